This design comes from an exercise in tuning for small area and a short achievable clock period on the open sky130 flow, not from production work.
At most, simulation tests tie the RTL to the original design; equivalence was not proved.
Order is by start time. A run may have started before the one above it ended, and the first run may already hold edits.
Not every run is shown, and edits may drop behaviour that the tests do not exercise.
Function not checked in runs 3 to 7 and 9: the RTL went through the layout flow alone.
Power is estimated from default activity; no workload was simulated.

==> flow/design.v <==
module Sign_Extenter_6bit(out_16, in_6);
output [15:0] out_16;
input [5:0] in_6;
assign out_16 = {{10{in_6[5]}},in_6[5:0]};
endmodule
module Sign_Extenter_9bit(out_16, in_9);
output [15:0] out_16;
input [8:0] in_9;
assign out_16 = {{7{in_9[8]}},in_9[8:0]};
endmodule
module Zero_Padder_9bit(out_16, in_9);
output [15:0] out_16;
input [8:0] in_9;
assign out_16 = {in_9[8:0], {7{1'b0}}};
endmodule
module PC_Plus_Immediate(PC_out, PC_in, Imm_in);
output [15:0] PC_out;
input [15:0] PC_in, Imm_in;
assign PC_out = PC_in + Imm_in;
endmodule
module mux2to1_16bit
(out_data,in_data0,in_data1,select);
input [15:0] in_data0,in_data1;
input select;
output reg [15:0] out_data;
always @(*)
  begin
    case (select)
      1'b0: out_data = in_data0;
      1'b1: out_data = in_data1;
	endcase
  end
endmodule 
module mux4to1_16bit
(out_data,in_data0,in_data1,in_data2,in_data3,select,reset);
input [15:0] in_data0,in_data1,in_data2,in_data3;
input [1:0] select;
input reset;
output reg [15:0] out_data;
always @(*)
  begin
    case (select)
      2'b00: 
		begin
			if(reset)
				out_data <= 16'b0;
			else
				out_data <= in_data0;
		end
      2'b01: 
		begin
			if(reset)
				out_data <= 16'b0;
			else
				out_data <= in_data1;
		end
      2'b10:
		begin
			if(reset)
				out_data <= 16'b0;
			else
				out_data <= in_data2;
		end
      2'b11:
		begin
			if(reset)
				out_data <= 16'b0;
			else
				out_data <= in_data3;
		end
    endcase
  end
endmodule 
module mux8to1_16bit(out_data,in_data0,in_data1,in_data2,in_data3,in_data4,in_data5,in_data6,in_data7,select);
input [15:0] in_data0,in_data1,in_data2,in_data3,in_data4,in_data5,in_data6,in_data7;
input [2:0] select;
output reg [15:0] out_data;
always @(*)
  begin
    case (select)
      3'b000: out_data = in_data0;
      3'b001: out_data = in_data1;
      3'b010: out_data = in_data2;
      3'b011: out_data = in_data3;
		3'b100: out_data = in_data4;
		3'b101: out_data = in_data5;
		3'b110: out_data = in_data6;
		3'b111: out_data = in_data7;
    endcase
  end
endmodule 
module decoder3to8(outp,inp,enable);
input [2:0]inp;
input enable;
output reg [7:0]outp;
always @(*)  
	begin  
		if(enable == 1'b1)
		begin
			case (inp)  
				3'b000 : outp <= 8'b00000001;  
				3'b001 : outp <= 8'b00000010;  
				3'b010 : outp <= 8'b00000100;   
				3'b011 : outp <= 8'b00001000;    
				3'b100 : outp <= 8'b00010000;    
				3'b101 : outp <= 8'b00100000;    
				3'b110 : outp <= 8'b01000000;   
				3'b111 : outp <= 8'b10000000;    
		 endcase  
		end
		else
			outp <= 8'b0;
  end  
endmodule
module register_16bit(data_out,data_in,clock,reset,enable);
input [15:0] data_in;
input clock,reset,enable;
output reg [15:0] data_out;
always @(posedge clock)
begin
	if(! reset)
	begin
		if(enable)
			data_out <= data_in;
	end
	else
		data_out <= 16'b0;
end
endmodule
module RegisterFile
(data_read0, 
data_read1, 
data_write, 
data_read0_address, 
data_read1_address, 
data_write_address, 
clock, 
reset, 
reg_write_enable);
input [15:0] data_write;
input [2:0] data_read0_address, data_read1_address, data_write_address;
input clock, reset, reg_write_enable;
output [15:0] data_read0, data_read1;
wire [15:0] reg_output [7:0];
wire [7:0] reg_enable ;
decoder3to8 decoder_regFile (reg_enable,data_write_address,reg_write_enable);
assign reg_output[0] = 16'b0;
genvar i;
generate
	for(i=1 ; i<8 ;i=i+1) begin : gen_reg
		register_16bit reg_i (reg_output[i],data_write,clock,reset,reg_enable[i]);
	end
endgenerate
mux8to1_16bit mux_0(data_read0,reg_output[0],reg_output[1],reg_output[2],reg_output[3],reg_output[4],reg_output[5],reg_output[6],reg_output[7],data_read0_address);
mux8to1_16bit mux_1(data_read1,reg_output[0],reg_output[1],reg_output[2],reg_output[3],reg_output[4],reg_output[5],reg_output[6],reg_output[7],data_read1_address);
endmodule
module PC(PC_out, PC_in, clock, reset);
output reg [15:0] PC_out;
input [15:0] PC_in;
input clock, reset;
always @(posedge clock)
begin
	if(! reset)
		PC_out <= PC_in;
	else
		PC_out <= 16'b0;
end
endmodule
module PC_Incrementer(PC_out, PC_in, reset, clock);
output reg [15:0] PC_out;
input [15:0] PC_in;
input reset, clock;
always @(*)
begin
	if(reset)
		PC_out <= 16'b0;
	else
		PC_out <= PC_in + 1'b1;
end
endmodule
module BP_Controller(PC_mux_sel_line, BTA_in, H_BP_out, clock, reset);
output reg PC_mux_sel_line;
input [15:0] BTA_in;
input clock, reset, H_BP_out;
always @(posedge clock)
begin
	if(reset)
		PC_mux_sel_line <= 1'b0;
	else if(BTA_in == 16'b0 && !reset)
		PC_mux_sel_line <= 1'b0;
	else if(BTA_in != 16'b0 && !reset && H_BP_out)
		PC_mux_sel_line <= 1'b1;
	else
		PC_mux_sel_line <= 1'b0;
end
endmodule
module BranchPredictor(add_BP_out, BTA_BP_out, BTA_BP_out_delayed, H_BP_out, add_BP_in, PC_BP_in, BTA_BP_in, H_BP_in, PC_in, clock, reset, BP_write_enable);
output reg [15:0] BTA_BP_out, BTA_BP_out_delayed;
output reg H_BP_out;
output reg [3:0] add_BP_out;
input [15:0] PC_BP_in, BTA_BP_in, PC_in;  
input H_BP_in, clock, reset, BP_write_enable;
input [2:0] add_BP_in;
reg [15:0] PC_BP[7:0];
reg [15:0] BTA_BP[7:0];
reg [2:0] add_BP[7:0];
reg H_BP[7:0];	 
integer k;
always @(posedge clock)
begin
	if(reset)
	begin
		for(k=0; k< 8; k=k+1)
		begin
			PC_BP[k] <= 16'b0;
			BTA_BP[k] <= 16'b0;
			add_BP[k] <= 3'b0;
			H_BP[k] <= 1'b0;
		end
	end
	else if(BP_write_enable)
	begin
		PC_BP[add_BP_in] <= PC_BP_in;
		BTA_BP[add_BP_in] <= BTA_BP_in;
		add_BP[add_BP_in] <= add_BP_in;
		H_BP[add_BP_in] <= H_BP_in;
	end
end
always @(*)  
begin
	if(PC_BP_in == PC_BP[0])
	begin
		add_BP_out <= {1'b1, add_BP[0]};
	end
	else if(PC_BP_in == PC_BP[1])
	begin
		add_BP_out <= {1'b1, add_BP[1]};
	end
	else if(PC_BP_in == PC_BP[2])
	begin
		add_BP_out <= {1'b1, add_BP[2]};
	end
	else if(PC_BP_in == PC_BP[3])
	begin
		add_BP_out <= {1'b1, add_BP[3]};
	end
	else if(PC_BP_in == PC_BP[4])
	begin
		add_BP_out <= {1'b1, add_BP[4]};
	end
	else if(PC_BP_in == PC_BP[5])
	begin
		add_BP_out <= {1'b1, add_BP[5]};
	end
	else if(PC_BP_in == PC_BP[6])
	begin
		add_BP_out <= {1'b1, add_BP[6]};
	end
	else if(PC_BP_in == PC_BP[7])
	begin
		add_BP_out <= {1'b1, add_BP[7]};
	end
	else 
	begin
		add_BP_out <= 4'b0000;
	end
end
always @(*)    
begin
	if(PC_in == PC_BP[0])
	begin
		BTA_BP_out <= BTA_BP[0];
		H_BP_out <= H_BP[0];
	end
	else if(PC_in == PC_BP[1])
		begin
		BTA_BP_out <= BTA_BP[1];
		H_BP_out <= H_BP[1];
	end
	else if(PC_in == PC_BP[2])
		begin
		BTA_BP_out <= BTA_BP[2];
		H_BP_out <= H_BP[2];
	end
	else if(PC_in == PC_BP[3])
		begin
		BTA_BP_out <= BTA_BP[3];
		H_BP_out <= H_BP[3];
	end
	else if(PC_in == PC_BP[4])
		begin
		BTA_BP_out <= BTA_BP[4];
		H_BP_out <= H_BP[4];
	end
	else if(PC_in == PC_BP[5])
		begin
		BTA_BP_out <= BTA_BP[5];
		H_BP_out <= H_BP[5];
	end
	else if(PC_in == PC_BP[6])
		begin
		BTA_BP_out <= BTA_BP[6];
		H_BP_out <= H_BP[6];
	end
	else if(PC_in == PC_BP[7])
		begin
		BTA_BP_out <= BTA_BP[7];
		H_BP_out <= H_BP[7];
	end
	else
		begin
		BTA_BP_out <= 16'b0;
		H_BP_out <= 1'b0;
	end
end
always @(posedge clock)    
begin
	if(PC_in == PC_BP[0])
	begin
		BTA_BP_out_delayed <= BTA_BP[0];
	end
	else if(PC_in == PC_BP[1])
		begin
		BTA_BP_out_delayed <= BTA_BP[1];
	end
	else if(PC_in == PC_BP[2])
		begin
		BTA_BP_out_delayed <= BTA_BP[2];
	end
	else if(PC_in == PC_BP[3])
		begin
		BTA_BP_out_delayed <= BTA_BP[3];
	end
	else if(PC_in == PC_BP[4])
		begin
		BTA_BP_out_delayed <= BTA_BP[4];
	end
	else if(PC_in == PC_BP[5])
		begin
		BTA_BP_out_delayed <= BTA_BP[5];
	end
	else if(PC_in == PC_BP[6])
		begin
		BTA_BP_out_delayed <= BTA_BP[6];
	end
	else if(PC_in == PC_BP[7])
		begin
		BTA_BP_out_delayed <= BTA_BP[7];
	end
	else
		begin
		BTA_BP_out_delayed <= 16'b0;
	end
end
endmodule
module Branch_Predictor_address_counter(count, clock, reset, enable);
output reg [1:0] count;
input clock,reset, enable;
always @(posedge clock)
begin
	if(reset)
		count <= 2'b0;
	else if(!reset && enable)
		count <= count + 1;
end
endmodule
module IF_ID_reg
(
PC_plus1_out_IF_ID,
PC_out_IF_ID,
Instruction_out_IF_ID,
Valid_out_IF_ID,
PC_plus1_in_IF_ID,
PC_in_IF_ID,
Instruction_in_IF_ID,
Valid_in_IF_ID,
clock,
flush
);
output reg [15:0] PC_plus1_out_IF_ID,PC_out_IF_ID, Instruction_out_IF_ID;
output reg Valid_out_IF_ID;
input [15:0] Instruction_in_IF_ID, PC_plus1_in_IF_ID, PC_in_IF_ID;
input Valid_in_IF_ID, clock, flush;
always @(posedge clock)
begin
	if(flush)  
	begin
		PC_plus1_out_IF_ID <= 16'b0;
		Instruction_out_IF_ID <= 16'b1111111111111111;
		PC_out_IF_ID <= 16'b0;
		Valid_out_IF_ID <= 1'b0;
	end
	else 
	begin
		PC_plus1_out_IF_ID <= PC_plus1_in_IF_ID;
		PC_out_IF_ID <= PC_in_IF_ID;
		Instruction_out_IF_ID <= Instruction_in_IF_ID;
		Valid_out_IF_ID <= Valid_in_IF_ID;
	end
end
endmodule
module Instruction_decoder(
WB,
Memory,
EX,
src1,
src2,
dest,
imm9,
imm6,
imm_controller,
Instruction
);
output reg [2:0] WB;
output reg [1:0] Memory;
output reg [3:0] EX;
output reg [3:0] src1, src2;
output reg [2:0] dest;
output reg [8:0] imm9;
output reg [5:0] imm6;
output reg imm_controller;
input [15:0] Instruction;
wire [1:0] condition;
assign condition = Instruction[1:0];
wire [3:0] opcode;
assign opcode = Instruction[15:12];
always @(*)
begin
	case(opcode)
		4'b0000:                              
		begin
			WB <= 3'b110;
			Memory <= 2'b00;
			EX[3] <= 1'b0;
			src1 <= {1'b1, Instruction[11:9]};
			src2 <= {1'b1, Instruction[8:6]};
			dest <= Instruction[5:3];
			imm6 <= Instruction[5:0];
			imm9 <= Instruction[8:0];
			imm_controller <= 1'b0;
				if(condition == 2'b00)          
					EX[2:0] <= 3'b000;	
				else if (condition == 2'b10)    
					EX[2:0] <= 3'b001;
				else if (condition == 2'b01)    
					EX[2:0] <= 3'b010;
				else
					EX[2:0] <= 3'b111;
		end
		4'b0001:  
		begin
			WB <= 3'b110;
			Memory <= 2'b00;
			EX <= 4'b1011;
			src1 <= {1'b1, Instruction[11:9]};
			src2 <= {1'b0, Instruction[8:6]};   
			dest <= Instruction[8:6];   
			imm6 <= Instruction[5:0];
			imm9 <= Instruction[8:0];
			imm_controller <= 1'b1;
		end
		4'b0010:  
		begin
			WB <= 3'b110;
			Memory <= 2'b00;
			EX[3] <= 1'b0;
			src1 <= {1'b1, Instruction[11:9]};
			src2 <= {1'b1, Instruction[8:6]};
			dest <= Instruction[5:3];
			imm6 <= Instruction[5:0];
			imm9 <= Instruction[8:0];
			imm_controller <= 1'b0;
				if(condition == 2'b00) 
					EX[2:0] <= 3'b100;	
				else if (condition == 2'b10) 
					EX[2:0] <= 3'b101;
				else if (condition == 2'b01) 
					EX[2:0] <= 3'b110;
				else
					EX[2:0] <= 3'b111;
		end
		4'b0011:  
		begin
			WB <= 3'b111;
			Memory <= 2'b00;
			EX <= 4'b1111;
			src1 <= {1'b0, Instruction[11:9]};  
			src2 <= {1'b0, Instruction[8:6]};   
			dest <= Instruction[11:9];  
			imm6 <= Instruction[5:0];
			imm9 <= Instruction[8:0];
			imm_controller <= 1'b0;
		end
		4'b0100:  
		begin
			WB <= 3'b100;
			Memory <= 2'b10;
			EX <= 4'b1011;
			src1 <= {1'b1, Instruction[11:9]};		 
			src2 <= {1'b0, Instruction[11:9]};  	 
			dest <= Instruction[8:6]; 		 
			imm6 <= Instruction[5:0];
			imm9 <= Instruction[8:0];
			imm_controller <= 1'b0;
		end
		4'b0101:  
		begin
			WB <= 3'b000;
			Memory <= 2'b01;
			EX <= 4'b1011;
			src1 <= {1'b1, Instruction[11:9]};		 
			src2 <= {1'b1, Instruction[8:6]};	  	 
			dest <= Instruction[8:6]; 				 
			imm6 <= Instruction[5:0];
			imm9 <= Instruction[8:0];
			imm_controller <= 1'b0;
		end
		4'b1100:  
		begin
			WB <= 3'b000;
			Memory <= 2'b00;
			EX <= 4'b0000;
			src1 <= {1'b1, Instruction[11:9]};  
			src2 <= {1'b1, Instruction[8:6]};   
			dest <= Instruction[11:9];  
			imm6 <= Instruction[5:0];
			imm9 <= Instruction[8:0];
			imm_controller <= 1'b0;
		end
		4'b1000:  
		begin
			WB <= 3'b101;
			Memory <= 2'b00;
			EX <= 4'b0000;
			src1 <= {1'b0, Instruction[11:9]};  
			src2 <= {1'b0, Instruction[8:6]};   
			dest <= Instruction[11:9];  
			imm6 <= Instruction[5:0];
			imm9 <= Instruction[8:0];
			imm_controller <= 1'b1;
		end
		4'b1001:  
		begin
			WB <= 3'b101;
			Memory <= 2'b00;
			EX <= 4'b0000;
			src1 <= {1'b0, Instruction[11:9]};  
			src2 <= {1'b1, Instruction[8:6]};   
			dest <= Instruction[11:9];  
			imm6 <= Instruction[5:0];
			imm9 <= Instruction[8:0];
			imm_controller <= 1'b0;
		end
		default :
			begin
			WB <= 3'b000;
			Memory <= 2'b00;
			EX <= 4'b1111;
			src1 <= {1'b0, Instruction[11:9]};  
			src2 <= {1'b1, Instruction[8:6]};  
			dest <= Instruction[11:9];  
			imm6 <= Instruction[5:0];
			imm9 <= Instruction[8:0];
			imm_controller <= 1'b0;
		end
	endcase
end
endmodule
module ID_RF_reg(
PC_out_ID_RF,
PC_plus1_out_ID_RF,
WB_out_ID_RF,
Memory_out_ID_RF,
Ex_out_ID_RF,
opcode_out,
src1_out_ID_RF,
src2_out_ID_RF,
dest_out_ID_RF,
imm9_out,
imm6_out,
Valid_out_ID_RF,
imm_controller_out,
PC_in_ID_RF,
PC_plus1_in_ID_RF,
WB_in_ID_RF,
Memory_in_ID_RF,
Ex_in_ID_RF,
opcode_in,
src1_in_ID_RF,
src2_in_ID_RF,
dest_in_ID_RF,
imm9_in,
imm6_in,
Valid_in_ID_RF,
imm_controller_in,
clock,
reset
);
output reg [15:0] PC_out_ID_RF;
output reg [15:0] PC_plus1_out_ID_RF;
output reg [2:0] WB_out_ID_RF;
output reg [1:0] Memory_out_ID_RF;
output reg [3:0] Ex_out_ID_RF;
output reg [3:0] src1_out_ID_RF, src2_out_ID_RF;
output reg [2:0] dest_out_ID_RF;
output reg [3:0] opcode_out;
output reg [5:0] imm6_out;
output reg [8:0] imm9_out;
output reg Valid_out_ID_RF, imm_controller_out;
input [15:0] PC_in_ID_RF;
input [15:0] PC_plus1_in_ID_RF;
input [2:0] WB_in_ID_RF;
input [1:0] Memory_in_ID_RF;
input [3:0] Ex_in_ID_RF;
input [3:0] src1_in_ID_RF, src2_in_ID_RF;
input [2:0] dest_in_ID_RF;
input [3:0] opcode_in;
input [8:0] imm9_in;
input [5:0] imm6_in;
input Valid_in_ID_RF, imm_controller_in;
input clock;
input reset;
always @(posedge clock)
begin
	if(! reset)
		begin
			PC_out_ID_RF <= PC_in_ID_RF;
			PC_plus1_out_ID_RF <= PC_plus1_in_ID_RF;
			WB_out_ID_RF <= WB_in_ID_RF;
			Memory_out_ID_RF <= Memory_in_ID_RF;
			Ex_out_ID_RF <= Ex_in_ID_RF;
			src1_out_ID_RF <= src1_in_ID_RF;
			src2_out_ID_RF <= src2_in_ID_RF;
			dest_out_ID_RF <= dest_in_ID_RF;
			imm9_out <= imm9_in;
			imm6_out <= imm6_in;
			opcode_out <= opcode_in;
			Valid_out_ID_RF <= Valid_in_ID_RF;
			imm_controller_out <= imm_controller_in;
		end
	else
		begin
			PC_out_ID_RF <= 16'b0;
			PC_plus1_out_ID_RF <= 16'b0;
			WB_out_ID_RF <= 3'b0;
			Memory_out_ID_RF <= 2'b0;
			Ex_out_ID_RF <= 4'b0;
			src1_out_ID_RF <= 4'b0;
			src2_out_ID_RF <= 4'b0;
			dest_out_ID_RF <= 3'b0;
			imm9_out <= 9'b0;
			imm6_out <= 6'b0;
			opcode_out <= 4'b1111;
			Valid_out_ID_RF <= 1'b0;
			imm_controller_out <= 1'b0;
		end
end
endmodule
module Branch_Load_controller
(
mux_controller,
valid,
BP_write_enable,
PC_BP_in,
BTA_BP_in,
H_BP_in,
add_BP_in,
enable1, 
enable2,
IF_ID_src1,
IF_ID_src2,
ID_RF_opcode,
IF_ID_opcode,
ID_RF_dest,
RA_read,
RB_read,
Valid_out_ID_RF,
add_BP_out,
BTA_in_pc_plus_imm,
PC_out_IF_ID,					 
PC_out_ID_RF,
count1,
count2,
clock,
reset
);
output reg [1:0] mux_controller;
output reg valid, BP_write_enable, H_BP_in, enable1, enable2;
output reg [15:0] PC_BP_in, BTA_BP_in;
output reg [2:0] add_BP_in;
input [3:0] IF_ID_src1, IF_ID_src2;
input [2:0] ID_RF_dest;
input [3:0] ID_RF_opcode, IF_ID_opcode, add_BP_out;
input [15:0] RA_read, RB_read, BTA_in_pc_plus_imm, PC_out_IF_ID, PC_out_ID_RF;
input Valid_out_ID_RF, clock, reset;
input [1:0] count1;
input [1:0] count2;
always @(*)
begin
	case(ID_RF_opcode)
		4'b1100:  
		begin
			if((RA_read == RB_read) && Valid_out_ID_RF && (PC_out_IF_ID == BTA_in_pc_plus_imm))
			begin
				mux_controller <= 2'b11;
				valid <=1'b1;                
				BP_write_enable <= 1'b0;
				PC_BP_in <= 16'b0;
				BTA_BP_in <= 16'b0;
				H_BP_in <= 1'b0;
				add_BP_in <= 3'b0;
				enable1 <= 1'b0;
				enable2 <= 1'b0;
			end
			else if((RA_read == RB_read) && Valid_out_ID_RF && (PC_out_IF_ID != BTA_in_pc_plus_imm))
			begin
				mux_controller <= 2'b01;
				valid <=1'b0;                
				BP_write_enable <= 1'b1;
				PC_BP_in <= PC_out_ID_RF;
				BTA_BP_in <= BTA_in_pc_plus_imm;
				H_BP_in <= 1'b1;
				if (add_BP_out[3] == 1'b0)
				begin
					add_BP_in <= {1'b0, count1};
				end
				else
				begin
					add_BP_in <= add_BP_out[2:0];
				end
				enable1 <= 1'b1;
				enable2 <= 1'b0;
			end
			else if((RA_read != RB_read) && Valid_out_ID_RF && (PC_out_IF_ID == BTA_in_pc_plus_imm))	 
			begin
				mux_controller <= 2'b10;
				valid <=1'b0;                
				BP_write_enable <= 1'b1;
				PC_BP_in <= PC_out_ID_RF;
				BTA_BP_in <= BTA_in_pc_plus_imm;
				H_BP_in <= 1'b0;
				add_BP_in <= add_BP_out[2:0];
				enable1 <= 1'b0;
				enable2 <= 1'b0;
			end
			else if((RA_read != RB_read) && Valid_out_ID_RF && (PC_out_IF_ID != BTA_in_pc_plus_imm)) 
			begin
				mux_controller <= 2'b11;
				valid <=1'b1;                
				BP_write_enable <= 1'b1;
				PC_BP_in <= PC_out_ID_RF;
				BTA_BP_in <= BTA_in_pc_plus_imm;
				H_BP_in <= 1'b0;
				if (add_BP_out[3] == 1'b0)
				begin
					add_BP_in <= {1'b0, count1};
				end
				else
				begin
					add_BP_in <= add_BP_out[2:0];
				end
				enable1 <= 1'b0;
				enable2 <= 1'b0;
			end
			else
			begin
				mux_controller <= 2'b11;
				valid <=1'b1;
				BP_write_enable <= 1'b0;
				PC_BP_in <= 16'b0;
				BTA_BP_in <= 16'b0;
				H_BP_in <= 1'b1;
				add_BP_in <= 3'b0;
				enable1 <= 1'b0;
				enable2 <= 1'b0;
			end	
		end
		4'b1000:  
		begin
			if(Valid_out_ID_RF && (PC_out_IF_ID == BTA_in_pc_plus_imm))
			begin
				mux_controller <= 2'b11;
				valid <=1'b1;                
				BP_write_enable <= 1'b0;
				PC_BP_in <= 16'b0;
				BTA_BP_in <= 16'b0;
				H_BP_in <= 1'b1;
				add_BP_in <= 3'b0;
				enable1 <= 1'b0;
				enable2 <= 1'b0;
			end
			else if(Valid_out_ID_RF && (PC_out_IF_ID != BTA_in_pc_plus_imm))
			begin
				mux_controller <= 2'b01;
				valid <=1'b0;                
				BP_write_enable <= 1'b1;
				PC_BP_in <= PC_out_ID_RF;
				BTA_BP_in <= BTA_in_pc_plus_imm;
				H_BP_in <= 1'b1;
				if (add_BP_out[3] == 1'b0)
				begin
					add_BP_in <= {1'b1, count2};
				end
				else
				begin
					add_BP_in <= add_BP_out[2:0];
				end
				enable1 <= 1'b0;
				enable2 <= 1'b1;
			end
			else
			begin
				mux_controller <= 2'b11;
				valid <=1'b1;
				BP_write_enable <= 1'b0;
				PC_BP_in <= 16'b0;
				BTA_BP_in <= 16'b0;
				H_BP_in <= 1'b0;
				add_BP_in <= 3'b0;
				enable1 <= 1'b0;
				enable2 <= 1'b0;
			end	
		end
		4'b1001:  
		begin
			if(Valid_out_ID_RF)
			begin
				mux_controller <= 2'b00;          
				valid <=1'b0;
				BP_write_enable <= 1'b0;
				PC_BP_in <= 16'b0;
				BTA_BP_in <= 16'b0;
				H_BP_in <= 1'b0;
				add_BP_in <= 3'b0;
				enable1 <= 1'b0;
				enable2 <= 1'b0;
			end
			else
			begin
				mux_controller <= 2'b11;
				valid <=1'b1;
				BP_write_enable <= 1'b0;
				PC_BP_in <= 16'b0;
				BTA_BP_in <= 16'b0;
				H_BP_in <= 1'b0;
				add_BP_in <= 3'b0;
				enable1 <= 1'b0;
				enable2 <= 1'b0;
			end
		end
		4'b0011:  
		begin
				mux_controller <= 2'b11;
				valid <=1'b1;
				BP_write_enable <= 1'b0;
				PC_BP_in <= 16'b0;
				BTA_BP_in <= 16'b0;
				H_BP_in <= 1'b0;
				add_BP_in <= 3'b0;
				enable1 <= 1'b0;
				enable2 <= 1'b0;
		end
		4'b0100:  
		begin
			if((((IF_ID_src1[2:0] == ID_RF_dest) && (IF_ID_src1[3] == 1'b1)) || ((IF_ID_src2[2:0] == ID_RF_dest) && (IF_ID_src2[3] == 1'b1))) && (IF_ID_opcode == 4'b0000 || IF_ID_opcode == 4'b0001 || IF_ID_opcode == 4'b0010 
			|| IF_ID_opcode == 4'b0101 || IF_ID_opcode == 4'b1100 || IF_ID_opcode == 4'b1001) && Valid_out_ID_RF)  
			begin
				mux_controller <= 2'b10;
				valid <=1'b0;
				BP_write_enable <= 1'b0;
				PC_BP_in <= 16'b0;
				BTA_BP_in <= 16'b0;
				H_BP_in <= 1'b0;
				add_BP_in <= 3'b0;
				enable1 <= 1'b0;
				enable2 <= 1'b0;
			end
			else
			begin
				mux_controller <= 2'b11;
				valid <=1'b1;
				BP_write_enable <= 1'b0;
				PC_BP_in <= 16'b0;
				BTA_BP_in <= 16'b0;
				H_BP_in <= 1'b0;
				add_BP_in <= 3'b0;
				enable1 <= 1'b0;
				enable2 <= 1'b0;
			end
		end
		default:
		begin
			mux_controller <= 2'b11;
			valid <=1'b1;
			BP_write_enable <= 1'b0;
			PC_BP_in <= 16'b0;
			BTA_BP_in <= 16'b0;
			H_BP_in <= 1'b0;
			add_BP_in <= 3'b0;
			enable1 <= 1'b0;
			enable2 <= 1'b0;
		end
	endcase
end
endmodule
module Forward_Controller
(
mux_controller_A,
mux_controller_B,
src1_ID_RF,
src2_ID_RF,
dest_RF_EX,
dest_EX_M,
dest_M_WB,
wb_RF_EX,
wb_EX_M,
wb_M_WB
);
output reg [1:0] mux_controller_A, mux_controller_B;
input [2:0] src1_ID_RF, src2_ID_RF, dest_RF_EX, dest_EX_M, dest_M_WB;
input wb_RF_EX, wb_EX_M, wb_M_WB;
always @(*)
begin
	if(src1_ID_RF == dest_RF_EX && wb_RF_EX)
		mux_controller_A <= 2'b01;
	else if(src1_ID_RF == dest_EX_M && wb_EX_M)
		mux_controller_A <= 2'b10;
	else if(src1_ID_RF == dest_M_WB && wb_M_WB)
		mux_controller_A <= 2'b11;
	else
		mux_controller_A <= 2'b00;
end
always @(*)
begin
	if(src2_ID_RF == dest_RF_EX && wb_RF_EX)
		mux_controller_B <= 2'b01;
	else if(src2_ID_RF == dest_EX_M && wb_EX_M)
		mux_controller_B <= 2'b10;
	else if(src2_ID_RF == dest_M_WB && wb_M_WB)
		mux_controller_B <= 2'b11;
	else
		mux_controller_B <= 2'b00;
end
endmodule
module RF_EX_reg
(
PC_plus1_out_RF_EX,
WB_out_RF_EX,
Memory_out_RF_EX,
Ex_out_RF_EX,
src1_out_RF_EX,
src2_out_RF_EX,
RA_data_out,
RB_data_out,
RB_direct_data_out,
SE16_out_RF_EX,
Zero_pad_out_RF_EX,
Dest_out_RF_EX,
Valid_out_RF_EX,
PC_plus1_in_RF_EX,
WB_in_RF_EX,
Memory_in_RF_EX,
Ex_in_RF_EX,
src1_in_RF_EX,
src2_in_RF_EX,
RA_data_in,
RB_data_in,
RB_direct_data_in,
SE16_in_RF_EX,
Zero_pad_in_RF_EX,
Dest_in_RF_EX,
Valid_in_RF_EX,
clock,
reset
);
output reg [15:0] PC_plus1_out_RF_EX;
output reg [2:0] WB_out_RF_EX;
output reg [1:0] Memory_out_RF_EX;
output reg [3:0] Ex_out_RF_EX;
output reg [3:0] src1_out_RF_EX, src2_out_RF_EX;
output reg [15:0] RA_data_out, RB_data_out, RB_direct_data_out, SE16_out_RF_EX, Zero_pad_out_RF_EX;
output reg [2:0] Dest_out_RF_EX;
output reg Valid_out_RF_EX;
input [15:0] PC_plus1_in_RF_EX;
input [2:0] WB_in_RF_EX;
input [1:0] Memory_in_RF_EX;
input [3:0] Ex_in_RF_EX;
input [3:0] src1_in_RF_EX, src2_in_RF_EX;
input [15:0] RA_data_in, RB_data_in, RB_direct_data_in, SE16_in_RF_EX, Zero_pad_in_RF_EX;
input [2:0] Dest_in_RF_EX;
input Valid_in_RF_EX;
input clock;
input reset;
always @(posedge clock)
begin
	if(! reset)
		begin
			PC_plus1_out_RF_EX <= PC_plus1_in_RF_EX;
			WB_out_RF_EX <= WB_in_RF_EX;
			Memory_out_RF_EX <= Memory_in_RF_EX;
			Ex_out_RF_EX <= Ex_in_RF_EX;
			src1_out_RF_EX <= src1_in_RF_EX;
			src2_out_RF_EX <= src2_in_RF_EX;
			RA_data_out <= RA_data_in;
			RB_data_out <= RB_data_in;
			RB_direct_data_out <= RB_direct_data_in;
			SE16_out_RF_EX <= SE16_in_RF_EX;
			Zero_pad_out_RF_EX <= Zero_pad_in_RF_EX;
			Dest_out_RF_EX <= Dest_in_RF_EX;
			Valid_out_RF_EX <= Valid_in_RF_EX;
		end
	else
		begin
			PC_plus1_out_RF_EX <= 16'b0;
			WB_out_RF_EX <= 3'b0;
			Memory_out_RF_EX <= 2'b0;
			Ex_out_RF_EX <= 4'b0;
			src1_out_RF_EX <= 4'b0;
			src2_out_RF_EX <= 4'b0;
			RA_data_out <= 16'b0;
			RB_data_out <= 16'b0;
			RB_direct_data_out <= 16'b0;
			SE16_out_RF_EX <= 16'b0;
			Zero_pad_out_RF_EX <= 16'b0;
			Dest_out_RF_EX <= 3'b0;
			Valid_out_RF_EX <= 1'b0;
		end
end
endmodule
module ALU(out_alu, carry_out, zero_out, ccr_enable, bus_a, bus_b, carry_in, zero_in, alu_control);
output reg [15:0] out_alu;
output reg carry_out, zero_out, ccr_enable;
input [15:0] bus_a, bus_b;
input [2:0] alu_control;
input carry_in, zero_in;
wire [16:0] temp_result;
assign temp_result = bus_a + bus_b;
always @(*)
begin
	out_alu <= 16'b0;
	carry_out <= carry_in;
	zero_out <= zero_in;
	ccr_enable <= 1'b0;
	case(alu_control)
		3'b000 :  
		begin
			out_alu <= temp_result[15:0];
			carry_out <= temp_result[16];
			if(temp_result[15:0] == 16'b0)
			begin
				zero_out <= 1'b1;
				ccr_enable <= 1'b1;
			end
			else
			begin
				zero_out <= 1'b0;
				ccr_enable <= 1'b1;
			end
		end
		3'b001 :  
		begin
			if(carry_in == 1'b1)
			begin
				out_alu <= temp_result[15:0];
				carry_out <= temp_result[16];
				if(temp_result[15:0] == 16'b0)
				begin
					zero_out <= 1'b1;
					ccr_enable <= 1'b1;
				end
				else
				begin
					zero_out <= 1'b0;
					ccr_enable <= 1'b1;
				end
			end
			else
			begin
				out_alu <= 16'b0;
				ccr_enable <= 1'b0;
			end
		end
		3'b010 :  
		begin
			if(zero_in == 1'b1)
			begin
				out_alu <= temp_result[15:0];
				carry_out <= temp_result[16];
				if(temp_result[15:0] == 16'b0) 
				begin
					zero_out <= 1'b1;
					ccr_enable <= 1'b1;
				end
				else
				begin
					zero_out <= 1'b0;
					ccr_enable <= 1'b1;
				end
			end
			else
			begin
				out_alu <= 16'b0;
				ccr_enable <= 1'b0;
			end
		end
		3'b011 :  
			begin
				out_alu <= temp_result[15:0];
				if(temp_result[15:0] == 16'b0)
				begin
					zero_out <= 1'b1;
					ccr_enable <= 1'b1;
				end
				else
				begin
					zero_out <= 1'b0;
					ccr_enable <= 1'b1;
				end
			end
		3'b100 :  
			begin
				out_alu <= ~(bus_a & bus_b);
				if(temp_result[15:0] == 16'b0)
				begin
					zero_out <= 1'b1;
					ccr_enable <= 1'b1;
				end
				else
				begin
					zero_out <= 1'b0;
					ccr_enable <= 1'b1;
				end
			end
		3'b101 :  
			begin
				out_alu <= ~(bus_a & bus_b);
				if(temp_result[15:0] == 16'b0)
				begin
					zero_out <= 1'b1;
					ccr_enable <= 1'b1;
				end
				else
				begin
					zero_out <= 1'b0;
					ccr_enable <= 1'b1;
				end
			end
		3'b110 :  
			begin
				out_alu <= ~(bus_a & bus_b);
				if(temp_result[15:0] == 16'b0)
				begin
					zero_out <= 1'b1;
					ccr_enable <= 1'b1;
				end
				else
				begin
					zero_out <= 1'b0;
					ccr_enable <= 1'b1;
				end
			end
		3'b111 :  
			out_alu <= 16'b0;
		default : 
			out_alu <= 16'b0;
	endcase
end
endmodule
module CCR(carry_out, zero_out, carry_in, zero_in, enable, clock, reset);
output reg carry_out, zero_out;
input carry_in, zero_in, enable, clock, reset;
always @(posedge clock)
begin
if(! reset)
	begin
		if(enable)
		begin
			carry_out <= carry_in;
			zero_out <= zero_in;
		end
	end
else
	begin
		carry_out <= 1'b0;
		zero_out <= 1'b0;
	end
end
endmodule
module ALU_with_CCR(
out_alu, bus_a, bus_b, alu_control, clock, reset
);
output [15:0] out_alu;
input [15:0] bus_a, bus_b;
input [2:0] alu_control;
input clock, reset;
wire carry_temp, zero_temp,zero_out, carry_in, carry_out, ccr_enable_temp;
ALU alu_instance(out_alu, carry_temp, zero_temp, ccr_enable_temp, bus_a, bus_b, carry_out, zero_out, alu_control);
CCR ccr_instance(carry_out, zero_out, carry_temp, zero_temp, ccr_enable_temp, clock, reset);
endmodule
module EX_M_reg
(
PC_plus1_out_EX_M,
WB_out_EX_M,
Memory_out_EX_M,
Memory_data_write_out_EX_M,
ALU_out,
Zero_pad_out_EX_M,
Dest_out_EX_M,
Valid_out_EX_M,
PC_plus1_in_EX_M,
WB_in_EX_M,
Memory_in_EX_M,
Memory_data_write_in_EX_M,
ALU_in,
Zero_pad_in_EX_M,
Dest_in_EX_M,
Valid_in_EX_M,
clock,
reset
);
output reg [15:0] PC_plus1_out_EX_M;
output reg [2:0] WB_out_EX_M;
output reg [1:0] Memory_out_EX_M;
output reg [15:0] ALU_out, Memory_data_write_out_EX_M, Zero_pad_out_EX_M;
output reg [2:0] Dest_out_EX_M;
output reg Valid_out_EX_M;
input [15:0] PC_plus1_in_EX_M;
input [2:0] WB_in_EX_M;
input [1:0] Memory_in_EX_M;
input [15:0] ALU_in, Memory_data_write_in_EX_M, Zero_pad_in_EX_M;
input [2:0] Dest_in_EX_M;
input Valid_in_EX_M;
input clock;
input reset;
always @(posedge clock)
begin
	if(! reset)
		begin
			PC_plus1_out_EX_M <= PC_plus1_in_EX_M;
			WB_out_EX_M <= WB_in_EX_M;
			Memory_out_EX_M <= Memory_in_EX_M;
			ALU_out <= ALU_in;
			Memory_data_write_out_EX_M <= Memory_data_write_in_EX_M;
			Zero_pad_out_EX_M <= Zero_pad_in_EX_M;
			Dest_out_EX_M <= Dest_in_EX_M;
			Valid_out_EX_M <= Valid_in_EX_M;
		end
	else
		begin
			PC_plus1_out_EX_M <= 16'b0;
			WB_out_EX_M <= 3'b0;
			Memory_out_EX_M <= 2'b0;
			ALU_out <= 16'b0;
			Memory_data_write_out_EX_M <=16'b0;
			Zero_pad_out_EX_M <= 16'b0;
			Dest_out_EX_M <= 3'b0;
			Valid_out_EX_M <= 1'b0;
		end
end
endmodule
module M_WB_reg
(
PC_plus1_out_M_WB,
WB_out_M_WB,
Memory_data_read_out_M_WB,
ALU_out,
Zero_pad_out_M_WB,
Dest_out_M_WB,
Valid_out_M_WB,
PC_plus1_in_M_WB,
WB_in_M_WB,
Memory_data_read_in_M_WB,
ALU_in,
Zero_pad_in_M_WB,
Dest_in_M_WB,
Valid_in_M_WB,
clock,
reset
);
output reg [15:0] PC_plus1_out_M_WB;
output reg [2:0] WB_out_M_WB;
output reg [15:0] ALU_out, Memory_data_read_out_M_WB, Zero_pad_out_M_WB;
output reg [2:0] Dest_out_M_WB;
output reg Valid_out_M_WB;
input [15:0] PC_plus1_in_M_WB;
input [2:0] WB_in_M_WB;
input [15:0] ALU_in, Memory_data_read_in_M_WB, Zero_pad_in_M_WB;
input [2:0] Dest_in_M_WB;
input Valid_in_M_WB;
input clock;
input reset;
always @(posedge clock)
begin
	if(! reset)
	begin
		PC_plus1_out_M_WB <= PC_plus1_in_M_WB;
		WB_out_M_WB <= WB_in_M_WB;
		ALU_out <= ALU_in;
		Memory_data_read_out_M_WB <= Memory_data_read_in_M_WB;
		Zero_pad_out_M_WB <= Zero_pad_in_M_WB;
		Dest_out_M_WB <= Dest_in_M_WB;
		Valid_out_M_WB <= Valid_in_M_WB;
	end
	else
	begin
		PC_plus1_out_M_WB <= 16'b0;
		WB_out_M_WB <= 3'b0;
		ALU_out <= 16'b0;
		Memory_data_read_out_M_WB <=16'b0;
		Zero_pad_out_M_WB <= 16'b0;
		Dest_out_M_WB <= 3'b0;
		Valid_out_M_WB <= 1'b0;
	end
end
endmodule
module CPU(clock, reset,
imem_addr, imem_data,
dmem_addr, dmem_wdata, dmem_we, dmem_re, dmem_rdata,
rf_we, rf_waddr, rf_wdata);
input clock, reset;
output [15:0] imem_addr;
input [15:0] imem_data;
output [15:0] dmem_addr, dmem_wdata;
output dmem_we, dmem_re;
input [15:0] dmem_rdata;
output rf_we;
output [2:0] rf_waddr;
output [15:0] rf_wdata;
wire [15:0] mux_out, pc_out, inst_bus, pc_plus_one, BTA_out, out_pc, PC_BP_in, BTA_BP_in, BTA_BP_out_delayed;
wire [2:0] WB, add_BP_in;
wire [1:0] Memory, count1, count2;
wire [3:0] EX;
wire [3:0] src1, src2, add_BP_out;
wire [2:0] dest;
wire [8:0] imm9;
wire [5:0] imm6;
wire [15:0] PC_plus1_out_IF_ID, PC_out_IF_ID, Instruction_out_IF_ID;
wire Valid_in, Valid_out_IF_ID, H_BP_in, enable1, enable2, PC_mux_sel, BP_write_enable, H_BP_out; 
wire imm_controller;
wire [15:0] PC_out_ID_RF;
wire [15:0] PC_plus1_out_ID_RF;
wire [2:0] WB_out_ID_RF;
wire [1:0] Memory_out_ID_RF;
wire [3:0] Ex_out_ID_RF;
wire [3:0] src1_out_ID_RF, src2_out_ID_RF;
wire [2:0] dest_out_ID_RF;
wire [3:0] opcode_out;
wire [5:0] imm6_out;
wire [8:0] imm9_out;
wire Valid_out_ID_RF, imm_controller_out;
wire Valid_in_and_gate;
wire [15:0] data_read0, data_read1, data_write;
wire [15:0] out_16_9bit, out_16_6bit, out_16_zero_padder;
wire [15:0] out_data;
wire [15:0] PC_out_mux_in;
wire [1:0] select_from_BL_controller;
wire [15:0] PC_plus1_out_RF_EX;
wire [2:0] WB_out_RF_EX;
wire [1:0] Memory_out_RF_EX;
wire [3:0] Ex_out_RF_EX;
wire [3:0] src1_out_RF_EX, src2_out_RF_EX;
wire [15:0] RA_data_out, RB_data_out, RB_direct_data_out, SE16_out_RF_EX, Zero_pad_out_RF_EX;
wire [2:0] Dest_out_RF_EX;
wire Valid_out_RF_EX;
wire [15:0] mux_instance2_4to1_out, mux_instance3_4to1_out, mux_instance2_2to1_out;
wire [15:0] alu_out_EX, alu_zero_pad_out_mux;
wire [1:0] mux_controller_A, mux_controller_B;
wire [15:0] PC_plus1_out_EX_M;
wire [2:0] WB_out_EX_M;
wire [1:0] Memory_out_EX_M;
wire [15:0] ALU_out_EX_M, Memory_data_write_out_EX_M, Zero_pad_out_EX_M, alu_mem_data_read_out_mux;
wire [2:0] Dest_out_EX_M;
wire Valid_out_EX_M;
wire [15:0] data_bus_read;
wire and1_output;
wire [15:0] PC_plus1_out_M_WB;
wire [2:0] WB_out_M_WB;
wire [15:0] ALU_out_M_WB, Memory_data_read_out_M_WB, Zero_pad_out_M_WB;
wire [2:0] Dest_out_M_WB;
wire Valid_out_M_WB;
wire reg_write_enable;
mux2to1_16bit mux2to1_16bit_instance5(out_pc, mux_out, BTA_BP_out_delayed, PC_mux_sel);
BP_Controller BP_Controller_instance(PC_mux_sel, BTA_out, H_BP_out, clock, reset);
PC pc_instance(pc_out, out_pc, clock, reset);
assign imem_addr = pc_out;
assign inst_bus = imem_data;
PC_Incrementer pc_incrementer_instance(pc_plus_one, pc_out, reset, clock);
BranchPredictor BranchPredictor_instance(add_BP_out, BTA_out, BTA_BP_out_delayed, H_BP_out, 
add_BP_in, PC_BP_in, BTA_BP_in, H_BP_in, mux_out, clock, reset, BP_write_enable);
Branch_Predictor_address_counter counter1(count1, clock, reset, enable1);
Branch_Predictor_address_counter counter2(count2, clock, reset, enable2);
IF_ID_reg if_id_reg_instance(PC_plus1_out_IF_ID, PC_out_IF_ID, Instruction_out_IF_ID, Valid_out_IF_ID,
 pc_plus_one, pc_out, inst_bus, Valid_in, clock, reset );
Instruction_decoder instruction_decoder_instance(WB, Memory, EX, src1, src2, dest, imm9, imm6, imm_controller, Instruction_out_IF_ID);
and and_instance3(Valid_in_and_gate, Valid_in, Valid_out_IF_ID);
ID_RF_reg id_RF_reg_instance(PC_out_ID_RF, PC_plus1_out_ID_RF, WB_out_ID_RF, Memory_out_ID_RF, Ex_out_ID_RF, opcode_out, src1_out_ID_RF,
src2_out_ID_RF, dest_out_ID_RF, imm9_out, imm6_out, Valid_out_ID_RF,imm_controller_out,
PC_out_IF_ID, PC_plus1_out_IF_ID, WB, Memory, EX,
Instruction_out_IF_ID[15:12], src1, src2, dest, imm9, imm6,
Valid_in_and_gate, imm_controller, clock,reset);
RegisterFile registerFile_instance(data_read0, data_read1, 
data_write, src1_out_ID_RF[2:0], src2_out_ID_RF[2:0], Dest_out_M_WB, clock, reset, reg_write_enable);
Sign_Extenter_9bit sign_Extenter_9bit_instance (out_16_9bit, imm9_out);
Sign_Extenter_6bit sign_Extenter_6bit_instance (out_16_6bit, imm6_out);
Zero_Padder_9bit zero_Padder_9bit_instance(out_16_zero_padder, imm9_out);
mux2to1_16bit mux2to1_16bit_instance1(out_data,out_16_6bit,out_16_9bit,imm_controller_out);
PC_Plus_Immediate pc_Plus_Immediate_instance (PC_out_mux_in, PC_out_ID_RF, out_data);
mux4to1_16bit mux4to1_16bit_instance1(mux_out,mux_instance2_2to1_out,PC_out_mux_in,PC_plus1_out_ID_RF,pc_plus_one,select_from_BL_controller, reset);
Branch_Load_controller branch_Load_controller_instance(select_from_BL_controller, 
Valid_in, BP_write_enable, PC_BP_in, BTA_BP_in, H_BP_in, add_BP_in,
enable1, enable2, src1, src2, opcode_out, Instruction_out_IF_ID[15:12], 
dest_out_ID_RF, mux_instance2_4to1_out, mux_instance2_2to1_out, Valid_out_ID_RF,
add_BP_out, PC_out_mux_in, PC_out_IF_ID, PC_out_ID_RF, count1, count2, clock, reset);
Forward_Controller forward_Controller_instance
(
mux_controller_A,
mux_controller_B,
src1_out_ID_RF[2:0], src2_out_ID_RF[2:0], Dest_out_RF_EX, Dest_out_EX_M, Dest_out_M_WB, WB_out_RF_EX[2], WB_out_EX_M[2], WB_out_M_WB[2]);
mux4to1_16bit mux4to1_16bit_instance2(mux_instance2_4to1_out, data_read0, alu_zero_pad_out_mux, alu_mem_data_read_out_mux, data_write, mux_controller_A, reset);
mux4to1_16bit mux4to1_16bit_instance3(mux_instance3_4to1_out, data_read1, alu_zero_pad_out_mux, alu_mem_data_read_out_mux, data_write, mux_controller_B, reset);
mux2to1_16bit mux2to1_16bit_instance2(mux_instance2_2to1_out, mux_instance3_4to1_out, out_16_6bit, Ex_out_ID_RF[3]);
RF_EX_reg rf_ex_reg_instance
(
PC_plus1_out_RF_EX, WB_out_RF_EX, Memory_out_RF_EX, Ex_out_RF_EX, src1_out_RF_EX, src2_out_RF_EX, RA_data_out,
RB_data_out, RB_direct_data_out, SE16_out_RF_EX, Zero_pad_out_RF_EX, Dest_out_RF_EX, Valid_out_RF_EX,
PC_plus1_out_ID_RF, WB_out_ID_RF, Memory_out_ID_RF, Ex_out_ID_RF, src1_out_ID_RF, src2_out_ID_RF,
mux_instance2_4to1_out, mux_instance2_2to1_out, mux_instance3_4to1_out, out_16_6bit, out_16_zero_padder, dest_out_ID_RF, Valid_out_ID_RF, clock, reset);
ALU_with_CCR alu_instance(alu_out_EX, RA_data_out, RB_data_out, Ex_out_RF_EX[2:0], clock, reset);
mux2to1_16bit mux2to1_16bit_instance3(alu_zero_pad_out_mux, alu_out_EX, Zero_pad_out_RF_EX, (WB_out_RF_EX[2] & WB_out_RF_EX[1] & WB_out_RF_EX[0]));
EX_M_reg EX_M_reg_instance
(
PC_plus1_out_EX_M, WB_out_EX_M, Memory_out_EX_M, Memory_data_write_out_EX_M, ALU_out_EX_M,
Zero_pad_out_EX_M, Dest_out_EX_M, Valid_out_EX_M,
PC_plus1_out_RF_EX, WB_out_RF_EX, Memory_out_RF_EX, RB_direct_data_out, alu_out_EX, Zero_pad_out_RF_EX,
Dest_out_RF_EX,Valid_out_RF_EX,clock,reset);
and and_instance1(and1_output, Memory_out_EX_M[1], Valid_out_EX_M);
assign dmem_addr = ALU_out_EX_M;
assign dmem_wdata = Memory_data_write_out_EX_M;
assign dmem_we = Memory_out_EX_M[0] & ~and1_output;
assign dmem_re = and1_output & ~Memory_out_EX_M[0];
assign data_bus_read = dmem_rdata;
mux4to1_16bit mux4to1_16bit_instance5(alu_mem_data_read_out_mux, data_bus_read, 16'b0, ALU_out_EX_M, Zero_pad_out_EX_M, WB_out_EX_M[1:0], reset);
M_WB_reg M_WB_reg_instance
(
PC_plus1_out_M_WB, WB_out_M_WB, Memory_data_read_out_M_WB, ALU_out_M_WB, Zero_pad_out_M_WB, Dest_out_M_WB, Valid_out_M_WB,
PC_plus1_out_EX_M, WB_out_EX_M, data_bus_read, ALU_out_EX_M, Zero_pad_out_EX_M, Dest_out_EX_M, Valid_out_EX_M, clock, reset);
mux4to1_16bit mux4to1_16bit_instance4(data_write, Memory_data_read_out_M_WB, 
PC_plus1_out_M_WB, ALU_out_M_WB, Zero_pad_out_M_WB, WB_out_M_WB[1:0], reset);
and and_instance2(reg_write_enable, WB_out_M_WB[2], Valid_out_M_WB);
assign rf_we = reg_write_enable;
assign rf_waddr = Dest_out_M_WB;
assign rf_wdata = data_write;
endmodule
==> flow/run.sh <==
#!/bin/bash
# synth_recipe.tcl (not shown) runs the flow's synth.tcl, then flattens the netlist and writes it again
# the make line also repeats each setting of config.mk as NAME=value (left out here)
make -C /OpenROAD-flow-scripts/flow DESIGN_CONFIG=/design/flow/config.mk WORK_HOME=/design/flow/orfs CLKGATE_MAP_FILE= SYNTH_SCRIPT=/design/flow/synth_recipe.tcl finish
==> flow/config.mk <==
export PLATFORM = sky130hd
export DESIGN_NAME = CPU
export DESIGN_NICKNAME = CPU
export VERILOG_FILES = /design/flow/design.v
export SDC_FILE = /design/flow/constraint.sdc
export NUM_CORES = 4
export LEC_CHECK = 0
export CAP_MARGIN = 20
export CORE_MARGIN = 2
export CORE_UTILIZATION = 40
export PLACE_DENSITY = 0.6
export SLEW_MARGIN = 20
==> flow/constraint.sdc <==
create_clock -name core_clock -period 12.0 [get_ports {clock}]
set_input_delay 2.4000 -clock core_clock [delete_from_list [all_inputs] [get_ports {clock}]]
set_output_delay 2.4000 -clock core_clock [all_outputs]
set_load 0.01 [all_outputs]
==> results of run 1 <==
[stage by stage]
stage	cell area [sq um]	power [mW]	instances	hold WS [ns]	util
2_1_floorplan	40900	3.19	4505	0.414	-
3_3_place_gp	43500	3.44	5788	0.415	0.428
4_1_cts	46300	6.08	5936	0.430	0.455
5_1_grt	46300	6.22	5936	0.442	0.455
6_report	46300	6.06	5938	0.433	0.456
3_5_place_dp	43500	3.44	5788	0.420	0.428
[worst max-delay path: stages]
cell	delay, ns
buf_8	0.20
or2_2	0.39
nor4_2	0.86
a22oi_1	0.26
a31oi_1	0.50
xor2_1	0.13
a211o_1	0.36
nor4_2	0.64
nand2_1	0.31
o21ai_2	0.93
buf_4	0.36
a31oi_1	0.14
a21oi_1	0.77
xnor2_1	0.20
nand4_1	0.51
nor4_4	0.62
nor2b_1	0.16
a221o_1	0.32
a222oi_1	0.38
or4b_1	0.50
nor4_1	0.25
a41oi_1	0.14
[cell type report]
class | count | share of cell area
Clock buffer | 110 | 0.0506
Clock inverter | 38 | 0.0102
Sequential cell | 775 | 0.398
Timing Repair Buffer | 228 | 0.0446
Multi-Input combinational cell | 3325 | 0.452
Inverter | 92 | 0.00746
Tap cell | 1368 | 0.0370
Antenna cell | 2 | 0.000108
[power groups by stage]
stage	combinational (mW)	sequential, mW	clock [mW]
floorplan	0.301	2.89	0
global placement	0.488	2.95	0
detailed placement	0.488	2.95	0
CTS	0.490	2.89	2.69
global route	0.525	2.90	2.79
finish	0.503	2.90	2.66
[flip-flops by register name (all words and copies together), names as in the netlist, 24 cells and up, named ones only]
name and flops:
BranchPredictor_instance.BTA_BP 128, BranchPredictor_instance.PC_BP 128, BranchPredictor_instance.add_BP 24, registerFile_instance.gen.reg_i.data_out 112
[cells by family (layout without fill, tap and decap cells)]
kind of cell	Yosys count	after routing
buf+inv	405	468
fa+ha+maj	34	34
flops	775	775
mux	120	120
xor+xnor	199	199
compound gates	1060	1060
other cells	1	14
simple gates	1900	1900
[placed cells by master, fill, tap and decap left out, drive strengths merged, types with 33 or more instances in the layout]
master / netlist / routed
o32ai: 43 / 43
nor4: 57 / 57
nor3: 116 / 116
a22oi: 52 / 52
clkdlybuf4s50: 0 / 102
mux2i: 47 / 47
a211oi: 100 / 100
or3: 33 / 33
o211ai: 41 / 41
inv: 91 / 94
edfxtp: 288 / 288
nand2b: 42 / 42
and3: 42 / 42
xor2: 64 / 64
nand3: 105 / 105
or2: 50 / 50
and2: 37 / 37
a21oi: 264 / 264
nor4bb: 38 / 38
a31oi: 79 / 79
clkbuf: 188 / 110
nor2b: 228 / 228
mux2: 44 / 44
nor2: 619 / 619
o21ai: 126 / 126
nand2: 411 / 411
buf: 125 / 126
dfxtp: 487 / 487
nand4: 38 / 38
xnor2: 132 / 132
[routing by layer]
layer  GRT usage  part of all wire
met2       0.534              0.44
met1       0.443              0.40
met5           0           0.00012
met3      0.0589             0.085
met4       0.212             0.073
[how the worst min path moves through the flow]
stage                                                             start                                                          to  slack, ns  cells after the start
global placement       if_id_reg_instance.PC_plus1_out_IF_ID[2]$_DFF_P_         id_RF_reg_instance.PC_plus1_out_ID_RF[2]$_SDFF_PP0_       0.42                      1
detailed placement  rf_ex_reg_instance.RB_direct_data_out[0]$_SDFF_PP0_  EX_M_reg_instance.Memory_data_write_out_EX_M[0]$_SDFF_PP0_       0.42                      1
CTS                    if_id_reg_instance.PC_plus1_out_IF_ID[5]$_DFF_P_         id_RF_reg_instance.PC_plus1_out_ID_RF[5]$_SDFF_PP0_       0.43                      1
finish                 if_id_reg_instance.PC_plus1_out_IF_ID[9]$_DFF_P_         id_RF_reg_instance.PC_plus1_out_ID_RF[9]$_SDFF_PP0_       0.43                      1
global route          EX_M_reg_instance.PC_plus1_out_EX_M[4]$_SDFF_PP0_           M_WB_reg_instance.PC_plus1_out_M_WB[4]$_SDFF_PP0_       0.44                      1
floorplan           rf_ex_reg_instance.RB_direct_data_out[0]$_SDFF_PP0_  EX_M_reg_instance.Memory_data_write_out_EX_M[0]$_SDFF_PP0_       0.41                      1
==> insert_results.sql, run 1 <==
INSERT INTO impl_metrics (metric_group, metric, value, unit) VALUES
('pwr', 'ir_drop', '0.124', 'mV'),
('logic_synthesis', 'synth_compound_gate_area_share', '0.182', ''),
('route', 'wl_per_cell', '30.8', 'microns'),
('cells_and_area', 'fillerInstances', '9827', ''),
('grt', 'grt_antenna_before_repair', '7', ''),
('timing', 'report.final.slew_viol_count', '0', ''),
('status', 'outcome', 'timing/DRC/antenna clean', ''),
('clocking', 'clkTransAtPathRegs', '0.06', 'ns'),
('timing', 'postLayoutSetupSlackWorst', '1.16', 'ns'),
('hold_path', 'worst_hold_path_type', 'register to register', ''),
('critical_path', 'r2r_slack', '1.89', 'ns'),
('grt', 'grt_first_pass_wirelength', '257', 'mm'),
('pwr', 'p_int', '4.50', 'mW'),
('clocking', 'tritoncts', 'built', ''),
('timing', 'max_freq', '92.3', 'MHz'),
('critical_path', 'worst_setup_path_endpoint', 'BP_Controller_instance.PC_mux_sel_line$_SDFF_PP0_', ''),
('timing', 'timing.final.crit_period', '10.84', 'ns'),
('timing', 'totalNegativeSetupSlack', '0', 'ns'),
('placed_design', 'dpl_hpwl', '138', 'mm'),
('route', 'routed_wirelength', '183', 'mm'),
('route', 'drt_first_pass_iters', '7', ''),
('cells_and_area', 'num-nets-final', '4575', ''),
('critical_path', 'worst-r2r-cell-count', '23', ''),
('route', 'average_via_count_per_standard_cell', '6.28', ''),
('floorplanning', 'rows', '117', ''),
('timing', 'final_hold_viol_count', '0', ''),
('route', 'detailroute.via_count', '37273', ''),
('clocking', 'cts_setup_buffers', '0', ''),
('logic_synthesis', 'netlist.top_cell.by_area', 'dfxtp_1', ''),
('logic_synthesis', 'synth_simple_gate_area_share', '0.232', ''),
('logic_synthesis', 'synthesis.area', '40900', 'sq um'),
('critical_path', 'start_kind', 'input pin', ''),
('clocking', 'max-clock-path-buffers', '3', ''),
('logic_synthesis', 'post_synth_num_cell_types', '114', ''),
('clocking', 'cts_made_buffers', '85', ''),
('cells_and_area', 'final-seq-area', '18400', 'sq um'),
('clocking', 'clock_tree.root_cell', 'clkbuf_16', ''),
('placed_design', 'pre_cts_slack', '0.743', 'ns'),
('logic_synthesis', 'fraction_of_synthesis_flops_using_an_asynchronous_set_or_reset_pin', '0', ''),
('logic_synthesis', 'synth_mux_area_frac', '0.0397', ''),
('pwr', 'power_density', '131', 'nW/um^2'),
('timing', 'fin_crit_sh', '0.903', ''),
('critical_path', 'startpoint', 'reset', ''),
('critical_path', 'critical_path_data_arrival_time', '11.38', 'ns'),
('pwr', 'power_switching_share', '0.257', ''),
('logic_synthesis', 'post_synth_most_frequent_cells', '618 x nor2_1, 487 x dfxtp_1, 410 x nand2_1, 288 x edfxtp_1, 258 x a21oi_1', ''),
('clocking', 'cts_hold_buffers', '0', ''),
('logic_synthesis', 'syn_area_per_cell', '9.09', 'sq um'),
('clocking', 'cts.repair.resized', '0', ''),
('critical_path', 'reg2reg_end', 'BP_Controller_instance.PC_mux_sel_line$_SDFF_PP0_', ''),
('logic_synthesis', 'synth-edff-count', '288', ''),
('critical_path', 'end_kind', 'register', ''),
('floorplanning', 'io-pin-count', '104', ''),
('logic_synthesis', 'synth-seq-cells', '775', ''),
('pwr', 'share_clk_of_total_power', '0.439', ''),
('flow_run', 'drv_cap', '0', ''),
('timing', 'setup_viol', '0', ''),
('logic_synthesis', 'synthFlopType', 'dfxtp_1', ''),
('logic_synthesis', 'synth_top_cell_area_share', '0.239', ''),
('pwr', 'pwr-share-comb', '0.083', ''),
('critical_path', 'critical_path.max_fanout', '83', ''),
('logic_synthesis', 'count_leader_synth', 'nor2_1', ''),
('route', 'final_ant_viol_nets', '0', ''),
('clocking', 'insertion_delay', '0.69', 'ns'),
('logic_synthesis', 'synthAdderAreaFrac', '0.0108', ''),
('pwr', 'seqPwrFrac', '0.478', ''),
('logic_synthesis', 'post_synth_inst_count', '4494', ''),
('critical_path', 'worstSetupPathType', 'input pin to register', ''),
('timing', 'timing_worst_slew_pin_value', '1.24', 'ns'),
('floorplanning', 'fp.dieArea', '105000', 'sq um'),
('pwr', 'switching_power', '1.56', 'mW');
==> run 2, diff against run 1 <==
==> flow/design.v (replaced) <==
module CPU(clock, reset,
imem_addr, imem_data,
dmem_addr, dmem_wdata, dmem_we, dmem_re, dmem_rdata,
rf_we, rf_waddr, rf_wdata);
input clock, reset;
output [15:0] imem_addr;
input  [15:0] imem_data;
output [15:0] dmem_addr, dmem_wdata;
output dmem_we, dmem_re;
input  [15:0] dmem_rdata;
output rf_we;
output [2:0] rf_waddr;
output [15:0] rf_wdata;
reg [15:0] pc;
reg [15:0] btb_pc  [0:7];
reg [8:0]  btb_off [0:7];
reg [7:0]  btb_pred;           
reg [7:1]  btb_wr;             
reg [1:0]  cnt1, cnt2;
reg [15:0] bp_key;             
reg [15:0] pc1, ir1;
reg        v1;
reg [15:0] pc2, ir2;
reg        v2;
reg [15:0] a3, b3, d3;         
reg [2:0]  op3, dst3;
reg        fw3, lhi3, lnk3, ld3, sw3, v3;
reg        bw_we, bw_nt, bw_jal, bw_pred, bw_en1, bw_en2;
reg [8:0]  bw_off;
reg [15:0] res4, wd4;
reg [2:0]  dst4;
reg        fw4, ld4, lnk4, sw4, re4, rw4;
reg [15:0] res5;
reg [2:0]  dst5;
reg        fw5, we5;
reg        cf, zf;
reg [15:0] rf [1:7];
assign imem_addr = pc;
wire [15:0] pc_inc = pc + 16'd1;
wire [3:0] op2 = ir2[15:12];
wire [2:0] ra2 = ir2[11:9];
wire [2:0] rb2 = ir2[8:6];
wire [2:0] rc2 = ir2[5:3];
wire is_alu2 = (op2 == 4'b0000) | (op2 == 4'b0010);
wire is_adi2 = (op2 == 4'b0001);
wire is_lhi2 = (op2 == 4'b0011);
wire is_lw2  = (op2 == 4'b0100);
wire is_sw2  = (op2 == 4'b0101);
wire is_beq2 = (op2 == 4'b1100);
wire is_jal2 = (op2 == 4'b1000);
wire is_jlr2 = (op2 == 4'b1001);
wire lnk2    = is_jal2 | is_jlr2;
wire fw2     = is_alu2 | is_adi2 | is_lhi2 | is_lw2 | lnk2;
wire [2:0] dst2 = is_alu2 ? rc2 : (is_adi2 | is_lw2 | is_sw2) ? rb2 : ra2;
wire immb2   = is_adi2 | is_lhi2 | is_lw2 | is_sw2 | ~(is_alu2 | is_beq2 | lnk2);
reg  [2:0] aop2;
always @(*) begin
  if (op2 == 4'b0000)
    case (ir2[1:0]) 2'b00: aop2 = 3'b000; 2'b10: aop2 = 3'b001; 2'b01: aop2 = 3'b010; default: aop2 = 3'b111; endcase
  else if (op2 == 4'b0010)
    case (ir2[1:0]) 2'b00: aop2 = 3'b100; 2'b10: aop2 = 3'b101; 2'b01: aop2 = 3'b110; default: aop2 = 3'b111; endcase
  else if (is_adi2 | is_lw2 | is_sw2)
    aop2 = 3'b011;
  else if (is_beq2 | lnk2)
    aop2 = 3'b000;
  else
    aop2 = 3'b111;
end
wire [15:0] se6 = {{10{ir2[5]}}, ir2[5:0]};
wire [8:0]  off2 = is_jal2 ? ir2[8:0] : {{3{ir2[5]}}, ir2[5:0]};
wire [15:0] bta = pc2 + {{7{off2[8]}}, off2};
wire [15:0] pc2_inc = pc2 + 16'd1;
wire [15:0] rda = (ra2 == 3'd0) ? 16'd0 : rf[ra2];
wire [15:0] rdb = (rb2 == 3'd0) ? 16'd0 : rf[rb2];
wire [16:0] sum3 = {1'b0, a3} + {1'b0, b3};
wire [15:0] nand3 = ~(a3 & b3);
reg  [15:0] alu3;
reg         cf_n, zf_n;
always @(*) begin
  alu3 = 16'd0;
  cf_n = cf;
  zf_n = zf;
  case (op3)
    3'b000: begin alu3 = sum3[15:0]; cf_n = sum3[16]; zf_n = (sum3[15:0] == 16'd0); end
    3'b001: if (cf) begin alu3 = sum3[15:0]; cf_n = sum3[16]; zf_n = (sum3[15:0] == 16'd0); end
    3'b010: if (zf) begin alu3 = sum3[15:0]; cf_n = sum3[16]; zf_n = (sum3[15:0] == 16'd0); end
    3'b011: begin alu3 = sum3[15:0]; zf_n = (sum3[15:0] == 16'd0); end
    3'b100, 3'b101, 3'b110: begin alu3 = nand3; zf_n = (sum3[15:0] == 16'd0); end
    default: ;
  endcase
end
wire [15:0] exfwd = lhi3 ? d3 : alu3;
wire [15:0] d3_inc = d3 + 16'd1;
wire [15:0] mfwd = ld4 ? dmem_rdata : (lnk4 ? 16'd0 : res4);
wire [15:0] fa = (fw3 & (ra2 == dst3)) ? exfwd :
                 (fw4 & (ra2 == dst4)) ? mfwd  :
                 (fw5 & (ra2 == dst5)) ? res5  : rda;
wire [15:0] fb = (fw3 & (rb2 == dst3)) ? exfwd :
                 (fw4 & (rb2 == dst4)) ? mfwd  :
                 (fw5 & (rb2 == dst5)) ? res5  : rdb;
wire [15:0] bm = immb2 ? se6 : fb;
wire eq = (fa == fb);
wire pm = (pc1 == bta);
wire [3:0] op1 = ir1[15:12];
wire s1v = (op1 == 4'b0000) | (op1 == 4'b0001) | (op1 == 4'b0010) | (op1 == 4'b0101) | (op1 == 4'b1100);
wire s2v = (op1 == 4'b0000) | (op1 == 4'b0010) | (op1 == 4'b0101) | (op1 == 4'b1100) | (op1 == 4'b1001);
wire dep = (s1v & (ir1[11:9] == rb2)) | (s2v & (ir1[8:6] == rb2));
wire vbeq    = v2 & is_beq2;
wire beq_tk  = vbeq & eq & ~pm;              
wire beq_nt  = vbeq & ~eq & pm;              
wire beq_upd = vbeq & ~eq & ~pm;             
wire jal_tk  = v2 & is_jal2 & ~pm;
wire jlr_tk  = v2 & is_jlr2;
wire lw_il   = v2 & is_lw2 & dep;
wire sq_eq1 = (vbeq & ~pm) | jal_tk | jlr_tk | lw_il;
wire sq_eq0 = (vbeq & pm) | jal_tk | jlr_tk | lw_il;
wire squash = eq ? sq_eq1 : sq_eq0;
wire [15:0] npc_eq1 = ((vbeq & ~pm) | jal_tk) ? bta : lw_il ? pc2_inc : pc_inc;
wire [15:0] npc_eq0 = jal_tk ? bta : ((vbeq & pm) | lw_il) ? pc2_inc : pc_inc;
wire [15:0] npc = jlr_tk ? bm : (eq ? npc_eq1 : npc_eq0);
wire [7:0] wrv = {btb_wr, 1'b0};
reg        hit2;
reg  [2:0] add2;
integer k;
always @(*) begin
  hit2 = 1'b0;
  add2 = 3'd0;
  for (k = 7; k >= 0; k = k - 1)
    if (btb_pc[k] == d3) begin
      hit2 = 1'b1;
      add2 = wrv[k] ? k : 3'd0;
    end
end
wire [2:0] bp_addr = (hit2 | bw_nt) ? add2 : (bw_jal ? {1'b1, cnt2} : {1'b0, cnt1});
reg        bp_sel;
reg  [8:0] bp_off;
always @(*) begin
  bp_sel = 1'b0;
  bp_off = btb_off[7];
  for (k = 7; k >= 0; k = k - 1)
    if (btb_pc[k] == bp_key) begin
      bp_sel = btb_pred[k];
      bp_off = btb_off[k];
    end
end
wire [15:0] bp_tgt = bp_key + {{7{bp_off[8]}}, bp_off};
always @(posedge clock) begin
  pc     <= reset ? 16'd0 : (bp_sel ? bp_tgt : npc);
  bp_key <= npc;
  pc1 <= pc;
  ir1 <= {imem_data[15:12] | {4{reset}}, imem_data[11:0]};
  v1  <= ~reset & ~squash;
  pc2 <= pc1;
  ir2 <= {ir1[15:12] | {4{reset}}, ir1[11:0]};
  v2  <= ~reset & ~squash & v1;
  a3   <= fa;
  b3   <= bm;
  d3   <= is_lhi2 ? {ir2[8:0], 7'd0} : ((lnk2 | is_beq2) ? pc2 : fb);
  op3  <= aop2;
  dst3 <= dst2;
  fw3  <= fw2;
  lhi3 <= is_lhi2;
  lnk3 <= lnk2;
  ld3  <= is_lw2;
  sw3  <= is_sw2;
  v3   <= v2;
  bw_we   <= beq_tk | beq_nt | beq_upd | jal_tk;
  bw_nt   <= beq_nt;
  bw_jal  <= is_jal2;
  bw_pred <= (beq_tk | jal_tk) & (bta != 16'd0);
  bw_en1  <= beq_tk;
  bw_en2  <= jal_tk;
  bw_off  <= off2;
  res4 <= lhi3 ? d3 : (lnk3 ? d3_inc : alu3);
  wd4  <= d3;
  dst4 <= dst3;
  fw4  <= ~reset & fw3;
  ld4  <= ld3;
  lnk4 <= lnk3;
  sw4  <= ~reset & sw3;
  re4  <= ~reset & ld3 & v3;
  rw4  <= ~reset & fw3 & v3;
  res5 <= ld4 ? dmem_rdata : res4;
  dst5 <= dst4;
  fw5  <= fw4;
  we5  <= ~reset & rw4;
  if (reset) begin
    cf <= 1'b0;
    zf <= 1'b1;
  end else begin
    cf <= cf_n;
    zf <= zf_n;
  end
  if (reset) begin
    cnt1 <= 2'd0;
    cnt2 <= 2'd0;
  end else begin
    if (bw_en1) cnt1 <= cnt1 + 2'd1;
    if (bw_en2) cnt2 <= cnt2 + 2'd1;
  end
end
wire [15:0] wdat = reset ? 16'd0 : res5;
genvar g;
generate
  for (g = 1; g < 8; g = g + 1) begin : gen_rf
    always @(posedge clock)
      if (reset | (we5 & (dst5 == g)))
        rf[g] <= wdat;
  end
endgenerate
generate
  for (g = 0; g < 8; g = g + 1) begin : gen_btb
    always @(posedge clock) begin
      if (reset | (bw_we & (bp_addr == g))) begin
        btb_pc[g]   <= reset ? 16'd0 : d3;
        btb_pred[g] <= ~reset & bw_pred;
      end
      if (~reset & bw_we & (bp_addr == g))
        btb_off[g] <= bw_off;
    end
    if (g != 0) begin : gen_wr
      always @(posedge clock)
        if (reset | (bw_we & (bp_addr == g)))
          btb_wr[g] <= ~reset;
    end
  end
endgenerate
assign dmem_addr  = res4;
assign dmem_wdata = wd4;
assign dmem_we    = sw4;
assign dmem_re    = re4;
assign rf_we      = we5;
assign rf_waddr   = dst5;
assign rf_wdata   = wdat;
endmodule
==> run 2 against run 1 <==
Against the previous run:
- still clean
- synthesized cell count fell by 38%
- global-route usage fell by 8.7 points
- via count fell by 39%
- critical path type is now input pin to output pin
- highest routed layer is now met4
==> insert_results.sql, run 2 <==
INSERT INTO impl_metrics (metric_group, metric, value, unit) VALUES
('logic_synthesis', 'yosys-top-cells-area', 'edfxtp_1 33%, dfxtp_1 16%, xor2_1 7.2%, xnor2_1 3.9%, mux2i_1 3.2%', ''),
('placed_design', 'dpl_hpwl', '70.7', 'mm'),
('timing', 'hold_slack', '0.325', 'ns'),
('cells_and_area', 'reg.largest.list', 'btb_pc (128), rf (112), btb_off (72)', ''),
('placed_design', 'pre_cts_slack', '5.50', 'ns'),
('timing', 'skew', '0.0175', 'ns'),
('pwr', 'post-layout-total-power', '4.84', 'mW'),
('critical_path', 'r2r_slack', '5.74', 'ns'),
('floorplanning', 'io-pin-count', '104', ''),
('cells_and_area', 'largest_register_ffs', '128', ''),
('cells_and_area', 'final_core_util', '0.459', ''),
('hold_path', 'timing.hold.worst_path_depth', '0', ''),
('critical_path', 'reg2reg_end', 'pc[14]$_SDFF_PP0_', ''),
('floorplanning', 'die-width', '276', 'microns'),
('timing', 'fin_crit_sh', '0.532', ''),
('logic_synthesis', 'synth-edff-count', '327', ''),
('clocking', 'max-clock-path-buffers', '3', ''),
('route', 'routed_wirelength', '101', 'mm'),
('timing', 'slew-limit-headroom', '0.216', ''),
('timing', 'timing_worst_slew_pin_value', '1.17', 'ns'),
('hold_path', 'holdCritStartpoint', 'ir1[2]$_DFF_P_', ''),
('clocking', 'cts_hold_buffers', '0', ''),
('route', 'detailroute.via_count', '22916', ''),
('critical_path', 'critical_path_data_arrival_time', '3.99', 'ns'),
('critical_path', 'start_kind', 'input pin', ''),
('timing', 'totalNegativeSetupSlack', '0', 'ns'),
('timing', 'grt_setup_unrepaired', 'false', ''),
('cells_and_area', 'most-common-layout-cells', '327 x edfxtp_1, 243 x xor2_1, 236 x dfxtp_1', ''),
('route', 'wl_per_cell', '26.1', 'microns'),
('logic_synthesis', 'synth-seq-cells', '568', ''),
('logic_synthesis', 'synth_sequential_area_ratio', '0.494', ''),
('logic_synthesis', 'synthesis.area', '29600', 'sq um'),
('placed_design', 'dpl_cell_area', '31500', 'sq um'),
('route', 'average_via_count_per_standard_cell', '5.95', ''),
('timing', 'max_freq', '157', 'MHz'),
('clocking', 'cts_made_buffers', '60', ''),
('critical_path', 'critical_path.max_fanout', '34', ''),
('clocking', 'clock_tree.root_cell', 'clkbuf_16', ''),
('timing', 'final_hold_viol_count', '0', ''),
('clocking', 'insertion_delay', '0.66', 'ns'),
('logic_synthesis', 'post_synth_most_frequent_cells', '327 x edfxtp_1, 243 x xor2_1, 241 x dfxtp_1, 193 x nor2_1, 182 x nand2_1', ''),
('clocking', 'tritoncts', 'built', ''),
('logic_synthesis', 'netlist.top_cell.by_area', 'edfxtp_1', ''),
('logic_synthesis', 'count_leader_synth', 'edfxtp_1', ''),
('hold_path', 'worst_hold_path_type', 'register to register', ''),
('route', 'final_ant_viol_nets', '0', ''),
('grt', 'grt_start_max_net_pins', '65', ''),
('clocking', 'clkTransAtPathRegs', '0.06', 'ns'),
('logic_synthesis', 'syn_area_per_cell', '10.6', 'sq um'),
('timing', 'postLayoutSetupSlackWorst', '5.61', 'ns'),
('logic_synthesis', 'fraction_of_synthesis_flops_using_an_asynchronous_set_or_reset_pin', '0', ''),
('critical_path', 'rr_startpoint', 'bp_key[14]$_DFF_P_', ''),
('floorplanning', 'start_util', '0.405', ''),
('clocking', 'number_of_h_tree_levels', '2', ''),
('grt', 'gr-usage-all-layers', '0.255', ''),
('cells_and_area', 'layout-drive-gt1-share', '0.104', ''),
('timing', 'report.final.slew_viol_count', '0', ''),
('logic_synthesis', 'synthFlopType', 'edfxtp_1', ''),
('clocking', 'cts_num_sinks', '568', ''),
('clocking', 'cts.repair.resized', '0', ''),
('timing', 'setup_viol', '0', ''),
('critical_path', 'worst-r2r-cell-count', '26', ''),
('logic_synthesis', 'synth_top_cell_area_share', '0.332', ''),
('critical_path', 'worstSetupPathType', 'input pin to output pin', ''),
('cells_and_area', 'flow.area_growth_from_synthesis', '13.1', '%'),
('critical_path', 'required', '9.60', 'ns'),
('route', 'drt_first_pass_iters', '17', ''),
('placed_design', 'dpl.cell_count', '3739', ''),
('cells_and_area', 'number_of_standard_cells_in_the_final_layout_excluding_fillers', '3854', ''),
('cells_and_area', 'finish.instance_area', '33500', 'sq um'),
('critical_path', 'end_kind', 'output pin', ''),
('floorplanning', 'fp.dieArea', '76200', 'sq um'),
('logic_synthesis', 'synthesis_warning_total', '20', ''),
('cells_and_area', 'num-nets-final', '2928', ''),
('grt', 'grt_first_pass_wirelength', '147', 'mm'),
('grt', 'grt-ovfl-total', '0', ''),
('pwr', 'power_density', '144', 'nW/um^2'),
('route', 'drc', '0', ''),
('grt', 'grt_antenna_before_repair', '2', ''),
('cells_and_area', 'registers.top_by_ff_count', 'btb_pc', ''),
('pwr', 'ir_drop', '0.124', 'mV'),
('placed_design', 'place_congestion', '0.979', ''),
('clocking', 'cts_setup_buffers', '0', ''),
('placed_design', 'portBuffers', '103', ''),
('hold_path', 'hold_end', 'ir2[2]$_DFF_P_', ''),
('cells_and_area', 'mostFrequentLayoutCell', 'edfxtp_1', ''),
('flow_run', 'drv_cap', '0', ''),
('floorplanning', 'die_height', '276', 'microns'),
('timing', 'timing.final.crit_period', '6.39', 'ns'),
('floorplanning', 'fp.coreArea', '73100', 'sq um'),
('floorplanning', 'rows', '99', ''),
('logic_synthesis', 'post_synth_num_cell_types', '105', ''),
('grt', 'via_count_of_the_first_global_routing_pass', '22336', ''),
('status', 'outcome', 'timing/DRC/antenna clean', ''),
('route', 'detailedRoute.firstIterationViolations', '2540', ''),
('pwr', 'static-leakage-power', '12.7', 'nW'),
('logic_synthesis', 'post_synth_inst_count', '2791', '');
[run 2: changes by cell type in the layout (fill, tap and decap cells not counted), moves of 50 or more]
cell / delta
xor2_1: +181
nor3_1: -78
nand2_1: -220
mux2i_1: +50
a31oi_1: -50
nor2b_1: -178
buf_4: -52
nor2_1: -424
a21oi_1: -99
dfxtp_1: -243
[run 2: final cells by class]
class	count	area, sq um
fill	6719	39600
sequential	568	14700
multi-input combinational	1997	14000
clock buffer	85	1730
timing repair buffer	170	1530
tap	959	1200
clock inverter	28	226
inverter	45	169
antenna	2	5.00
[run 2: report_power, final]
part	switching [mW]	total, mW	internal [mW]
sequential	0.0989	2.28	2.18
clock	0.829	1.86	1.03
combinational	0.433	0.699	0.266
[run 2: worst max path at each step]
stage                                  start           endpoint  depth (start not counted)
after floorplan                        reset       rf_wdata[12]                          3
after global placement         dmem_rdata[2]   pc[3]$_SDFF_PP0_                         12
after detailed placement       dmem_rdata[2]   pc[3]$_SDFF_PP0_                         12
after CTS                              reset        rf_wdata[7]                          3
after global routing      bp_key[14]$_DFF_P_  pc[14]$_SDFF_PP0_                         26
final                                  reset        rf_wdata[3]                          3
[run 2: worst max-delay path: stages]
cell	delay (ns)
buf_2	0.34
nor2b_1	0.57
clkdlybuf4s50_1	0.66
[run 2: logic make-up after synthesis]
logic type                 count (synthesis)  share of synthesized area
and+or+nand+nor                          768                      0.130
xor gates and xnor gates                 377                      0.113
muxes                                    162                     0.0607
AOI/OAI and AO/OA                        638                      0.145
adders and majority gates                 52                     0.0227
DFF                                      568                      0.494
buffers and inverters                    226                     0.0343
[run 2: metal layers]
layer	global-route usage	vias to the layer above	part of all wire
met4	0.127	0	0.055
li1	-	10361	-
met3	0.0332	258	0.071
met1	0.336	11260	0.42
met2	0.414	1037	0.46
met5	0	-	0
==> run 3, diff against run 2 <==
--- a/flow/design.v
+++ b/flow/design.v
@@ -13,7 +13,7 @@
 output [15:0] rf_wdata;
 reg [15:0] pc;
 reg [15:0] btb_pc  [0:7];
-reg [8:0]  btb_off [0:7];
+reg [10:0] btb_tgt [0:7];      
 reg [7:0]  btb_pred;           
 reg [7:1]  btb_wr;             
 reg [1:0]  cnt1, cnt2;
@@ -22,11 +22,14 @@
 reg        v1;
 reg [15:0] pc2, ir2;
 reg        v2;
+reg [15:0] bta;                
+reg        pm, c9;             
+reg        rst_q;              
 reg [15:0] a3, b3, d3;         
 reg [2:0]  op3, dst3;
 reg        fw3, lhi3, lnk3, ld3, sw3, v3;
 reg        bw_we, bw_nt, bw_jal, bw_pred, bw_en1, bw_en2;
-reg [8:0]  bw_off;
+reg [10:0] bw_tgt;
 reg [15:0] res4, wd4;
 reg [2:0]  dst4;
 reg        fw4, ld4, lnk4, sw4, re4, rw4;
@@ -68,7 +71,6 @@
 end
 wire [15:0] se6 = {{10{ir2[5]}}, ir2[5:0]};
 wire [8:0]  off2 = is_jal2 ? ir2[8:0] : {{3{ir2[5]}}, ir2[5:0]};
-wire [15:0] bta = pc2 + {{7{off2[8]}}, off2};
 wire [15:0] pc2_inc = pc2 + 16'd1;
 wire [15:0] rda = (ra2 == 3'd0) ? 16'd0 : rf[ra2];
 wire [15:0] rdb = (rb2 == 3'd0) ? 16'd0 : rf[rb2];
@@ -100,7 +102,8 @@
                  (fw5 & (rb2 == dst5)) ? res5  : rdb;
 wire [15:0] bm = immb2 ? se6 : fb;
 wire eq = (fa == fb);
-wire pm = (pc1 == bta);
+wire [8:0]  off1 = (ir1[15:12] == 4'b1000) ? ir1[8:0] : {{3{ir1[5]}}, ir1[5:0]};
+wire [15:0] bta1 = pc1 + {{7{off1[8]}}, off1};
 wire [3:0] op1 = ir1[15:12];
 wire s1v = (op1 == 4'b0000) | (op1 == 4'b0001) | (op1 == 4'b0010) | (op1 == 4'b0101) | (op1 == 4'b1100);
 wire s2v = (op1 == 4'b0000) | (op1 == 4'b0010) | (op1 == 4'b0101) | (op1 == 4'b1100) | (op1 == 4'b1001);
@@ -133,17 +136,19 @@
 end
 wire [2:0] bp_addr = (hit2 | bw_nt) ? add2 : (bw_jal ? {1'b1, cnt2} : {1'b0, cnt1});
 reg        bp_sel;
-reg  [8:0] bp_off;
+reg [10:0] bp_t;
 always @(*) begin
   bp_sel = 1'b0;
-  bp_off = btb_off[7];
+  bp_t   = btb_tgt[7];
   for (k = 7; k >= 0; k = k - 1)
     if (btb_pc[k] == bp_key) begin
       bp_sel = btb_pred[k];
-      bp_off = btb_off[k];
-    end
-end
-wire [15:0] bp_tgt = bp_key + {{7{bp_off[8]}}, bp_off};
+      bp_t   = btb_tgt[k];
+    end
+end
+wire [6:0]  key_hi_inc = bp_key[15:9] + 7'd1;
+wire [6:0]  key_hi_dec = bp_key[15:9] - 7'd1;
+wire [15:0] bp_tgt = {bp_t[10] ? key_hi_inc : (bp_t[9] ? key_hi_dec : bp_key[15:9]), bp_t[8:0]};
 always @(posedge clock) begin
   pc     <= reset ? 16'd0 : (bp_sel ? bp_tgt : npc);
   bp_key <= npc;
@@ -153,6 +158,10 @@
   pc2 <= pc1;
   ir2 <= {ir1[15:12] | {4{reset}}, ir1[11:0]};
   v2  <= ~reset & ~squash & v1;
+  bta <= bta1;
+  pm  <= (pc == bta1);
+  c9  <= bta1[9] ^ pc1[9] ^ off1[8];
+  rst_q <= reset;
   a3   <= fa;
   b3   <= bm;
   d3   <= is_lhi2 ? {ir2[8:0], 7'd0} : ((lnk2 | is_beq2) ? pc2 : fb);
@@ -170,7 +179,7 @@
   bw_pred <= (beq_tk | jal_tk) & (bta != 16'd0);
   bw_en1  <= beq_tk;
   bw_en2  <= jal_tk;
-  bw_off  <= off2;
+  bw_tgt  <= {c9 & ~off2[8], off2[8] & ~c9, bta[8:0]};
   res4 <= lhi3 ? d3 : (lnk3 ? d3_inc : alu3);
   wd4  <= d3;
   dst4 <= dst3;
@@ -184,14 +193,14 @@
   dst5 <= dst4;
   fw5  <= fw4;
   we5  <= ~reset & rw4;
-  if (reset) begin
+  if (rst_q) begin
     cf <= 1'b0;
     zf <= 1'b1;
   end else begin
     cf <= cf_n;
     zf <= zf_n;
   end
-  if (reset) begin
+  if (rst_q) begin
     cnt1 <= 2'd0;
     cnt2 <= 2'd0;
   end else begin
@@ -199,29 +208,29 @@
     if (bw_en2) cnt2 <= cnt2 + 2'd1;
   end
 end
-wire [15:0] wdat = reset ? 16'd0 : res5;
+wire [15:0] wdat = rst_q ? 16'd0 : res5;
 genvar g;
 generate
   for (g = 1; g < 8; g = g + 1) begin : gen_rf
     always @(posedge clock)
-      if (reset | (we5 & (dst5 == g)))
+      if (rst_q | (we5 & (dst5 == g)))
         rf[g] <= wdat;
   end
 endgenerate
 generate
   for (g = 0; g < 8; g = g + 1) begin : gen_btb
     always @(posedge clock) begin
-      if (reset | (bw_we & (bp_addr == g))) begin
-        btb_pc[g]   <= reset ? 16'd0 : d3;
-        btb_pred[g] <= ~reset & bw_pred;
+      if (rst_q | (bw_we & (bp_addr == g))) begin
+        btb_pc[g]   <= rst_q ? 16'd0 : d3;
+        btb_pred[g] <= ~rst_q & bw_pred;
       end
-      if (~reset & bw_we & (bp_addr == g))
-        btb_off[g] <= bw_off;
+      if (~rst_q & bw_we & (bp_addr == g))
+        btb_tgt[g] <= bw_tgt;
     end
     if (g != 0) begin : gen_wr
       always @(posedge clock)
-        if (reset | (bw_we & (bp_addr == g)))
-          btb_wr[g] <= ~reset;
+        if (rst_q | (bw_we & (bp_addr == g)))
+          btb_wr[g] <= ~rst_q;
     end
   end
 endgenerate
@@ -231,5 +240,5 @@
 assign dmem_re    = re4;
 assign rf_we      = we5;
 assign rf_waddr   = dst5;
-assign rf_wdata   = wdat;
+assign rf_wdata   = reset ? 16'd0 : res5;    
 endmodule
==> flow/flow/run.sh (new file) <==
#!/bin/bash
# Standard ORFS layout, with faster port buffers and a timing-repair target
# tighter than the clock period (the SDC and clock period are unchanged).
set -euo pipefail
bash standard.sh \
  "BUFFER_PORTS_ARGS=-buffer_cell sky130_fd_sc_hd__buf_4" \
  "SETUP_SLACK_MARGIN=7" \
  finish > flow.log 2>&1
==> flow/standard.sh (new file) <==
#!/bin/bash
# synth_recipe.tcl (not shown) runs the flow's synth.tcl, then flattens the netlist and writes it again
# the make line also repeats each setting of config.mk as NAME=value (left out here)
make -C /OpenROAD-flow-scripts/flow DESIGN_CONFIG=/design/flow/config.mk WORK_HOME=/design/flow/orfs CLKGATE_MAP_FILE= SYNTH_SCRIPT=/design/flow/synth_recipe.tcl "${@:-finish}"
removed: flow/run.sh
==> run 3 against run 2 <==
Against the previous run:
- synthesized cell count is 0.32% higher
- clock power is 19% higher
- die area increased by 1.7%
- sequential power rose by 8%
- largest cell class unchanged
- routed wire length increased by 0.99%
==> insert_results.sql, run 3 <==
INSERT INTO impl_metrics (metric_group, metric, value, unit) VALUES
('cells_and_area', 'mostFrequentLayoutCell', 'edfxtp_1', ''),
('pwr', 'ir_drop', '0.121', 'mV'),
('floorplanning', 'fp.coreArea', '74400', 'sq um'),
('timing', 'fin_crit_sh', '0.431', ''),
('pwr', 'share_clk_of_total_power', '0.412', ''),
('grt', 'grt_start_max_net_pins', '57', ''),
('timing', 'postLayoutSetupSlackWorst', '6.83', 'ns'),
('route', 'drc', '0', ''),
('logic_synthesis', 'fraction_of_synthesis_flops_using_an_asynchronous_set_or_reset_pin', '0', ''),
('flow_run', 'drv_cap', '0', ''),
('route', 'drt_first_pass_iters', '8', ''),
('pwr', 'p_int', '3.89', 'mW'),
('placed_design', 'place_congestion', '0.936', ''),
('pwr', 'switching_power', '1.46', 'mW'),
('placed_design', 'dpl_hpwl', '68.9', 'mm'),
('critical_path', 'required', '9.60', 'ns'),
('pwr', 'seqPwrFrac', '0.460', ''),
('critical_path', 'end_kind', 'output pin', ''),
('grt', 'gr-usage-all-layers', '0.258', ''),
('logic_synthesis', 'synth_sequential_area_ratio', '0.516', ''),
('hold_path', 'worst_hold_path_type', 'register to register', ''),
('timing', 'totalNegativeSetupSlack', '0', 'ns'),
('cells_and_area', 'final-seq-area', '15600', 'sq um'),
('floorplanning', 'start_util', '0.405', ''),
('floorplanning', 'die-width', '278', 'microns'),
('clocking', 'cts_hold_buffers', '0', ''),
('clocking', 'max-clock-path-buffers', '3', ''),
('cells_and_area', 'registers.top_by_ff_count', 'btb_pc', ''),
('logic_synthesis', 'syn_area_per_cell', '10.8', 'sq um'),
('clocking', 'clock_tree.root_cell', 'clkbuf_16', ''),
('grt', 'grt_first_pass_wirelength', '149', 'mm'),
('logic_synthesis', 'post_synth_most_frequent_cells', '343 x edfxtp_1, 262 x dfxtp_1, 216 x xor2_1, 191 x nor2_1, 185 x nand2_1', ''),
('timing', 'slew-limit-headroom', '0.185', ''),
('logic_synthesis', 'post_synth_num_cell_types', '93', ''),
('timing', 'report.final.slew_viol_count', '0', ''),
('pwr', 'power_density', '154', 'nW/um^2'),
('timing', 'timing_worst_slew_pin_value', '1.22', 'ns'),
('logic_synthesis', 'synth_top_cell_area_share', '0.342', ''),
('cells_and_area', 'final_core_util', '0.466', ''),
('critical_path', 'critical_path_data_arrival_time', '2.77', 'ns'),
('timing', 'setup_viol', '0', ''),
('clocking', 'clkTransAtPathRegs', '0.06', 'ns'),
('critical_path', 'worstSetupPathType', 'input pin to output pin', ''),
('placed_design', 'pre_cts_slack', '5.61', 'ns'),
('floorplanning', 'fp.dieArea', '77500', 'sq um'),
('logic_synthesis', 'yosys-top-cells-area', 'edfxtp_1 34%, dfxtp_1 17%, xor2_1 6.3%, xnor2_1 4.7%, mux2i_1 3.6%', ''),
('route', 'average_via_count_per_standard_cell', '5.99', ''),
('logic_synthesis', 'synth-seq-cells', '605', ''),
('placed_design', 'dpl.cell_count', '3752', ''),
('cells_and_area', 'layout-drive-gt1-share', '0.145', ''),
('grt', 'globalRoute.busiestLayer', 'met2', ''),
('critical_path', 'critical_path.max_fanout', '5', ''),
('logic_synthesis', 'synthesis.area', '30100', 'sq um'),
('cells_and_area', 'most-common-layout-cells', '343 x edfxtp_1, 255 x dfxtp_1, 216 x xor2_1', ''),
('pwr', 'pwr-share-comb', '0.128', ''),
('logic_synthesis', 'post_synth_inst_count', '2800', ''),
('grt', 'grt_antenna_before_repair', '3', ''),
('route', 'final_ant_viol_nets', '0', ''),
('floorplanning', 'die_height', '278', 'microns'),
('timing', 'skew', '0.0401', 'ns'),
('floorplanning', 'rows', '100', ''),
('cells_and_area', 'number_of_standard_cells_in_the_final_layout_excluding_fillers', '3896', ''),
('logic_synthesis', 'synth-edff-count', '343', ''),
('grt', 'grt-ovfl-total', '0', ''),
('cells_and_area', 'reg.largest.list', 'btb_pc (128), rf (112), btb_tgt (88)', ''),
('route', 'detailroute.via_count', '23329', ''),
('grt', 'via_count_of_the_first_global_routing_pass', '22738', ''),
('grt', 'met3_use_gr', '0.0499', ''),
('logic_synthesis', 'synthesis_warning_total', '20', ''),
('logic_synthesis', 'netlist.top_cell.by_area', 'edfxtp_1', ''),
('cells_and_area', 'largest_register_ffs', '128', ''),
('status', 'outcome', 'timing/DRC/antenna clean', ''),
('route', 'routed_wirelength', '102', 'mm'),
('critical_path', 'start_kind', 'input pin', ''),
('clocking', 'cts_num_sinks', '605', ''),
('cells_and_area', 'multi_input_area', '13800', 'sq um'),
('cells_and_area', 'diodes', '0', ''),
('clocking', 'cts_made_buffers', '70', ''),
('timing', 'timing.final.crit_period', '5.17', 'ns'),
('pwr', 'power_switching_share', '0.273', ''),
('logic_synthesis', 'count_leader_synth', 'edfxtp_1', ''),
('clocking', 'number_of_h_tree_levels', '3', ''),
('cells_and_area', 'flow.area_growth_from_synthesis', '15.2', '%'),
('timing', 'grt_setup_unrepaired', 'true', ''),
('cells_and_area', 'fillerInstances', '6693', ''),
('grt', 'grt_use_met1', '0.355', ''),
('timing', 'final_hold_viol_count', '0', ''),
('floorplanning', 'io-pin-count', '104', ''),
('cells_and_area', 'num-nets-final', '2941', ''),
('clocking', 'insertion_delay', '0.64', 'ns'),
('logic_synthesis', 'synthFlopType', 'edfxtp_1', ''),
('grt', 'gr-usage-met2', '0.407', ''),
('timing', 'max_freq', '193', 'MHz'),
('placed_design', 'portBuffers', '103', ''),
('pwr', 'static-leakage-power', '13.3', 'nW'),
('clocking', 'tritoncts', 'built', ''),
('route', 'wl_per_cell', '26.1', 'microns'),
('route', 'detailedRoute.firstIterationViolations', '2389', '');
==> run 3: cells by family (layout without fill, tap and decap cells) <==
group                      Yosys count  in the layout  synth area share
muxes                              167            167            0.0609
adders and majority gates           38             38            0.0163
AOI/OAI and AO/OA                  581            581             0.129
and+or+nand+nor                    797            798             0.136
DFF                                605            605             0.516
buffers and inverters              234            360            0.0322
xor gates and xnor gates           378            378             0.110
==> run 3: worst paths after layout <==
path                  start                to  slack [ns]  cells past startpoint
min          pc1[4]$_DFF_P_    pc2[4]$_DFF_P_        0.36                      0
max                   reset      rf_wdata[15]        6.83                      3
max reg2reg   a3[1]$_DFF_P_  pc[2]$_SDFF_PP0_        7.15                     15
min reg2reg  pc1[4]$_DFF_P_    pc2[4]$_DFF_P_        0.36                      0
==> run 3: repair_timing <==
item / 4_1_cts / 5_1_grt
endpoints found under the setup margin: 54 / 50
cloned: 4 / 0
pin swaps: 2 / 2
setup buffers: 4 / 4
gates resized for setup: 25 / 13
==> run 3: power by group through the flow <==
stage	Combinational, mW	Sequential [mW]	Clock, mW
floorplan	0.441	2.44	0
global placement	0.649	2.50	0
detailed placement	0.655	2.50	0
CTS	0.668	2.46	2.23
global route	0.729	2.47	2.31
finish	0.686	2.46	2.21
==> run 3: final cells by class <==
cell class,instances,area share
clock buffer,97,0.0579
clock inverter,33,0.0111
inverter,59,0.00638
multi-input combinational,1962,0.399
sequential,605,0.448
tap,969,0.0350
timing repair buffer,171,0.0420
==> run 3: worst max-delay path, stage by stage <==
cell     delay [ns]
buf_16         0.13
nor2b_4        0.12
buf_6          0.11
==> run 3: routing by layer <==
| metal | share of wire | wire, microns |
|---|---|---|
| met1 | 0.43 | 43600 |
| met2 | 0.45 | 46200 |
| met3 | 0.084 | 8590 |
| met4 | 0.032 | 3240 |
| met5 | 0 | 0 |
==> run 3: per-stage QoR <==
stage / hold slack (ns) / total power, mW / area (sq um)
6_report: 0.355 / 5.35 / 34700
5_1_grt: 0.360 / 5.51 / 34700
3_5_place_dp: 0.346 / 3.16 / 31900
2_1_floorplan: 0.324 / 2.88 / 30300
4_1_cts: 0.358 / 5.35 / 34600
3_3_place_gp: 0.327 / 3.15 / 31900
==> run 4, diff against run 3 <==
--- a/flow/design.v
+++ b/flow/design.v
@@ -236,7 +236,7 @@
 endgenerate
 assign dmem_addr  = res4;
 assign dmem_wdata = wd4;
-assign dmem_we    = sw4;
+assign dmem_we    = sw4 & ~re4 & ~fw4 & ~ld4;
 assign dmem_re    = re4;
 assign rf_we      = we5;
 assign rf_waddr   = dst5;
==> flow/flow/run.sh (replaced) <==
#!/bin/bash
# Standard ORFS layout, with faster port buffers and a timing-repair target
# tighter than the clock period (the SDC and clock period are unchanged).
set -euo pipefail
bash standard.sh \
  "BUFFER_PORTS_ARGS=-buffer_cell sky130_fd_sc_hd__buf_2" \
  "SETUP_SLACK_MARGIN=7" \
  finish > flow.log 2>&1
--- a/flow/config.mk
+++ b/flow/config.mk
@@ -8,5 +8,8 @@
 export CAP_MARGIN = 20
 export CORE_MARGIN = 2
 export CORE_UTILIZATION = 40
+export CTS_BUF_LIST = sky130_fd_sc_hd__clkbuf_8
+export CTS_CLUSTER_DIAMETER = 60
+export CTS_CLUSTER_SIZE = 20
 export PLACE_DENSITY = 0.6
 export SLEW_MARGIN = 20
==> run 4 against run 3 <==
Against the previous run:
- sequential share of layout area rose by 1.7 points
- global-route usage rose by 0.40 points
- highest routed layer unchanged
- routed wire length rose by 2.9%
- largest cell class unchanged
- largest power group unchanged
==> insert_results.sql, run 4 <==
INSERT INTO impl_metrics (metric_group, metric, value, unit) VALUES
('grt', 'gr-usage-all-layers', '0.262', ''),
('timing', 'grt_setup_unrepaired', 'true', ''),
('clocking', 'cts_hold_buffers', '0', ''),
('critical_path', 'critical_path_data_arrival_time', '3.08', 'ns'),
('route', 'final_ant_viol_nets', '0', ''),
('grt', 'grt_first_pass_wirelength', '149', 'mm'),
('timing', 'setup_viol', '0', ''),
('critical_path', 'worstSetupPathType', 'input pin to output pin', ''),
('clocking', 'cts_num_sinks', '605', ''),
('timing', 'timing.final.crit_period', '5.48', 'ns'),
('pwr', 'static-leakage-power', '12.6', 'nW'),
('timing', 'hold_slack', '0.360', 'ns'),
('timing', 'report.final.slew_viol_count', '0', ''),
('logic_synthesis', 'post_synth_num_cell_types', '93', ''),
('route', 'dr_wl_met3', '10.3', 'mm'),
('route', 'wl_met1', '44.5', 'mm'),
('pwr', 'share_clk_of_total_power', '0.308', ''),
('logic_synthesis', 'synth_sequential_area_ratio', '0.517', ''),
('route', 'wl_per_cell', '27.3', 'microns'),
('status', 'outcome', 'timing/DRC/antenna clean', ''),
('cells_and_area', 'flow.area_growth_from_synthesis', '11.1', '%'),
('grt', 'grt_antenna_before_repair', '5', ''),
('timing', 'timing_worst_slew_pin_value', '1.31', 'ns'),
('floorplanning', 'rows', '100', ''),
('floorplanning', 'die-width', '278', 'microns'),
('cells_and_area', 'layout-drive-gt1-share', '0.160', ''),
('cells_and_area', 'most-common-layout-cells', '343 x edfxtp_1, 256 x dfxtp_1, 231 x xor2_1', ''),
('route', 'length_of_routed_met2_wiring', '46.1', 'mm'),
('clocking', 'insertion_delay', '0.71', 'ns'),
('logic_synthesis', 'fraction_of_synthesis_flops_using_an_asynchronous_set_or_reset_pin', '0', ''),
('clocking', 'clock_tree.root_cell', 'clkbuf_8', ''),
('cells_and_area', 'fillerInstances', '6879', ''),
('cells_and_area', 'num-nets-final', '2888', ''),
('route', 'detailroute.via_count', '23144', ''),
('timing', 'skew', '0.0514', 'ns'),
('logic_synthesis', 'netlist.top_cell.by_area', 'edfxtp_1', ''),
('placed_design', 'dpl_cell_area', '31700', 'sq um'),
('route', 'topRoutingLayerUsed', 'met4', ''),
('route', 'drc', '0', ''),
('floorplanning', 'io-pin-count', '104', ''),
('pwr', 'pwr-share-comb', '0.154', ''),
('timing', 'max_freq', '183', 'MHz'),
('route', 'routed_wirelength', '105', 'mm'),
('hold_path', 'worst_hold_path_type', 'register to register', ''),
('timing', 'slew-limit-headroom', '0.128', ''),
('logic_synthesis', 'synthFlopType', 'edfxtp_1', ''),
('timing', 'fin_crit_sh', '0.456', ''),
('pwr', 'p_int', '3.16', 'mW'),
('grt', 'via_count_of_the_first_global_routing_pass', '22186', ''),
('logic_synthesis', 'yosys-top-cells-area', 'edfxtp_1 34%, dfxtp_1 17%, xor2_1 6.7%, xnor2_1 4.4%, a21oi_1 2.7%', ''),
('logic_synthesis', 'count_leader_synth', 'edfxtp_1', ''),
('pwr', 'switching_power', '1.38', 'mW'),
('placed_design', 'portBuffers', '103', ''),
('placed_design', 'dpl_hpwl', '72.4', 'mm'),
('route', 'detailedRoute.firstIterationViolations', '2661', ''),
('pwr', 'ir_drop', '0.119', 'mV'),
('cells_and_area', 'reg.largest.list', 'btb_pc (128), rf (112), btb_tgt (88)', ''),
('grt', 'grt-ovfl-total', '0', ''),
('pwr', 'power_switching_share', '0.303', ''),
('critical_path', 'required', '9.60', 'ns'),
('clocking', 'tritoncts', 'built', ''),
('logic_synthesis', 'post_synth_inst_count', '2748', ''),
('clocking', 'clkTransAtPathRegs', '0.11', 'ns'),
('route', 'drt_first_pass_iters', '6', ''),
('logic_synthesis', 'synth_top_cell_area_share', '0.342', ''),
('pwr', 'seqPwrFrac', '0.538', ''),
('critical_path', 'critical_path.max_fanout', '6', ''),
('placed_design', 'place_congestion', '0.965', ''),
('critical_path', 'end_kind', 'output pin', ''),
('pwr', 'power_density', '136', 'nW/um^2'),
('floorplanning', 'fp.coreArea', '74400', 'sq um'),
('logic_synthesis', 'synthesis.area', '30100', 'sq um'),
('cells_and_area', 'finish.instance_area', '33400', 'sq um'),
('cells_and_area', 'largest_register_ffs', '128', ''),
('critical_path', 'start_kind', 'input pin', ''),
('logic_synthesis', 'synth-seq-cells', '605', ''),
('clocking', 'max-clock-path-buffers', '3', ''),
('cells_and_area', 'registers.top_by_ff_count', 'btb_pc', ''),
('logic_synthesis', 'synth-edff-count', '343', ''),
('floorplanning', 'start_util', '0.404', ''),
('route', 'average_via_count_per_standard_cell', '6.04', ''),
('floorplanning', 'fp.dieArea', '77400', 'sq um'),
('logic_synthesis', 'post_synth_most_frequent_cells', '343 x edfxtp_1, 262 x dfxtp_1, 231 x xor2_1, 192 x nor2_1, 160 x a21oi_1', ''),
('cells_and_area', 'mostFrequentLayoutCell', 'edfxtp_1', ''),
('floorplanning', 'die_height', '278', 'microns'),
('clocking', 'number_of_h_tree_levels', '2', ''),
('timing', 'final_hold_viol_count', '0', ''),
('clocking', 'cts_made_buffers', '51', ''),
('logic_synthesis', 'syn_area_per_cell', '10.9', 'sq um'),
('logic_synthesis', 'synthesis_warning_total', '20', ''),
('timing', 'totalNegativeSetupSlack', '0', 'ns'),
('grt', 'grt_start_max_net_pins', '60', ''),
('flow_run', 'drv_cap', '0', '');
[run 4: cell types whose count changed after synthesis, moves of 8 or more]
| cell | delta |
|---|---|
| xnor2_1 | -11 |
| nand4_1 | -13 |
| o211ai_1 | +17 |
| xor2_1 | +15 |
| inv_1 | -15 |
| buf_4 | +15 |
| o21ai_1 | -16 |
| mux2_2 | +19 |
| a211o_1 | +15 |
| mux2i_1 | -31 |
| a211oi_1 | +11 |
| and3_1 | -8 |
| nand3_1 | +8 |
| nand2_1 | -39 |
[run 4: metrics by stage]
stage          utilization  worst slack, ns  power (mW)  std cells
3_5_place_dp         0.425             5.35        3.15       3704
6_report             0.449             6.52        4.54       3829
2_1_floorplan            -             6.75        2.88       2748
5_1_grt              0.449             6.52        4.68       3829
3_3_place_gp         0.425             5.50        3.14       3703
4_1_cts              0.446             6.54        4.53       3813
[run 4: path summary, 6_finish.rpt]
kind | slack, ns | cells after the start | endpoint | start
setup / recovery | 6.52 | 5 | rf_wdata[2] | reset
setup reg to reg | 7.15 | 15 | bp_key[1]$_DFF_P_ | a3[0]$_DFF_P_
hold / removal | 0.36 | 0 | ld4$_DFF_P_ | ld3$_DFF_P_
hold reg to reg | 0.36 | 0 | ld4$_DFF_P_ | ld3$_DFF_P_
[run 4: cell type report]
cell class | count | area [sq um] | share of cell area
Multi-Input combinational cell | 1919 | 13800 | 0.413
Clock inverter | 42 | 508 | 0.0152
Antenna cell | 1 | 2.50 | 0.0000748
Inverter | 43 | 161 | 0.00483
Timing Repair Buffer | 196 | 1450 | 0.0432
Tap cell | 969 | 1210 | 0.0363
Clock buffer | 54 | 743 | 0.0222
Sequential cell | 605 | 15600 | 0.465
[run 4: routing by layer]
metal,vias up,GRT usage
met5,-,0
li1,10274,-
met4,0,0.0877
met3,198,0.0562
met1,11451,0.361
met2,1221,0.408
[run 4: power by group through the flow]
stage	Clock, mW	Combinational (mW)	Sequential, mW
5_1_grt	1.49	0.740	2.45
3_3_place_gp	0	0.656	2.48
4_1_cts	1.42	0.675	2.44
2_1_floorplan	0	0.440	2.44
6_report	1.40	0.699	2.44
3_5_place_dp	0	0.660	2.49
[run 4: cells by family (layout without fill, tap and decap cells)]
logic type / count (synthesis) / count (layout) / synth area share
fa+ha+maj: 38 / 38 / 0.0163
simple gates: 727 / 729 / 0.122
mux: 152 / 152 / 0.0571
xor+xnor: 382 / 382 / 0.111
flops: 605 / 605 / 0.517
compound gates: 618 / 618 / 0.143
buf+inv: 226 / 335 / 0.0335
other cells: 0 / 1 / 0
[run 4: critical path, stage by stage]
cell and delay (ns):
buf_8 0.10, buf_12 0.14, buf_16 0.17, nor2b_4 0.13, buf_6 0.11
[run 4: repair_timing]
action / CTS / global route
endpoints found under the setup margin: 53 / 37
resized for setup: 30 / 10
pin swaps: 1 / 4
setup buffers: 10 / 10
cloned: 3 / 3
hold endpoints to repair: 0 / 0
==> run 5, diff against run 4 <==
--- a/flow/config.mk
+++ b/flow/config.mk
@@ -8,8 +8,8 @@
 export CAP_MARGIN = 20
 export CORE_MARGIN = 2
 export CORE_UTILIZATION = 40
-export CTS_BUF_LIST = sky130_fd_sc_hd__clkbuf_8
-export CTS_CLUSTER_DIAMETER = 60
-export CTS_CLUSTER_SIZE = 20
+export CTS_BUF_LIST = sky130_fd_sc_hd__clkbuf_4 sky130_fd_sc_hd__clkbuf_8
+export CTS_CLUSTER_DIAMETER = 40
+export CTS_CLUSTER_SIZE = 12
 export PLACE_DENSITY = 0.6
 export SLEW_MARGIN = 20
==> run 5 against run 4 <==
Against the previous run:
- power up 14%
- clock power up 45%
- largest cell class unchanged
- worst setup slack worse by 0.0075 ns
- critical endpoint unchanged
- final cell count up 1.9%
- first-iteration DRC count up 5.7%
- synthesized cell count unchanged
- fmax down 0.14%
- critical path depth unchanged
- die area unchanged
- design area up 2.7%
- highest routed layer is now met5
- combinational power down 0.7%
==> insert_results.sql, run 5 <==
INSERT INTO impl_metrics (metric_group, metric, value, unit) VALUES
('cells_and_area', 'mostFrequentLayoutCell', 'edfxtp_1', ''),
('timing', 'grt_setup_unrepaired', 'true', ''),
('route', 'average_via_count_per_standard_cell', '5.99', ''),
('timing', 'final_hold_viol_count', '0', ''),
('grt', 'grt_antenna_before_repair', '7', ''),
('pwr', 'power_density', '150', 'nW/um^2'),
('grt', 'globalRoute.busiestLayer', 'met2', ''),
('logic_synthesis', 'yosys-top-cells-area', 'edfxtp_1 34%, dfxtp_1 17%, xor2_1 6.7%, xnor2_1 4.4%, a21oi_1 2.7%', ''),
('timing', 'totalNegativeSetupSlack', '0', 'ns'),
('clocking', 'cts_hold_buffers', '0', ''),
('timing', 'skew', '0.0270', 'ns'),
('logic_synthesis', 'synthesis_warning_total', '20', ''),
('flow_run', 'drv_cap', '0', ''),
('cells_and_area', 'most-common-layout-cells', '343 x edfxtp_1, 256 x dfxtp_1, 231 x xor2_1', ''),
('cells_and_area', 'largest_register_ffs', '128', ''),
('grt', 'grt_first_pass_wirelength', '152', 'mm'),
('grt', 'grt-ovfl-total', '0', ''),
('timing', 'slew-limit-headroom', '0.110', ''),
('logic_synthesis', 'fraction_of_synthesis_flops_using_an_asynchronous_set_or_reset_pin', '0', ''),
('cells_and_area', 'number_of_standard_cells_in_the_final_layout_excluding_fillers', '3903', ''),
('cells_and_area', 'reg.largest.list', 'btb_pc (128), rf (112), btb_tgt (88)', ''),
('logic_synthesis', 'synthesis.area', '30100', 'sq um'),
('timing', 'report.final.slew_viol_count', '0', ''),
('floorplanning', 'io-pin-count', '104', ''),
('clocking', 'number_of_h_tree_levels', '3', ''),
('route', 'final_ant_viol_nets', '0', ''),
('critical_path', 'critical_path_data_arrival_time', '3.08', 'ns'),
('timing', 'max_freq', '182', 'MHz'),
('cells_and_area', 'registers.top_by_ff_count', 'btb_pc', ''),
('logic_synthesis', 'synth_top_cell_area_share', '0.342', ''),
('grt', 'via_count_of_the_first_global_routing_pass', '22707', ''),
('floorplanning', 'rows', '100', ''),
('timing', 'timing.final.crit_period', '5.48', 'ns'),
('cells_and_area', 'fillerInstances', '6838', ''),
('clocking', 'clock_tree.root_cell', 'clkbuf_8', ''),
('grt', 'gr-usage-all-layers', '0.265', ''),
('cells_and_area', 'multi_input_area', '13800', 'sq um'),
('pwr', 'ir_drop', '0.0896', 'mV'),
('logic_synthesis', 'synth_sequential_area_ratio', '0.517', ''),
('logic_synthesis', 'count_leader_synth', 'edfxtp_1', ''),
('cells_and_area', 'layout-drive-gt1-share', '0.181', ''),
('logic_synthesis', 'synth-edff-count', '343', ''),
('critical_path', 'start_kind', 'input pin', ''),
('timing', 'fin_crit_sh', '0.457', ''),
('logic_synthesis', 'post_synth_num_cell_types', '93', ''),
('cells_and_area', 'final-seq-area', '15600', 'sq um'),
('hold_path', 'worst_hold_path_type', 'register to register', ''),
('critical_path', 'worstSetupPathType', 'input pin to output pin', ''),
('logic_synthesis', 'post_synth_most_frequent_cells', '343 x edfxtp_1, 262 x dfxtp_1, 231 x xor2_1, 192 x nor2_1, 160 x a21oi_1', ''),
('grt', 'met3_use_gr', '0.0515', ''),
('clocking', 'tritoncts', 'built', ''),
('logic_synthesis', 'syn_area_per_cell', '10.9', 'sq um'),
('critical_path', 'critical_path.max_fanout', '6', ''),
('route', 'routed_wirelength', '105', 'mm'),
('placed_design', 'pre_cts_slack', '5.35', 'ns'),
('status', 'outcome', 'timing/DRC/antenna clean', ''),
('clocking', 'insertion_delay', '0.70', 'ns'),
('critical_path', 'required', '9.60', 'ns'),
('placed_design', 'place_congestion', '0.965', ''),
('clocking', 'cts_made_buffers', '92', ''),
('placed_design', 'portBuffers', '103', ''),
('timing', 'timing_worst_slew_pin_value', '1.32', 'ns'),
('logic_synthesis', 'netlist.top_cell.by_area', 'edfxtp_1', ''),
('cells_and_area', 'flow.area_growth_from_synthesis', '14.2', '%'),
('grt', 'grt_use_met1', '0.368', ''),
('grt', 'gr-usage-met2', '0.410', ''),
('clocking', 'cts_num_sinks', '605', ''),
('timing', 'setup_viol', '0', ''),
('route', 'wl_per_cell', '26.9', 'microns'),
('route', 'detailroute.via_count', '23387', ''),
('critical_path', 'end_kind', 'output pin', ''),
('route', 'detailedRoute.firstIterationViolations', '2813', ''),
('logic_synthesis', 'synthFlopType', 'edfxtp_1', ''),
('floorplanning', 'die_height', '278', 'microns'),
('route', 'drt_first_pass_iters', '6', ''),
('logic_synthesis', 'synth-seq-cells', '605', ''),
('floorplanning', 'start_util', '0.404', ''),
('timing', 'postLayoutSetupSlackWorst', '6.52', 'ns'),
('cells_and_area', 'num-nets-final', '2928', ''),
('logic_synthesis', 'post_synth_inst_count', '2748', ''),
('placed_design', 'dpl_hpwl', '72.4', 'mm'),
('clocking', 'max-clock-path-buffers', '3', ''),
('pwr', 'static-leakage-power', '13.0', 'nW'),
('clocking', 'clkTransAtPathRegs', '0.07', 'ns'),
('floorplanning', 'fp.dieArea', '77400', 'sq um'),
('floorplanning', 'die-width', '278', 'microns'),
('floorplanning', 'fp.coreArea', '74400', 'sq um'),
('grt', 'grt_start_max_net_pins', '60', ''),
('placed_design', 'dpl.cell_count', '3704', ''),
('route', 'drc', '0', '');
## run 5: worst paths after layout
path / from / endpoint / slack [ns] / depth (start not counted)
worst min-delay path: pc1[14]$_DFF_P_ / pc2[14]$_DFF_P_ / 0.35 / 0
worst max-delay path: reset / rf_wdata[2] / 6.52 / 5
worst max register to register: ir2[6]$_DFF_P_ / pc[13]$_SDFF_PP0_ / 7.22 / 13
worst min register to register: pc1[14]$_DFF_P_ / pc2[14]$_DFF_P_ / 0.35 / 0
## run 5: cell families (layout without fill, tap and decap cells)
logic type,Yosys count,in the layout,synth area share
and+or+nand+nor,727,729,0.122
AOI/OAI and AO/OA,618,618,0.143
DFF,605,605,0.517
xor gates and xnor gates,382,382,0.111
buffers and inverters,226,409,0.0335
muxes,152,152,0.0571
adders and majority gates,38,38,0.0163
other,0,1,0
## run 5: worst max-delay path, cell delays in order
cell	delay [ns]
buf_8	0.10
buf_12	0.14
buf_16	0.17
nor2b_4	0.13
buf_6	0.11
## run 5: timing repair
item | in CTS | in global routing
gates resized for setup | 30 | 8
setup buffers | 10 | 9
pin swaps | 1 | 2
endpoints found under the setup margin | 53 | 37
cloned | 3 | 2
## run 5: final cells by class
type / count / share of cell area
clock buffers: 108 / 0.0413
well taps: 969 / 0.0353
flip-flops and latches: 605 / 0.453
clock inverters: 63 / 0.0227
multi-input cells: 1919 / 0.401
inverters: 43 / 0.00470
diodes: 1 / 0.0000729
repair buffers: 195 / 0.0417
## run 5: through the flow
stage	hold WS, ns	total power, mW	area, sq um	utilization
after floorplan	0.324	2.88	30300	-
after global placement	0.335	3.14	31700	0.425
after detailed placement	0.337	3.15	31700	0.425
after CTS	0.351	5.18	34200	0.459
after global routing	0.352	5.34	34300	0.461
final	0.350	5.17	34300	0.461
## run 5: power breakdown
group / switching, mW / internal, mW
clock: 0.940 / 1.09
sequential: 0.119 / 2.32
combinational: 0.436 / 0.258
## run 5: layer usage
| metal | wire, microns | share of wire | up-vias |
|---|---|---|---|
| li1 | - | - | 10390 |
| met1 | 45000 | 0.43 | 11617 |
| met2 | 46500 | 0.44 | 1162 |
| met3 | 10000 | 0.095 | 216 |
| met4 | 3440 | 0.033 | 2 |
| met5 | 13 | 0.00012 | - |
==> run 6, diff against run 5 <==
==> flow/flow/run.sh (replaced) <==
#!/bin/bash
# Standard ORFS layout, with faster port buffers and a timing-repair target
# tighter than the clock period (the SDC and clock period are unchanged).
set -euo pipefail
bash standard.sh \
  "BUFFER_PORTS_ARGS=-buffer_cell sky130_fd_sc_hd__buf_4" \
  "SETUP_SLACK_MARGIN=7" \
  finish > flow.log 2>&1
--- a/flow/config.mk
+++ b/flow/config.mk
@@ -8,8 +8,8 @@
 export CAP_MARGIN = 20
 export CORE_MARGIN = 2
 export CORE_UTILIZATION = 40
-export CTS_BUF_LIST = sky130_fd_sc_hd__clkbuf_4 sky130_fd_sc_hd__clkbuf_8
-export CTS_CLUSTER_DIAMETER = 40
-export CTS_CLUSTER_SIZE = 12
+export CTS_BUF_LIST = sky130_fd_sc_hd__clkbuf_8
+export CTS_CLUSTER_DIAMETER = 50
+export CTS_CLUSTER_SIZE = 16
 export PLACE_DENSITY = 0.6
 export SLEW_MARGIN = 20
==> run 6 against run 5 <==
Against the previous run:
- worst setup slack better by 0.12 ns
- sequential power hardly changed
- sequential share of layout area is 0.46 points higher
- fmax is 2.2% higher
- combinational power is 1% higher
- via count is 0.27% lower
- power is 5.8% lower
- first-iteration DRC count is 5.2% lower
- critical path type unchanged
- critical endpoint is now rf_wdata[10]
- largest cell class unchanged
==> insert_results.sql, run 6 <==
INSERT INTO impl_metrics (metric_group, metric, value, unit) VALUES
('status', 'outcome', 'timing/DRC/antenna clean', ''),
('floorplanning', 'die-width', '278', 'microns'),
('cells_and_area', 'layout-drive-gt1-share', '0.166', ''),
('floorplanning', 'fp.dieArea', '77400', 'sq um'),
('floorplanning', 'io-pin-count', '104', ''),
('timing', 'final_hold_viol_count', '0', ''),
('grt', 'grt_start_max_net_pins', '62', ''),
('cells_and_area', 'multi_input_area', '13800', 'sq um'),
('cells_and_area', 'fillerInstances', '6822', ''),
('logic_synthesis', 'post_synth_most_frequent_cells', '343 x edfxtp_1, 262 x dfxtp_1, 231 x xor2_1, 192 x nor2_1, 160 x a21oi_1', ''),
('grt', 'grt_first_pass_wirelength', '152', 'mm'),
('critical_path', 'start_kind', 'input pin', ''),
('timing', 'postLayoutSetupSlackWorst', '6.64', 'ns'),
('pwr', 'post-layout-total-power', '4.87', 'mW'),
('clocking', 'cts_num_sinks', '605', ''),
('timing', 'timing_worst_slew_pin_value', '1.18', 'ns'),
('critical_path', 'crit_slowest_cell', 'buf_16', ''),
('timing', 'hold_slack', '0.356', 'ns'),
('critical_path', 'r2r_slack', '7.16', 'ns'),
('logic_synthesis', 'synthFlopType', 'edfxtp_1', ''),
('cells_and_area', 'mostFrequentLayoutCell', 'edfxtp_1', ''),
('critical_path', 'worst_setup_path_endpoint', 'rf_wdata[10]', ''),
('logic_synthesis', 'synthesis.area', '30100', 'sq um'),
('clocking', 'clkTransAtPathRegs', '0.09', 'ns'),
('timing', 'slew-limit-headroom', '0.213', ''),
('grt', 'via_count_of_the_first_global_routing_pass', '22628', ''),
('logic_synthesis', 'synth_top_cell_area_share', '0.342', ''),
('pwr', 'seqPwrFrac', '0.502', ''),
('critical_path', 'critical-path-top-cell-by-count', 'buf_16', ''),
('timing', 'grt_setup_unrepaired', 'true', ''),
('route', 'detailedRoute.firstIterationViolations', '2668', ''),
('critical_path', 'critical_path_data_arrival_time', '2.96', 'ns'),
('logic_synthesis', 'synthesis_warning_total', '20', ''),
('cells_and_area', 'final-seq-area', '15600', 'sq um'),
('critical_path', 'crit_buf_inv', '3', ''),
('cells_and_area', 'finish.instance_area', '34000', 'sq um'),
('placed_design', 'pre_cts_slack', '5.38', 'ns'),
('pwr', 'pwr-share-comb', '0.144', ''),
('critical_path', 'worstSetupPathType', 'input pin to output pin', ''),
('logic_synthesis', 'yosys-top-cells-area', 'edfxtp_1 34%, dfxtp_1 17%, xor2_1 6.7%, xnor2_1 4.4%, a21oi_1 2.7%', ''),
('critical_path', 'critPathTopFamily', 'buffers and inverters', ''),
('route', 'final_ant_viol_nets', '0', ''),
('clocking', 'insertion_delay', '0.73', 'ns'),
('pwr', 'ir_drop', '0.108', 'mV'),
('critical_path', 'critical_path.max_fanout', '5', ''),
('cells_and_area', 'reg.largest.list', 'btb_pc (128), rf (112), btb_tgt (88)', ''),
('clocking', 'clock_tree.root_cell', 'clkbuf_8', ''),
('cells_and_area', 'largest_register_ffs', '128', ''),
('pwr', 'power_switching_share', '0.305', ''),
('cells_and_area', 'final_core_util', '0.457', ''),
('timing', 'setup_viol', '0', ''),
('route', 'detailroute.via_count', '23325', ''),
('placed_design', 'place_congestion', '0.953', ''),
('placed_design', 'dpl_cell_area', '31900', 'sq um'),
('route', 'wl_per_cell', '27.2', 'microns'),
('clocking', 'cts_made_buffers', '76', ''),
('placed_design', 'dpl_hpwl', '72.2', 'mm'),
('critical_path', 'path_cells', 'buf_16 > buf_16 > nor2b_4 > buf_6', ''),
('route', 'routed_wirelength', '105', 'mm'),
('route', 'average_via_count_per_standard_cell', '6.04', ''),
('cells_and_area', 'registers.top_by_ff_count', 'btb_pc', ''),
('pwr', 'power_density', '143', 'nW/um^2'),
('timing', 'skew', '0.0883', 'ns'),
('floorplanning', 'fp.coreArea', '74400', 'sq um'),
('critical_path', 'rr_startpoint', 'ir2[6]$_DFF_P_', ''),
('route', 'drc', '0', ''),
('logic_synthesis', 'synth_sequential_area_ratio', '0.517', ''),
('logic_synthesis', 'post_synth_inst_count', '2748', ''),
('critical_path', 'reg2reg_end', 'pc[4]$_SDFF_PP0_', ''),
('critical_path', 'worstSetupPathDepth', '4', ''),
('logic_synthesis', 'count_leader_synth', 'edfxtp_1', ''),
('pwr', 'share_clk_of_total_power', '0.354', ''),
('timing', 'fin_crit_sh', '0.447', ''),
('critical_path', 'worst-r2r-cell-count', '13', ''),
('grt', 'grt_antenna_before_repair', '8', ''),
('cells_and_area', 'number_of_standard_cells_in_the_final_layout_excluding_fillers', '3859', ''),
('timing', 'totalNegativeSetupSlack', '0', 'ns'),
('route', 'drt_first_pass_iters', '8', ''),
('logic_synthesis', 'syn_area_per_cell', '10.9', 'sq um'),
('hold_path', 'worst_hold_path_type', 'register to register', ''),
('pwr', 'switching_power', '1.48', 'mW'),
('floorplanning', 'rows', '100', ''),
('floorplanning', 'start_util', '0.404', ''),
('clocking', 'number_of_h_tree_levels', '3', ''),
('floorplanning', 'die_height', '278', 'microns'),
('placed_design', 'dpl.cell_count', '3698', ''),
('logic_synthesis', 'synth-seq-cells', '605', ''),
('timing', 'report.final.slew_viol_count', '0', ''),
('cells_and_area', 'most-common-layout-cells', '343 x edfxtp_1, 256 x dfxtp_1, 231 x xor2_1', ''),
('logic_synthesis', 'netlist.top_cell.by_area', 'edfxtp_1', ''),
('clocking', 'max-clock-path-buffers', '3', ''),
('cells_and_area', 'num-nets-final', '2898', ''),
('logic_synthesis', 'post_synth_num_cell_types', '93', ''),
('flow_run', 'drv_cap', '0', ''),
('grt', 'gr-usage-all-layers', '0.265', ''),
('critical_path', 'end_kind', 'output pin', ''),
('clocking', 'tritoncts', 'built', ''),
('grt', 'grt-ovfl-total', '0', ''),
('critical_path', 'required', '9.60', 'ns'),
('pwr', 'p_int', '3.39', 'mW'),
('critical_path', 'startpoint', 'reset', ''),
('logic_synthesis', 'synth-edff-count', '343', ''),
('critical_path', 'cpPeakStageDelay', '0.17', 'ns'),
('placed_design', 'portBuffers', '103', ''),
('logic_synthesis', 'fraction_of_synthesis_flops_using_an_asynchronous_set_or_reset_pin', '0', ''),
('pwr', 'static-leakage-power', '12.8', 'nW'),
('clocking', 'cts_hold_buffers', '0', ''),
('timing', 'timing.final.crit_period', '5.36', 'ns'),
('cells_and_area', 'flow.area_growth_from_synthesis', '13.0', '%'),
('timing', 'max_freq', '186', 'MHz');
[run 6: timing repair]
action                     4_1_cts  5_1_grt
gates cloned                     3        1
pin swaps                        2        1
setup buffers                    4        7
gates resized for setup         31        2
setup endpoints to repair       54       37
[run 6: cell type report]
class                      instances  area share
sequential                       605       0.457
multi-input combinational       1918       0.405
clock inverter                    64      0.0203
timing repair buffer             182      0.0457
clock buffer                      77      0.0312
inverter                          43     0.00475
tap                              969      0.0357
antenna                            1   0.0000736
[run 6: worst min path at each step]
stage,cells past startpoint,slack [ns],endpoint,from
finish,0,0.36,ld4$_DFF_P_,ld3$_DFF_P_
global route,0,0.37,ld4$_DFF_P_,ld3$_DFF_P_
CTS,0,0.36,ld4$_DFF_P_,ld3$_DFF_P_
detailed placement,0,0.34,ld4$_DFF_P_,ld3$_DFF_P_
global placement,0,0.33,ld4$_DFF_P_,ld3$_DFF_P_
floorplan,0,0.32,ld4$_DFF_P_,ld3$_DFF_P_
[run 6: cell families after synthesis]
kind of cell / share of synthesized area
buffers and inverters: 0.0335
multiplexers: 0.0571
flip-flops: 0.517
AO/OA/AOI/OAI: 0.143
XOR/XNOR: 0.111
adder cells (fa/ha/maj): 0.0163
AND/OR/NAND/NOR: 0.122
[run 6: power groups by stage]
stage	registers [mW]	logic [mW]	clock network [mW]
after detailed placement	2.49	0.668	0
after floorplan	2.44	0.440	0
after global placement	2.48	0.665	0
after CTS	2.44	0.683	1.75
after global routing	2.45	0.742	1.83
final	2.44	0.701	1.73
[run 6: per-layer routing]
layer  vias to the layer above  GRT usage  share of wire  routed length, microns
li1                      10298          -              -                       -
met3                       228     0.0442          0.092                    9670
met4                         0     0.0858          0.033                    3440
met2                      1270      0.409           0.44                   46600
met5                         -          0              0                       0
met1                     11529      0.378           0.43                   45100
==> run 7, diff against run 6 <==
--- a/flow/config.mk
+++ b/flow/config.mk
@@ -7,9 +7,9 @@
 export LEC_CHECK = 0
 export CAP_MARGIN = 20
 export CORE_MARGIN = 2
-export CORE_UTILIZATION = 40
+export CORE_UTILIZATION = 55
 export CTS_BUF_LIST = sky130_fd_sc_hd__clkbuf_8
 export CTS_CLUSTER_DIAMETER = 50
 export CTS_CLUSTER_SIZE = 16
-export PLACE_DENSITY = 0.6
+export PLACE_DENSITY = 0.7
 export SLEW_MARGIN = 20
==> run 7 against run 6 <==
Against the previous run:
- sequential power about the same
- still clean on timing, DRC and antenna
- core utilization increased by 16 points
- first-iteration DRC count increased by 26%
- largest cell class unchanged
==> insert_results.sql, run 7 <==
INSERT INTO impl_metrics (metric_group, metric, value, unit) VALUES
('status', 'outcome', 'timing/DRC/antenna clean', ''),
('hold_path', 'worst_hold_path_type', 'register to register', ''),
('critical_path', 'critPathTopFamily', 'buffers and inverters', ''),
('logic_synthesis', 'synth-seq-cells', '605', ''),
('route', 'average_via_count_per_standard_cell', '6.53', ''),
('cells_and_area', 'num-nets-final', '2877', ''),
('pwr', 'power_density', '140', 'nW/um^2'),
('timing', 'timing_worst_slew_pin_value', '1.18', 'ns'),
('route', 'topRoutingLayerUsed', 'met4', ''),
('logic_synthesis', 'synth_sequential_area_ratio', '0.517', ''),
('timing', 'report.final.slew_viol_count', '0', ''),
('floorplanning', 'die-width', '238', 'microns'),
('critical_path', 'worstSetupPathType', 'input pin to output pin', ''),
('timing', 'max_freq', '193', 'MHz'),
('route', 'wl_per_cell', '27.8', 'microns'),
('floorplanning', 'rows', '85', ''),
('hold_path', 'hold_end', 'ld4$_DFF_P_', ''),
('placed_design', 'place_congestion', '0.969', ''),
('logic_synthesis', 'count_leader_synth', 'edfxtp_1', ''),
('placed_design', 'portBuffers', '103', ''),
('logic_synthesis', 'post_synth_most_frequent_cells', '343 x edfxtp_1, 262 x dfxtp_1, 231 x xor2_1, 192 x nor2_1, 160 x a21oi_1', ''),
('route', 'length_of_routed_met2_wiring', '43.5', 'mm'),
('critical_path', 'end_kind', 'output pin', ''),
('critical_path', 'critical_path_data_arrival_time', '2.78', 'ns'),
('critical_path', 'path_cells', 'buf_16 > nor2b_4 > buf_6', ''),
('logic_synthesis', 'synth_top_cell_area_share', '0.342', ''),
('cells_and_area', 'flow.area_growth_from_synthesis', '10.6', '%'),
('floorplanning', 'fp.coreArea', '53900', 'sq um'),
('placed_design', 'dpl_hpwl', '67.7', 'mm'),
('cells_and_area', 'largest_register_ffs', '128', ''),
('route', 'routed_wirelength', '98.9', 'mm'),
('timing', 'final_hold_viol_count', '0', ''),
('cells_and_area', 'fillerInstances', '4349', ''),
('timing', 'setup_viol', '0', ''),
('grt', 'grt_start_max_net_pins', '62', ''),
('route', 'drt_first_pass_iters', '9', ''),
('clocking', 'cts_num_sinks', '605', ''),
('placed_design', 'pre_cts_slack', '5.49', 'ns'),
('clocking', 'cts_hold_buffers', '0', ''),
('logic_synthesis', 'post_synth_num_cell_types', '93', ''),
('timing', 'postLayoutSetupSlackWorst', '6.82', 'ns'),
('critical_path', 'start_kind', 'input pin', ''),
('timing', 'timing.final.crit_period', '5.18', 'ns'),
('grt', 'gr-usage-all-layers', '0.345', ''),
('logic_synthesis', 'synthesis.area', '30100', 'sq um'),
('pwr', 'post-layout-total-power', '4.65', 'mW'),
('cells_and_area', 'most-common-layout-cells', '343 x edfxtp_1, 255 x dfxtp_1, 231 x xor2_1', ''),
('clocking', 'cts_made_buffers', '61', ''),
('cells_and_area', 'mostFrequentLayoutCell', 'edfxtp_1', ''),
('cells_and_area', 'registers.top_by_ff_count', 'btb_pc', ''),
('route', 'drc', '0', ''),
('logic_synthesis', 'synthesis_warning_total', '20', ''),
('critical_path', 'crit_slowest_cell', 'buf_16', ''),
('grt', 'grt_first_pass_wirelength', '144', 'mm'),
('route', 'dr_wl_met3', '9.88', 'mm'),
('floorplanning', 'io-pin-count', '104', ''),
('grt', 'grt_antenna_before_repair', '3', ''),
('logic_synthesis', 'post_synth_inst_count', '2748', ''),
('hold_path', 'holdCritStartpoint', 'ld3$_DFF_P_', ''),
('critical_path', 'reg2reg_end', 'pc[13]$_SDFF_PP0_', ''),
('critical_path', 'rr_startpoint', 'a3[0]$_DFF_P_', ''),
('logic_synthesis', 'synth-edff-count', '343', ''),
('route', 'final_ant_viol_nets', '0', ''),
('timing', 'totalNegativeSetupSlack', '0', 'ns'),
('clocking', 'tritoncts', 'built', ''),
('logic_synthesis', 'netlist.top_cell.by_area', 'edfxtp_1', ''),
('grt', 'grt-ovfl-total', '0', ''),
('grt', 'via_count_of_the_first_global_routing_pass', '22137', ''),
('critical_path', 'r2r_slack', '7.16', 'ns'),
('timing', 'slew-limit-headroom', '0.207', ''),
('critical_path', 'required', '9.60', 'ns'),
('clocking', 'number_of_h_tree_levels', '2', ''),
('hold_path', 'timing.hold.worst_path_depth', '0', ''),
('cells_and_area', 'layout-drive-gt1-share', '0.156', ''),
('floorplanning', 'fp.dieArea', '56600', 'sq um'),
('flow_run', 'drv_cap', '0', ''),
('route', 'detailroute.via_count', '23215', ''),
('clocking', 'insertion_delay', '0.75', 'ns'),
('route', 'detailedRoute.firstIterationViolations', '3364', ''),
('cells_and_area', 'reg.largest.list', 'btb_pc (128), rf (112), btb_tgt (88)', ''),
('floorplanning', 'die_height', '238', 'microns'),
('clocking', 'max-clock-path-buffers', '3', ''),
('critical_path', 'crit_buf_inv', '2', ''),
('logic_synthesis', 'synthFlopType', 'edfxtp_1', ''),
('clocking', 'clock_tree.root_cell', 'clkbuf_8', ''),
('cells_and_area', 'final_core_util', '0.617', ''),
('timing', 'grt_setup_unrepaired', 'true', ''),
('critical_path', 'critical_path.max_fanout', '5', ''),
('timing', 'fin_crit_sh', '0.432', ''),
('route', 'wl_met1', '41.8', 'mm'),
('critical_path', 'worst-r2r-cell-count', '15', ''),
('pwr', 'static-leakage-power', '12.6', 'nW'),
('floorplanning', 'start_util', '0.558', ''),
('pwr', 'ir_drop', '0.135', 'mV'),
('logic_synthesis', 'yosys-top-cells-area', 'edfxtp_1 34%, dfxtp_1 17%, xor2_1 6.7%, xnor2_1 4.4%, a21oi_1 2.7%', ''),
('timing', 'skew', '0.0436', 'ns'),
('logic_synthesis', 'fraction_of_synthesis_flops_using_an_asynchronous_set_or_reset_pin', '0', ''),
('clocking', 'clkTransAtPathRegs', '0.10', 'ns'),
('logic_synthesis', 'syn_area_per_cell', '10.9', 'sq um'),
('critical_path', 'cpPeakStageDelay', '0.13', 'ns');
-- run 7: cell types whose count changed in the layout (fill, tap and decap cells not counted), moves of 3 or more --
cell,previous run,this run
clkbuf_8,77,63
clkinvlp_4,7,2
buf_4,156,152
clkinv_8,6,2
inv_1,49,53
clkinv_4,6,3
nor2_1,187,190
nor2_2,5,2
-- run 7: worst max-delay path by stage --
stage	to	from	cells past startpoint	slack, ns
2_1_floorplan	rf_wdata[10]	reset	3	6.75
3_3_place_gp	pc[13]$_SDFF_PP0_	dmem_rdata[13]	12	5.51
3_5_place_dp	pc[13]$_SDFF_PP0_	dmem_rdata[13]	12	5.49
4_1_cts	rf_wdata[7]	reset	3	6.82
5_1_grt	rf_wdata[10]	reset	3	6.81
6_report	rf_wdata[7]	reset	3	6.82
-- run 7: where the power goes --
group          switching [mW]  leakage, nW  total [mW]  internal [mW]
logic                   0.423         6.29       0.686          0.262
registers               0.120         5.58        2.44           2.32
clock network           0.824        0.777        1.52          0.701
-- run 7: what timing repair did --
action,in CTS,in global routing
setup endpoints to repair,52,40
endpoints found under the hold margin,0,0
buffers inserted,3,6
gates cloned,2,1
pin swaps,1,2
gates resized for setup,24,8
-- run 7: logic make-up (layout without fill, tap and decap cells) --
| logic type | after synthesis | in the layout | synth area share |
|---|---|---|---|
| mux | 152 | 152 | 0.0571 |
| flops | 605 | 605 | 0.517 |
| simple gates | 727 | 728 | 0.122 |
| buf+inv | 226 | 335 | 0.0335 |
| other cells | 0 | 2 | 0 |
| compound gates | 618 | 618 | 0.143 |
| fa+ha+maj | 38 | 38 | 0.0163 |
| xor+xnor | 382 | 382 | 0.111 |
-- run 7: layer usage --
layer  vias up  track usage
li1      10258            -
met1     11395        0.494
met2      1332        0.524
met3       230       0.0688
met4         0        0.123
met5         -            0
-- run 7: cell type report --
cell class                 count  area, sq um  area share
antenna                        2         5.00    0.000150
clock buffer                  63          867      0.0261
clock inverter                53          573      0.0172
inverter                      43          161     0.00485
multi-input combinational   1918        13800       0.414
sequential                   605        15600       0.467
tap                          696          871      0.0262
timing repair buffer         176         1470      0.0441
-- run 7: worst reg2reg max path, stage by stage (launching register included) --
cell	delay, ns
dfxtp_1	0.32
ha_1	0.27
fa_1	0.46
a211oi_2	0.33
nor3_2	0.15
o2111ai_1	0.36
a311oi_2	0.19
xor2_1	0.50
a311oi_2	0.28
xor2_1	0.21
o21ai_0	0.15
a2111oi_2	0.39
buf_4	0.30
and2_4	0.33
o211ai_1	0.17
a2111oi_2	0.34
-- run 7: metrics by stage --
stage / instance area (sq um) / std cells / hold WS, ns
floorplan: 30300 / 2748 / 0.324
global placement: 31500 / 3423 / 0.332
detailed placement: 31500 / 3423 / 0.336
CTS: 33100 / 3544 / 0.350
global route: 33300 / 3554 / 0.353
finish: 33300 / 3556 / 0.344
==> run 8, diff against run 7 <==
--- a/flow/design.v
+++ b/flow/design.v
@@ -38,9 +38,14 @@
 reg        fw5, we5;
 reg        cf, zf;
 reg [15:0] rf [1:7];
-assign imem_addr = pc;
-wire [15:0] pc_inc = pc + 16'd1;
-wire [3:0] op2 = ir2[15:12];
+wire [15:0] pc_e  = rst_q ? 16'd0 : pc;
+wire [15:0] ir1_e = {ir1[15:12] | {4{rst_q}}, ir1[11:0]};
+wire        v1_e  = v1 & ~rst_q;
+wire [15:0] ir2_e = {ir2[15:12] | {4{rst_q}}, ir2[11:0]};
+wire        v2_e  = v2 & ~rst_q;
+assign imem_addr = pc_e;
+wire [15:0] pc_inc = pc_e + 16'd1;
+wire [3:0] op2 = ir2_e[15:12];
 wire [2:0] ra2 = ir2[11:9];
 wire [2:0] rb2 = ir2[8:6];
 wire [2:0] rc2 = ir2[5:3];
@@ -104,17 +109,17 @@
 wire eq = (fa == fb);
 wire [8:0]  off1 = (ir1[15:12] == 4'b1000) ? ir1[8:0] : {{3{ir1[5]}}, ir1[5:0]};
 wire [15:0] bta1 = pc1 + {{7{off1[8]}}, off1};
-wire [3:0] op1 = ir1[15:12];
+wire [3:0] op1 = ir1_e[15:12];
 wire s1v = (op1 == 4'b0000) | (op1 == 4'b0001) | (op1 == 4'b0010) | (op1 == 4'b0101) | (op1 == 4'b1100);
 wire s2v = (op1 == 4'b0000) | (op1 == 4'b0010) | (op1 == 4'b0101) | (op1 == 4'b1100) | (op1 == 4'b1001);
 wire dep = (s1v & (ir1[11:9] == rb2)) | (s2v & (ir1[8:6] == rb2));
-wire vbeq    = v2 & is_beq2;
+wire vbeq    = v2_e & is_beq2;
 wire beq_tk  = vbeq & eq & ~pm;              
 wire beq_nt  = vbeq & ~eq & pm;              
 wire beq_upd = vbeq & ~eq & ~pm;             
-wire jal_tk  = v2 & is_jal2 & ~pm;
-wire jlr_tk  = v2 & is_jlr2;
-wire lw_il   = v2 & is_lw2 & dep;
+wire jal_tk  = v2_e & is_jal2 & ~pm;
+wire jlr_tk  = v2_e & is_jlr2;
+wire lw_il   = v2_e & is_lw2 & dep;
 wire sq_eq1 = (vbeq & ~pm) | jal_tk | jlr_tk | lw_il;
 wire sq_eq0 = (vbeq & pm) | jal_tk | jlr_tk | lw_il;
 wire squash = eq ? sq_eq1 : sq_eq0;
@@ -150,16 +155,16 @@
 wire [6:0]  key_hi_dec = bp_key[15:9] - 7'd1;
 wire [15:0] bp_tgt = {bp_t[10] ? key_hi_inc : (bp_t[9] ? key_hi_dec : bp_key[15:9]), bp_t[8:0]};
 always @(posedge clock) begin
-  pc     <= reset ? 16'd0 : (bp_sel ? bp_tgt : npc);
+  pc     <= bp_sel ? bp_tgt : npc;
   bp_key <= npc;
-  pc1 <= pc;
-  ir1 <= {imem_data[15:12] | {4{reset}}, imem_data[11:0]};
-  v1  <= ~reset & ~squash;
+  pc1 <= pc_e;
+  ir1 <= imem_data;
+  v1  <= ~squash;
   pc2 <= pc1;
-  ir2 <= {ir1[15:12] | {4{reset}}, ir1[11:0]};
-  v2  <= ~reset & ~squash & v1;
+  ir2 <= ir1_e;
+  v2  <= ~squash & v1_e;
   bta <= bta1;
-  pm  <= (pc == bta1);
+  pm  <= (pc_e == bta1);
   c9  <= bta1[9] ^ pc1[9] ^ off1[8];
   rst_q <= reset;
   a3   <= fa;
@@ -172,7 +177,7 @@
   lnk3 <= lnk2;
   ld3  <= is_lw2;
   sw3  <= is_sw2;
-  v3   <= v2;
+  v3   <= v2_e;
   bw_we   <= beq_tk | beq_nt | beq_upd | jal_tk;
   bw_nt   <= beq_nt;
   bw_jal  <= is_jal2;
--- a/flow/config.mk
+++ b/flow/config.mk
@@ -7,9 +7,9 @@
 export LEC_CHECK = 0
 export CAP_MARGIN = 20
 export CORE_MARGIN = 2
-export CORE_UTILIZATION = 55
+export CORE_UTILIZATION = 70
 export CTS_BUF_LIST = sky130_fd_sc_hd__clkbuf_8
 export CTS_CLUSTER_DIAMETER = 50
 export CTS_CLUSTER_SIZE = 16
-export PLACE_DENSITY = 0.7
+export PLACE_DENSITY = 0.82
 export SLEW_MARGIN = 20
==> run 8 against run 7 <==
Against the previous run:
- still clean
- clock power is 16% lower
- count of clock-buffer cells in the layout is 7 lower
- worst setup slack better by 0.0075 ns
- global-route usage is 8.5 points higher
- via count is 5.3% higher
- core utilization is 15 points higher
- design area is 0.91% lower
- sequential share of layout area is 0.43 points higher
- power is 2.1% lower
- flip-flop and latch count stayed put
- critical path type unchanged
- largest cell class unchanged
- largest power group unchanged
- highest routed layer unchanged
==> insert_results.sql, run 8 <==
INSERT INTO impl_metrics (metric_group, metric, value, unit) VALUES
('status', 'outcome', 'timing/DRC/antenna clean', ''),
('placed_design', 'dpl.cell_count', '3384', ''),
('clocking', 'clock_tree.root_cell', 'clkbuf_8', ''),
('timing', 'grt_setup_unrepaired', 'true', ''),
('grt', 'via_count_of_the_first_global_routing_pass', '23523', ''),
('clocking', 'cts_num_sinks', '605', ''),
('critical_path', 'cpPeakStageDelay', '0.14', 'ns'),
('grt', 'gr-usage-all-layers', '0.430', ''),
('clocking', 'max-clock-path-buffers', '3', ''),
('logic_synthesis', 'synth_xor_area_frac', '0.106', ''),
('route', 'final_ant_viol_nets', '0', ''),
('timing', 'report.final.slew_viol_count', '0', ''),
('critical_path', 'critical_path_data_arrival_time', '2.77', 'ns'),
('route', 'detailroute.via_count', '24449', ''),
('critical_path', 'critical_path.max_fanout', '6', ''),
('cells_and_area', 'most-common-layout-cells', '343 x edfxtp_1, 254 x dfxtp_1, 230 x xor2_1', ''),
('critical_path', 'end_kind', 'output pin', ''),
('cells_and_area', 'registers.top_by_ff_count', 'btb_pc', ''),
('clocking', 'cts_made_buffers', '53', ''),
('placed_design', 'portBuffers', '103', ''),
('cells_and_area', 'flow.area_growth_from_synthesis', '8.58', '%'),
('timing', 'skew', '0.0343', 'ns'),
('logic_synthesis', 'count_leader_synth', 'edfxtp_1', ''),
('route', 'average_via_count_per_standard_cell', '7.00', ''),
('cells_and_area', 'finish.instance_area', '33000', 'sq um'),
('route', 'wl_per_cell', '27.8', 'microns'),
('cells_and_area', 'mostFrequentLayoutCell', 'edfxtp_1', ''),
('route', 'detailedRoute.firstIterationViolations', '3844', ''),
('logic_synthesis', 'synth_sequential_area_ratio', '0.512', ''),
('clocking', 'clkTransAtPathRegs', '0.10', 'ns'),
('logic_synthesis', 'netlist.top_cell.by_area', 'edfxtp_1', ''),
('logic_synthesis', 'largest_family_of_logic_cells_by_synthesized_area', 'compound AO/OA/AOI/OAI gates', ''),
('critical_path', 'rr_startpoint', 'ir2[9]$_DFF_P_', ''),
('placed_design', 'place_congestion', '1.00', ''),
('timing', 'totalNegativeSetupSlack', '0', 'ns'),
('logic_synthesis', 'post_synth_most_frequent_cells', '343 x edfxtp_1, 262 x dfxtp_1, 230 x xor2_1, 179 x nor2_1, 169 x nand2_1', ''),
('route', 'routed_wirelength', '96.9', 'mm'),
('hold_path', 'timing.hold.worst_path_depth', '0', ''),
('pwr', 'post-layout-total-power', '4.55', 'mW'),
('logic_synthesis', 'synthesis.area', '30400', 'sq um'),
('placed_design', 'pre_cts_slack', '5.92', 'ns'),
('critical_path', 'crit_slowest_cell', 'buf_16', ''),
('critical_path', 'start_kind', 'input pin', ''),
('timing', 'timing.final.crit_period', '5.17', 'ns'),
('floorplanning', 'start_util', '0.706', ''),
('cells_and_area', 'largest_register_ffs', '128', ''),
('cells_and_area', 'num-nets-final', '2935', ''),
('cells_and_area', 'layout-drive-gt1-share', '0.132', ''),
('pwr', 'ir_drop', '0.164', 'mV'),
('placed_design', 'dpl_cell_area', '31600', 'sq um'),
('grt', 'grt_first_pass_wirelength', '144', 'mm'),
('timing', 'hold_slack', '0.343', 'ns'),
('timing', 'final_hold_viol_count', '0', ''),
('cells_and_area', 'number_of_standard_cells_in_the_final_layout_excluding_fillers', '3492', ''),
('hold_path', 'hold_end', 'wd4[3]$_DFF_P_', ''),
('grt', 'grt_start_max_net_pins', '78', ''),
('logic_synthesis', 'post_synth_inst_count', '2818', ''),
('timing', 'setup_viol', '0', ''),
('timing', 'slew-limit-headroom', '0.159', ''),
('clocking', 'number_of_h_tree_levels', '2', ''),
('logic_synthesis', 'synth-seq-cells', '605', ''),
('logic_synthesis', 'synthFlopType', 'edfxtp_1', ''),
('logic_synthesis', 'synth_compound_gate_area_share', '0.143', ''),
('timing', 'max_freq', '193', 'MHz'),
('route', 'drc', '0', ''),
('floorplanning', 'fp.dieArea', '45100', 'sq um'),
('floorplanning', 'rows', '76', ''),
('logic_synthesis', 'synthAdderAreaFrac', '0.0162', ''),
('flow_run', 'drv_cap', '0', ''),
('logic_synthesis', 'post_synth_num_cell_types', '106', ''),
('logic_synthesis', 'synth-edff-count', '343', ''),
('logic_synthesis', 'synth_mux_area_frac', '0.0571', ''),
('cells_and_area', 'fillerInstances', '2835', ''),
('logic_synthesis', 'synth_simple_gate_area_share', '0.129', ''),
('floorplanning', 'die-width', '212', 'microns'),
('critical_path', 'path_cells', 'buf_16 > nor2b_4 > buf_6', ''),
('clocking', 'tritoncts', 'built', ''),
('floorplanning', 'die_height', '212', 'microns'),
('floorplanning', 'fp.coreArea', '43000', 'sq um'),
('logic_synthesis', 'synth_top_cell_area_share', '0.339', ''),
('grt', 'grt-ovfl-total', '0', ''),
('logic_synthesis', 'fraction_of_synthesis_flops_using_an_asynchronous_set_or_reset_pin', '0', ''),
('pwr', 'power_density', '138', 'nW/um^2'),
('critical_path', 'required', '9.60', 'ns'),
('timing', 'timing_worst_slew_pin_value', '1.26', 'ns'),
('floorplanning', 'io-pin-count', '104', ''),
('hold_path', 'worst_hold_path_type', 'register to register', ''),
('critical_path', 'r2r_slack', '7.21', 'ns'),
('logic_synthesis', 'syn_area_per_cell', '10.8', 'sq um'),
('grt', 'grt_antenna_before_repair', '2', ''),
('logic_synthesis', 'yosys-top-cells-area', 'edfxtp_1 34%, dfxtp_1 17%, xor2_1 6.6%, xnor2_1 4.0%, mux2i_1 3.6%', ''),
('logic_synthesis', 'synthesis_warning_total', '20', ''),
('timing', 'postLayoutSetupSlackWorst', '6.83', 'ns'),
('cells_and_area', 'final_core_util', '0.767', ''),
('cells_and_area', 'reg.largest.list', 'btb_pc (128), rf (112), btb_tgt (88)', ''),
('route', 'drt_first_pass_iters', '7', ''),
('critical_path', 'reg2reg_end', 'bp_key[2]$_DFF_P_', ''),
('critical_path', 'worst-r2r-cell-count', '13', ''),
('placed_design', 'dpl_hpwl', '66.4', 'mm'),
('pwr', 'static-leakage-power', '12.7', 'nW'),
('timing', 'fin_crit_sh', '0.431', ''),
('critical_path', 'worstSetupPathType', 'input pin to output pin', ''),
('hold_path', 'holdCritStartpoint', 'd3[3]$_SDFF_PP0_', ''),
('clocking', 'insertion_delay', '0.72', 'ns');
run 8: what timing repair did:
action                     4_1_cts  5_1_grt
gates resized for setup         25        4
hold endpoints to repair         0        0
cloned                           2        1
hold buffers                     0        0
pin swaps                        0        3
setup endpoints to repair       51       47
setup buffers                    1        4
run 8: worst max path at each step:
stage | startpoint | to | slack, ns
floorplan | reset | rf_wdata[11] | 6.90
global placement | dmem_rdata[5] | bp_key[0]$_DFF_P_ | 5.78
detailed placement | dmem_rdata[5] | bp_key[0]$_DFF_P_ | 5.92
CTS | reset | rf_wdata[9] | 6.82
global route | reset | rf_wdata[2] | 6.81
finish | reset | rf_wdata[7] | 6.83
run 8: worst max-delay path, delay by kind of cell:
family / cells / cell delay [ns]
buffers and inverters: 2 / 0.25
AND/OR/NAND/NOR: 1 / 0.12
run 8: per-layer routing:
metal  up-vias  share of wire  global-route usage
met5         -              0                   0
met4         0          0.046               0.184
met3       344           0.14              0.0954
met2      1940           0.43               0.645
met1     11736           0.38               0.605
li1      10429              -                   -
run 8: area by class of cell:
type                    count  area, sq um  area share
clock buffers              56          771      0.0234
inverters                  60          225     0.00683
diodes                      1         2.50   0.0000759
flip-flops and latches    605        15600       0.472
multi-input cells        1972        13900       0.423
well taps                 585          732      0.0222
clock inverters            42          335      0.0102
repair buffers            171         1410      0.0427
run 8: report_power, final:
part | internal [mW] | total [mW] | switching (mW)
clock network | 0.505 | 1.27 | 0.765
logic | 0.304 | 0.784 | 0.480
registers | 2.34 | 2.50 | 0.155
run 8: logic make-up (layout without fill, tap and decap cells):
logic type | Yosys count | after routing
flip-flops | 605 | 605
buffers and inverters | 242 | 329
other | 0 | 1
AND/OR/NAND/NOR | 762 | 762
adder cells (fa/ha/maj) | 38 | 38
multiplexers | 158 | 158
XOR/XNOR | 368 | 368
AO/OA/AOI/OAI | 645 | 646
==> run 9, diff against run 8 <==
--- a/flow/design.v
+++ b/flow/design.v
@@ -13,7 +13,7 @@
 output [15:0] rf_wdata;
 reg [15:0] pc;
 reg [15:0] btb_pc  [0:7];
-reg [10:0] btb_tgt [0:7];      
+reg [8:0]  btb_tgt [0:7];      
 reg [7:0]  btb_pred;           
 reg [7:1]  btb_wr;             
 reg [1:0]  cnt1, cnt2;
@@ -23,13 +23,13 @@
 reg [15:0] pc2, ir2;
 reg        v2;
 reg [15:0] bta;                
-reg        pm, c9;             
+reg        pm;                 
 reg        rst_q;              
 reg [15:0] a3, b3, d3;         
 reg [2:0]  op3, dst3;
 reg        fw3, lhi3, lnk3, ld3, sw3, v3;
 reg        bw_we, bw_nt, bw_jal, bw_pred, bw_en1, bw_en2;
-reg [10:0] bw_tgt;
+reg [8:0]  bw_tgt;
 reg [15:0] res4, wd4;
 reg [2:0]  dst4;
 reg        fw4, ld4, lnk4, sw4, re4, rw4;
@@ -141,7 +141,7 @@
 end
 wire [2:0] bp_addr = (hit2 | bw_nt) ? add2 : (bw_jal ? {1'b1, cnt2} : {1'b0, cnt1});
 reg        bp_sel;
-reg [10:0] bp_t;
+reg [8:0]  bp_t;
 always @(*) begin
   bp_sel = 1'b0;
   bp_t   = btb_tgt[7];
@@ -151,9 +151,7 @@
       bp_t   = btb_tgt[k];
     end
 end
-wire [6:0]  key_hi_inc = bp_key[15:9] + 7'd1;
-wire [6:0]  key_hi_dec = bp_key[15:9] - 7'd1;
-wire [15:0] bp_tgt = {bp_t[10] ? key_hi_inc : (bp_t[9] ? key_hi_dec : bp_key[15:9]), bp_t[8:0]};
+wire [15:0] bp_tgt = bp_key + {{7{bp_t[8]}}, bp_t};
 always @(posedge clock) begin
   pc     <= bp_sel ? bp_tgt : npc;
   bp_key <= npc;
@@ -165,7 +163,6 @@
   v2  <= ~squash & v1_e;
   bta <= bta1;
   pm  <= (pc_e == bta1);
-  c9  <= bta1[9] ^ pc1[9] ^ off1[8];
   rst_q <= reset;
   a3   <= fa;
   b3   <= bm;
@@ -184,7 +181,7 @@
   bw_pred <= (beq_tk | jal_tk) & (bta != 16'd0);
   bw_en1  <= beq_tk;
   bw_en2  <= jal_tk;
-  bw_tgt  <= {c9 & ~off2[8], off2[8] & ~c9, bta[8:0]};
+  bw_tgt  <= off2;
   res4 <= lhi3 ? d3 : (lnk3 ? d3_inc : alu3);
   wd4  <= d3;
   dst4 <= dst3;
--- a/flow/config.mk
+++ b/flow/config.mk
@@ -7,9 +7,9 @@
 export LEC_CHECK = 0
 export CAP_MARGIN = 20
 export CORE_MARGIN = 2
-export CORE_UTILIZATION = 70
+export CORE_UTILIZATION = 55
 export CTS_BUF_LIST = sky130_fd_sc_hd__clkbuf_8
 export CTS_CLUSTER_DIAMETER = 50
 export CTS_CLUSTER_SIZE = 16
-export PLACE_DENSITY = 0.82
+export PLACE_DENSITY = 0.7
 export SLEW_MARGIN = 20
==> run 9 against run 8 <==
Against the previous run:
- critical path type unchanged
- core utilization shrank 14 points
- flip-flop and latch count down 19
- count of clock-buffer cells in the layout rose by 8
- critical path depth unchanged
- critical endpoint is now rf_wdata[2]
- sequential share of layout area decreased by 2.4 points
- register-to-register slack worse by 0.33 ns
- die area rose by 26%
- still clean on timing, DRC and antenna
==> insert_results.sql, run 9 <==
INSERT INTO impl_metrics (metric_group, metric, value, unit) VALUES
('grt', 'grt_start_max_net_pins', '63', ''),
('logic_synthesis', 'synth_top_cell_area_share', '0.326', ''),
('critical_path', 'path_cells', 'buf_16 > nor2b_4 > buf_6', ''),
('critical_path', 'crit_slowest_cell', 'buf_16', ''),
('grt', 'via_count_of_the_first_global_routing_pass', '22947', ''),
('placed_design', 'portBuffers', '103', ''),
('logic_synthesis', 'yosys-top-cells-area', 'edfxtp_1 33%, dfxtp_1 17%, xor2_1 6.6%, xnor2_1 4.5%, mux2i_1 3.6%', ''),
('logic_synthesis', 'synth-seq-cells', '586', ''),
('timing', 'timing_worst_slew_pin_value', '1.16', 'ns'),
('cells_and_area', 'largest_register_ffs', '128', ''),
('hold_path', 'worst_hold_path_type', 'register to register', ''),
('critical_path', 'worstSetupPathType', 'input pin to output pin', ''),
('clocking', 'clock_tree.root_cell', 'clkbuf_8', ''),
('timing', 'setup_viol', '0', ''),
('flow_run', 'drv_cap', '0', ''),
('grt', 'grt-ovfl-total', '0', ''),
('route', 'drt_first_pass_iters', '6', ''),
('route', 'detailedRoute.firstIterationViolations', '2506', ''),
('logic_synthesis', 'post_synth_most_frequent_cells', '327 x edfxtp_1, 259 x dfxtp_1, 227 x xor2_1, 219 x nor2_1, 188 x nand2_1', ''),
('logic_synthesis', 'synth_sequential_area_ratio', '0.497', ''),
('cells_and_area', 'reg.largest.list', 'btb_pc (128), rf (112), btb_tgt (72)', ''),
('logic_synthesis', 'synthesis_warning_total', '20', ''),
('cells_and_area', 'registers.top_by_ff_count', 'btb_pc', ''),
('timing', 'totalNegativeSetupSlack', '0', 'ns'),
('timing', 'slew-limit-headroom', '0.227', ''),
('timing', 'max_freq', '193', 'MHz'),
('route', 'average_via_count_per_standard_cell', '6.43', ''),
('cells_and_area', 'layout-drive-gt1-share', '0.160', ''),
('logic_synthesis', 'post_synth_num_cell_types', '95', ''),
('logic_synthesis', 'syn_area_per_cell', '10.6', 'sq um'),
('floorplanning', 'rows', '85', ''),
('timing', 'report.final.slew_viol_count', '0', ''),
('pwr', 'ir_drop', '0.121', 'mV'),
('pwr', 'power_density', '138', 'nW/um^2'),
('timing', 'skew', '0.0410', 'ns'),
('critical_path', 'end_kind', 'output pin', ''),
('floorplanning', 'fp.dieArea', '56700', 'sq um'),
('clocking', 'cts_made_buffers', '58', ''),
('placed_design', 'place_congestion', '1.02', ''),
('cells_and_area', 'most-common-layout-cells', '327 x edfxtp_1, 239 x dfxtp_1, 227 x xor2_1', ''),
('clocking', 'clkTransAtPathRegs', '0.10', 'ns'),
('pwr', 'post-layout-total-power', '4.63', 'mW'),
('logic_synthesis', 'netlist.top_cell.by_area', 'edfxtp_1', ''),
('cells_and_area', 'flow.area_growth_from_synthesis', '11.4', '%'),
('clocking', 'cts_num_sinks', '586', ''),
('cells_and_area', 'fillerInstances', '4414', ''),
('placed_design', 'dpl_hpwl', '72.0', 'mm'),
('timing', 'grt_setup_unrepaired', 'true', ''),
('cells_and_area', 'mostFrequentLayoutCell', 'edfxtp_1', ''),
('timing', 'postLayoutSetupSlackWorst', '6.82', 'ns'),
('logic_synthesis', 'post_synth_inst_count', '2859', ''),
('placed_design', 'pre_cts_slack', '5.97', 'ns'),
('clocking', 'insertion_delay', '0.74', 'ns'),
('critical_path', 'start_kind', 'input pin', ''),
('critical_path', 'cpPeakStageDelay', '0.14', 'ns'),
('floorplanning', 'start_util', '0.558', ''),
('logic_synthesis', 'synthFlopType', 'edfxtp_1', ''),
('route', 'drc', '0', ''),
('grt', 'grt_first_pass_wirelength', '150', 'mm'),
('logic_synthesis', 'count_leader_synth', 'edfxtp_1', ''),
('status', 'outcome', 'timing/DRC/antenna clean', ''),
('critical_path', 'crit_buf_inv', '2', ''),
('critical_path', 'critPathTopFamily', 'buffers and inverters', ''),
('floorplanning', 'die_height', '238', 'microns'),
('floorplanning', 'io-pin-count', '104', ''),
('timing', 'hold_slack', '0.356', 'ns'),
('critical_path', 'critical_path.max_fanout', '6', ''),
('critical_path', 'required', '9.60', 'ns'),
('logic_synthesis', 'synth-edff-count', '327', ''),
('cells_and_area', 'num-nets-final', '3022', ''),
('clocking', 'number_of_h_tree_levels', '2', ''),
('route', 'final_ant_viol_nets', '0', ''),
('critical_path', 'critical_path_data_arrival_time', '2.78', 'ns'),
('clocking', 'cts_hold_buffers', '0', ''),
('timing', 'timing.final.crit_period', '5.18', 'ns'),
('logic_synthesis', 'synthesis.area', '30200', 'sq um'),
('clocking', 'max-clock-path-buffers', '3', ''),
('grt', 'grt_antenna_before_repair', '4', ''),
('route', 'detailroute.via_count', '23684', ''),
('route', 'wl_per_cell', '28.0', 'microns'),
('floorplanning', 'fp.coreArea', '54000', 'sq um'),
('floorplanning', 'die-width', '238', 'microns'),
('route', 'routed_wirelength', '103', 'mm'),
('pwr', 'static-leakage-power', '13.1', 'nW'),
('timing', 'fin_crit_sh', '0.432', ''),
('clocking', 'tritoncts', 'built', ''),
('logic_synthesis', 'fraction_of_synthesis_flops_using_an_asynchronous_set_or_reset_pin', '0', ''),
('grt', 'gr-usage-all-layers', '0.359', ''),
('timing', 'final_hold_viol_count', '0', '');
-- run 9: changes by cell type after synthesis, sizes merged, moves of 10 or more --
cell and delta:
nand2 +17, buf -33, ha +13, o22ai -10, o21ai -30, edfxtp -16
a32oi +11, xnor2 +16, nor2 +42, nand3 -13, a211oi -15, mux2 +29
clkbuf +36
-- run 9: cell type report --
| class | count | area [sq um] | area share |
|---|---|---|---|
| Sequential cell | 586 | 15100 | 0.448 |
| Inverter | 60 | 229 | 0.00681 |
| Clock buffer | 64 | 881 | 0.0262 |
| Antenna cell | 3 | 7.51 | 0.000223 |
| Multi-Input combinational cell | 2031 | 14500 | 0.431 |
| Timing Repair Buffer | 199 | 1660 | 0.0493 |
| Tap cell | 696 | 871 | 0.0259 |
| Clock inverter | 43 | 433 | 0.0129 |
-- run 9: worst paths after layout --
kind / start / to / slack (ns) / cells past startpoint
setup / recovery: reset / rf_wdata[2] / 6.82 / 3
hold / removal: ld3$_DFF_P_ / ld4$_DFF_P_ / 0.36 / 0
setup reg to reg: btb_pc[0][0]$_DFFE_PP_ / pc[14]$_DFF_P_ / 6.88 / 20
hold reg to reg: ld3$_DFF_P_ / ld4$_DFF_P_ / 0.36 / 0
-- run 9: per-layer routing --
metal | vias up | GRT usage | share of wire
met4 | 2 | 0.206 | 0.069
met2 | 1246 | 0.583 | 0.46
met3 | 306 | 0.0596 | 0.077
met1 | 11534 | 0.456 | 0.39
li1 | 10596 | - | -
met5 | - | 0 | 0.000068
-- run 9: worst register-to-register path, delay by kind of cell (launching register included) --
kind	cells	cell delay, ns
AOI/OAI and AO/OA	10	1.73
and+or+nand+nor	4	1.24
adders and majority gates	2	0.59
DFF	1	0.49
buffers and inverters	1	0.40
xor gates and xnor gates	2	0.34
muxes	1	0.26
-- run 9: cell families (layout without fill, tap and decap cells) --
| family | after synthesis | after routing | synth area share |
|---|---|---|---|
| AOI/OAI and AO/OA | 602 | 602 | 0.133 |
| xor gates and xnor gates | 381 | 381 | 0.111 |
| adders and majority gates | 52 | 52 | 0.0223 |
| buffers and inverters | 245 | 366 | 0.0341 |
| DFF | 586 | 586 | 0.497 |
| muxes | 186 | 186 | 0.0684 |
| other | 0 | 3 | 0 |
| and+or+nand+nor | 807 | 810 | 0.135 |
-- run 9: what timing repair did --
action / CTS / global route
buffers inserted: 29 / 11
cloned: 5 / 0
pin swaps: 8 / 7
resized for setup: 56 / 30
setup endpoints to repair: 53 / 50
-- run 9: report_power, final --
part	internal (mW)	switching, mW
Combinational	0.319	0.506
Clock	0.599	0.802
Sequential	2.26	0.146
Total	3.18	1.45
-- run 9: per-stage QoR --
step,area [sq um],utilization,cells
after CTS,33400,0.618,3668
after global placement,31600,0.584,3527
final,33600,0.622,3682
after global routing,33600,0.622,3680
after floorplan,30300,-,2859
after detailed placement,31600,0.584,3527
==> run 10, diff against run 9 <==
--- a/flow/design.v
+++ b/flow/design.v
@@ -13,7 +13,7 @@
 output [15:0] rf_wdata;
 reg [15:0] pc;
 reg [15:0] btb_pc  [0:7];
-reg [8:0]  btb_tgt [0:7];      
+reg [10:0] btb_tgt [0:7];      
 reg [7:0]  btb_pred;           
 reg [7:1]  btb_wr;             
 reg [1:0]  cnt1, cnt2;
@@ -23,13 +23,13 @@
 reg [15:0] pc2, ir2;
 reg        v2;
 reg [15:0] bta;                
-reg        pm;                 
+reg        pm, c9;             
 reg        rst_q;              
 reg [15:0] a3, b3, d3;         
 reg [2:0]  op3, dst3;
 reg        fw3, lhi3, lnk3, ld3, sw3, v3;
 reg        bw_we, bw_nt, bw_jal, bw_pred, bw_en1, bw_en2;
-reg [8:0]  bw_tgt;
+reg [10:0] bw_tgt;
 reg [15:0] res4, wd4;
 reg [2:0]  dst4;
 reg        fw4, ld4, lnk4, sw4, re4, rw4;
@@ -141,7 +141,7 @@
 end
 wire [2:0] bp_addr = (hit2 | bw_nt) ? add2 : (bw_jal ? {1'b1, cnt2} : {1'b0, cnt1});
 reg        bp_sel;
-reg [8:0]  bp_t;
+reg [10:0] bp_t;
 always @(*) begin
   bp_sel = 1'b0;
   bp_t   = btb_tgt[7];
@@ -151,7 +151,9 @@
       bp_t   = btb_tgt[k];
     end
 end
-wire [15:0] bp_tgt = bp_key + {{7{bp_t[8]}}, bp_t};
+wire [6:0]  key_hi_inc = bp_key[15:9] + 7'd1;
+wire [6:0]  key_hi_dec = bp_key[15:9] - 7'd1;
+wire [15:0] bp_tgt = {bp_t[10] ? key_hi_inc : (bp_t[9] ? key_hi_dec : bp_key[15:9]), bp_t[8:0]};
 always @(posedge clock) begin
   pc     <= bp_sel ? bp_tgt : npc;
   bp_key <= npc;
@@ -163,6 +165,7 @@
   v2  <= ~squash & v1_e;
   bta <= bta1;
   pm  <= (pc_e == bta1);
+  c9  <= bta1[9] ^ pc1[9] ^ off1[8];
   rst_q <= reset;
   a3   <= fa;
   b3   <= bm;
@@ -181,7 +184,7 @@
   bw_pred <= (beq_tk | jal_tk) & (bta != 16'd0);
   bw_en1  <= beq_tk;
   bw_en2  <= jal_tk;
-  bw_tgt  <= off2;
+  bw_tgt  <= {c9 & ~off2[8], off2[8] & ~c9, bta[8:0]};
   res4 <= lhi3 ? d3 : (lnk3 ? d3_inc : alu3);
   wd4  <= d3;
   dst4 <= dst3;
==> flow/flow/run.sh (replaced) <==
#!/bin/bash
# Standard ORFS layout, with faster port buffers and a timing-repair target
# tighter than the clock period (the SDC and clock period are unchanged).
set -euo pipefail
bash standard.sh \
  "BUFFER_PORTS_ARGS=-buffer_cell sky130_fd_sc_hd__buf_2" \
  "SETUP_SLACK_MARGIN=6.85" \
  finish > flow.log 2>&1
==> flow/config.mk (replaced) <==
export PLATFORM = sky130hd
export DESIGN_NAME = CPU
export DESIGN_NICKNAME = CPU
export VERILOG_FILES = /design/flow/design.v
export SDC_FILE = /design/flow/constraint.sdc
export NUM_CORES = 4
export LEC_CHECK = 0
export CAP_MARGIN = 10
export CORE_MARGIN = 2
export CORE_UTILIZATION = 62
export CTS_BUF_LIST = sky130_fd_sc_hd__clkbuf_8
export CTS_CLUSTER_DIAMETER = 50
export CTS_CLUSTER_SIZE = 16
export PLACE_DENSITY = 0.75
export SLEW_MARGIN = 10
==> run 10 against run 9 <==
Against the previous run:
- critical path depth unchanged
- first-iteration DRC count up 22%
- routed wire length down 4.3%
- largest cell class unchanged
- critical path type unchanged
- flip-flop and latch count up 19
- sequential power up 4%
- non-clock buffer count down 37
==> insert_results.sql, run 10 <==
INSERT INTO impl_metrics (metric_group, metric, value, unit) VALUES
('status', 'outcome', 'timing/DRC/antenna clean', ''),
('pwr', 'ir_drop', '0.132', 'mV'),
('logic_synthesis', 'synthesis_warning_total', '20', ''),
('critical_path', 'path_cells', 'clkbuf_16 > nor2b_1 > buf_2', ''),
('route', 'final_ant_viol_nets', '0', ''),
('pwr', 'switching_power', '1.46', 'mW'),
('timing', 'grt_setup_unrepaired', 'true', ''),
('timing', 'fin_crit_sh', '0.437', ''),
('floorplanning', 'fp.coreArea', '48600', 'sq um'),
('logic_synthesis', 'post_synth_most_frequent_cells', '343 x edfxtp_1, 262 x dfxtp_1, 230 x xor2_1, 179 x nor2_1, 169 x nand2_1', ''),
('critical_path', 'critical_path.max_fanout', '5', ''),
('logic_synthesis', 'synth-seq-cells', '605', ''),
('pwr', 'seqPwrFrac', '0.539', ''),
('timing', 'max_freq', '191', 'MHz'),
('placed_design', 'place_congestion', '0.955', ''),
('logic_synthesis', 'yosys-top-cells-area', 'edfxtp_1 34%, dfxtp_1 17%, xor2_1 6.6%, xnor2_1 4.0%, mux2i_1 3.6%', ''),
('pwr', 'pwr-share-comb', '0.167', ''),
('cells_and_area', 'most-common-layout-cells', '343 x edfxtp_1, 255 x dfxtp_1, 230 x xor2_1', ''),
('floorplanning', 'die_height', '225', 'microns'),
('clocking', 'insertion_delay', '0.73', 'ns'),
('route', 'routed_wirelength', '98.5', 'mm'),
('logic_synthesis', 'synth_sequential_area_ratio', '0.512', ''),
('cells_and_area', 'largest_register_ffs', '128', ''),
('timing', 'slew-limit-headroom', '0.204', ''),
('cells_and_area', 'flow.area_growth_from_synthesis', '7.83', '%'),
('pwr', 'p_int', '3.18', 'mW'),
('route', 'detailedRoute.firstIterationViolations', '3066', ''),
('cells_and_area', 'finish.instance_area', '32700', 'sq um'),
('critical_path', 'start_kind', 'input pin', ''),
('timing', 'final_hold_viol_count', '0', ''),
('logic_synthesis', 'post_synth_inst_count', '2818', ''),
('logic_synthesis', 'synth_top_cell_area_share', '0.339', ''),
('timing', 'totalNegativeSetupSlack', '0', 'ns'),
('logic_synthesis', 'syn_area_per_cell', '10.8', 'sq um'),
('critical_path', 'critical_path_data_arrival_time', '2.84', 'ns'),
('clocking', 'tritoncts', 'built', ''),
('logic_synthesis', 'count_leader_synth', 'edfxtp_1', ''),
('clocking', 'max-clock-path-buffers', '3', ''),
('clocking', 'clkTransAtPathRegs', '0.09', 'ns'),
('clocking', 'cts_made_buffers', '60', ''),
('logic_synthesis', 'netlist.top_cell.by_area', 'edfxtp_1', ''),
('placed_design', 'dpl_cell_area', '31300', 'sq um'),
('logic_synthesis', 'synth-edff-count', '343', ''),
('logic_synthesis', 'synthFlopType', 'edfxtp_1', ''),
('timing', 'timing_worst_slew_pin_value', '1.19', 'ns'),
('logic_synthesis', 'fraction_of_synthesis_flops_using_an_asynchronous_set_or_reset_pin', '0', ''),
('route', 'wl_per_cell', '27.8', 'microns'),
('cells_and_area', 'layout-drive-gt1-share', '0.130', ''),
('timing', 'setup_viol', '0', ''),
('critical_path', 'worstSetupPathType', 'input pin to output pin', ''),
('flow_run', 'drv_cap', '0', ''),
('floorplanning', 'die-width', '225', 'microns'),
('route', 'drc', '0', ''),
('route', 'drt_first_pass_iters', '6', ''),
('floorplanning', 'start_util', '0.624', ''),
('critical_path', 'critPathTopFamily', 'buffers and inverters', ''),
('critical_path', 'end_kind', 'output pin', ''),
('route', 'average_via_count_per_standard_cell', '6.74', ''),
('placed_design', 'dpl_hpwl', '67.8', 'mm'),
('floorplanning', 'rows', '81', ''),
('logic_synthesis', 'post_synth_num_cell_types', '106', ''),
('floorplanning', 'io-pin-count', '104', ''),
('logic_synthesis', 'synthesis.area', '30400', 'sq um'),
('cells_and_area', 'mostFrequentLayoutCell', 'edfxtp_1', ''),
('critical_path', 'crit_buf_inv', '2', ''),
('timing', 'report.final.slew_viol_count', '0', ''),
('clocking', 'cts_hold_buffers', '0', ''),
('cells_and_area', 'registers.top_by_ff_count', 'btb_pc', ''),
('clocking', 'number_of_h_tree_levels', '2', ''),
('cells_and_area', 'num-nets-final', '2932', ''),
('grt', 'grt-ovfl-total', '0', ''),
('timing', 'timing.final.crit_period', '5.24', 'ns'),
('route', 'detailroute.via_count', '23846', ''),
('grt', 'grt_antenna_before_repair', '5', ''),
('pwr', 'power_switching_share', '0.314', ''),
('critical_path', 'cpPeakStageDelay', '0.15', 'ns'),
('clocking', 'cts_num_sinks', '605', ''),
('grt', 'grt_first_pass_wirelength', '143', 'mm'),
('grt', 'gr-usage-all-layers', '0.384', ''),
('clocking', 'clock_tree.root_cell', 'clkbuf_8', ''),
('pwr', 'static-leakage-power', '12.7', 'nW'),
('hold_path', 'worst_hold_path_type', 'register to register', ''),
('timing', 'skew', '0.0397', 'ns'),
('pwr', 'share_clk_of_total_power', '0.294', ''),
('grt', 'via_count_of_the_first_global_routing_pass', '22356', ''),
('critical_path', 'required', '9.60', 'ns'),
('floorplanning', 'fp.dieArea', '50800', 'sq um'),
('pwr', 'power_density', '141', 'nW/um^2'),
('cells_and_area', 'reg.largest.list', 'btb_pc (128), rf (112), btb_tgt (88)', ''),
('grt', 'grt_start_max_net_pins', '59', ''),
('critical_path', 'crit_slowest_cell', 'nor2b_1', ''),
('placed_design', 'portBuffers', '103', '');
-- run 10: cell families (layout without fill, tap and decap cells) --
family / after synthesis / after routing / synth area share
AOI/OAI and AO/OA: 645 / 645 / 0.143
xor gates and xnor gates: 368 / 368 / 0.106
adders and majority gates: 38 / 38 / 0.0162
buffers and inverters: 242 / 336 / 0.0362
DFF: 605 / 605 / 0.512
muxes: 158 / 158 / 0.0571
other: 0 / 3 / 0
and+or+nand+nor: 762 / 762 / 0.129
-- run 10: timing repair --
item                                    4_1_cts  5_1_grt
gates resized for setup                       6       16
endpoints found under the setup margin       38       29
gates cloned                                  1        1
setup buffers                                 0        2
-- run 10: worst reg2reg max path: cells and delay by family (launching register included) --
| family | cells | cell delay (ns) |
|---|---|---|
| AO/OA/AOI/OAI | 3 | 0.87 |
| XOR/XNOR | 2 | 0.51 |
| buffers and inverters | 2 | 0.84 |
| flip-flops | 1 | 0.32 |
| AND/OR/NAND/NOR | 7 | 2.58 |
-- run 10: worst paths after layout --
kind / startpoint / to / slack, ns / cells past startpoint
max: reset / rf_wdata[5] / 6.76 / 3
max reg2reg: ir2[9]$_DFF_P_ / pc[0]$_DFF_P_ / 6.79 / 14
min reg2reg: pc1[0]$_DFF_P_ / pc2[0]$_DFF_P_ / 0.35 / 0
min: pc1[0]$_DFF_P_ / pc2[0]$_DFF_P_ / 0.35 / 0
-- run 10: cell type report --
cell class | count | area (sq um)
antenna | 3 | 7.51
clock buffer | 64 | 881
clock inverter | 50 | 407
fill | 3788 | 15900
inverter | 60 | 225
multi-input combinational | 1971 | 13800
sequential | 605 | 15600
tap | 622 | 778
timing repair buffer | 162 | 1050
-- run 10: stage by stage --
step | utilization | hold WS [ns] | instances | total power, mW | worst slack (ns)
after floorplan | - | 0.324 | 2818 | 2.98 | 6.82
after global placement | 0.643 | 0.347 | 3416 | 3.26 | 6.30
after detailed placement | 0.643 | 0.342 | 3416 | 3.27 | 6.21
after CTS | 0.670 | 0.357 | 3531 | 4.60 | 6.82
after global routing | 0.673 | 0.357 | 3534 | 4.76 | 6.75
final | 0.673 | 0.351 | 3537 | 4.63 | 6.76
-- run 10: power groups by stage --
stage	clock network [mW]	logic [mW]	registers (mW)
after global routing	1.44	0.813	2.51
after detailed placement	0	0.738	2.54
after CTS	1.37	0.744	2.49
after floorplan	0	0.516	2.47
final	1.36	0.773	2.50
after global placement	0	0.726	2.53
-- run 10: layer usage --
layer,up-vias,track usage,share of wire
met1,11560,0.553,0.41
li1,10434,-,-
met5,-,0,0.00037
met4,4,0.153,0.042
met2,1576,0.566,0.43
met3,272,0.0817,0.12
==> run 11, diff against run 10 <==
--- a/flow/flow/run.sh
+++ b/flow/flow/run.sh
@@ -4,5 +4,5 @@
 set -euo pipefail
 bash standard.sh \
   "BUFFER_PORTS_ARGS=-buffer_cell sky130_fd_sc_hd__buf_2" \
-  "SETUP_SLACK_MARGIN=6.85" \
+  "SETUP_SLACK_MARGIN=7" \
   finish > flow.log 2>&1
==> flow/config.mk (replaced) <==
export PLATFORM = sky130hd
export DESIGN_NAME = CPU
export DESIGN_NICKNAME = CPU
export VERILOG_FILES = /design/flow/design.v
export SDC_FILE = /design/flow/constraint.sdc
export NUM_CORES = 4
export LEC_CHECK = 0
export CAP_MARGIN = 20
export CORE_MARGIN = 2
export CORE_UTILIZATION = 55
export CTS_BUF_LIST = sky130_fd_sc_hd__clkbuf_8
export CTS_CLUSTER_DIAMETER = 50
export CTS_CLUSTER_SIZE = 16
export PLACE_DENSITY = 0.7
export SLEW_MARGIN = 20
==> run 11 against run 10 <==
Against the previous run:
- still clean
- routed wire length increased by 1.4%
- combinational power about the same
- worst setup slack improved by 0.059 ns
- critical path depth unchanged
- global-route usage decreased by 3.8 points
- flip-flop and latch count unchanged
- hold slack improved by 0.00057 ns
- core utilization decreased by 6.6 points
- largest power group unchanged
==> insert_results.sql, run 11 <==
INSERT INTO impl_metrics (metric_group, metric, value, unit) VALUES
('status', 'outcome', 'timing/DRC/antenna clean', ''),
('route', 'average_via_count_per_standard_cell', '6.54', ''),
('clocking', 'insertion_delay', '0.69', 'ns'),
('route', 'drc', '0', ''),
('logic_synthesis', 'post_synth_inst_count', '2818', ''),
('floorplanning', 'io-pin-count', '104', ''),
('grt', 'via_count_of_the_first_global_routing_pass', '22335', ''),
('logic_synthesis', 'synthesis_warning_total', '20', ''),
('floorplanning', 'fp.coreArea', '54900', 'sq um'),
('floorplanning', 'rows', '86', ''),
('route', 'wl_per_cell', '27.5', 'microns'),
('logic_synthesis', 'synth_sequential_area_ratio', '0.512', ''),
('flow_run', 'drv_cap', '0', ''),
('logic_synthesis', 'syn_area_per_cell', '10.8', 'sq um'),
('clocking', 'clock_tree.root_cell', 'clkbuf_8', ''),
('grt', 'grt_start_max_net_pins', '79', ''),
('clocking', 'cts_num_sinks', '605', ''),
('timing', 'skew', '0.0394', 'ns'),
('logic_synthesis', 'post_synth_most_frequent_cells', '343 x edfxtp_1, 262 x dfxtp_1, 230 x xor2_1, 179 x nor2_1, 169 x nand2_1', ''),
('timing', 'fin_crit_sh', '0.432', ''),
('clocking', 'number_of_h_tree_levels', '3', ''),
('timing', 'grt_setup_unrepaired', 'true', ''),
('clocking', 'clkTransAtPathRegs', '0.09', 'ns'),
('grt', 'grt_first_pass_wirelength', '146', 'mm'),
('cells_and_area', 'flow.area_growth_from_synthesis', '9.75', '%'),
('grt', 'gr-usage-all-layers', '0.346', ''),
('floorplanning', 'die-width', '239', 'microns'),
('cells_and_area', 'reg.largest.list', 'btb_pc (128), rf (112), btb_tgt (88)', ''),
('critical_path', 'critical_path_data_arrival_time', '2.78', 'ns'),
('logic_synthesis', 'synth_top_cell_area_share', '0.339', ''),
('logic_synthesis', 'synthesis.area', '30400', 'sq um'),
('timing', 'report.final.slew_viol_count', '0', ''),
('cells_and_area', 'registers.top_by_ff_count', 'btb_pc', ''),
('floorplanning', 'start_util', '0.553', ''),
('route', 'drt_first_pass_iters', '6', ''),
('logic_synthesis', 'synth-seq-cells', '605', ''),
('timing', 'timing_worst_slew_pin_value', '1.19', 'ns'),
('cells_and_area', 'most-common-layout-cells', '343 x edfxtp_1, 253 x dfxtp_1, 230 x xor2_1', ''),
('cells_and_area', 'fillerInstances', '4501', ''),
('floorplanning', 'die_height', '239', 'microns'),
('logic_synthesis', 'fraction_of_synthesis_flops_using_an_asynchronous_set_or_reset_pin', '0', ''),
('timing', 'totalNegativeSetupSlack', '0', 'ns'),
('logic_synthesis', 'count_leader_synth', 'edfxtp_1', ''),
('placed_design', 'portBuffers', '103', ''),
('timing', 'max_freq', '193', 'MHz'),
('floorplanning', 'fp.dieArea', '57100', 'sq um'),
('timing', 'final_hold_viol_count', '0', ''),
('clocking', 'max-clock-path-buffers', '3', ''),
('critical_path', 'start_kind', 'input pin', ''),
('route', 'final_ant_viol_nets', '0', ''),
('route', 'routed_wirelength', '99.8', 'mm'),
('cells_and_area', 'largest_register_ffs', '128', ''),
('logic_synthesis', 'synthFlopType', 'edfxtp_1', ''),
('cells_and_area', 'layout-drive-gt1-share', '0.143', ''),
('route', 'detailedRoute.firstIterationViolations', '3065', ''),
('critical_path', 'path_cells', 'buf_16 > nor2b_4 > buf_6', ''),
('clocking', 'cts_made_buffers', '67', ''),
('cells_and_area', 'finish.instance_area', '33300', 'sq um'),
('critical_path', 'end_kind', 'output pin', ''),
('timing', 'setup_viol', '0', ''),
('cells_and_area', 'num-nets-final', '2943', ''),
('pwr', 'ir_drop', '0.108', 'mV'),
('critical_path', 'crit_slowest_cell', 'buf_16', ''),
('critical_path', 'required', '9.60', 'ns'),
('placed_design', 'dpl_cell_area', '31400', 'sq um'),
('logic_synthesis', 'post_synth_num_cell_types', '106', ''),
('critical_path', 'crit_buf_inv', '2', ''),
('critical_path', 'worstSetupPathType', 'input pin to output pin', ''),
('pwr', 'static-leakage-power', '12.8', 'nW'),
('route', 'detailroute.via_count', '23762', ''),
('grt', 'grt_antenna_before_repair', '4', ''),
('clocking', 'tritoncts', 'built', ''),
('logic_synthesis', 'synth-edff-count', '343', ''),
('critical_path', 'critPathTopFamily', 'buffers and inverters', ''),
('placed_design', 'dpl_hpwl', '69.0', 'mm'),
('critical_path', 'critical_path.max_fanout', '6', ''),
('grt', 'grt-ovfl-total', '0', ''),
('timing', 'timing.final.crit_period', '5.18', 'ns'),
('logic_synthesis', 'yosys-top-cells-area', 'edfxtp_1 34%, dfxtp_1 17%, xor2_1 6.6%, xnor2_1 4.0%, mux2i_1 3.6%', ''),
('logic_synthesis', 'netlist.top_cell.by_area', 'edfxtp_1', ''),
('cells_and_area', 'mostFrequentLayoutCell', 'edfxtp_1', ''),
('hold_path', 'worst_hold_path_type', 'register to register', ''),
('pwr', 'power_density', '145', 'nW/um^2'),
('critical_path', 'cpPeakStageDelay', '0.13', 'ns'),
('timing', 'slew-limit-headroom', '0.204', ''),
('placed_design', 'place_congestion', '0.967', '');
## run 11: path summary, 6_finish.rpt
check | endpoint | slack [ns] | from | depth (start not counted)
worst max-delay path | rf_wdata[9] | 6.82 | reset | 3
worst min register to register | pc2[13]$_DFF_P_ | 0.35 | pc1[13]$_DFF_P_ | 0
worst max register to register | bp_key[0]$_DFF_P_ | 7.23 | ir2[6]$_DFF_P_ | 13
worst min-delay path | pc2[13]$_DFF_P_ | 0.35 | pc1[13]$_DFF_P_ | 0
## run 11: where the power goes
| group | switching, mW | leakage [nW] | internal [mW] |
|---|---|---|---|
| Clock | 0.853 | 0.792 | 0.701 |
| Sequential | 0.176 | 5.58 | 2.34 |
| Combinational | 0.468 | 6.46 | 0.302 |
## run 11: through the flow
| step | hold slack (ns) | instances | worst slack [ns] | util | power (mW) |
|---|---|---|---|---|---|
| final | 0.352 | 3631 | 6.82 | 0.607 | 4.84 |
| after global routing | 0.359 | 3628 | 6.81 | 0.607 | 4.99 |
| after CTS | 0.354 | 3621 | 6.82 | 0.605 | 4.82 |
| after detailed placement | 0.343 | 3493 | 6.01 | 0.573 | 3.28 |
| after global placement | 0.341 | 3493 | 5.92 | 0.573 | 3.27 |
| after floorplan | 0.324 | 2818 | 6.90 | - | 2.99 |
## run 11: logic make-up (layout without fill, tap and decap cells)
group	Yosys count	count (layout)	share of synthesized area
adder cells (fa/ha/maj)	38	38	0.0162
AND/OR/NAND/NOR	762	762	0.129
multiplexers	158	158	0.0571
XOR/XNOR	368	368	0.106
AO/OA/AOI/OAI	645	645	0.143
flip-flops	605	605	0.512
buffers and inverters	242	347	0.0362
other	0	4	0
## run 11: layout make-up
type                            instances  area, sq um  share of cell area
Sequential cell                       605        15600               0.467
Multi-Input combinational cell       1971        13900               0.419
Timing Repair Buffer                  166         1200              0.0360
Clock buffer                           73         1000              0.0302
Tap cell                              704          881              0.0264
Clock inverter                         48          497              0.0149
Inverter                               60          229             0.00687
Antenna cell                            4         10.0            0.000300
## run 11: layer usage
layer  wire [microns]  share of wire  GRT usage  up-vias
li1                 -              -          -    10475
met1            42100           0.42      0.503    11625
met2            43100           0.43      0.515     1433
met3            10800           0.11     0.0590      227
met4             3840          0.038      0.138        2
met5               13        0.00013          0        -
## run 11: timing repair
item | in CTS | in global routing
setup buffers | 5 | 6
gates cloned | 2 | 0
pin swaps | 1 | 1
hold buffers | 0 | 0
hold endpoints to repair | 0 | 0
resized for setup | 28 | 12
endpoints found under the setup margin | 54 | 55
==> run 12, diff against run 11 <==
==> flow/config.mk (replaced) <==
export PLATFORM = sky130hd
export DESIGN_NAME = CPU
export DESIGN_NICKNAME = CPU
export VERILOG_FILES = /design/flow/design.v
export SDC_FILE = /design/flow/constraint.sdc
export NUM_CORES = 4
export LEC_CHECK = 0
export CAP_MARGIN = 10
export CORE_MARGIN = 2
export CORE_UTILIZATION = 62
export CTS_BUF_LIST = sky130_fd_sc_hd__clkbuf_8
export CTS_CLUSTER_DIAMETER = 50
export CTS_CLUSTER_SIZE = 16
export PLACE_DENSITY = 0.75
export SLEW_MARGIN = 10
==> run 12 against run 11 <==
Against the previous run:
- still clean
- combinational power down 0.8%
- core utilization up 7.2 points
- flip-flop and latch count unchanged
- clock power down 11%
- largest cell class unchanged
==> insert_results.sql, run 12 <==
INSERT INTO impl_metrics (metric_group, metric, value, unit) VALUES
('logic_synthesis', 'synth-seq-cells', '605', ''),
('status', 'outcome', 'timing/DRC/antenna clean', ''),
('pwr', 'power_density', '141', 'nW/um^2'),
('pwr', 'seqPwrFrac', '0.540', ''),
('hold_path', 'holdCritStartpoint', 'ir1[4]$_DFF_P_', ''),
('timing', 'grt_setup_unrepaired', 'true', ''),
('pwr', 'post-layout-total-power', '4.66', 'mW'),
('placed_design', 'dpl_hpwl', '66.9', 'mm'),
('timing', 'slew-limit-headroom', '0.0902', ''),
('logic_synthesis', 'post_synth_inst_count', '2818', ''),
('route', 'drc', '0', ''),
('critical_path', 'rr_startpoint', 'ir2[10]$_DFF_P_', ''),
('cells_and_area', 'most-common-layout-cells', '343 x edfxtp_1, 255 x dfxtp_1, 230 x xor2_1', ''),
('clocking', 'clock_tree.root_cell', 'clkbuf_8', ''),
('cells_and_area', 'registers.top_by_ff_count', 'btb_pc', ''),
('pwr', 'static-leakage-power', '12.8', 'nW'),
('route', 'detailedRoute.firstIterationViolations', '3433', ''),
('timing', 'timing_worst_slew_pin_value', '1.36', 'ns'),
('cells_and_area', 'largest_register_ffs', '128', ''),
('floorplanning', 'fp.dieArea', '50800', 'sq um'),
('timing', 'report.final.slew_viol_count', '0', ''),
('grt', 'grt_antenna_before_repair', '7', ''),
('grt', 'grt_start_max_net_pins', '79', ''),
('logic_synthesis', 'synthesis.area', '30400', 'sq um'),
('critical_path', 'cpPeakStageDelay', '0.14', 'ns'),
('floorplanning', 'io-pin-count', '104', ''),
('critical_path', 'critical_path.max_fanout', '6', ''),
('pwr', 'share_clk_of_total_power', '0.296', ''),
('logic_synthesis', 'synth_simple_gate_area_share', '0.129', ''),
('floorplanning', 'die_height', '225', 'microns'),
('floorplanning', 'rows', '81', ''),
('route', 'final_ant_viol_nets', '0', ''),
('logic_synthesis', 'largest_family_of_logic_cells_by_synthesized_area', 'compound AO/OA/AOI/OAI gates', ''),
('grt', 'gr-usage-all-layers', '0.379', ''),
('critical_path', 'critPathTopFamily', 'buffers and inverters', ''),
('cells_and_area', 'num-nets-final', '2942', ''),
('floorplanning', 'fp.coreArea', '48600', 'sq um'),
('route', 'wl_per_cell', '27.4', 'microns'),
('logic_synthesis', 'synth_top_cell_area_share', '0.339', ''),
('logic_synthesis', 'synth_compound_gate_area_share', '0.143', ''),
('grt', 'grt_first_pass_wirelength', '142', 'mm'),
('cells_and_area', 'final_core_util', '0.679', ''),
('cells_and_area', 'mostFrequentLayoutCell', 'edfxtp_1', ''),
('critical_path', 'end_kind', 'output pin', ''),
('cells_and_area', 'fillerInstances', '3633', ''),
('grt', 'grt-ovfl-total', '0', ''),
('pwr', 'ir_drop', '0.137', 'mV'),
('critical_path', 'start_kind', 'input pin', ''),
('logic_synthesis', 'synthAdderAreaFrac', '0.0162', ''),
('logic_synthesis', 'synth_xor_area_frac', '0.106', ''),
('logic_synthesis', 'synthesis_warning_total', '20', ''),
('flow_run', 'drv_cap', '0', ''),
('pwr', 'p_int', '3.23', 'mW'),
('cells_and_area', 'layout-drive-gt1-share', '0.135', ''),
('clocking', 'clkTransAtPathRegs', '0.10', 'ns'),
('critical_path', 'crit_slowest_cell', 'nor2b_4', ''),
('logic_synthesis', 'syn_area_per_cell', '10.8', 'sq um'),
('clocking', 'cts_made_buffers', '57', ''),
('clocking', 'insertion_delay', '0.72', 'ns'),
('critical_path', 'startpoint', 'reset', ''),
('logic_synthesis', 'yosys-top-cells-area', 'edfxtp_1 34%, dfxtp_1 17%, xor2_1 6.6%, xnor2_1 4.0%, mux2i_1 3.6%', ''),
('cells_and_area', 'flow.area_growth_from_synthesis', '8.77', '%'),
('logic_synthesis', 'fraction_of_synthesis_flops_using_an_asynchronous_set_or_reset_pin', '0', ''),
('floorplanning', 'start_util', '0.624', ''),
('pwr', 'pwr-share-comb', '0.164', ''),
('route', 'detailroute.via_count', '23783', ''),
('pwr', 'switching_power', '1.43', 'mW'),
('timing', 'timing.final.crit_period', '5.19', 'ns'),
('hold_path', 'worst_hold_path_type', 'register to register', ''),
('logic_synthesis', 'synth_sequential_area_ratio', '0.512', ''),
('critical_path', 'worstSetupPathType', 'input pin to output pin', ''),
('critical_path', 'critical_path_data_arrival_time', '2.79', 'ns'),
('grt', 'via_count_of_the_first_global_routing_pass', '22039', ''),
('floorplanning', 'die-width', '225', 'microns'),
('logic_synthesis', 'netlist.top_cell.by_area', 'edfxtp_1', ''),
('route', 'average_via_count_per_standard_cell', '6.71', ''),
('timing', 'setup_viol', '0', ''),
('clocking', 'max-clock-path-buffers', '3', ''),
('critical_path', 'crit_buf_inv', '2', ''),
('critical_path', 'path_cells', 'buf_16 > nor2b_4 > buf_6', ''),
('critical_path', 'required', '9.60', 'ns'),
('cells_and_area', 'reg.largest.list', 'btb_pc (128), rf (112), btb_tgt (88)', ''),
('cells_and_area', 'final-seq-area', '15600', 'sq um'),
('logic_synthesis', 'synthFlopType', 'edfxtp_1', ''),
('cells_and_area', 'multi_input_area', '13900', 'sq um'),
('timing', 'max_freq', '193', 'MHz'),
('placed_design', 'portBuffers', '103', ''),
('placed_design', 'place_congestion', '1.00', ''),
('logic_synthesis', 'post_synth_num_cell_types', '106', ''),
('timing', 'skew', '0.0431', 'ns'),
('clocking', 'number_of_h_tree_levels', '2', ''),
('logic_synthesis', 'count_leader_synth', 'edfxtp_1', ''),
('pwr', 'power_switching_share', '0.306', ''),
('timing', 'totalNegativeSetupSlack', '0', 'ns'),
('logic_synthesis', 'synth-edff-count', '343', ''),
('timing', 'final_hold_viol_count', '0', ''),
('route', 'routed_wirelength', '97.2', 'mm'),
('logic_synthesis', 'post_synth_most_frequent_cells', '343 x edfxtp_1, 262 x dfxtp_1, 230 x xor2_1, 179 x nor2_1, 169 x nand2_1', ''),
('timing', 'hold_slack', '0.355', 'ns'),
('route', 'drt_first_pass_iters', '8', ''),
('timing', 'fin_crit_sh', '0.433', ''),
('clocking', 'tritoncts', 'built', ''),
('logic_synthesis', 'synth_mux_area_frac', '0.0571', ''),
('clocking', 'cts_num_sinks', '605', '');
==> run 12: kinds of logic (layout without fill, tap and decap cells) <==
group / count (synthesis) / in the layout
AOI/OAI and AO/OA: 645 / 646
xor gates and xnor gates: 368 / 368
adders and majority gates: 38 / 38
buffers and inverters: 242 / 341
DFF: 605 / 605
muxes: 158 / 158
other: 0 / 4
and+or+nand+nor: 762 / 762
==> run 12: metrics by stage <==
stage | worst slack, ns | area, sq um | cells
floorplan | 6.90 | 30500 | 2818
global placement | 5.77 | 31400 | 3414
detailed placement | 5.59 | 31400 | 3414
CTS | 6.85 | 32800 | 3524
global route | 6.80 | 33000 | 3542
finish | 6.81 | 33000 | 3544
==> run 12: layout make-up <==
| cell class | instances | share of cell area |
|---|---|---|
| clock inverters | 47 | 0.0137 |
| diodes | 4 | 0.000303 |
| clock buffers | 60 | 0.0250 |
| multi-input cells | 1972 | 0.422 |
| well taps | 622 | 0.0236 |
| repair buffers | 174 | 0.0378 |
| flip-flops and latches | 605 | 0.471 |
| inverters | 60 | 0.00682 |
==> run 12: layer usage <==
layer,track usage,part of all wire
met4,0.152,0.042
met2,0.546,0.42
met3,0.0881,0.12
met1,0.553,0.42
met5,0,0.000093
==> run 12: power groups by stage <==
stage / clock network, mW / registers [mW] / logic, mW
2_1_floorplan: 0 / 2.47 / 0.522
3_3_place_gp: 0 / 2.55 / 0.709
3_5_place_dp: 0 / 2.55 / 0.719
4_1_cts: 1.39 / 2.51 / 0.732
5_1_grt: 1.46 / 2.52 / 0.810
6_report: 1.38 / 2.52 / 0.764
==> run 12: final timing paths <==
check	end	cells past startpoint	slack (ns)
setup reg to reg	pc[0]$_DFF_P_	14	7.04
hold / removal	ir2[4]$_DFF_P_	0	0.36
setup / recovery	rf_wdata[1]	3	6.81
hold reg to reg	ir2[4]$_DFF_P_	0	0.36
==> run 12: repair_timing <==
item	in CTS	in global routing
buffers inserted	1	15
setup endpoints to repair	57	53
pin swaps	0	4
resized for setup	29	6
hold buffers	0	0
gates cloned	2	1
==> run 13, diff against run 12 <==
--- a/flow/flow/run.sh
+++ b/flow/flow/run.sh
@@ -4,5 +4,5 @@
 set -euo pipefail
 bash standard.sh \
   "BUFFER_PORTS_ARGS=-buffer_cell sky130_fd_sc_hd__buf_2" \
-  "SETUP_SLACK_MARGIN=7" \
+  "SETUP_SLACK_MARGIN=7.5" \
   finish > flow.log 2>&1
==> flow/config.mk (replaced) <==
export PLATFORM = sky130hd
export DESIGN_NAME = CPU
export DESIGN_NICKNAME = CPU
export VERILOG_FILES = /design/flow/design.v
export SDC_FILE = /design/flow/constraint.sdc
export NUM_CORES = 4
export LEC_CHECK = 0
export CAP_MARGIN = 20
export CORE_MARGIN = 2
export CORE_UTILIZATION = 55
export CTS_BUF_LIST = sky130_fd_sc_hd__clkbuf_8
export CTS_CLUSTER_DIAMETER = 50
export CTS_CLUSTER_SIZE = 16
export PLACE_DENSITY = 0.7
export SLEW_MARGIN = 20
==> run 13 against run 12 <==
Against the previous run:
- still clean on timing, DRC and antenna
- critical path depth unchanged
- fmax increased by 0.45%
- flip-flop and latch count unchanged
- area after synthesis unchanged
- largest cell class unchanged
==> insert_results.sql, run 13 <==
INSERT INTO impl_metrics (metric_group, metric, value, unit) VALUES
('logic_synthesis', 'syn_area_per_cell', '10.8', 'sq um'),
('clocking', 'number_of_h_tree_levels', '2', ''),
('timing', 'grt_setup_unrepaired', 'true', ''),
('critical_path', 'end_kind', 'output pin', ''),
('pwr', 'post-layout-total-power', '4.72', 'mW'),
('timing', 'skew', '0.0386', 'ns'),
('logic_synthesis', 'fraction_of_synthesis_flops_using_an_asynchronous_set_or_reset_pin', '0', ''),
('timing', 'postLayoutSetupSlackWorst', '6.83', 'ns'),
('critical_path', 'required', '9.60', 'ns'),
('floorplanning', 'die_height', '239', 'microns'),
('route', 'routed_wirelength', '100', 'mm'),
('critical_path', 'worstSetupPathType', 'input pin to output pin', ''),
('route', 'detailroute.via_count', '23774', ''),
('cells_and_area', 'number_of_standard_cells_in_the_final_layout_excluding_fillers', '3629', ''),
('timing', 'report.final.slew_viol_count', '0', ''),
('cells_and_area', 'reg.largest.list', 'btb_pc (128), rf (112), btb_tgt (88)', ''),
('cells_and_area', 'layout-drive-gt1-share', '0.159', ''),
('status', 'outcome', 'timing/DRC/antenna clean', ''),
('timing', 'totalNegativeSetupSlack', '0', 'ns'),
('hold_path', 'hold_end', 'pc2[14]$_DFF_P_', ''),
('pwr', 'share_clk_of_total_power', '0.301', ''),
('grt', 'grt_antenna_before_repair', '2', ''),
('route', 'drc', '0', ''),
('pwr', 'switching_power', '1.46', 'mW'),
('logic_synthesis', 'synth_sequential_area_ratio', '0.512', ''),
('logic_synthesis', 'netlist.top_cell.by_area', 'edfxtp_1', ''),
('clocking', 'cts_num_sinks', '605', ''),
('hold_path', 'worst_hold_path_type', 'register to register', ''),
('hold_path', 'holdCritStartpoint', 'pc1[14]$_DFF_P_', ''),
('floorplanning', 'io-pin-count', '104', ''),
('route', 'detailedRoute.firstIterationViolations', '3083', ''),
('timing', 'slew-limit-headroom', '0.208', ''),
('logic_synthesis', 'post_synth_num_cell_types', '106', ''),
('clocking', 'max-clock-path-buffers', '3', ''),
('timing', 'max_freq', '193', 'MHz'),
('critical_path', 'critical_path.max_fanout', '6', ''),
('placed_design', 'place_congestion', '0.964', ''),
('floorplanning', 'fp.coreArea', '54900', 'sq um'),
('timing', 'final_hold_viol_count', '0', ''),
('hold_path', 'timing.hold.worst_path_depth', '0', ''),
('pwr', 'power_switching_share', '0.309', ''),
('logic_synthesis', 'yosys-top-cells-area', 'edfxtp_1 34%, dfxtp_1 17%, xor2_1 6.6%, xnor2_1 4.0%, mux2i_1 3.6%', ''),
('logic_synthesis', 'post_synth_most_frequent_cells', '343 x edfxtp_1, 262 x dfxtp_1, 230 x xor2_1, 179 x nor2_1, 169 x nand2_1', ''),
('cells_and_area', 'most-common-layout-cells', '343 x edfxtp_1, 238 x dfxtp_1, 229 x xor2_1', ''),
('logic_synthesis', 'synth-seq-cells', '605', ''),
('cells_and_area', 'flow.area_growth_from_synthesis', '10.8', '%'),
('clocking', 'insertion_delay', '0.72', 'ns'),
('cells_and_area', 'registers.top_by_ff_count', 'btb_pc', ''),
('clocking', 'cts_made_buffers', '58', ''),
('placed_design', 'portBuffers', '103', ''),
('cells_and_area', 'largest_register_ffs', '128', ''),
('logic_synthesis', 'count_leader_synth', 'edfxtp_1', ''),
('grt', 'grt_start_max_net_pins', '57', ''),
('placed_design', 'pre_cts_slack', '6.22', 'ns'),
('timing', 'setup_viol', '0', ''),
('critical_path', 'rr_startpoint', 'a3[0]$_DFF_P_', ''),
('critical_path', 'critical_path_data_arrival_time', '2.77', 'ns'),
('pwr', 'seqPwrFrac', '0.532', ''),
('logic_synthesis', 'synthFlopType', 'edfxtp_1', ''),
('floorplanning', 'die-width', '239', 'microns'),
('cells_and_area', 'num-nets-final', '2948', ''),
('cells_and_area', 'finish.instance_area', '33600', 'sq um'),
('critical_path', 'r2r_slack', '7.62', 'ns'),
('placed_design', 'dpl_hpwl', '68.6', 'mm'),
('clocking', 'tritoncts', 'built', ''),
('critical_path', 'worst-r2r-cell-count', '15', ''),
('logic_synthesis', 'post_synth_inst_count', '2818', ''),
('pwr', 'pwr-share-comb', '0.166', ''),
('logic_synthesis', 'synthesis.area', '30400', 'sq um'),
('route', 'wl_per_cell', '27.6', 'microns'),
('grt', 'via_count_of_the_first_global_routing_pass', '22360', ''),
('placed_design', 'dpl.cell_count', '3497', ''),
('clocking', 'clock_tree.root_cell', 'clkbuf_8', ''),
('placed_design', 'dpl_cell_area', '31600', 'sq um'),
('logic_synthesis', 'synth_top_cell_area_share', '0.339', ''),
('pwr', 'power_density', '140', 'nW/um^2'),
('timing', 'timing.final.crit_period', '5.17', 'ns'),
('pwr', 'p_int', '3.26', 'mW'),
('floorplanning', 'rows', '86', ''),
('cells_and_area', 'final_core_util', '0.613', ''),
('critical_path', 'start_kind', 'input pin', ''),
('grt', 'grt-ovfl-total', '0', ''),
('logic_synthesis', 'synthesis_warning_total', '20', ''),
('floorplanning', 'fp.dieArea', '57100', 'sq um'),
('critical_path', 'reg2reg_end', 'pc[0]$_DFF_P_', ''),
('timing', 'timing_worst_slew_pin_value', '1.19', 'ns'),
('route', 'drt_first_pass_iters', '8', ''),
('grt', 'grt_first_pass_wirelength', '145', 'mm'),
('clocking', 'cts_hold_buffers', '0', ''),
('flow_run', 'drv_cap', '0', ''),
('route', 'final_ant_viol_nets', '0', ''),
('timing', 'hold_slack', '0.349', 'ns'),
('floorplanning', 'start_util', '0.553', ''),
('grt', 'gr-usage-all-layers', '0.344', ''),
('pwr', 'ir_drop', '0.130', 'mV'),
('cells_and_area', 'mostFrequentLayoutCell', 'edfxtp_1', ''),
('pwr', 'static-leakage-power', '12.9', 'nW'),
('clocking', 'clkTransAtPathRegs', '0.10', 'ns'),
('logic_synthesis', 'synth-edff-count', '343', ''),
('route', 'average_via_count_per_standard_cell', '6.55', ''),
('timing', 'fin_crit_sh', '0.431', '');
run 13: cell counts after synthesis:
Identical to the previous run, type by type.
run 13: worst max-delay path by stage:
stage / startpoint / end / slack, ns
floorplan: reset / rf_wdata[11] / 6.90
global placement: dmem_rdata[5] / bp_key[0]$_DFF_P_ / 6.25
detailed placement: dmem_rdata[5] / pc[0]$_DFF_P_ / 6.22
CTS: reset / rf_wdata[9] / 6.85
global route: reset / rf_wdata[1] / 6.83
finish: reset / rf_wdata[1] / 6.83
run 13: layout make-up:
class,count,area [sq um]
flip-flops and latches,605,15600
diodes,1,2.50
well taps,704,881
repair buffers,177,1380
multi-input cells,1974,14200
clock buffers,61,840
inverters,60,229
clock inverters,47,479
fillers,4441,21200
run 13: cells by family (layout without fill, tap and decap cells):
group | after synthesis | count (layout) | synth area share
xor+xnor | 368 | 368 | 0.106
mux | 158 | 158 | 0.0571
compound gates | 645 | 648 | 0.143
buf+inv | 242 | 345 | 0.0362
other cells | 0 | 1 | 0
fa+ha+maj | 38 | 38 | 0.0162
simple gates | 762 | 762 | 0.129
flops | 605 | 605 | 0.512
run 13: power by group through the flow:
| stage | clock (mW) | sequential (mW) | combinational (mW) |
|---|---|---|---|
| floorplan | 0 | 2.47 | 0.526 |
| global placement | 0 | 2.55 | 0.723 |
| detailed placement | 0 | 2.55 | 0.734 |
| CTS | 1.43 | 2.50 | 0.761 |
| global route | 1.51 | 2.52 | 0.829 |
| finish | 1.42 | 2.51 | 0.786 |
run 13: critical path: stages:
cell and delay, ns:
buf_16 0.13, nor2b_4 0.13, buf_6 0.11
run 13: per-layer routing:
metal / wire length [microns] / GRT usage
met5: 0 / 0
met3: 10600 / 0.0642
met1: 42300 / 0.499
met2: 42700 / 0.504
met4: 4440 / 0.146
run 13: what timing repair did:
item / CTS / global route
gates cloned: 4 / 2
setup buffers: 9 / 8
setup endpoints to repair: 88 / 99
gates resized for setup: 60 / 42
pin swaps: 3 / 7

[afterwards: timing with drivers on the ports]
The results above use ideal ports. As a check the final layouts listed here were re-extracted and re-timed, cells and wires unchanged.
Step 1, drivers: a clkbuf_16 drives clock and a buf_2 each remaining input, both assumed.
Step 2 also shifts input and output timing later by t, the mid clock arrival at the registers, as if the neighbouring blocks saw the same clock.
a / b / c = ideal ports / drivers / drivers and shift; a / b = the first two.
run | t, ns | setup slack, ns | worst hold slack (ns) | worst setup path at the end | worst register clock-pin slew, ns
run 1 | 0.755 | 1.163 / 1.181 / 0.426 | 0.433 / 0.433 / 0.433 | input to register | 0.07 / 0.07
run 2 | 0.711 | 5.610 / 5.481 / 5.432 | 0.325 / 0.325 / 0.325 | input to register | 0.07 / 0.07
run 3 | 0.677 | 6.825 / 6.520 / 6.489 | 0.355 / 0.355 / 0.355 | input to register | 0.07 / 0.07
run 4 | 0.749 | 6.524 / 6.478 / 6.436 | 0.360 / 0.360 / 0.360 | input to register | 0.12 / 0.12
run 5 | 0.756 | 6.517 / 6.471 / 6.471 | 0.350 / 0.350 / 0.350 | input to output | 0.08 / 0.08
run 6 | 0.744 | 6.636 / 6.514 / 6.410 | 0.356 / 0.356 / 0.356 | input to register | 0.10 / 0.10
run 7 | 0.780 | 6.818 / 6.522 / 6.378 | 0.344 / 0.344 / 0.344 | input to register | 0.10 / 0.10
run 8 | 0.758 | 6.825 / 6.608 / 6.420 | 0.343 / 0.343 / 0.343 | input to register | 0.11 / 0.11
run 9 | 0.776 | 6.819 / 6.587 / 6.332 | 0.356 / 0.356 / 0.356 | input to register | 0.11 / 0.11
run 10 | 0.772 | 6.758 / 6.637 / 6.342 | 0.351 / 0.351 / 0.351 | input to register | 0.11 / 0.11
run 11 | 0.732 | 6.817 / 6.573 / 6.469 | 0.352 / 0.352 / 0.352 | input to register | 0.10 / 0.10
run 12 | 0.762 | 6.807 / 6.663 / 6.299 | 0.355 / 0.355 / 0.355 | input to register | 0.10 / 0.10
run 13 | 0.763 | 6.830 / 6.683 / 6.683 | 0.349 / 0.349 / 0.349 | input to output | 0.11 / 0.11
After both steps every run listed still meets setup and hold. For run 1, which loses most, drivers alone change the setup slack by +0.018 ns; drivers and shift together by -0.737 ns.
